What follows belongs to an exercise in optimizing a design on an open flow for small area and a short achievable clock period; a production flow would make more cautious choices. Where RTL was checked, it was by simulation tests only, not by an equivalence proof against the original. Runs are listed by start time; runs that overlapped did not see each other's results, and the first one shown may already differ from the original design. The series may have gaps, and a smaller design here may also do less where the tests do not look. For run 1, only the layout was checked, not whether the RTL still works.

File: config.mk
export PLATFORM = sky130hd
export DESIGN_NAME = RISCV_Processor
export DESIGN_NICKNAME = RISCV_Processor
export VERILOG_FILES = /design/flow/design.v
export SDC_FILE = /design/flow/constraint.sdc
export NUM_CORES = 8
export LEC_CHECK = 0
export CAP_MARGIN = 20
export CORE_MARGIN = 2
export CORE_UTILIZATION = 40
export SETUP_SLACK_MARGIN = 0.5
export SLEW_MARGIN = 20
File: constraint.sdc
create_clock -name core_clock -period 13.0 [get_ports {clk}]
set_input_delay 2.6000 -clock core_clock [delete_from_list [all_inputs] [get_ports {clk}]]
set_output_delay 2.6000 -clock core_clock [all_outputs]
set_load 0.01 [all_outputs]
File: design.v
`timescale 1ns / 1ps
module ALU(
    input logic [3:0] ALUops, 
    input logic [31:0] READ_Reg_1,
    input logic [31:0] READ_Imm_Data_2,
    output logic [31:0] ALU_Output,
    output logic Branch_Output
    );
    always_comb begin
        case(ALUops)
            4'd0 : ALU_Output = READ_Reg_1 + READ_Imm_Data_2;  
            4'd1 : ALU_Output = READ_Reg_1 - READ_Imm_Data_2;  
            4'd2 : ALU_Output = READ_Reg_1 << READ_Imm_Data_2[4:0];  
            4'd3 : ALU_Output = READ_Reg_1 >> READ_Imm_Data_2[4:0];  
            4'd4 : ALU_Output = $signed(READ_Reg_1) >>> READ_Imm_Data_2[4:0];  
            4'd5 : ALU_Output = READ_Reg_1 ^ READ_Imm_Data_2;  
            4'd6 : ALU_Output = READ_Reg_1 | READ_Imm_Data_2;  
            4'd7 : ALU_Output = READ_Reg_1 & READ_Imm_Data_2;  
            4'd8 : ALU_Output = {31'd0, $signed(READ_Reg_1) < $signed(READ_Imm_Data_2)};  
            4'd15 : ALU_Output = {31'd0, $unsigned(READ_Reg_1) < $unsigned(READ_Imm_Data_2)};  
            default : ALU_Output = 32'hFFBBFFAA;  
        endcase
    end
    always_comb begin
    case(ALUops)
        4'd9 : Branch_Output = READ_Reg_1 == READ_Imm_Data_2;  
        4'd10 : Branch_Output = READ_Reg_1 != READ_Imm_Data_2;  
        4'd11 : Branch_Output = $signed(READ_Reg_1) < $signed(READ_Imm_Data_2);  
        4'd12 : Branch_Output = $signed(READ_Reg_1) >= $signed(READ_Imm_Data_2);  
        4'd13 : Branch_Output = $unsigned(READ_Reg_1) < $unsigned(READ_Imm_Data_2);  
        4'd14 : Branch_Output = $unsigned(READ_Reg_1) >= $unsigned(READ_Imm_Data_2);  
        default : Branch_Output = 1'd0;  
    endcase
    end
endmodule
`timescale 1ns / 1ps
module ALU_CU(
    input logic [2:0] ALU_INST,
    input logic [3:0]INST,  
    output logic [3:0] ALUops
    );
    always_comb begin
        case (ALU_INST)
          3'd0 : ALUops = 4'd0;  
          3'd1 : ALUops = 4'd0;  
          3'd2 : begin  
             case(INST[2:0])
                 3'b000 : ALUops = 4'd0;  
                 3'b010 : ALUops = 4'd8;  
                 3'b011 : ALUops = 4'd15;  
                 3'b100 : ALUops = 4'd5;  
                 3'b110 : ALUops = 4'd6;  
                 3'b111 : ALUops = 4'd7;  
                 3'b001 : ALUops = 4'd2;  
                 3'b101 : begin
                     case(INST[3])
                        1'b0 : ALUops = 4'd3;  
                        1'b1 : ALUops = 4'd4;  
                        default : ALUops = 4'd0;
                     endcase
                 end
                 default : ALUops = 4'd0;
            endcase
           end
          3'd3 : begin  
            case(INST[2:0])
                3'b000 : ALUops = 4'd9;  
                3'b001 : ALUops = 4'd10;  
                3'b100 : ALUops = 4'd11;  
                3'b101 : ALUops = 4'd12;  
                3'b110 : ALUops = 4'd13;  
                3'b111 : ALUops = 4'd14;  
                default : ALUops = 4'd15;  
           endcase
          end
          3'd4 : begin  
              case(INST)
                  4'b0000 : ALUops = 4'd0;  
                  4'b1000 : ALUops = 4'd1;  
                  4'b0001 : ALUops = 4'd2;  
                  4'b0010 : ALUops = 4'd8;  
                  4'b0011 : ALUops = 4'd15;  
                  4'b0100 : ALUops = 4'd5;  
                  4'b0101 : ALUops = 4'd3;  
                  4'b1101 : ALUops = 4'd4;  
                  4'b0110 : ALUops = 4'd6;  
                  4'b0111 : ALUops = 4'd7;  
                  default : ALUops = 4'd0;
             endcase
            end
          default: ALUops = 4'd0;  
        endcase
    end
endmodule
`timescale 1ns / 1ps
module ALU_InMux(
    input logic ALU_IN_CTRL,
    input logic [31:0] Imm,
    input logic [31:0] REG_READ,
    output logic [31:0] ALU_In
    );
    assign ALU_In = ALU_IN_CTRL ? Imm : REG_READ;
endmodule
`timescale 1ns / 1ps
module ALU_OutMux(
    input logic [2:0]ALU_OUT_CTRL,
    input logic [31:0] MEM_READ,
    input logic [31:0] ALU_OUT,
    input logic [31:0] PC_Imm,
    input logic [31:0] PC_4,
    input logic [31:0] Imm,
    output logic [31:0] REG_WRITE
    );
    always_comb begin
        case(ALU_OUT_CTRL)
            3'b000 : REG_WRITE = ALU_OUT;
            3'b001 : REG_WRITE = MEM_READ;
            3'b010 : REG_WRITE = PC_Imm; 
            3'b011 : REG_WRITE = Imm;  
            3'b101 : REG_WRITE = PC_4;  
            default : REG_WRITE = 32'd0;
        endcase
    end
endmodule
`timescale 1ns / 1ps
module Branch_Logic_Unit(
    input logic [1:0] CTRL_BRANCH,
    input logic BRANCH_LOGIC,
    output logic [1:0] PC_Sel
    );
    always_comb begin
        case(CTRL_BRANCH)
            2'b00 : PC_Sel = 2'b00; 
            2'b01 : PC_Sel = 2'b01; 
            2'b10 : PC_Sel = 2'b10; 
            2'b11 : PC_Sel = {1'b0, BRANCH_LOGIC};  
        endcase
    end
endmodule
`timescale 1ns / 1ps
module Control_FSM(
        input logic [9:0] INST, 
        output logic REG_READ_Ctrl_1, output logic REG_READ_Ctrl_2,
        output logic ALU_IN_CTRL,
        output logic [2:0]ALU_OUT_CTRL,
        output logic [2:0] ALU_INST,
        output logic [2:0] IMM_CTRL,
        output logic Reg_WRITE,
        output logic write_enable, output logic read_enable, output logic [2:0] mem_type,
        output logic [1:0] CTRL_BRANCH
    );
    always @(*) begin
        case(INST[6:0])
            7'b0110111 : begin  
                {REG_READ_Ctrl_1, REG_READ_Ctrl_2, IMM_CTRL, ALU_IN_CTRL} = 6'b000000;  
                ALU_INST = 3'd0;  
                {mem_type, read_enable, write_enable} = 5'b00000;  
                {Reg_WRITE, ALU_OUT_CTRL} = 4'b1011; 
                CTRL_BRANCH = 2'b00; 
            end
            7'b0010111 : begin  
                {REG_READ_Ctrl_1, REG_READ_Ctrl_2, IMM_CTRL, ALU_IN_CTRL} = 6'b000000; 
                ALU_INST = 3'd0;
                {mem_type, read_enable, write_enable} = 5'b00000;
                {Reg_WRITE, ALU_OUT_CTRL} = 4'b1010;
                CTRL_BRANCH = 2'b00;
            end
            7'b1101111 : begin  
                {REG_READ_Ctrl_1, REG_READ_Ctrl_2, IMM_CTRL, ALU_IN_CTRL} = 6'b000010;
                ALU_INST = 3'd0;
                {mem_type, read_enable, write_enable} = 5'b00000;
                {Reg_WRITE, ALU_OUT_CTRL} = 4'b1101;
                CTRL_BRANCH = 2'b01;
            end
            7'b1100111 : begin  
                {REG_READ_Ctrl_1, REG_READ_Ctrl_2, IMM_CTRL, ALU_IN_CTRL} = 6'b100101;
                ALU_INST = 3'd1;
                {mem_type, read_enable, write_enable} = 5'b00000;
                {Reg_WRITE, ALU_OUT_CTRL} = 4'b1101;
                CTRL_BRANCH = 2'b10;
            end
            7'b1100011 : begin  
                {REG_READ_Ctrl_1, REG_READ_Ctrl_2, IMM_CTRL, ALU_IN_CTRL} = 6'b111100;
                ALU_INST = 3'd3;
                {mem_type, read_enable, write_enable} = 5'b00000;
                {Reg_WRITE, ALU_OUT_CTRL} = 4'b0111;
                CTRL_BRANCH = 2'b11;
            end
            7'b0000011 : begin  
                {REG_READ_Ctrl_1, REG_READ_Ctrl_2, IMM_CTRL, ALU_IN_CTRL} = 6'b101001;
                ALU_INST = 3'd1;
                case(INST[9:7])
                  3'b000 : {mem_type, read_enable, write_enable} = 5'b00010;
                  3'b001 : {mem_type, read_enable, write_enable} = 5'b00110;
                  3'b010 : {mem_type, read_enable, write_enable} = 5'b01010;
                  3'b100 : {mem_type, read_enable, write_enable} = 5'b10010;
                  3'b101 : {mem_type, read_enable, write_enable} = 5'b11010;
                  default : {mem_type, read_enable, write_enable} = 5'd0;  
                endcase
                {Reg_WRITE, ALU_OUT_CTRL} = 4'b1001;
                CTRL_BRANCH = 2'b00;
            end
            7'b0100011 : begin  
                {REG_READ_Ctrl_1, REG_READ_Ctrl_2, IMM_CTRL, ALU_IN_CTRL} = 6'b110111;
                ALU_INST = 3'd1;
                case(INST[9:7])
                  3'b000 : {mem_type, read_enable, write_enable} = 5'b00001;
                  3'b001 : {mem_type, read_enable, write_enable} = 5'b00101;
                  3'b010 : {mem_type, read_enable, write_enable} = 5'b01001;
                  default : {mem_type, read_enable, write_enable} = 5'd0;  
                endcase
                {Reg_WRITE, ALU_OUT_CTRL} = 4'b0111;
                CTRL_BRANCH = 2'b00;
            end
            7'b0010011 : begin  
                case(INST[9:7])
                    3'b001 : {REG_READ_Ctrl_1, REG_READ_Ctrl_2, IMM_CTRL, ALU_IN_CTRL} = 6'b101011;
                    3'b101 : {REG_READ_Ctrl_1, REG_READ_Ctrl_2, IMM_CTRL, ALU_IN_CTRL} = 6'b101011;
                    default: {REG_READ_Ctrl_1, REG_READ_Ctrl_2, IMM_CTRL, ALU_IN_CTRL} = 6'b101011;
                endcase
                ALU_INST = 3'd2;
                {mem_type, read_enable, write_enable} = 5'b00000;
                {Reg_WRITE, ALU_OUT_CTRL} = 4'b1000;
                CTRL_BRANCH = 2'b00;
            end
            7'b0110011 : begin  
                {REG_READ_Ctrl_1, REG_READ_Ctrl_2, IMM_CTRL, ALU_IN_CTRL} = 6'b111110;
                ALU_INST = 3'd4;
                {mem_type, read_enable, write_enable} = 5'b00000;
                {Reg_WRITE, ALU_OUT_CTRL} = 4'b1000;
                CTRL_BRANCH = 2'b00;
            end
            default : {REG_READ_Ctrl_1, REG_READ_Ctrl_2, IMM_CTRL, ALU_IN_CTRL, ALU_INST, mem_type, read_enable, write_enable, Reg_WRITE, ALU_OUT_CTRL, CTRL_BRANCH} = 20'd0; 
        endcase         
    end
endmodule
`timescale 1ns / 1ps
module DATA_MEMORY(
  input logic clk,
  input logic reset,
  input logic [3:0] address,  
  input logic [31:0] write_data,
  input logic write_enable,
  input logic [2:0] mem_type,  
  input logic read_enable,
  output logic [31:0] read_data
);
  reg [7:0]mem [15:0];
  logic [3:0] address_1, address_2, address_3;
  assign address_1 = address + 4'd1;
  assign address_2 = address + 4'd2;
  assign address_3 = address + 4'd3;
  always @(posedge clk or posedge reset) begin
    if (reset==1'b1)begin
        for (int i = 0; i < 16; i++)
            begin
            mem[i] <= 0;
            end
    end
   else if (write_enable) begin
        case(mem_type)
            3'b000 : mem[address] <= write_data[7:0];  
            3'b001 : begin  
                mem[address] <= write_data[7:0];
                mem[address_1] <= write_data[15:8]; 
            end
            3'b010 : begin  
                mem[address] <= write_data[7:0];
                mem[address_1] <= write_data[15:8]; 
                mem[address_2] <= write_data[23:16]; 
                mem[address_3] <= write_data[31:24]; 
            end
            default: mem[address] <= write_data[7:0];
        endcase
        end
    end
    assign read_data = ((mem_type == 3'b010)  && read_enable) ? 32'(signed'({mem[address_3], mem[address_2], mem[address_1], mem[address]}))  :   
                  ((mem_type == 3'b000)  && read_enable) ? 32'(signed'(mem[address])):   
                  ((mem_type == 3'b100)  && read_enable) ? 32'(unsigned'(mem[address])):   
                  ((mem_type == 3'b001)  && read_enable) ? 32'(signed'({mem[address_1], mem[address]})):   
                  ((mem_type == 3'b110)  && read_enable) ? 32'(unsigned'({mem[address_1], mem[address]})):   
                  32'd0;
endmodule
`timescale 1ns / 1ps
module Immediate_Generation(
    input logic [31:0] INST,
    input logic  [2:0] IMM_CTRL,
    output logic [31:0] Imm_Gen
    );
    always_comb begin
        case(IMM_CTRL)
            3'd0 : Imm_Gen = {INST[31:12], 12'd0} ;  
            3'd1 : Imm_Gen = 32'(signed'({INST[31], INST[19:12], INST[20], INST[30:21], 1'b0}));  
            3'd2 : Imm_Gen = 32'(signed'(INST[31:20]));  
            3'd3 : Imm_Gen = 32'(signed'({INST[31:25], INST[11:7]}));  
            3'd4 : Imm_Gen = 32'(signed'(INST[31:20])); 
            3'd5 : begin
                case(INST[14:12])  
                    3'b001 : Imm_Gen = 32'(signed'(INST[24:20]));
                    3'b101 : Imm_Gen = 32'(signed'(INST[24:20]));
                    default: Imm_Gen = 32'(signed'(INST[31:20]));
                endcase
            end
            3'd6 : Imm_Gen = 32'(signed'({INST[31], INST[7], INST[30:25], INST[11:8], 1'b0}));  
            default: Imm_Gen = 32'd0;
        endcase
     end   
endmodule
`timescale 1ns / 1ps
module PC_Inc(
    input logic [31:0] PC,
    input logic [31:0] Imm_Out,
    output logic [31:0] PC_4,
    output logic [31:0] PC_Imm
    );
    assign PC_4 = PC + 32'd4; 
    assign PC_Imm = PC + Imm_Out;
endmodule
`timescale 1ns / 1ps
module PC_Mux(
    input logic [1:0] PC_Sel,
    input logic [31:0] PC_4,
    input logic [31:0] PC_Imm,
    input logic [31:0] ALU_JALR,
    output logic [31:0] PC_IN
    );
    always_comb begin
        case(PC_Sel)
            2'b00 : PC_IN = PC_4;
            2'b01 : PC_IN = PC_Imm;
            2'b10 : PC_IN = {ALU_JALR[31:1],1'b0};
            default : PC_IN = PC_4;
        endcase
    end
endmodule
`timescale 1ns / 1ps
module Program_Counter(
	input logic clk,
	input logic reset,
    input logic [31:0] PC_in,
    output logic [31:0] PC_out
    );
    always @ (posedge clk or posedge reset)
    begin
        if(reset)
            PC_out <= 32'd0;
        else
            PC_out <= PC_in;
    end
endmodule
`timescale 1ns / 1ps
module Register_File(
    input logic Reg_WRITE,
    input logic reset,
    input logic clk,
    input logic [4:0] WRITE_Addr,
    input logic [31:0] WRITE_Data,
    input logic [4:0] Reg_Addr_1,
    input logic [4:0] Reg_Addr_2,
    input logic REG_READ_Ctrl_1,
    input logic REG_READ_Ctrl_2,
    output logic [31:0] READ_Data_1,
    output logic [31:0] READ_Data_2
    );
    logic [4:0] READ_Addr_1;
    logic [4:0] READ_Addr_2;
    assign READ_Addr_1 = REG_READ_Ctrl_1 ?  Reg_Addr_1 : 5'd0; 
    assign READ_Addr_2 = REG_READ_Ctrl_2 ?  Reg_Addr_2 : 5'd0; 
	reg [31:0]REG_File [31:0];
    assign READ_Data_1 = REG_File[READ_Addr_1];
    assign READ_Data_2 = REG_File[READ_Addr_2];
    always @(posedge clk or posedge reset) 
    begin
        if (reset==1'b1)
        begin
            for (integer k=0; k<32; k++) 
            begin
                REG_File[k] <= 32'd0;
            end
        end    
        else if (Reg_WRITE == 1'b1 && WRITE_Addr != 5'd0) 
            REG_File[WRITE_Addr] <= WRITE_Data;      
    end
endmodule
`timescale 1ns / 1ps
module RISCV_Processor(  
    input logic reset,
    input logic clk,
    input logic [31:0] Instruction,  
    output logic [31:0] PC_out, 
    output logic [31:0] ALU_Output  
    );
    logic [31:0] read_data;
    logic [31:0] READ_Data_1;
    logic [31:0] READ_Data_2;
    logic [2:0] IMM_CTRL;
    logic [2:0] ALU_INST;
    logic ALU_IN_CTRL;
    logic [1:0] CTRL_BRANCH;
    logic write_enable;
    logic [2:0] mem_type;
    logic read_enable;
    logic [2:0] ALU_OUT_CTRL;
    logic [31:0] Imm_Gen;
    logic [3:0] ALUops;
    logic [31:0] ALU_In;
    logic [31:0] PC_4;
    logic [31:0] PC_Imm;
    logic Branch_Output;
    logic Reg_WRITE;
    logic [1:0] PC_Sel;
    logic [31:0] WRITE_Data;
    logic [31:0] PC_in; 
    Program_Counter PC (.clk(clk), .reset(reset), .PC_in(PC_in), .PC_out(PC_out));
    logic REG_READ_Ctrl_1;
    logic REG_READ_Ctrl_2;
    Register_File RF(.Reg_WRITE(Reg_WRITE), .reset(reset), .clk(clk),
    .WRITE_Addr(Instruction[11:7]), .WRITE_Data(WRITE_Data),
    .Reg_Addr_1(Instruction[19:15]), .Reg_Addr_2(Instruction[24:20]),
    .REG_READ_Ctrl_1(REG_READ_Ctrl_1), .REG_READ_Ctrl_2(REG_READ_Ctrl_2),
    .READ_Data_1(READ_Data_1), .READ_Data_2(READ_Data_2)); 
    Immediate_Generation IG(.INST(Instruction), .IMM_CTRL(IMM_CTRL), .Imm_Gen(Imm_Gen));
    ALU_CU ALUCU(.ALU_INST(ALU_INST), .INST({Instruction[30],Instruction[14:12]}), .ALUops(ALUops));
    ALU_InMux ALU_IN_dut(.ALU_IN_CTRL(ALU_IN_CTRL), .Imm(Imm_Gen), .REG_READ(READ_Data_2), .ALU_In(ALU_In));
    PC_Inc PCI(.PC(PC_out), .Imm_Out(Imm_Gen), .PC_4(PC_4), .PC_Imm(PC_Imm));
    ALU ALU_dut(.ALUops(ALUops), .READ_Reg_1(READ_Data_1), .READ_Imm_Data_2(ALU_In),
    .ALU_Output(ALU_Output), .Branch_Output(Branch_Output));  
    Branch_Logic_Unit BLU(.PC_Sel(PC_Sel), .BRANCH_LOGIC(Branch_Output), .CTRL_BRANCH(CTRL_BRANCH));
    PC_Mux PCM(.PC_Sel(PC_Sel), .PC_4(PC_4), .PC_Imm(PC_Imm), .ALU_JALR(ALU_Output), .PC_IN(PC_in));
    ALU_OutMux ALU_Out(.ALU_OUT_CTRL(ALU_OUT_CTRL), .MEM_READ(read_data), .ALU_OUT(ALU_Output),
    .PC_Imm(PC_Imm), .PC_4(PC_4), .Imm(Imm_Gen), .REG_WRITE(WRITE_Data) ); 
    DATA_MEMORY DM(.address(ALU_Output[3:0]), .clk(clk), .reset(reset),
    .write_data(READ_Data_2), .write_enable(write_enable),
    .mem_type(mem_type), .read_enable(read_enable), .read_data(read_data));
    Control_FSM CFSM(.INST({Instruction[14:12], Instruction[6:0]}),
             .REG_READ_Ctrl_1(REG_READ_Ctrl_1),
             .REG_READ_Ctrl_2(REG_READ_Ctrl_2),
             .ALU_IN_CTRL(ALU_IN_CTRL),
             .ALU_OUT_CTRL(ALU_OUT_CTRL),
             .ALU_INST(ALU_INST),
             .IMM_CTRL(IMM_CTRL),
             .Reg_WRITE(Reg_WRITE),
             .write_enable(write_enable), .read_enable(read_enable), .mem_type(mem_type),
             .CTRL_BRANCH(CTRL_BRANCH)
         );
endmodule
File: run.sh
#!/bin/bash
# synth_recipe.tcl (not shown) runs the flow's synth.tcl, then flattens the netlist and writes it again
# the make line also repeats each setting of config.mk as NAME=value (left out here)
make -C /OpenROAD-flow-scripts/flow DESIGN_CONFIG=/design/flow/config.mk WORK_HOME=/design/flow/orfs CLKGATE_MAP_FILE= SYNTH_SCRIPT=/design/flow/synth_recipe.tcl finish
==> flow_summary.ini, run 1 <==
[sta]
finalSetupViolCount = 0
fin_skew_ps = 74.4
finalSetupTns_ps = 0
worst_pin_slew_ps = 1300
fin_hold_ws_ps = 403
fin_crit_sh_pct = 96.2
rsz0062_at_grt = yes
min_period_ps = 12510
relSlewSlack_pct = 13.2
fmax_mhz = 79.9
hold_viol_final = 0
report.final.slew_viol_count = 0

[setup_path]
critical_path_class = input pin to output pin
cpMaxStageDelayCell = nand4_1
critPathMostFrequentCell = buf_4
r2r_cells = 33
cp-start-kind = input pin
crit_arrival_ps = 9910
worstPathRequired_ps = 10400
cp.depth = 25
crit_fanout = 25
worst_setup_path_end_kind = output pin
path_delay_family = buffers and inverters
path_buf_inv = 10
max_stage_delay_ps = 660

[detailed_routing]
vias_per_cell = 7.44
routedWlPerCell_um = 43.1
dr.pass1.iters = 14
final_antenna_net_count = 0
drt-total-wl_mm = 573
detail_route.iter0.violations = 17900
drc = 0
vias = 98800

[global_route]
grt_pass1_wl_mm = 772
grt-ovfl-total = 0
antenna_found_initial = 50
grt_usage_pct = 52.3
grt.met2_usage_pct = 71.9
first_global_vias = 91600
top_usage_layer = met2
grt_max_degree = 166
use_met1_pct = 63.7
met3_usage_pct = 21.1

[logic_synthesis]
synth-simple-area-share_pct = 17.6
syn-mean-instance-area_um2 = 8.14
synth_compound_area_share_pct = 32.4
synth-xor-area-share_pct = 0.853
synth.mux.area_fraction_pct = 5.51
synth_top_family_by_area = compound AO/OA/AOI/OAI gates
ys_warn_count = 12
ys.flop_type = dfrtp_1
synth_area_leaders = dfrtp_1 (36%), a21oi_1 (8.0%), nor2_1 (6.6%), a22oi_1 (4.8%), nand2_1 (3.6%)
synth_seq_area_share_pct = 35.6
yosys.area.top_type_share_pct = 35.6
synth_largest_area_cell = dfrtp_1
ys_top_cells_by_count = nor2_1 (1462), a21oi_1 (1325), dfrtp_1 (1184), nand2_1 (805), clkbuf_1 (680)
ys_ff_latch = 1184
post-synth-top-count-cell = nor2_1
ys_types = 133
synth_edf_count = 0
yosys.area_share.adder_pct = 2.10
netlist_area_um2 = 83200
synthArstFlopShare_pct = 100
syn_inst = 10200

[cts]
cts_num_sinks = 1184
numCtsBuffers = 141
cts_root_buf = clkbuf_16
ctsHtreeMaxLevel = 4
clockBufferDepth = 3
cts_tree = done
hold_buffers = 0
clk_latency_ps = 850
clk_pin_slew_worst_paths_ps = 60

[place]
place_inst = 13000
port_buffers = 97
gp_congestion = 1.14
hpwl_mm = 404

[floorplanning]
design.core.area_um2 = 207000
ios = 98
die_w_um = 460
die_y_um = 460
num_rows = 167
initial_core_util_pct = 40.2
die-area_um2 = 212000

[final_layout]
stdcell_count = 13300
seq_area_um2 = 29600
final_layout_size_suffix_gt1_share_pct = 16.4
fin_util_pct = 47.5
nets = 10600
multi_input_area_um2 = 50100
nFillCells = 20100
area_growth_syn_to_layout_pct = 18.2

[flow_run]
drv_cap = 0

[min_path]
hold_class = flop to flop
min_path_cells = 0

[outcome]
outcome = no timing/DRC/antenna violations
[kinds of logic (layout without fill, tap and decap cells)]
kind of cell,after synthesis,after routing
buf+inv,1158,1488
mux,433,433
other cells,0,32
compound gates,3941,3942
flops,1184,1184
xor+xnor,81,81
simple gates,3284,3284
fa+ha+maj,138,138
[final cells by class]
class / instances / share of cell area, %
flip-flops and latches: 1184 / 30.2
clock buffers: 192 / 4.12
diodes: 32 / 0.0815
multi-input cells: 7878 / 51.0
clock inverters: 59 / 0.877
repair buffers: 1082 / 9.68
well taps: 2704 / 3.44
inverters: 155 / 0.601
[placed cells by master (no fill, tap or decap), drive strengths merged, types with 189 or more instances in the layout]
master,instances
mux2i,286
buf,995
clkbuf,192
a22oi,529
a221oi,259
o21ai,534
nand3,303
nor2,1465
nor3,189
dfrtp,1184
a21oi,1337
nand2,809
[metal layers]
metal | wire length, µm | up-vias
li1 | - | 38700
met2 | 225000 | 9153
met1 | 204000 | 47900
met5 | 375 | -
met4 | 60200 | 44
met3 | 83100 | 3005
[worst paths after layout]
path                                    start                  end  slack, ps
max                            Instruction[6]       ALU_Output[30]        490
min                        RF.REG_File[0][19]   RF.REG_File[0][19]        400
max reg2reg                RF.REG_File[28][2]  RF.REG_File[17][19]       3480
min reg2reg                RF.REG_File[0][19]   RF.REG_File[0][19]        400
max in group asynchronous               reset  RF.REG_File[18][13]       8310
min in group asynchronous               reset   RF.REG_File[19][1]       2360
[per-stage QoR]
step | cell area [µm²] | setup slack, ps
2_1_floorplan | 83200 | -5950
3_3_place_gp | 92700 | 114
3_5_place_dp | 92700 | 157
4_1_cts | 97800 | 455
5_1_grt | 98200 | 449
6_report | 98300 | 491
[sequential cells by signal, summed over array words and instances (netlist names)]
register	cells
DM.mem	128
PC.PC_out	32
RF.REG_File	1024
[repair_timing]
action                     CTS  global route
setup buffers               13            20
resized for setup           14            37
pin swaps                    6            15
cloned                       0             1
setup endpoints to repair    8            15
Power of run 1 is not shown: the default activity estimate is doubtful for this run.
==> inputs of run 2 (changes only) <==
==> design.v (replaced) <==
`timescale 1ns / 1ps
module RISCV_Processor(
    input  logic        reset,
    input  logic        clk,
    input  logic [31:0] Instruction,
    output logic [31:0] PC_out,
    output logic [31:0] ALU_Output
    );
    logic [31:0] I;
    assign I = Instruction;
    logic b2, b3, b4, b5, b6;
    assign {b6, b5, b4, b3, b2} = I[6:2];
    logic [2:0] f3;
    assign f3 = I[14:12];
    logic is_lui, is_auipc, is_jal, is_jalr, is_br, is_ld, is_st, is_imm, is_op;
    assign is_jal   = b3;
    assign is_jalr  = b6 & b2 & ~b3;
    assign is_br    = b6 & ~b2;
    assign is_ld    = ~b6 & ~b4 & ~b5;
    assign is_st    = ~b6 & ~b4 & b5;
    assign is_lui   = ~b6 & b4 & b5 & b2;
    assign is_auipc = ~b6 & b4 & ~b5 & b2;
    assign is_imm   = ~b6 & b4 & ~b5 & ~b2;
    assign is_op    = ~b6 & b4 & b5 & ~b2;
    logic arith;                      
    assign arith = ~b6 & b4 & ~b2;
    logic [31:0] imm_is;              
    assign imm_is = {{21{I[31]}}, I[30:25], is_st ? I[11:7] : I[24:20]};
    logic [31:0] imm_pc;              
    always_comb begin
        if (b6 & ~b2)      imm_pc = {{20{I[31]}}, I[7], I[30:25], I[11:8], 1'b0};      
        else if (b6)       imm_pc = {{12{I[31]}}, I[19:12], I[20], I[30:21], 1'b0};    
        else               imm_pc = {I[31:12], 12'd0};                                 
    end
    logic [31:0] R [1:31];
    logic [31:1] rv;                  
    logic [31:0] rs1v, rs2v;
    logic [31:1] selA, selB, wen;
    logic [31:0] wd;
    logic        rwrite;
    assign rwrite = ~is_br & ~is_st;
    always_comb begin
        rs1v = 32'd0;
        rs2v = 32'd0;
        for (int i = 1; i < 32; i++) begin
            selA[i] = (I[19:15] == 5'(i)) & rv[i];
            selB[i] = (I[24:20] == 5'(i)) & rv[i];
            wen[i]  = (I[11:7]  == 5'(i)) & rwrite;
            rs1v = rs1v | ({32{selA[i]}} & R[i]);
            rs2v = rs2v | ({32{selB[i]}} & R[i]);
        end
    end
    always_ff @(posedge clk or posedge reset) begin
        if (reset) rv <= '0;
        else       rv <= rv | wen;
    end
    always_ff @(posedge clk) begin
        for (int i = 1; i < 32; i++)
            if (wen[i]) R[i] <= wd;
    end
    logic [31:0] opb;
    assign opb = (is_op | is_br) ? rs2v : imm_is;
    logic sub;
    assign sub = is_br | (arith & ((f3 == 3'b010) | (f3 == 3'b011) | (is_op & I[30] & (f3 == 3'b000))));
    logic [32:0] sum;
    assign sum = {1'b0, rs1v} + {1'b0, opb ^ {32{sub}}} + {32'd0, sub};
    logic ltu, lt, eq;
    assign ltu = (rs1v[31] ^ opb[31]) ? opb[31]  : sum[31];
    assign lt  = (rs1v[31] ^ opb[31]) ? rs1v[31] : sum[31];
    logic [31:0] x_xor;
    assign x_xor = rs1v ^ opb;
    assign eq = ~|x_xor;
    logic [4:0] shamt;
    assign shamt = opb[4:0];
    logic [31:0] sll_r, sr_r;
    assign sll_r = rs1v << shamt;
    assign sr_r  = $signed({I[30] & rs1v[31], rs1v}) >>> shamt;
    logic [31:0] alu;
    always_comb begin
        case (arith ? f3 : 3'b000)
            3'b000: alu = sum[31:0];
            3'b001: alu = sll_r;
            3'b010: alu = {31'd0, lt};
            3'b011: alu = {31'd0, ltu};
            3'b100: alu = x_xor;
            3'b101: alu = sr_r;
            3'b110: alu = rs1v | opb;
            default: alu = rs1v & opb;
        endcase
    end
    assign ALU_Output = alu;
    logic [31:1] pc;
    assign PC_out = {pc, 1'b0};
    logic [31:0] pc4, pcimm;
    assign pc4   = PC_out + 32'd4;
    assign pcimm = PC_out + imm_pc;
    logic taken;
    assign taken = (f3[2] ? (f3[1] ? ltu : lt) : eq) ^ f3[0];
    logic [31:1] npc;
    always_comb begin
        if (is_jalr)                      npc = sum[31:1];
        else if (is_jal | (is_br & taken)) npc = pcimm[31:1];
        else                              npc = pc4[31:1];
    end
    always_ff @(posedge clk or posedge reset) begin
        if (reset) pc <= '0;
        else       pc <= npc;
    end
    logic [7:0] M [0:15];
    logic [15:0] mv;
    logic [3:0] a;
    assign a = sum[3:0];
    logic [31:0] wrot;
    always_comb begin
        case (a[1:0])
            2'd0: wrot = rs2v;
            2'd1: wrot = {rs2v[23:0], rs2v[31:24]};
            2'd2: wrot = {rs2v[15:0], rs2v[31:16]};
            default: wrot = {rs2v[7:0], rs2v[31:8]};
        endcase
    end
    logic [15:0] mwen;
    always_comb begin
        for (int j = 0; j < 16; j++) begin
            logic [3:0] d;
            d = 4'(j) - a;
            mwen[j] = is_st & ((d == 4'd0) | ((d == 4'd1) & (f3[1] | f3[0])) | ((d[3:1] == 3'd1) & f3[1]));
        end
    end
    always_ff @(posedge clk or posedge reset) begin
        if (reset) mv <= '0;
        else       mv <= mv | mwen;
    end
    always_ff @(posedge clk) begin
        for (int j = 0; j < 16; j++)
            if (mwen[j]) M[j] <= wrot[8*(j%4) +: 8];
    end
    logic [8:0] E [0:15];
    logic [8:0] cb [0:6];
    logic [8:0] lb [0:3];
    always_comb begin
        for (int j = 0; j < 16; j++) E[j] = {mv[j], M[j]};
        for (int m = 0; m < 7; m++) begin
            case (a[3:2])
                2'd0: cb[m] = E[(m + 0) % 16];
                2'd1: cb[m] = E[(m + 4) % 16];
                2'd2: cb[m] = E[(m + 8) % 16];
                default: cb[m] = E[(m + 12) % 16];
            endcase
        end
        for (int k = 0; k < 4; k++) begin
            case (a[1:0])
                2'd0: lb[k] = cb[k];
                2'd1: lb[k] = cb[k + 1];
                2'd2: lb[k] = cb[k + 2];
                default: lb[k] = cb[k + 3];
            endcase
        end
    end
    logic [7:0] by0, by1, by2, by3;
    assign by0 = lb[0][7:0] & {8{lb[0][8]}};
    assign by1 = lb[1][7:0] & {8{lb[1][8]}};
    assign by2 = lb[2][7:0] & {8{lb[2][8]}};
    assign by3 = lb[3][7:0] & {8{lb[3][8]}};
    logic lsign;
    assign lsign = ~f3[2] & (f3[0] ? by1[7] : by0[7]);
    logic [31:0] ldata;
    assign ldata = {f3[1] ? {by3, by2} : {16{lsign}},
                    (f3[1] | f3[0]) ? by1 : {8{lsign}},
                    by0};
    always_comb begin
        if (is_ld)                  wd = ldata;
        else if (is_lui)            wd = imm_pc;
        else if (is_auipc)          wd = pcimm;
        else if (is_jal | is_jalr)  wd = pc4;
        else                        wd = alu;
    end
endmodule
==> run 2 against run 1 <==
Effect of this change:
- global-route usage down 7.2 points
- register-to-register slack better by 1400 ps
- synthesized cell count is 41% lower
- via count decreased by 34%
- maximum frequency is essentially flat
==> flow_summary.ini, run 2 <==
[outcome]
outcome = no timing/DRC/antenna violations

[floorplanning]
design.core.area_um2 = 165000
initial_core_util_pct = 40.4
die_y_um = 412
num_rows = 149
die_w_um = 412
ios = 98
die-area_um2 = 170000

[logic_synthesis]
ys_warn_count = 6
yosys.area.top_type_share_pct = 50.5
synth_largest_area_cell = edfxtp_1
synthArstFlopShare_pct = 6.51
ys_ff_latch = 1198
post-synth-top-count-cell = edfxtp_1
synth_edf_count = 1120
syn_inst = 6040
syn-mean-instance-area_um2 = 11.0
ys.flop_type = edfxtp_1
synth_area_leaders = edfxtp_1 (50%), a22oi_1 (4.8%), nand3_1 (4.2%), dfrtp_1 (2.9%), nand2_1 (2.7%)
netlist_area_um2 = 66700
synth_seq_area_share_pct = 53.4
ys_types = 107
ys_top_cells_by_count = edfxtp_1 (1120), nand3_1 (558), nand2_1 (486), a22oi_1 (429), clkbuf_1 (342)

[global_route]
grt_usage_pct = 45.1
grt-ovfl-total = 0
grt_max_degree = 72
antenna_found_initial = 29
grt_pass1_wl_mm = 521
first_global_vias = 59700

[cts]
cts_num_sinks = 1198
ctsHtreeMaxLevel = 4
cts_root_buf = clkbuf_16
hold_buffers = 0
clk_pin_slew_worst_paths_ps = 60
cts_tree = done
clockBufferDepth = 3
clk_latency_ps = 860
numCtsBuffers = 135

[sta]
fin_crit_sh_pct = 96.3
report.final.slew_viol_count = 0
min_period_ps = 12510
hold_viol_final = 0
rsz0062_at_grt = no
worst_pin_slew_ps = 1280
fin_skew_ps = 56.7
relSlewSlack_pct = 14.7
fmax_mhz = 79.9
finalSetupViolCount = 0
finalSetupTns_ps = 0

[final_layout]
top_register = R
multi_input_area_um2 = 29300
final_common_cell = edfxtp_1
final_layout_size_suffix_gt1_share_pct = 16.8
nFillCells = 15200
largest_register_ffs = 992
final_cell_mix = edfxtp_1 (1120), nand3_1 (557), buf_4 (530), nand2_1 (486), a22oi_1 (424)
area_growth_syn_to_layout_pct = 17.7
top_regs = R x992, M x128
nets = 6517
fin_util_pct = 47.5
seq_area_um2 = 35600

[setup_path]
crit_arrival_ps = 9910
critical_path_class = input pin to output pin
worstPathRequired_ps = 10400
worst_setup_path_end_kind = output pin
startpoint = Instruction[15]
r2r-start = rv[15]
crit_fanout = 16
r2r_cells = 19
r2r_slack_ps = 4870
r2r-end = R[16][25]
cp-start-kind = input pin

[detailed_routing]
detail_route.iter0.violations = 14000
final_antenna_net_count = 0
drc = 0
dr.pass1.iters = 14
vias = 65100
vias_per_cell = 7.51
drt-total-wl_mm = 395
routedWlPerCell_um = 45.5

[place]
hpwl_mm = 258
gp_congestion = 1.03
port_buffers = 94

[min_path]
min_to = mv[1]
worstHoldStart = mv[1]
min_path_cells = 1
hold_class = flop to flop

[flow_run]
drv_cap = 0
[run 2: cells by family after synthesis]
kind of cell / after synthesis / synth area share (%)
and+or+nand+nor: 2237 / 17.4
DFF: 1198 / 53.4
muxes: 255 / 4.86
other: 1 / 0.00563
xor gates and xnor gates: 123 / 1.62
buffers and inverters: 618 / 3.75
adders and majority gates: 140 / 2.65
AOI/OAI and AO/OA: 1468 / 16.3
[run 2: area by class of cell]
cell class                      instances  area share (%)
Tap cell                             2189            3.49
Multi-Input combinational cell       4224            37.4
Antenna cell                           21          0.0670
Inverter                              125           0.605
Timing Repair Buffer                  659            7.16
Sequential cell                      1198            45.4
Clock inverter                         82            1.43
Clock buffer                          164            4.51
[run 2: through the flow]
step,hold slack (ps),setup WS [ps],instances,instance area (µm²)
2_1_floorplan,440,1880,6040,66700
3_3_place_gp,462,248,8386,73500
3_5_place_dp,460,208,8387,73600
4_1_cts,474,576,8633,78200
5_1_grt,503,501,8645,78400
6_report,477,486,8662,78400
[run 2: metal layers]
| metal | vias to the layer above | GRT usage [%] | wire length (µm) |
|---|---|---|---|
| met3 | 2147 | 19.3 | 62100 |
| met5 | - | 1.22 | 457 |
| met4 | 30 | 37.0 | 41900 |
| li1 | 24600 | - | - |
| met2 | 6828 | 63.6 | 159000 |
| met1 | 31500 | 53.2 | 131000 |
[run 2: worst max-delay path by stage]
stage                      to  slack (ps)  cells after the start
6_report       ALU_Output[22]         490                     20
5_1_grt        ALU_Output[27]         500                     28
4_1_cts        ALU_Output[22]         580                     26
3_5_place_dp   ALU_Output[22]         210                     27
3_3_place_gp   ALU_Output[22]         250                     23
2_1_floorplan   ALU_Output[2]        1880                     24
[run 2: what timing repair did]
item                       4_1_cts  5_1_grt
pin swaps                        1        5
gates resized for setup          6       21
buffers inserted                 0        7
setup endpoints to repair        5        8
[run 2: critical path: stages]
cell and delay, ps:
clkdlybuf4s50_1 770, buf_4 340, and3b_2 590, buf_4 360, buf_4 220, nand3_1 110
nand4_1 110, nor4_1 410, nand4_1 700, ha_1 520, buf_4 150, or4_1 510
a211o_1 290, a31o_2 240, a21oi_1 170, xnor2_1 210, a2111oi_1 780, buf_4 230
nor2_1 60, clkdlybuf4s50_1 480
Power of run 2 is not shown: the default activity estimate is doubtful for this run.
==> inputs of run 3 (changes only) <==
--- a/config.mk
+++ b/config.mk
@@ -8,5 +8,5 @@
 export CAP_MARGIN = 20
 export CORE_MARGIN = 2
 export CORE_UTILIZATION = 40
-export SETUP_SLACK_MARGIN = 0.5
+export SETUP_SLACK_MARGIN = 5
 export SLEW_MARGIN = 20
==> run 3 against run 2 <==
Effect of this change:
- via count increased by 10%
- sequential cell count unchanged
- global-route usage increased by 2.4 points
- critical endpoint is now ALU_Output[28]
- still clean on timing, DRC and antenna
- synthesized cell count unchanged
- count of clock-buffer cells in the layout decreased by 3
- maximum frequency increased by 17%
- register-to-register slack improved by 860 ps
==> flow_summary.ini, run 3 <==
[logic_synthesis]
synth-xor-area-share_pct = 1.62
syn_inst = 6040
post-synth-top-count-cell = edfxtp_1
synth_top_family_by_area = simple AND/OR/NAND/NOR gates
synth_seq_area_share_pct = 53.4
synth_largest_area_cell = edfxtp_1
synth.mux.area_fraction_pct = 4.86
synth_edf_count = 1120
ys_ff_latch = 1198
netlist_area_um2 = 66700
ys_types = 107
synthArstFlopShare_pct = 6.51
ys_top_cells_by_count = edfxtp_1 (1120), nand3_1 (558), nand2_1 (486), a22oi_1 (429), clkbuf_1 (342)
yosys.area_share.adder_pct = 2.65
yosys.area.top_type_share_pct = 50.5
syn-mean-instance-area_um2 = 11.0
ys.flop_type = edfxtp_1
ys_warn_count = 6
synth_compound_area_share_pct = 16.3
synth-simple-area-share_pct = 17.4
synth_area_leaders = edfxtp_1 (50%), a22oi_1 (4.8%), nand3_1 (4.2%), dfrtp_1 (2.9%), nand2_1 (2.7%)

[detailed_routing]
drt-total-wl_mm = 423
final_antenna_net_count = 0
dr.pass1.iters = 17
routedWlPerCell_um = 45.8
vias = 71800
vias_per_cell = 7.79
drc = 0
detail_route.iter0.violations = 17200

[final_layout]
final_layout_size_suffix_gt1_share_pct = 29.5
top_regs = R x992, M x128
area_growth_syn_to_layout_pct = 32.1
fin_util_pct = 53.3
largest_register_ffs = 992
final_common_cell = edfxtp_1
top_register = R
final_cell_mix = edfxtp_1 (1120), buf_4 (743), nand3_1 (540), nand2_1 (473), a22oi_1 (405)
nets = 7019

[cts]
ctsHtreeMaxLevel = 4
numCtsBuffers = 135
clk_latency_ps = 860
hold_buffers = 0
cts_num_sinks = 1198
clk_pin_slew_worst_paths_ps = 60
clockBufferDepth = 3
cts_root_buf = clkbuf_16
cts_tree = done

[global_route]
first_global_vias = 63600
grt_max_degree = 100
grt_pass1_wl_mm = 547
grt_usage_pct = 47.5
grt-ovfl-total = 0
antenna_found_initial = 38

[sta]
min_period_ps = 10660
rsz0062_at_grt = yes
fin_crit_sh_pct = 82.0
worst_pin_slew_ps = 1350
report.final.slew_viol_count = 0
hold_viol_final = 0
finalSetupTns_ps = 0
fin_skew_ps = 70.8
fmax_mhz = 93.8
relSlewSlack_pct = 10.0
finalSetupViolCount = 0

[setup_path]
crit_arrival_ps = 8060
cp-start-kind = input pin
worst_setup_path_end_kind = output pin
cpMaxStageDelayCell = a222oi_1
crit_fanout = 10
critical_path_class = input pin to output pin
max_stage_delay_ps = 630
worstPathRequired_ps = 10400

[floorplanning]
ios = 98
die_w_um = 412
design.core.area_um2 = 165000
initial_core_util_pct = 40.4
num_rows = 149
die-area_um2 = 170000
die_y_um = 412

[outcome]
outcome = no timing/DRC/antenna violations

[min_path]
hold_class = flop to flop

[flow_run]
drv_cap = 0

[place]
hpwl_mm = 253
port_buffers = 94
gp_congestion = 1.08
-- run 3: cell counts after synthesis --
Identical to the previous run, type by type.
-- run 3: repair_timing --
action                                  in CTS  in global routing
pin swaps                                  243                160
endpoints found under the setup margin    1327                998
resized for setup                          908                272
buffers inserted                           370                120
gates cloned                                28                 14
-- run 3: cells by family (layout without fill, tap and decap cells) --
| kind of cell | count (synthesis) | count (layout) |
|---|---|---|
| AOI/OAI and AO/OA | 1468 | 1473 |
| xor gates and xnor gates | 123 | 123 |
| adders and majority gates | 140 | 140 |
| buffers and inverters | 618 | 1519 |
| DFF | 1198 | 1198 |
| muxes | 255 | 255 |
| other | 1 | 73 |
| and+or+nand+nor | 2237 | 2247 |
-- run 3: final timing paths --
check / startpoint / endpoint / slack, ps / cells after the start
max: Instruction[22] / ALU_Output[28] / 2340 / 27
max reg2reg: rv[5] / R[27][30] / 5730 / 27
min: mv[1] / mv[1] / 470 / 1
min reg2reg: mv[1] / mv[1] / 470 / 1
max in group asynchronous: reset / mv[2] / 9550 / 3
min in group asynchronous: reset / rv[18] / 2110 / 2
-- run 3: through the flow --
stage / hold WS [ps] / setup slack (ps) / instance area (µm²) / std cells
after floorplan: 440 / 3010 / 67600 / 6040
after global placement: 458 / 857 / 73800 / 8363
after detailed placement: 456 / 782 / 73800 / 8364
after CTS: 470 / 2540 / 85500 / 9010
after global routing: 504 / 2350 / 87900 / 9149
final: 468 / 2340 / 88000 / 9217
-- run 3: area by class of cell --
type                       count  area [µm²]
antenna                       72         180
clock buffer                 161        3530
clock inverter                87        1060
fill                       14300       77200
inverter                     125         514
multi-input combinational   4239       32800
sequential                  1198       35600
tap                         2189        2740
timing repair buffer        1146       11600
-- run 3: worst max-delay path: cells and delay by family --
kind,cells,cell delay [ps]
adder cells (fa/ha/maj),1,300
multiplexers,1,180
AO/OA/AOI/OAI,9,2490
XOR/XNOR,1,80
AND/OR/NAND/NOR,5,830
buffers and inverters,10,1540
-- run 3: routing by layer --
layer | GRT usage [%] | share of wire, %
met5 | 2.54 | 0.29
met4 | 39.7 | 12
met3 | 27.1 | 18
met2 | 63.6 | 38
met1 | 54.0 | 31
Power of run 3 is not shown: the default activity estimate is doubtful for this run.
==> inputs of run 4 (changes only) <==
--- a/design.v
+++ b/design.v
@@ -63,7 +63,9 @@
     logic sub;
     assign sub = is_br | (arith & ((f3 == 3'b010) | (f3 == 3'b011) | (is_op & I[30] & (f3 == 3'b000))));
     logic [32:0] sum;
-    assign sum = {1'b0, rs1v} + {1'b0, opb ^ {32{sub}}} + {32'd0, sub};
+    logic [32:0] sum_x;               
+    assign sum_x = {rs1v, 1'b1} + {opb ^ {32{sub}}, sub};
+    assign sum   = {1'b0, sum_x[32:1]};
     logic ltu, lt, eq;
     assign ltu = (rs1v[31] ^ opb[31]) ? opb[31]  : sum[31];
     assign lt  = (rs1v[31] ^ opb[31]) ? rs1v[31] : sum[31];
@@ -72,20 +74,29 @@
     assign eq = ~|x_xor;
     logic [4:0] shamt;
     assign shamt = opb[4:0];
-    logic [31:0] sll_r, sr_r;
-    assign sll_r = rs1v << shamt;
-    assign sr_r  = $signed({I[30] & rs1v[31], rs1v}) >>> shamt;
-    logic [31:0] alu;
+    logic [31:0] sh_in, sr_r, sll_r;
+    logic        sh_left;
+    assign sh_left = ~f3[2];
     always_comb begin
-        case (arith ? f3 : 3'b000)
-            3'b000: alu = sum[31:0];
-            3'b001: alu = sll_r;
-            3'b010: alu = {31'd0, lt};
-            3'b011: alu = {31'd0, ltu};
-            3'b100: alu = x_xor;
-            3'b101: alu = sr_r;
-            3'b110: alu = rs1v | opb;
-            default: alu = rs1v & opb;
+        for (int k = 0; k < 32; k++) begin
+            sh_in[k] = sh_left ? rs1v[31 - k] : rs1v[k];
+            sll_r[k] = sr_r[31 - k];
+        end
+    end
+    assign sr_r = 32'($signed({~sh_left & I[30] & rs1v[31], sh_in}) >>> shamt);
+    logic [31:0] alu, alu_o;
+    logic        sel_sum;
+    assign sel_sum = ~arith | (f3 == 3'b000);
+    assign alu = sel_sum ? sum[31:0] : alu_o;
+    always_comb begin
+        case (f3)
+            3'b001: alu_o = sll_r;
+            3'b010: alu_o = {31'd0, lt};
+            3'b011: alu_o = {31'd0, ltu};
+            3'b100: alu_o = x_xor;
+            3'b101: alu_o = sr_r;
+            3'b110: alu_o = rs1v | opb;
+            default: alu_o = rs1v & opb;
         endcase
     end
     assign ALU_Output = alu;
@@ -136,24 +147,26 @@
             if (mwen[j]) M[j] <= wrot[8*(j%4) +: 8];
     end
     logic [8:0] E [0:15];
-    logic [8:0] cb [0:6];
+    logic [8:0] bw [0:3];
     logic [8:0] lb [0:3];
     always_comb begin
         for (int j = 0; j < 16; j++) E[j] = {mv[j], M[j]};
-        for (int m = 0; m < 7; m++) begin
-            case (a[3:2])
-                2'd0: cb[m] = E[(m + 0) % 16];
-                2'd1: cb[m] = E[(m + 4) % 16];
-                2'd2: cb[m] = E[(m + 8) % 16];
-                default: cb[m] = E[(m + 12) % 16];
+        for (int b = 0; b < 4; b++) begin
+            logic [1:0] w;
+            w = a[3:2] + {1'b0, (2'(b) < a[1:0])};
+            case (w)
+                2'd0: bw[b] = E[b];
+                2'd1: bw[b] = E[4 + b];
+                2'd2: bw[b] = E[8 + b];
+                default: bw[b] = E[12 + b];
             endcase
         end
         for (int k = 0; k < 4; k++) begin
             case (a[1:0])
-                2'd0: lb[k] = cb[k];
-                2'd1: lb[k] = cb[k + 1];
-                2'd2: lb[k] = cb[k + 2];
-                default: lb[k] = cb[k + 3];
+                2'd0: lb[k] = bw[k];
+                2'd1: lb[k] = bw[(k + 1) % 4];
+                2'd2: lb[k] = bw[(k + 2) % 4];
+                default: lb[k] = bw[(k + 3) % 4];
             endcase
         end
     end
--- a/config.mk
+++ b/config.mk
@@ -5,8 +5,11 @@
 export SDC_FILE = /design/flow/constraint.sdc
 export NUM_CORES = 8
 export LEC_CHECK = 0
+export ABC_AREA = 1
 export CAP_MARGIN = 20
 export CORE_MARGIN = 2
 export CORE_UTILIZATION = 40
+export CTS_BUF_LIST = sky130_fd_sc_hd__clkbuf_8
 export SETUP_SLACK_MARGIN = 5
 export SLEW_MARGIN = 20
+export TNS_END_PERCENT = 0
==> run 4 against run 3 <==
Effect of this change:
- still clean on timing, DRC and antenna
- sequential share of layout area up 2.3 points
- global-route usage down 2.5 points
- clock skew up 24 ps
- critical path depth down 3
- sequential cell count unchanged
- final cell count up 16%
- die area down 0.68%
- via count down 4.0%
- count of clock-buffer cells in the layout up 50
- design area down 5.5%
- critical endpoint is now ALU_Output[11]
==> flow_summary.ini, run 4 <==
[global_route]
first_global_vias = 62500
grt_usage_pct = 45.0
use_met1_pct = 53.3
grt_pass1_wl_mm = 517
antenna_found_initial = 38
grt-ovfl-total = 0
met3_usage_pct = 19.1
top_usage_layer = met2
grt.met2_usage_pct = 63.5
grt_max_degree = 56

[detailed_routing]
routedWlPerCell_um = 36.5
detail_route.iter0.violations = 12600
dr.pass1.iters = 8
final_antenna_net_count = 0
drt-total-wl_mm = 391
vias = 69000
drc = 0
vias_per_cell = 6.44

[setup_path]
critical_path_class = input pin to output pin
worstPathRequired_ps = 10400
r2r_slack_ps = 5240
worst_setup_path_end_kind = output pin
crit_fanout = 9
critPathMostFrequentCell = nand3_1
path_delay_family = simple AND/OR/NAND/NOR gates
max_stage_delay_ps = 530
crit_arrival_ps = 7420
path_buf_inv = 7
cp-start-kind = input pin
cpMaxStageDelayCell = clkdlybuf4s50_1
path_cells = clkdlybuf4s15_2 -> inv_2 -> nand2_1 -> nor2_4 -> buf_4 -> buf_4 -> nand3_1 -> nand2_1 -> nor2_1 -> nand2_1 -> nor2_1 -> buf_4 -> nand3_1 -> nand2_1 -> nand2_1 -> nand3_1 -> nand3_1 -> nand3_1 -> nand3_1 -> nand3_1 -> nand4_1 -> nand2_2 -> inv_1 -> clkdlybuf4s50_1

[sta]
fin_hold_ws_ps = 459
report.final.slew_viol_count = 0
relSlewSlack_pct = 18.5
hold_viol_final = 0
min_period_ps = 10020
rsz0062_at_grt = yes
fin_skew_ps = 95.0
finalSetupViolCount = 0
fin_crit_sh_pct = 77.1
fmax_mhz = 99.8
worst_pin_slew_ps = 1220
finalSetupTns_ps = 0

[cts]
cts_tree = done
clk_latency_ps = 1040
clk_pin_slew_worst_paths_ps = 60
ctsHtreeMaxLevel = 4
cts_root_buf = clkbuf_8
clockBufferDepth = 3
hold_buffers = 0
numCtsBuffers = 206
cts_num_sinks = 1198

[logic_synthesis]
ys.flop_type = edfxtp_1
post-synth-top-count-cell = nand2_1
ys_warn_count = 6
synth_seq_area_share_pct = 53.8
yosys.area.top_type_share_pct = 50.8
synth_area_leaders = edfxtp_1 (51%), nand2_1 (10%), inv_1 (5.3%), nand3_1 (5.1%), o21ai_0 (4.1%)
ys_ff_latch = 1198
synth_edf_count = 1120
ys_types = 61
ys_top_cells_by_count = nand2_1 (1760), edfxtp_1 (1120), inv_1 (929), nand3_1 (681), nor2_1 (671)
syn-mean-instance-area_um2 = 8.77
synthArstFlopShare_pct = 6.51
synth_largest_area_cell = edfxtp_1
syn_inst = 7552
netlist_area_um2 = 66200

[final_layout]
final_layout_size_suffix_gt1_share_pct = 19.8
top_register = R
final_cell_mix = nand2_1 (1626), edfxtp_1 (1120), inv_1 (945), nand3_1 (658), buf_4 (599)
nets = 8490
area_growth_syn_to_layout_pct = 25.7
final_common_cell = nand2_1
nFillCells = 15600
top_regs = R x992, M x128
largest_register_ffs = 992
stdcell_count = 10700

[floorplanning]
num_rows = 149
ios = 98
design.core.area_um2 = 165000
die_y_um = 411
die_w_um = 411
die-area_um2 = 169000
initial_core_util_pct = 40.2

[outcome]
outcome = no timing/DRC/antenna violations

[place]
gp_congestion = 1.04
hpwl_mm = 253
place_inst = 10000
port_buffers = 94

[min_path]
hold_class = flop to flop

[flow_run]
drv_cap = 0
## run 4: cell families (layout without fill, tap and decap cells)
| logic type | after synthesis | after routing | synth area share (%) |
|---|---|---|---|
| compound gates | 1435 | 1435 | 13.1 |
| xor+xnor | 116 | 116 | 1.53 |
| fa+ha+maj | 146 | 146 | 2.77 |
| flops | 1198 | 1198 | 53.8 |
| simple gates | 3379 | 3379 | 21.5 |
| buf+inv | 1277 | 2194 | 7.35 |
| other cells | 1 | 44 | 0.00566 |
## run 4: stage by stage
| step | setup WS (ps) | utilization, % | area (µm²) |
|---|---|---|---|
| final | 2980 | 50.6 | 83200 |
| after global placement | 691 | 44.5 | 73200 |
| after CTS | 3140 | 49.0 | 80700 |
| after global routing | 3000 | 50.5 | 83100 |
| after detailed placement | 610 | 44.5 | 73200 |
| after floorplan | 4220 | - | 66500 |
## run 4: final timing paths
| kind | startpoint | end | depth (start not counted) |
|---|---|---|---|
| min | mv[11] | mv[11] | 2 |
| max in group asynchronous | reset | rv[10] | 3 |
| min in group asynchronous | reset | pc[4] | 2 |
| min reg2reg | mv[11] | mv[11] | 2 |
| max | Instruction[15] | ALU_Output[11] | 24 |
| max reg2reg | rv[31] | R[24][9] | 32 |
## run 4: final cells by class
cell class	instances	area (µm²)	share of cell area, %
clock inverters	156	1000	1.21
clock buffers	211	2900	3.49
inverters	956	3810	4.58
repair buffers	869	8400	10.1
multi-input cells	5077	28700	34.4
diodes	43	108	0.129
repair inverters	2	15.0	0.0180
flip-flops and latches	1198	35600	42.8
well taps	2189	2740	3.29
## run 4: tightest hold or removal path: stages, from the launching register on
cell	delay (ps)
dfrtp_1	320
inv_1	50
nand2_1	60
## run 4: timing repair
item                       in CTS  in global routing
resized for setup             607                340
setup endpoints to repair    1322               1041
pin swaps                     112                165
gates cloned                    7                  2
setup buffers                 162                 93
## run 4: routing by layer
layer / vias up / part of all wire (%) / wire length [µm]
met2: 6437 / 40 / 157000
li1: 27700 / - / -
met3: 1980 / 16 / 60800
met4: 24 / 10 / 41000
met1: 32900 / 34 / 131000
met5: - / 0.096 / 375
Power of run 4 is not shown: the default activity estimate is doubtful for this run.
==> inputs of run 5 (changes only) <==
==> flow/run.sh (new file) <==
#!/bin/bash
# Layout flow: the standard ORFS flow (standard.sh) with three changes.
#  1. Synthesis is synth_recipe.tcl unchanged except that its ABC technology-mapping
#     call uses the script flow/area.abc (area-recovering mapping) instead of ORFS's.
#     Registers are mapped before ABC runs, so they are the standard synthesis's.
#  2. Clock tree synthesis uses clkbuf_8 buffers and inserts no dummy loads.
#  3. Ports are buffered with buf_1 cells; timing repair resizes them where needed.
# Each tool's full output goes to the ORFS logs under orfs/logs/, and make's own
# output to flow_make.log, in the folder this runs in.
set -euo pipefail
W=$(pwd)

# synthesis script: an abc wrapper that swaps in our ABC script, then the standard flow's script
{
  cat <<'TCL'
proc abc {args} {
  set i [lsearch -exact $args -script]
  if {$i >= 0} { set args [lreplace $args [expr {$i + 1}] [expr {$i + 1}] $::env(OWN_ABC_SCRIPT)] }
  yosys abc {*}$args
}
TCL
  cat "$W/synth_recipe.tcl"
} > "$W/own_synth.tcl"
export OWN_ABC_SCRIPT="$W/flow/area.abc"

sed -e "s#SYNTH_SCRIPT=[^ ]*#SYNTH_SCRIPT=$W/own_synth.tcl#" "$W/standard.sh" > "$W/own_standard.sh"
grep -q "SYNTH_SCRIPT=$W/own_synth.tcl" "$W/own_standard.sh"

bash "$W/own_standard.sh" \
  "CTS_ARGS=-sink_clustering_enable -repair_clock_nets -buf_list sky130_fd_sc_hd__clkbuf_8 -dont_use_dummy_load" \
  "BUFFER_PORTS_ARGS=-buffer_cell sky130_fd_sc_hd__buf_1" \
  finish > "$W/flow_make.log" 2>&1
test -s "$W/out/final.def"
==> flow/area.abc (new file) <==
strash
&get -n
&dch -f
&nf
&put
strash
&get -n
&dch -f
&nf
&put
strash
&get -n
&dch -f
&nf
&put
buffer -c
upsize -c
dnsize -c
==> standard.sh (new file) <==
#!/bin/bash
# synth_recipe.tcl (not shown) runs the flow's synth.tcl, then flattens the netlist and writes it again
# the make line also repeats each setting of config.mk as NAME=value (left out here)
make -C /OpenROAD-flow-scripts/flow DESIGN_CONFIG=/design/flow/config.mk WORK_HOME=/design/flow/orfs CLKGATE_MAP_FILE= SYNTH_SCRIPT=/design/flow/synth_recipe.tcl "${@:-finish}"
--- a/config.mk
+++ b/config.mk
@@ -5,11 +5,9 @@
 export SDC_FILE = /design/flow/constraint.sdc
 export NUM_CORES = 8
 export LEC_CHECK = 0
-export ABC_AREA = 1
 export CAP_MARGIN = 20
 export CORE_MARGIN = 2
 export CORE_UTILIZATION = 40
-export CTS_BUF_LIST = sky130_fd_sc_hd__clkbuf_8
 export SETUP_SLACK_MARGIN = 5
 export SLEW_MARGIN = 20
 export TNS_END_PERCENT = 0
removed: run.sh
==> run 5 against run 4 <==
Effect of this change:
- sequential cell count unchanged
- critical path depth up 2
- core utilization down 4.0 points
- highest routed layer unchanged
- still clean on timing, DRC and antenna
==> flow_summary.ini, run 5 <==
[outcome]
outcome = no timing/DRC/antenna violations

[logic_synthesis]
post-synth-top-count-cell = edfxtp_1
synth_edf_count = 1120
synthArstFlopShare_pct = 6.51
synth_seq_area_share_pct = 59.6
yosys.area.top_type_share_pct = 56.3
ys_top_cells_by_count = edfxtp_1 (1120), a222oi_1 (446), nand2_1 (366), clkbuf_1 (330), nor2_1 (286)
ys_types = 84
ys_ff_latch = 1198
ys.flop_type = edfxtp_1
netlist_area_um2 = 59700
synth_area_leaders = edfxtp_1 (56%), a222oi_1 (7.5%), a22oi_1 (3.5%), dfrtp_1 (3.3%), ha_1 (3.0%)
synth_largest_area_cell = edfxtp_1
syn_inst = 4855
syn-mean-instance-area_um2 = 12.3
ys_warn_count = 6

[global_route]
grt_max_degree = 93
grt_pass1_wl_mm = 388
first_global_vias = 49400
antenna_found_initial = 19
grt_usage_pct = 36.4
grt-ovfl-total = 0

[place]
port_buffers = 94
hpwl_mm = 176
place_ws_ps = 1190
gp_congestion = 1.03

[cts]
numCtsBuffers = 198
cts_num_sinks = 1198
clk_latency_ps = 970
cts_root_buf = clkbuf_8
ctsHtreeMaxLevel = 4
hold_buffers = 0
cts_tree = done
clockBufferDepth = 3
clk_pin_slew_worst_paths_ps = 50

[floorplanning]
initial_core_util_pct = 40.3
die_w_um = 390
ios = 98
die-area_um2 = 152000
num_rows = 141
die_y_um = 390
design.core.area_um2 = 148000

[setup_path]
r2r_cells = 27
worstPathRequired_ps = 10400
crit_fanout = 11
worst_setup_path_end_kind = output pin
cp-start-kind = input pin
crit_arrival_ps = 8130
critical_path_class = input pin to output pin

[final_layout]
nets = 5356
final_layout_size_suffix_gt1_share_pct = 19.0
top_register = R
final_cell_mix = edfxtp_1 (1120), a222oi_1 (446), buf_4 (376), nand2_1 (360), a22oi_1 (273)
final_common_cell = edfxtp_1
top_regs = R x992, M x128
largest_register_ffs = 992
area_growth_syn_to_layout_pct = 15.4

[min_path]
min_path_cells = 1
hold_class = flop to flop

[sta]
worst_pin_slew_ps = 1130
report.final.slew_viol_count = 0
relSlewSlack_pct = 23.7
fin_hold_ws_ps = 463
min_period_ps = 10730
fin_crit_sh_pct = 82.5
finalWorstSetupSlack_ps = 2270
fmax_mhz = 93.2
hold_viol_final = 0
fin_skew_ps = 175
finalSetupViolCount = 0
finalSetupTns_ps = 0
rsz0062_at_grt = yes

[detailed_routing]
final_antenna_net_count = 0
vias_per_cell = 7.48
dr.pass1.iters = 13
drt-total-wl_mm = 287
drc = 0
detail_route.iter0.violations = 12300
vias = 53300
routedWlPerCell_um = 40.3

[flow_run]
drv_cap = 0
## run 5: through the flow
| step | util [%] | instances | area, µm² |
|---|---|---|---|
| floorplan | - | 4855 | 59900 |
| global placement | 42.8 | 6710 | 63300 |
| detailed placement | 42.8 | 6710 | 63400 |
| CTS | 46.3 | 7080 | 68500 |
| global route | 46.5 | 7105 | 68900 |
| finish | 46.6 | 7123 | 68900 |
## run 5: layout make-up
type	instances	area [µm²]
fillers	13100	79100
flip-flops and latches	1198	35600
multi-input cells	3153	23600
repair buffers	516	4140
clock buffers	198	2730
well taps	1930	2410
inverters	109	449
diodes	19	47.5
## run 5: worst max-delay path: stages
cell      delay [ps]
buf_4            200
nor2_1           150
and2_1           240
and3_4           310
a222oi_1         530
nand3_1          200
nor4_2           380
nand3_2          260
ha_1             400
a21o_1           180
a31o_4           210
a21oi_2          130
o21bai_1          90
buf_4            140
buf_4            120
buf_4            120
buf_4            120
buf_4            120
buf_4            120
buf_4            120
buf_4            120
buf_4            120
buf_4            120
xor2_1           470
o22a_1           350
buf_1            200
## run 5: routing by layer
metal / vias up / wire length, µm / GRT usage (%)
li1: 20500 / - / -
met1: 25700 / 96300 / 44.7
met2: 5605 / 115000 / 51.0
met3: 1441 / 49700 / 15.9
met4: 18 / 26100 / 25.6
met5: - / 232 / 0.287
## run 5: final timing paths
kind / start / end / slack (ps)
max: Instruction[17] / ALU_Output[4] / 2270
min in group asynchronous: reset / mv[8] / 1830
max in group asynchronous: reset / pc[11] / 10110
min: mv[10] / mv[10] / 460
max reg2reg: rv[15] / R[29][24] / 4990
min reg2reg: mv[10] / mv[10] / 460
## run 5: repair_timing
item                                    4_1_cts  5_1_grt
endpoints found under the setup margin     1213     1075
resized for setup                           193       40
endpoints found under the hold margin         0        0
setup buffers                               166       24
cloned                                        6        0
pin swaps                                    90       49
## run 5: cells by family (layout without fill, tap and decap cells)
logic type | Yosys count | after routing | synth area share [%]
buf+inv | 507 | 823 | 3.24
flops | 1198 | 1198 | 59.6
simple gates | 1158 | 1161 | 9.26
other cells | 1 | 20 | 0.00628
xor+xnor | 127 | 127 | 1.95
compound gates | 1591 | 1591 | 20.4
mux | 127 | 127 | 2.41
fa+ha+maj | 146 | 146 | 3.07
Power of run 5 is not shown: the default activity estimate is doubtful for this run.
==> inputs of run 6 (changes only) <==
--- a/flow/run.sh
+++ b/flow/run.sh
@@ -3,7 +3,8 @@
 #  1. Synthesis is synth_recipe.tcl unchanged except that its ABC technology-mapping
 #     call uses the script flow/area.abc (area-recovering mapping) instead of ORFS's.
 #     Registers are mapped before ABC runs, so they are the standard synthesis's.
-#  2. Clock tree synthesis uses clkbuf_8 buffers and inserts no dummy loads.
+#  2. Clock tree synthesis uses clkbuf_8 buffers, clusters of at most 16 sinks
+#     within 60 um, and inserts no dummy loads.
 #  3. Ports are buffered with buf_1 cells; timing repair resizes them where needed.
 # Each tool's full output goes to the ORFS logs under orfs/logs/, and make's own
 # output to flow_make.log, in the folder this runs in.
@@ -27,7 +28,7 @@
 grep -q "SYNTH_SCRIPT=$W/own_synth.tcl" "$W/own_standard.sh"
 
 bash "$W/own_standard.sh" \
-  "CTS_ARGS=-sink_clustering_enable -repair_clock_nets -buf_list sky130_fd_sc_hd__clkbuf_8 -dont_use_dummy_load" \
+  "CTS_ARGS=-sink_clustering_enable -repair_clock_nets -buf_list sky130_fd_sc_hd__clkbuf_8 -dont_use_dummy_load -sink_clustering_size 16 -sink_clustering_max_diameter 60" \
   "BUFFER_PORTS_ARGS=-buffer_cell sky130_fd_sc_hd__buf_1" \
   finish > "$W/flow_make.log" 2>&1
 test -s "$W/out/final.def"
==> run 6 against run 5 <==
Effect of this change:
- count of clock-buffer cells in the layout decreased by 97
- register-to-register slack got worse by 80 ps
- hold slack improved by 8.5 ps
- first-iteration DRC count increased by 1.8%
- core utilization decreased by 0.77 points
- maximum frequency decreased by 0.19%
- sequential share of layout area increased by 0.86 points
==> flow_summary.ini, run 6 <==
[sta]
relSlewSlack_pct = 23.4
fin_crit_sh_pct = 82.7
min_period_ps = 10750
hold_viol_final = 0
rsz0062_at_grt = yes
worst_pin_slew_ps = 1150
fin_skew_ps = 167
finalSetupViolCount = 0
fmax_mhz = 93.0
report.final.slew_viol_count = 0
finalSetupTns_ps = 0

[floorplanning]
die_w_um = 390
initial_core_util_pct = 40.3
die-area_um2 = 152000
ios = 98
die_y_um = 390
num_rows = 141
design.core.area_um2 = 148000

[setup_path]
critPathMostFrequentCell = buf_4
path_delay_family = buffers and inverters
critical_path_class = input pin to output pin
crit_arrival_ps = 8150
crit_fanout = 11
cp-start-kind = input pin
worstPathRequired_ps = 10400
path_buf_inv = 13
max_stage_delay_ps = 740
worst_setup_path_end_kind = output pin
cpMaxStageDelayCell = nor2_4
r2r_slack_ps = 4910

[logic_synthesis]
synth_edf_count = 1120
ys_warn_count = 6
synth_seq_area_share_pct = 59.6
netlist_area_um2 = 59700
post-synth-top-count-cell = edfxtp_1
yosys.area.top_type_share_pct = 56.3
syn-mean-instance-area_um2 = 12.3
ys_ff_latch = 1198
ys_top_cells_by_count = edfxtp_1 (1120), a222oi_1 (446), nand2_1 (366), clkbuf_1 (330), nor2_1 (286)
synth_largest_area_cell = edfxtp_1
synth_area_leaders = edfxtp_1 (56%), a222oi_1 (7.5%), a22oi_1 (3.5%), dfrtp_1 (3.3%), ha_1 (3.0%)
syn_inst = 4855
ys_types = 84
ys.flop_type = edfxtp_1
synthArstFlopShare_pct = 6.51

[global_route]
grt_max_degree = 93
grt_pass1_wl_mm = 386
antenna_found_initial = 19
first_global_vias = 48600
grt-ovfl-total = 0
grt_usage_pct = 36.2

[final_layout]
area_growth_syn_to_layout_pct = 13.5
final_common_cell = edfxtp_1
top_register = R
largest_register_ffs = 992
nets = 5273
top_regs = R x992, M x128
nFillCells = 13300
final_layout_size_suffix_gt1_share_pct = 17.8
final_cell_mix = edfxtp_1 (1120), a222oi_1 (446), buf_4 (383), nand2_1 (360), a22oi_1 (272)

[detailed_routing]
drc = 0
detail_route.iter0.violations = 12500
vias = 52700
final_antenna_net_count = 0
drt-total-wl_mm = 285
dr.pass1.iters = 15
vias_per_cell = 7.49
routedWlPerCell_um = 40.5

[cts]
clk_pin_slew_worst_paths_ps = 50
numCtsBuffers = 101
clockBufferDepth = 3
clk_latency_ps = 940
cts_num_sinks = 1198
ctsHtreeMaxLevel = 3
cts_root_buf = clkbuf_8
cts_tree = done
hold_buffers = 0

[min_path]
hold_class = flop to flop

[flow_run]
drv_cap = 0

[place]
hpwl_mm = 176
port_buffers = 94
gp_congestion = 1.03

[outcome]
outcome = no timing/DRC/antenna violations
==> run 6: cell counts after synthesis <==
No cell type changed its count.
==> run 6: path summary, 6_finish.rpt <==
kind	from	to	cells after the start
max	Instruction[16]	ALU_Output[4]	26
min	mv[11]	mv[11]	1
max reg2reg	rv[4]	R[2][21]	27
min reg2reg	mv[11]	mv[11]	1
max in group asynchronous	reset	pc[11]	3
min in group asynchronous	reset	rv[12]	2
==> run 6: cell families after synthesis <==
family | count (synthesis) | synth area share (%)
and+or+nand+nor | 1158 | 9.26
other | 1 | 0.00628
xor gates and xnor gates | 127 | 1.95
muxes | 127 | 2.41
adders and majority gates | 146 | 3.07
AOI/OAI and AO/OA | 1591 | 20.4
buffers and inverters | 507 | 3.24
DFF | 1198 | 59.6
==> run 6: layer usage <==
layer  wire length (µm)  track usage [%]  vias up
li1                   -                -    20300
met1              96100             44.7    25600
met2             115000             51.4     5326
met3              48200             15.0     1395
met4              25500             24.6       14
met5                242            0.893        -
==> run 6: cell type report <==
cell class                      instances  area, µm²  share of cell area, %
Clock buffer                          101       1390                   2.05
Multi-Input combinational cell       3154      23600                   34.9
Inverter                              109        457                  0.674
Timing Repair Buffer                  529       4250                   6.27
Sequential cell                      1198      35600                   52.5
Antenna cell                           15       37.5                 0.0554
Tap cell                             1930       2410                   3.56
==> run 6: metrics by stage <==
| stage | setup WS [ps] | cells | hold WS (ps) | cell area, µm² | util, % |
|---|---|---|---|---|---|
| final | 2250 | 7036 | 471 | 67800 | 45.8 |
| after global routing | 2270 | 7026 | 484 | 67800 | 45.8 |
| after CTS | 2610 | 6995 | 472 | 67300 | 45.4 |
| after detailed placement | 1190 | 6710 | 451 | 63400 | 42.8 |
| after global placement | 1230 | 6710 | 448 | 63300 | 42.8 |
| after floorplan | 3200 | 4855 | 431 | 59900 | - |
==> run 6: repair_timing <==
action | CTS | global route
buffers inserted | 178 | 26
endpoints found under the setup margin | 1265 | 1091
resized for setup | 214 | 51
gates cloned | 6 | 0
pin swaps | 102 | 55
Power of run 6 is not shown: the default activity estimate is doubtful for this run.
==> inputs of run 7 (changes only) <==
--- a/design.v
+++ b/design.v
@@ -1,3 +1,37 @@
+`timescale 1ns / 1ps
+module ALU(
+    input  logic [31:0] a,
+    input  logic [31:0] b,
+    input  logic        sub,         
+    input  logic        sel_sum,
+    input  logic        sel_slt,     
+    input  logic        uns,         
+    input  logic [31:0] other,
+    output logic [31:0] sum,
+    output logic        lt,          
+    output logic        ltu,         
+    output logic [31:0] y
+    );
+    logic [32:0] sum_x;              
+    assign sum_x = {a, 1'b1} + {b ^ {32{sub}}, sub};
+    assign sum   = sum_x[32:1];
+    assign ltu = (a[31] ^ b[31]) ? b[31] : sum[31];
+    assign lt  = (a[31] ^ b[31]) ? a[31] : sum[31];
+    assign y = sel_sum ? sum : sel_slt ? {31'd0, uns ? ltu : lt} : other;
+endmodule
+`timescale 1ns / 1ps
+module Register_File(
+    input  logic [32*31-1:0] r,      
+    input  logic [31:1]      v,
+    input  logic [4:0]       a,
+    output logic [31:0]      q
+    );
+    always_comb begin
+        q = 32'd0;
+        for (int i = 1; i < 32; i++)
+            q = q | ({32{(a == 5'(i)) & v[i]}} & r[32*(i-1) +: 32]);
+    end
+endmodule
 `timescale 1ns / 1ps
 module RISCV_Processor(
     input  logic        reset,
@@ -35,21 +69,19 @@
     logic [31:0] R [1:31];
     logic [31:1] rv;                  
     logic [31:0] rs1v, rs2v;
-    logic [31:1] selA, selB, wen;
+    logic [31:1] wen;
     logic [31:0] wd;
     logic        rwrite;
     assign rwrite = ~is_br & ~is_st;
-    always_comb begin
-        rs1v = 32'd0;
-        rs2v = 32'd0;
+    logic [32*31-1:0] Rf;             
+    always_comb begin
         for (int i = 1; i < 32; i++) begin
-            selA[i] = (I[19:15] == 5'(i)) & rv[i];
-            selB[i] = (I[24:20] == 5'(i)) & rv[i];
-            wen[i]  = (I[11:7]  == 5'(i)) & rwrite;
-            rs1v = rs1v | ({32{selA[i]}} & R[i]);
-            rs2v = rs2v | ({32{selB[i]}} & R[i]);
-        end
-    end
+            Rf[32*(i-1) +: 32] = R[i];
+            wen[i] = (I[11:7] == 5'(i)) & rwrite;
+        end
+    end
+    Register_File RA (.r(Rf), .v(rv), .a(I[19:15]), .q(rs1v));
+    Register_File RB (.r(Rf), .v(rv), .a(I[24:20]), .q(rs2v));
     always_ff @(posedge clk or posedge reset) begin
         if (reset) rv <= '0;
         else       rv <= rv | wen;
@@ -63,12 +95,15 @@
     logic sub;
     assign sub = is_br | (arith & ((f3 == 3'b010) | (f3 == 3'b011) | (is_op & I[30] & (f3 == 3'b000))));
     logic [32:0] sum;
-    logic [32:0] sum_x;               
-    assign sum_x = {rs1v, 1'b1} + {opb ^ {32{sub}}, sub};
-    assign sum   = {1'b0, sum_x[32:1]};
     logic ltu, lt, eq;
-    assign ltu = (rs1v[31] ^ opb[31]) ? opb[31]  : sum[31];
-    assign lt  = (rs1v[31] ^ opb[31]) ? rs1v[31] : sum[31];
+    logic [31:0] alu, alu_o;
+    logic        sel_sum;
+    assign sel_sum = ~arith | (f3 == 3'b000);
+    logic sel_slt;
+    assign sel_slt = arith & (f3[2:1] == 2'b01);
+    ALU AL (.a(rs1v), .b(opb), .sub(sub), .sel_sum(sel_sum), .sel_slt(sel_slt), .uns(f3[0]),
+            .other(alu_o), .sum(sum[31:0]), .lt(lt), .ltu(ltu), .y(alu));
+    assign sum[32] = 1'b0;
     logic [31:0] x_xor;
     assign x_xor = rs1v ^ opb;
     assign eq = ~|x_xor;
@@ -84,15 +119,9 @@
         end
     end
     assign sr_r = 32'($signed({~sh_left & I[30] & rs1v[31], sh_in}) >>> shamt);
-    logic [31:0] alu, alu_o;
-    logic        sel_sum;
-    assign sel_sum = ~arith | (f3 == 3'b000);
-    assign alu = sel_sum ? sum[31:0] : alu_o;
     always_comb begin
         case (f3)
             3'b001: alu_o = sll_r;
-            3'b010: alu_o = {31'd0, lt};
-            3'b011: alu_o = {31'd0, ltu};
             3'b100: alu_o = x_xor;
             3'b101: alu_o = sr_r;
             3'b110: alu_o = rs1v | opb;
==> flow/run.sh (replaced) <==
#!/bin/bash
# Layout flow: the standard ORFS flow (standard.sh) with these changes.
#  1. Synthesis is synth_recipe.tcl unchanged except for its ABC technology-mapping
#     call. The modules ALU (adder and output select) and Register_File (one read
#     port) are kept apart until that call, which maps ALU with ORFS's speed script
#     (flow/speed.abc), Register_File with a delay-relaxed area script
#     (flow/relaxed.abc) and the rest with an area script (flow/area.abc).
#     synth_recipe.tcl then flattens the design as usual. Registers are mapped
#     before ABC runs and all sit in the top module, so they are the standard
#     synthesis's.
#  2. Clock tree synthesis uses clkbuf_8 buffers, clusters of at most 16 sinks
#     within 60 um, and inserts no dummy loads.
#  3. Ports are buffered with buf_1 cells; timing repair resizes them where needed.
# Each tool's full output goes to the ORFS logs under orfs/logs/, and make's own
# output to flow_make.log, in the folder this runs in.
set -euo pipefail
W=$(pwd)

{
  cat <<'TCL'
proc abc {args} {
  set i [lsearch -exact $args -script]
  set j [expr {$i + 1}]
  set done [list]
  foreach {m sc} $::env(OWN_ABC_MAP) {
    yosys abc {*}[lreplace $args $j $j $sc] $m
    lappend done $m
  }
  foreach m [split [string trim [tee -q -s result.string select -list-mod *]] "\n"] {
    if {[lsearch -exact $done $m] < 0} {
      yosys abc {*}[lreplace $args $j $j $::env(OWN_ABC_SCRIPT)] $m
    }
  }
}
TCL
  cat "$W/synth_recipe.tcl"
} > "$W/own_synth.tcl"
export OWN_ABC_SCRIPT="$W/flow/area.abc"
export OWN_ABC_MAP="ALU $W/flow/speed.abc Register_File $W/flow/relaxed.abc"

sed -e "s#SYNTH_SCRIPT=[^ ]*#SYNTH_SCRIPT=$W/own_synth.tcl#" "$W/standard.sh" > "$W/own_standard.sh"
grep -q "SYNTH_SCRIPT=$W/own_synth.tcl" "$W/own_standard.sh"

bash "$W/own_standard.sh" \
  "SYNTH_KEEP_MODULES=ALU Register_File" \
  "CTS_ARGS=-sink_clustering_enable -repair_clock_nets -buf_list sky130_fd_sc_hd__clkbuf_8 -dont_use_dummy_load -sink_clustering_size 16 -sink_clustering_max_diameter 60" \
  "BUFFER_PORTS_ARGS=-buffer_cell sky130_fd_sc_hd__buf_1" \
  finish > "$W/flow_make.log" 2>&1
test -s "$W/out/final.def"
==> flow/relaxed.abc (new file) <==
strash
&get -n
&dch -f
&nf -R 30
&put
strash
&get -n
&dch -f
&nf -R 30
&put
strash
&get -n
&dch -f
&nf -R 30
&put
buffer -c
upsize -c
dnsize -c
==> flow/speed.abc (new file) <==
&get -n
&st
&dch
&nf
&st
&syn2
&if -g -K 6
&synch2
&nf
&st
&syn2
&if -g -K 6
&synch2
&nf
&st
&syn2
&if -g -K 6
&synch2
&nf
&st
&syn2
&if -g -K 6
&synch2
&nf
&st
&syn2
&if -g -K 6
&synch2
&nf
&put
buffer -c
topo
stime -c
upsize -c
dnsize -c
==> run 7 against run 6 <==
Effect of this change:
- still clean on timing, DRC and antenna
- hold slack lost 8.8 ps
- core utilization shrank 1.1 points
- count of clock-buffer cells in the layout grew 1
- critical path type unchanged
- largest cell class unchanged
==> flow_summary.ini, run 7 <==
[sta]
finalSetupTns_ps = 0
min_period_ps = 10490
rsz0062_at_grt = yes
fin_skew_ps = 170
relSlewSlack_pct = 26.8
fin_crit_sh_pct = 80.7
report.final.slew_viol_count = 0
finalSetupViolCount = 0
hold_viol_final = 0
worst_pin_slew_ps = 1090
fmax_mhz = 95.4
finalWorstSetupSlack_ps = 2510

[final_layout]
nFillCells = 14100
largest_register_ffs = 992
final_layout_size_suffix_gt1_share_pct = 16.0
final_cell_mix = edfxtp_1 (1120), a22oi_1 (475), nand2_1 (293), buf_4 (251), o21ai_0 (239)
stdcell_count = 7274
area_growth_syn_to_layout_pct = 11.3
fin_util_pct = 44.7
final_common_cell = edfxtp_1
top_register = R
top_regs = R x992, M x128
nets = 5404

[cts]
cts_root_buf = clkbuf_8
numCtsBuffers = 102
ctsHtreeMaxLevel = 3
clk_latency_ps = 930
cts_num_sinks = 1198
clk_pin_slew_worst_paths_ps = 70
hold_buffers = 0
clockBufferDepth = 3
cts_tree = done

[floorplanning]
die_w_um = 397
design.core.area_um2 = 154000
die_y_um = 397
ios = 98
num_rows = 144
initial_core_util_pct = 40.2
die-area_um2 = 157000

[detailed_routing]
final_antenna_net_count = 0
vias_per_cell = 7.07
dr.pass1.iters = 11
routedWlPerCell_um = 35.4
drc = 0
drt-total-wl_mm = 257
vias = 51400
detail_route.iter0.violations = 8855

[min_path]
hold_class = flop to flop
min_path_cells = 1
worstHoldStart = mv[0]
min_to = mv[0]

[global_route]
antenna_found_initial = 19
grt_max_degree = 117
first_global_vias = 47900
grt_usage_pct = 31.6
grt_pass1_wl_mm = 356
grt-ovfl-total = 0

[setup_path]
crit_fanout = 14
worstPathRequired_ps = 10400
r2r-start = rv[7]
r2r_cells = 27
r2r-end = R[6][31]
critical_path_class = input pin to output pin
worst_setup_path_end_kind = output pin
r2r_slack_ps = 4600
crit_arrival_ps = 7890
cp-start-kind = input pin

[logic_synthesis]
ys_warn_count = 7
ys.flop_type = edfxtp_1
synth_area_leaders = edfxtp_1 (54%), a22oi_1 (5.9%), a22o_1 (3.3%), dfrtp_1 (3.2%), ha_1 (3.0%)
ys_ff_latch = 1198
netlist_area_um2 = 61700
syn-mean-instance-area_um2 = 12.0
ys_top_cells_by_count = edfxtp_1 (1120), a22oi_1 (485), clkbuf_1 (342), nand2_1 (297), o21ai_0 (253)
ys_types = 98
synth_seq_area_share_pct = 57.7
synth_edf_count = 1120
syn_inst = 5138
synth_largest_area_cell = edfxtp_1
yosys.area.top_type_share_pct = 54.5
post-synth-top-count-cell = edfxtp_1
synthArstFlopShare_pct = 6.51

[place]
place_inst = 7065
gp_congestion = 1.00
place_ws_ps = 1220
port_buffers = 94
hpwl_mm = 165

[outcome]
outcome = no timing/DRC/antenna violations

[flow_run]
drv_cap = 0
## run 7: metal layers
metal	vias up	global-route usage [%]	part of all wire [%]
li1	21200	-	-
met1	25700	41.4	37
met2	3725	47.6	44
met3	841	8.03	12
met4	22	17.8	6.6
met5	-	0	0.056
## run 7: cell type report
| type | instances | area [µm²] | share of cell area [%] |
|---|---|---|---|
| multi-input combinational | 3434 | 25800 | 37.6 |
| inverter | 108 | 418 | 0.608 |
| timing repair inverter | 1 | 5.00 | 0.00729 |
| tap | 2044 | 2560 | 3.72 |
| timing repair buffer | 378 | 2890 | 4.20 |
| sequential | 1198 | 35600 | 51.8 |
| antenna | 9 | 22.5 | 0.0328 |
| clock buffer | 102 | 1400 | 2.04 |
## run 7: repair_timing
| action | in CTS | in global routing |
|---|---|---|
| setup endpoints to repair | 1327 | 1082 |
| gates cloned | 12 | 0 |
| pin swaps | 68 | 56 |
| gates resized for setup | 226 | 61 |
| setup buffers | 64 | 22 |
## run 7: worst max path at each step
stage / startpoint / to / slack [ps] / cells after the start
after floorplan: Instruction[20] / ALU_Output[30] / 3420 / 24
after global routing: Instruction[23] / ALU_Output[0] / 2540 / 22
final: Instruction[15] / ALU_Output[13] / 2510 / 19
after global placement: Instruction[20] / ALU_Output[0] / 1230 / 20
after detailed placement: Instruction[22] / ALU_Output[27] / 1220 / 22
after CTS: Instruction[23] / ALU_Output[28] / 2710 / 23
## run 7: critical path, cell delays in order
cell	delay, ps
buf_4	250
buf_4	300
nor2b_1	330
and3_2	580
buf_4	410
a22oi_1	110
nand4_1	110
or3_1	320
nand2_1	240
nor2_2	410
nor3_2	160
a32o_1	260
a21o_1	210
a21oi_1	410
nor2_1	120
o31ai_1	460
nand2_1	130
o211ai_1	210
buf_1	200
## run 7: Yosys stat by module (local to each module, per instance)
module | flip-flops and latches | cells inside | area (µm²)
ALU | 0 | 365 | 2570
RISCV_Processor | 1198 | 3207 | 47800
Register_File | 0 | 783 | 5660
## run 7: kinds of logic (layout without fill, tap and decap cells)
family                   after synthesis  after routing  share of synthesized area (%)
buffers and inverters                516            589                           3.34
AO/OA/AOI/OAI                       1941           1942                           23.7
other                                  1             10                        0.00608
AND/OR/NAND/NOR                     1164           1173                           9.69
adder cells (fa/ha/maj)              149            149                           3.02
flip-flops                          1198           1198                           57.7
XOR/XNOR                             119            119                           1.69
multiplexers                          50             50                          0.924
## run 7: through the flow
step	cell area (µm²)	hold WS [ps]
finish	68700	463
global route	68700	475
CTS	68200	465
detailed placement	65300	448
global placement	65300	444
floorplan	62000	431
Power of run 7 is not shown: the default activity estimate is doubtful for this run.
==> inputs of run 8 (changes only) <==
--- a/flow/run.sh
+++ b/flow/run.sh
@@ -8,8 +8,8 @@
 #     synth_recipe.tcl then flattens the design as usual. Registers are mapped
 #     before ABC runs and all sit in the top module, so they are the standard
 #     synthesis's.
-#  2. Clock tree synthesis uses clkbuf_8 buffers, clusters of at most 16 sinks
-#     within 60 um, and inserts no dummy loads.
+#  2. Clock tree synthesis uses clkbuf_8 buffers, clusters of at most 12 sinks
+#     within 50 um, and inserts no dummy loads.
 #  3. Ports are buffered with buf_1 cells; timing repair resizes them where needed.
 # Each tool's full output goes to the ORFS logs under orfs/logs/, and make's own
 # output to flow_make.log, in the folder this runs in.
@@ -43,7 +43,7 @@
 
 bash "$W/own_standard.sh" \
   "SYNTH_KEEP_MODULES=ALU Register_File" \
-  "CTS_ARGS=-sink_clustering_enable -repair_clock_nets -buf_list sky130_fd_sc_hd__clkbuf_8 -dont_use_dummy_load -sink_clustering_size 16 -sink_clustering_max_diameter 60" \
+  "CTS_ARGS=-sink_clustering_enable -repair_clock_nets -buf_list sky130_fd_sc_hd__clkbuf_8 -dont_use_dummy_load -sink_clustering_size 12 -sink_clustering_max_diameter 50" \
   "BUFFER_PORTS_ARGS=-buffer_cell sky130_fd_sc_hd__buf_1" \
   finish > "$W/flow_make.log" 2>&1
 test -s "$W/out/final.def"
--- a/config.mk
+++ b/config.mk
@@ -7,7 +7,8 @@
 export LEC_CHECK = 0
 export CAP_MARGIN = 20
 export CORE_MARGIN = 2
-export CORE_UTILIZATION = 40
+export CORE_UTILIZATION = 55
+export PLACE_DENSITY = 0.7
 export SETUP_SLACK_MARGIN = 5
 export SLEW_MARGIN = 20
 export TNS_END_PERCENT = 0
==> run 8 against run 7 <==
Effect of this change:
- still clean on timing, DRC and antenna
- critical path depth increased by 2
- first-iteration DRC count increased by 6.5%
- maximum frequency increased by 1.9%
- non-clock buffer count increased by 41
- via count increased by 1.7%
- largest cell class unchanged
==> flow_summary.ini, run 8 <==
[place]
port_buffers = 94
gp_congestion = 1.11
hpwl_mm = 157

[flow_run]
drv_cap = 0

[cts]
hold_buffers = 0
cts_tree = done
clockBufferDepth = 3
numCtsBuffers = 131
clk_pin_slew_worst_paths_ps = 50
cts_root_buf = clkbuf_8
clk_latency_ps = 880
ctsHtreeMaxLevel = 4
cts_num_sinks = 1198

[sta]
fmax_mhz = 97.2
finalSetupTns_ps = 0
rsz0062_at_grt = yes
hold_viol_final = 0
worst_pin_slew_ps = 1210
report.final.slew_viol_count = 0
fin_crit_sh_pct = 79.1
finalSetupViolCount = 0
fin_skew_ps = 114
min_period_ps = 10280
relSlewSlack_pct = 19.3

[detailed_routing]
detail_route.iter0.violations = 9434
drc = 0
final_antenna_net_count = 0
routedWlPerCell_um = 36.3
dr.pass1.iters = 13
vias_per_cell = 7.72
vias = 52300
drt-total-wl_mm = 246

[logic_synthesis]
ys_warn_count = 7
ys_types = 98
ys.flop_type = edfxtp_1
ys_ff_latch = 1198
synth_area_leaders = edfxtp_1 (54%), a22oi_1 (5.9%), a22o_1 (3.3%), dfrtp_1 (3.2%), ha_1 (3.0%)
synth_edf_count = 1120
synth_seq_area_share_pct = 57.7
syn_inst = 5138
synth_largest_area_cell = edfxtp_1
syn-mean-instance-area_um2 = 12.0
netlist_area_um2 = 61700
synthArstFlopShare_pct = 6.51
yosys.area.top_type_share_pct = 54.5
post-synth-top-count-cell = edfxtp_1
ys_top_cells_by_count = edfxtp_1 (1120), a22oi_1 (485), clkbuf_1 (342), nand2_1 (297), o21ai_0 (253)

[floorplanning]
die_w_um = 339
design.core.area_um2 = 111000
ios = 98
die-area_um2 = 115000
initial_core_util_pct = 55.6
num_rows = 122
die_y_um = 339

[final_layout]
top_register = R
final_cell_mix = edfxtp_1 (1120), a22oi_1 (475), nand2_1 (293), buf_4 (287), o21ai_0 (237)
area_growth_syn_to_layout_pct = 11.4
largest_register_ffs = 992
nets = 5467
final_layout_size_suffix_gt1_share_pct = 17.1
fin_util_pct = 61.9
top_regs = R x992, M x128
final_common_cell = edfxtp_1

[global_route]
grt_usage_pct = 41.4
first_global_vias = 49300
antenna_found_initial = 12
grt_max_degree = 117
grt_pass1_wl_mm = 343
grt-ovfl-total = 0

[min_path]
hold_class = flop to flop

[setup_path]
crit_arrival_ps = 7680
critical_path_class = input pin to output pin
worstPathRequired_ps = 10400
crit_fanout = 9
cp-start-kind = input pin
worst_setup_path_end_kind = output pin

[outcome]
outcome = no timing/DRC/antenna violations
[run 8: kinds of logic (layout without fill, tap and decap cells)]
group / count (synthesis) / after routing / synth area share, %
other: 1 / 5 / 0.00608
xor gates and xnor gates: 119 / 119 / 1.69
AOI/OAI and AO/OA: 1941 / 1942 / 23.7
buffers and inverters: 516 / 658 / 3.34
muxes: 50 / 50 / 0.924
and+or+nand+nor: 1164 / 1167 / 9.69
DFF: 1198 / 1198 / 57.7
adders and majority gates: 149 / 149 / 3.02
[run 8: worst max-delay path, cell delays in order]
cell      delay (ps)
buf_8            160
nand2b_4         240
nor4bb_4          60
buf_4            170
buf_12           160
buf_4            160
a22o_1           190
a221oi_1         280
nand4_1          350
or3_4            550
o21a_1           300
xor2_1           170
ha_1             420
a21o_1           220
a21o_1           170
a21oi_1          200
nor4b_4          400
nor3_2           110
or4_1            410
o211ai_1         140
buf_2            180
[run 8: timing repair]
action / in CTS / in global routing
buffers inserted: 60 / 63
endpoints found under the hold margin: 0 / 0
pin swaps: 54 / 87
setup endpoints to repair: 1327 / 1065
resized for setup: 189 / 114
gates cloned: 6 / 2
[run 8: layout make-up]
class	instances	area (µm²)
antenna	4	10.0
clock buffer	131	1800
fill	8776	42200
inverter	108	420
multi-input combinational	3428	25800
sequential	1198	35600
tap	1488	1860
timing repair buffer	419	3240
[run 8: worst paths after layout]
check / end / slack, ps / start / cells past startpoint
max in group asynchronous: pc[15] / 9900 / reset / 3
min reg2reg: mv[0] / 470 / mv[0] / 1
max reg2reg: R[11][31] / 4630 / rv[8] / 27
min in group asynchronous: mv[7] / 1730 / reset / 2
min: mv[0] / 470 / mv[0] / 1
max: ALU_Output[28] / 2720 / Instruction[22] / 21
[run 8: through the flow]
step / cell area (µm²) / setup WS, ps / hold WS, ps / std cells
2_1_floorplan: 62000 / 3420 / 431 / 5138
3_3_place_gp: 64600 / 1130 / 447 / 6509
3_5_place_dp: 64700 / 1260 / 447 / 6510
4_1_cts: 67700 / 2750 / 472 / 6707
5_1_grt: 68700 / 2700 / 485 / 6773
6_report: 68700 / 2720 / 472 / 6776
[run 8: per-module statistics from Yosys, one instance, submodules excluded]
module           cells inside  flops+latches  cell area [µm²]  copies in the design
RISCV_Processor          3207           1198            47800                     1
Register_File             783              0             5660                     2
ALU                       365              0             2570                     1
[run 8: layer usage]
layer | routed length, µm | GRT usage (%) | part of all wire, %
met1 | 83300 | 52.3 | 34
met2 | 104000 | 59.8 | 42
met3 | 37200 | 13.2 | 15
met4 | 21300 | 30.1 | 8.7
met5 | 125 | 0 | 0.051
Power of run 8 is not shown: the default activity estimate is doubtful for this run.
==> inputs of run 9 (changes only) <==
--- a/design.v
+++ b/design.v
@@ -3,13 +3,13 @@
     input  logic [31:0] a,
     input  logic [31:0] b,
     input  logic        sub,         
-    input  logic        sel_sum,
-    input  logic        sel_slt,     
-    input  logic        uns,         
-    input  logic [31:0] other,
+    input  logic        arith,       
+    input  logic [2:0]  f3,
+    input  logic        i30,         
     output logic [31:0] sum,
     output logic        lt,          
     output logic        ltu,         
+    output logic        eq,          
     output logic [31:0] y
     );
     logic [32:0] sum_x;              
@@ -17,19 +17,56 @@
     assign sum   = sum_x[32:1];
     assign ltu = (a[31] ^ b[31]) ? b[31] : sum[31];
     assign lt  = (a[31] ^ b[31]) ? a[31] : sum[31];
-    assign y = sel_sum ? sum : sel_slt ? {31'd0, uns ? ltu : lt} : other;
+    logic [31:0] x_xor;
+    assign x_xor = a ^ b;
+    assign eq = ~|x_xor;
+    logic [31:0] sh_in, sr_r, sll_r;
+    logic        sh_left;
+    assign sh_left = ~f3[2];
+    always_comb begin
+        for (int k = 0; k < 32; k++) begin
+            sh_in[k] = sh_left ? a[31 - k] : a[k];
+            sll_r[k] = sr_r[31 - k];
+        end
+    end
+    assign sr_r = 32'($signed({~sh_left & i30 & a[31], sh_in}) >>> b[4:0]);
+    always_comb begin
+        if (~arith) y = sum;
+        else case (f3)
+            3'b000: y = sum;
+            3'b001: y = sll_r;
+            3'b010: y = {31'd0, lt};
+            3'b011: y = {31'd0, ltu};
+            3'b100: y = x_xor;
+            3'b101: y = sr_r;
+            3'b110: y = a | b;
+            default: y = a & b;
+        endcase
+    end
 endmodule
 `timescale 1ns / 1ps
 module Register_File(
     input  logic [32*31-1:0] r,      
-    input  logic [31:1]      v,
-    input  logic [4:0]       a,
+    input  logic [31:1]      sel,
     output logic [31:0]      q
     );
     always_comb begin
         q = 32'd0;
         for (int i = 1; i < 32; i++)
-            q = q | ({32{(a == 5'(i)) & v[i]}} & r[32*(i-1) +: 32]);
+            q = q | ({32{sel[i]}} & r[32*(i-1) +: 32]);
+    end
+endmodule
+module RF_Decode(
+    input  logic [31:1] v,
+    input  logic [4:0]  a,
+    output logic [31:1] sel
+    );
+    logic [3:0] lo;
+    logic [7:0] hi;
+    always_comb begin
+        for (int k = 0; k < 4; k++) lo[k] = (a[1:0] == 2'(k));
+        for (int k = 0; k < 8; k++) hi[k] = (a[4:2] == 3'(k));
+        for (int i = 1; i < 32; i++) sel[i] = lo[i % 4] & hi[i / 4] & v[i];
     end
 endmodule
 `timescale 1ns / 1ps
@@ -80,8 +117,11 @@
             wen[i] = (I[11:7] == 5'(i)) & rwrite;
         end
     end
-    Register_File RA (.r(Rf), .v(rv), .a(I[19:15]), .q(rs1v));
-    Register_File RB (.r(Rf), .v(rv), .a(I[24:20]), .q(rs2v));
+    logic [31:1] selA, selB;
+    RF_Decode DA (.v(rv), .a(I[19:15]), .sel(selA));
+    RF_Decode DB (.v(rv), .a(I[24:20]), .sel(selB));
+    Register_File RA (.r(Rf), .sel(selA), .q(rs1v));
+    Register_File RB (.r(Rf), .sel(selB), .q(rs2v));
     always_ff @(posedge clk or posedge reset) begin
         if (reset) rv <= '0;
         else       rv <= rv | wen;
@@ -94,40 +134,10 @@
     assign opb = (is_op | is_br) ? rs2v : imm_is;
     logic sub;
     assign sub = is_br | (arith & ((f3 == 3'b010) | (f3 == 3'b011) | (is_op & I[30] & (f3 == 3'b000))));
-    logic [32:0] sum;
-    logic ltu, lt, eq;
-    logic [31:0] alu, alu_o;
-    logic        sel_sum;
-    assign sel_sum = ~arith | (f3 == 3'b000);
-    logic sel_slt;
-    assign sel_slt = arith & (f3[2:1] == 2'b01);
-    ALU AL (.a(rs1v), .b(opb), .sub(sub), .sel_sum(sel_sum), .sel_slt(sel_slt), .uns(f3[0]),
-            .other(alu_o), .sum(sum[31:0]), .lt(lt), .ltu(ltu), .y(alu));
-    assign sum[32] = 1'b0;
-    logic [31:0] x_xor;
-    assign x_xor = rs1v ^ opb;
-    assign eq = ~|x_xor;
-    logic [4:0] shamt;
-    assign shamt = opb[4:0];
-    logic [31:0] sh_in, sr_r, sll_r;
-    logic        sh_left;
-    assign sh_left = ~f3[2];
-    always_comb begin
-        for (int k = 0; k < 32; k++) begin
-            sh_in[k] = sh_left ? rs1v[31 - k] : rs1v[k];
-            sll_r[k] = sr_r[31 - k];
-        end
-    end
-    assign sr_r = 32'($signed({~sh_left & I[30] & rs1v[31], sh_in}) >>> shamt);
-    always_comb begin
-        case (f3)
-            3'b001: alu_o = sll_r;
-            3'b100: alu_o = x_xor;
-            3'b101: alu_o = sr_r;
-            3'b110: alu_o = rs1v | opb;
-            default: alu_o = rs1v & opb;
-        endcase
-    end
+    logic [31:0] sum, alu;
+    logic        ltu, lt, eq;
+    ALU AL (.a(rs1v), .b(opb), .sub(sub), .arith(arith), .f3(f3), .i30(I[30]),
+            .sum(sum), .lt(lt), .ltu(ltu), .eq(eq), .y(alu));
     assign ALU_Output = alu;
     logic [31:1] pc;
     assign PC_out = {pc, 1'b0};
==> flow/run.sh (replaced) <==
#!/bin/bash
# Layout flow: the standard ORFS flow (standard.sh) with these changes.
#  1. Synthesis is synth_recipe.tcl unchanged except for its ABC technology-mapping
#     call. The modules ALU, Register_File (one read port's AND-OR) and RF_Decode
#     (one read port's select decoder) are kept apart until that call, which maps
#     ALU with ORFS's area script (flow/map.abc), RF_Decode with ORFS's speed
#     script (flow/speed.abc), Register_File with a delay-relaxed area-recovering
#     script (flow/relaxed.abc) and the rest with an area-recovering script
#     (flow/area.abc). synth_recipe.tcl then flattens the design as usual.
#     Registers are mapped before ABC runs and all sit in the top module, so they
#     are the standard synthesis's.
#  2. Clock tree synthesis uses clkbuf_8 buffers, clusters of at most 12 sinks
#     within 50 um, and inserts no dummy loads.
#  3. Ports are buffered with buf_1 cells; timing repair resizes them where needed.
# Each tool's full output goes to the ORFS logs under orfs/logs/, and make's own
# output to flow_make.log, in the folder this runs in.
set -euo pipefail
W=$(pwd)

{
  cat <<'TCL'
proc abc {args} {
  set i [lsearch -exact $args -script]
  set j [expr {$i + 1}]
  set done [list]
  foreach {m sc} $::env(OWN_ABC_MAP) {
    yosys abc {*}[lreplace $args $j $j $sc] $m
    lappend done $m
  }
  foreach m [split [string trim [tee -q -s result.string select -list-mod *]] "\n"] {
    if {[lsearch -exact $done $m] < 0} {
      yosys abc {*}[lreplace $args $j $j $::env(OWN_ABC_SCRIPT)] $m
    }
  }
}
TCL
  cat "$W/synth_recipe.tcl"
} > "$W/own_synth.tcl"
export OWN_ABC_SCRIPT="$W/flow/area.abc"
export OWN_ABC_MAP="ALU $W/flow/map.abc RF_Decode $W/flow/speed.abc Register_File $W/flow/relaxed.abc"

sed -e "s#SYNTH_SCRIPT=[^ ]*#SYNTH_SCRIPT=$W/own_synth.tcl#" "$W/standard.sh" > "$W/own_standard.sh"
grep -q "SYNTH_SCRIPT=$W/own_synth.tcl" "$W/own_standard.sh"

bash "$W/own_standard.sh" \
  "SYNTH_KEEP_MODULES=ALU Register_File RF_Decode" \
  "CTS_ARGS=-sink_clustering_enable -repair_clock_nets -buf_list sky130_fd_sc_hd__clkbuf_8 -dont_use_dummy_load -sink_clustering_size 12 -sink_clustering_max_diameter 50" \
  "BUFFER_PORTS_ARGS=-buffer_cell sky130_fd_sc_hd__buf_1" \
  finish > "$W/flow_make.log" 2>&1
test -s "$W/out/final.def"
==> flow/map.abc (new file) <==
strash
dch
map -B 0.9
topo
stime -c
buffer -c
upsize -c
dnsize -c
--- a/config.mk
+++ b/config.mk
@@ -7,8 +7,7 @@
 export LEC_CHECK = 0
 export CAP_MARGIN = 20
 export CORE_MARGIN = 2
-export CORE_UTILIZATION = 55
-export PLACE_DENSITY = 0.7
+export CORE_UTILIZATION = 40
 export SETUP_SLACK_MARGIN = 5
 export SLEW_MARGIN = 20
 export TNS_END_PERCENT = 0
==> run 9 against run 8 <==
Effect of this change:
- core utilization shrank 16 points
- wire length rose by 6.5%
- design area grew 3.8%
- clock skew increased by 11 ps
- area after synthesis is 0.95% higher
- maximum frequency up 5.0%
- sequential share of layout area shrank 1.9 points
- first-iteration DRC count fell by 13%
- register-to-register slack improved by 270 ps
- final cell count increased by 14%
- non-clock buffer count up 101
- synthesized cell count up 4.3%
- highest routed layer unchanged
==> flow_summary.ini, run 9 <==
[outcome]
outcome = no timing/DRC/antenna violations

[detailed_routing]
vias = 53000
routedWlPerCell_um = 33.9
final_antenna_net_count = 0
detail_route.iter0.violations = 8176
drc = 0
drt-total-wl_mm = 262
dr.pass1.iters = 13
vias_per_cell = 6.86

[cts]
cts_tree = done
cts_root_buf = clkbuf_8
clockBufferDepth = 3
clk_latency_ps = 910
cts_num_sinks = 1198
clk_pin_slew_worst_paths_ps = 50
ctsHtreeMaxLevel = 4
numCtsBuffers = 135

[setup_path]
crit_fanout = 22
path_delay_family = simple AND/OR/NAND/NOR gates
path_buf_inv = 6
worstPathRequired_ps = 10400
worst_setup_path_end_kind = output pin
max_stage_delay_ps = 430
path_cells = buf_1 -> buf_4 -> and3b_2 -> and3_2 -> buf_4 -> a221oi_1 -> nand4_1 -> nor2_4 -> nand4_1 -> buf_4 -> buf_4 -> o21ai_1 -> nand2_1 -> nand3_1 -> nand3_1 -> nand3_1 -> nand3_1 -> nand3_1 -> nand4_1 -> nand2_1 -> nand2_1 -> buf_1
critPathMostFrequentCell = nand3_1
crit_arrival_ps = 7190
critical_path_class = input pin to output pin
cpMaxStageDelayCell = nand4_1
cp-start-kind = input pin

[global_route]
grt_usage_pct = 32.0
antenna_found_initial = 9
grt-ovfl-total = 0
first_global_vias = 49700
grt_pass1_wl_mm = 363
grt_max_degree = 114

[final_layout]
final_cell_mix = edfxtp_1 (1120), nand2_1 (461), a22oi_1 (390), buf_4 (382), nand3_1 (353)
nets = 5853
nFillCells = 14200
area_growth_syn_to_layout_pct = 14.5
final_area_um2 = 71400
top_regs = R x992, M x128
largest_register_ffs = 992
final_common_cell = edfxtp_1
final_layout_size_suffix_gt1_share_pct = 20.3
top_register = R

[sta]
worst_pin_slew_ps = 1180
relSlewSlack_pct = 20.4
finalSetupTns_ps = 0
finalSetupViolCount = 0
hold_viol_final = 0
rsz0062_at_grt = yes
fmax_mhz = 102
report.final.slew_viol_count = 0
min_period_ps = 9790
fin_skew_ps = 125
fin_crit_sh_pct = 75.3

[logic_synthesis]
yosys.area.top_type_share_pct = 54.0
ys_types = 86
synth_area_leaders = edfxtp_1 (54%), a22oi_1 (4.7%), a22o_1 (3.7%), dfrtp_1 (3.1%), nand2_1 (3.0%)
ys_top_cells_by_count = edfxtp_1 (1120), nand2_1 (504), a22oi_1 (391), nand3_1 (360), nor2_1 (309)
syn-mean-instance-area_um2 = 11.6
ys_ff_latch = 1198
ys_warn_count = 9
syn_inst = 5358
ys.flop_type = edfxtp_1
netlist_area_um2 = 62300
synth_edf_count = 1120
post-synth-top-count-cell = edfxtp_1
synth_seq_area_share_pct = 57.1
synth_largest_area_cell = edfxtp_1
synthArstFlopShare_pct = 6.51

[floorplanning]
num_rows = 144
die_y_um = 399
die-area_um2 = 159000
design.core.area_um2 = 154000
initial_core_util_pct = 40.4
ios = 98
die_w_um = 399

[min_path]
hold_class = flop to flop

[place]
port_buffers = 94
hpwl_mm = 169
placed_area_um2 = 65600
gp_congestion = 1.01

[flow_run]
drv_cap = 0
==> run 9: cell types whose count changed after synthesis, sizes merged, moves of 65 or more <==
cell,before,now
nor2,228,310
a32oi,72,7
a22oi,485,397
or3,76,4
clkbuf,343,234
nand3,62,361
nand2,297,514
==> run 9: cell type report <==
class | instances | area, µm² | share of cell area (%)
well taps | 2044 | 2560 | 3.58
multi-input cells | 3672 | 26700 | 37.4
repair inverters | 2 | 12.5 | 0.0175
diodes | 12 | 30.0 | 0.0421
inverters | 143 | 562 | 0.787
repair buffers | 520 | 4060 | 5.68
flip-flops and latches | 1198 | 35600 | 49.9
clock buffers | 135 | 1860 | 2.60
==> run 9: kinds of logic (layout without fill, tap and decap cells) <==
group,after synthesis,count (layout),share of synthesized area [%]
AOI/OAI and AO/OA,1690,1690,21.1
xor gates and xnor gates,106,106,1.54
adders and majority gates,147,147,2.96
buffers and inverters,506,800,3.56
DFF,1198,1198,57.1
muxes,36,36,0.791
other,1,13,0.00602
and+or+nand+nor,1674,1692,12.9
==> run 9: through the flow <==
step           utilization, %  worst slack (ps)  hold slack, ps  cells
2_1_floorplan               -              4310             434   5358
3_3_place_gp             42.5              1290             449   7326
3_5_place_dp             42.5              1250             451   7326
4_1_cts                  45.7              3460             469   7675
5_1_grt                  46.2              3160             480   7721
6_report                 46.2              3210             462   7726
==> run 9: Yosys stat by module, one instance, submodules excluded <==
| module | cell area [µm²] | flops+latches | cells | copies in the design |
|---|---|---|---|---|
| RF_Decode | 318 | 0 | 47 | 2 |
| Register_File | 5400 | 0 | 701 | 2 |
| RISCV_Processor | 43900 | 1198 | 2585 | 1 |
| ALU | 6930 | 0 | 1277 | 1 |
==> run 9: what timing repair did <==
action | CTS | global route
cloned | 19 | 2
endpoints found under the setup margin | 1322 | 1059
buffers inserted | 195 | 37
gates resized for setup | 352 | 106
hold buffers | 0 | 0
pin swaps | 189 | 105
==> run 9: final timing paths <==
check | from | to | slack, ps | cells past startpoint
worst max register to register | rv[23] | R[27][17] | 4900 | 24
max in group asynchronous | reset | pc[17] | 9840 | 3
worst max-delay path | Instruction[16] | ALU_Output[2] | 3210 | 22
worst min register to register | mv[14] | mv[14] | 460 | 1
min in group asynchronous | reset | rv[2] | 1800 | 2
worst min-delay path | mv[14] | mv[14] | 460 | 1
==> run 9: routing by layer <==
layer	wire [µm]	global-route usage [%]	vias to the layer above
li1	-	-	22100
met4	16900	17.1	10
met3	31400	8.59	793
met5	82	0	-
met1	97800	41.1	26500
met2	116000	49.3	3720
Power of run 9 is not shown: the default activity estimate is doubtful for this run.
==> inputs of run 10 (changes only) <==
--- a/design.v
+++ b/design.v
@@ -50,11 +50,14 @@
     input  logic [31:1]      sel,
     output logic [31:0]      q
     );
-    always_comb begin
-        q = 32'd0;
-        for (int i = 1; i < 32; i++)
-            q = q | ({32{sel[i]}} & r[32*(i-1) +: 32]);
-    end
+    logic [31:0] t [0:31];
+    always_comb begin
+        t[0] = 32'd0;
+        for (int i = 1; i < 32; i++) t[i] = {32{sel[i]}} & r[32*(i-1) +: 32];
+        for (int w = 16; w >= 1; w = w / 2)
+            for (int i = 0; i < w; i++) t[i] = t[2*i] | t[2*i + 1];
+    end
+    assign q = t[0];
 endmodule
 module RF_Decode(
     input  logic [31:1] v,
==> run 10 against run 9 <==
Effect of this change:
- now fails the layout checks on max-capacitance violations, max-slew violations
- final cell count is 2.5% lower
- sequential share of layout area is 0.62 points higher
- sequential cell count stayed put
- wire length is 4.1% higher
- critical path type unchanged
==> flow_summary.ini, run 10 <==
[outcome]
violations = max-capacitance violations, max-slew violations
outcome = complete, but fails checks

[detailed_routing]
drt-total-wl_mm = 273
final_antenna_net_count = 0
routedWlPerCell_um = 36.2
vias = 52500
vias_per_cell = 6.97
dr.pass1.iters = 10
drc = 0
detail_route.iter0.violations = 7907

[place]
gp_congestion = 1.02
port_buffers = 94
place_inst = 7206
hpwl_mm = 174

[logic_synthesis]
syn-mean-instance-area_um2 = 11.7
syn_inst = 5262
synth_largest_area_cell = edfxtp_1
ys_warn_count = 10
synth_area_leaders = edfxtp_1 (55%), a22oi_1 (6.3%), dfrtp_1 (3.2%), ha_1 (3.0%), nand2_1 (2.9%)
netlist_area_um2 = 61600
synth_edf_count = 1120
synth_seq_area_share_pct = 57.8
synthArstFlopShare_pct = 6.51
ys_top_cells_by_count = edfxtp_1 (1120), a22oi_1 (516), nand2_1 (471), nand3_1 (351), clkbuf_1 (261)
ys_ff_latch = 1198
ys_types = 83
yosys.area.top_type_share_pct = 54.6
ys.flop_type = edfxtp_1
post-synth-top-count-cell = edfxtp_1

[sta]
min_period_ps = 9800
fin_crit_sh_pct = 75.4
worst_pin_slew_ps = 2220
finalSetupViolCount = 0
fmax_mhz = 102
finalSetupTns_ps = 0
rsz0062_at_grt = yes
hold_viol_final = 0
relSlewSlack_pct = -49.3
report.final.slew_viol_count = 3
fin_skew_ps = 150

[setup_path]
critPathMostFrequentCell = nand3_1
path_delay_family = simple AND/OR/NAND/NOR gates
crit_fanout = 42
path_buf_inv = 6
worstPathRequired_ps = 10400
cp-start-kind = input pin
path_cells = buf_12 -> buf_8 -> and3b_2 -> and3_4 -> buf_12 -> a222oi_1 -> nand4_1 -> or3_4 -> nand2_1 -> o21ai_4 -> buf_4 -> inv_6 -> nand3_1 -> nand3_1 -> nand3_1 -> nand3_1 -> nand3_1 -> nand3_1 -> o211ai_1 -> nand2_1 -> buf_1
max_stage_delay_ps = 570
crit_arrival_ps = 7200
r2r_cells = 28
cpMaxStageDelayCell = or3_4
critical_path_class = input pin to output pin
worst_setup_path_end_kind = output pin
cp.depth = 21

[global_route]
met3_usage_pct = 10.7
antenna_found_initial = 19
first_global_vias = 49300
grt_max_degree = 103
top_usage_layer = met2
grt_pass1_wl_mm = 374
grt-ovfl-total = 0
grt.met2_usage_pct = 50.6
use_met1_pct = 42.7
grt_usage_pct = 33.6

[min_path]
min_path_cells = 1
hold_class = flop to flop

[floorplanning]
die_w_um = 396
design.core.area_um2 = 152000
num_rows = 143
die-area_um2 = 157000
die_y_um = 396
ios = 98
initial_core_util_pct = 40.4

[final_layout]
top_regs = R x992, M x128
top_register = R
nets = 5677
fin_util_pct = 46.2
final_layout_size_suffix_gt1_share_pct = 19.0
largest_register_ffs = 992
multi_input_area_um2 = 26300
nFillCells = 13900
final_common_cell = edfxtp_1
seq_area_um2 = 35600
area_growth_syn_to_layout_pct = 14.5
stdcell_count = 7532
final_cell_mix = edfxtp_1 (1120), a22oi_1 (514), nand2_1 (427), nand3_1 (341), buf_4 (283)

[cts]
clk_pin_slew_worst_paths_ps = 70
clockBufferDepth = 3
numCtsBuffers = 138
ctsHtreeMaxLevel = 4
cts_num_sinks = 1198
clk_latency_ps = 950
cts_root_buf = clkbuf_8
cts_tree = done
hold_buffers = 0

[flow_run]
drv_cap = 1
[run 10: cell types whose count changed after synthesis, moves of 29 or more]
| cell | before | now |
|---|---|---|
| buf_2 | 62 | 33 |
| a22o_1 | 263 | 200 |
| nand2_1 | 504 | 471 |
| nor2_1 | 309 | 236 |
| or3_1 | 4 | 70 |
| a221oi_2 | 70 | 8 |
| a22oi_1 | 391 | 516 |
[run 10: kinds of logic after synthesis]
group | after synthesis | synth area share, %
buffers and inverters | 503 | 3.63
multiplexers | 35 | 1.11
XOR/XNOR | 117 | 1.71
flip-flops | 1198 | 57.8
AO/OA/AOI/OAI | 1647 | 19.9
other | 1 | 0.00609
adder cells (fa/ha/maj) | 147 | 3.00
AND/OR/NAND/NOR | 1614 | 12.9
[run 10: final timing paths]
kind / startpoint / slack, ps / to
setup / recovery: Instruction[24] / 3200 / ALU_Output[11]
min in group asynchronous: reset / 1680 / mv[0]
setup reg to reg: rv[1] / 5090 / R[6][27]
hold reg to reg: mv[9] / 470 / mv[9]
hold / removal: mv[9] / 470 / mv[9]
max in group asynchronous: reset / 9930 / pc[4]
[run 10: cell type report]
cell class	instances	share of cell area (%)
Timing Repair inverter	2	0.0213
Timing Repair Buffer	432	5.04
Inverter	141	0.777
Multi-Input combinational cell	3583	37.4
Sequential cell	1198	50.5
Antenna cell	8	0.0284
Clock buffer	138	2.69
Tap cell	2030	3.60
[run 10: per-layer routing]
metal  up-vias  wire length, µm
li1      21600                -
met2      4035           118000
met3       967            36600
met5         -              250
met4        24            19400
met1     25900            98700
[run 10: worst register-to-register path, delay by kind of cell (launching register included)]
family	cells	cell delay, ps
adders and majority gates	2	440
xor gates and xnor gates	3	830
buffers and inverters	6	920
DFF	1	500
AOI/OAI and AO/OA	8	1940
muxes	1	470
and+or+nand+nor	8	2550
[run 10: per-module statistics from Yosys, one instance, submodules excluded]
module	flops+latches	cells	times used	area, µm²
Register_File	0	701	2	5220
RF_Decode	0	47	2	318
RISCV_Processor	1198	2489	1	43600
ALU	0	1277	1	6930
[run 10: repair_timing]
item,4_1_cts,5_1_grt
resized for setup,426,42
pin swaps,184,58
setup buffers,136,9
hold endpoints to repair,0,0
cloned,30,1
setup endpoints to repair,1231,1055
[run 10: per-stage QoR]
stage	hold slack (ps)	instance area, µm²	setup WS, ps
after CTS	474	70100	3450
after global routing	487	70500	3190
after floorplan	434	62000	4220
final	469	70500	3200
after global placement	446	64900	1300
after detailed placement	456	64900	1190
Power of run 10 is not shown: the default activity estimate is doubtful for this run.
==> inputs of run 11 (changes only) <==
--- a/config.mk
+++ b/config.mk
@@ -7,7 +7,8 @@
 export LEC_CHECK = 0
 export CAP_MARGIN = 20
 export CORE_MARGIN = 2
-export CORE_UTILIZATION = 40
+export CORE_UTILIZATION = 55
+export PLACE_DENSITY = 0.7
 export SETUP_SLACK_MARGIN = 5
 export SLEW_MARGIN = 20
 export TNS_END_PERCENT = 0
==> run 11 against run 10 <==
Effect of this change:
- via count is 1.7% higher
- highest routed layer unchanged
- final cell count is 7.1% lower
- core utilization is 17 points higher
- count of clock-buffer cells in the layout is 6 lower
- die area is 27% lower
- non-clock buffer count is 13 higher
- still fails the layout checks on max-capacitance violations, max-slew violations
- critical path depth is 1 lower
- sequential cell count stayed put
- design area is 0.87% lower
==> flow_summary.ini, run 11 <==
[outcome]
outcome = complete, but fails checks
violations = max-capacitance violations, max-slew violations

[logic_synthesis]
ys_top_cells_by_count = edfxtp_1 (1120), a22oi_1 (516), nand2_1 (471), nand3_1 (351), clkbuf_1 (261)
syn_inst = 5262
synth_edf_count = 1120
ys.flop_type = edfxtp_1
netlist_area_um2 = 61600
synthArstFlopShare_pct = 6.51
synth_area_leaders = edfxtp_1 (55%), a22oi_1 (6.3%), dfrtp_1 (3.2%), ha_1 (3.0%), nand2_1 (2.9%)
synth_largest_area_cell = edfxtp_1
post-synth-top-count-cell = edfxtp_1
ys_warn_count = 10
synth_seq_area_share_pct = 57.8
yosys.area.top_type_share_pct = 54.6
ys_ff_latch = 1198
syn-mean-instance-area_um2 = 11.7
ys_types = 83

[setup_path]
max_stage_delay_ps = 500
crit_arrival_ps = 7180
critical_path_class = input pin to output pin
path_delay_family = simple AND/OR/NAND/NOR gates
cpMaxStageDelayCell = or3_4
worstPathRequired_ps = 10400
path_buf_inv = 4
critPathMostFrequentCell = nand2_1
path_cells = buf_8 -> and3b_2 -> and3_4 -> bufbuf_16 -> a22o_1 -> a221oi_1 -> nand4_1 -> or3_4 -> a21o_2 -> xor2_1 -> ha_2 -> nand2_2 -> nor2_1 -> inv_1 -> o21ai_2 -> a31oi_1 -> xnor2_1 -> nand2_1 -> nand2_1 -> buf_1
crit_fanout = 12
cp-start-kind = input pin
worst_setup_path_end_kind = output pin

[detailed_routing]
drt-total-wl_mm = 260
detail_route.iter0.violations = 9970
routedWlPerCell_um = 37.1
drc = 0
vias_per_cell = 7.63
final_antenna_net_count = 0
vias = 53400
dr.pass1.iters = 14

[final_layout]
area_growth_syn_to_layout_pct = 13.5
top_regs = R x992, M x128
largest_register_ffs = 992
nets = 5679
final_common_cell = edfxtp_1
seq_area_um2 = 35600
final_cell_mix = edfxtp_1 (1120), a22oi_1 (515), nand2_1 (426), nand3_1 (341), buf_4 (296)
final_layout_size_suffix_gt1_share_pct = 19.3
multi_input_area_um2 = 26300
nFillCells = 8812
top_register = R

[floorplanning]
die-area_um2 = 115000
ios = 98
die_y_um = 339
design.core.area_um2 = 111000
die_w_um = 339
initial_core_util_pct = 55.6
num_rows = 122

[place]
port_buffers = 94
gp_congestion = 1.06
hpwl_mm = 164

[global_route]
grt_usage_pct = 43.8
grt_pass1_wl_mm = 359
grt_max_degree = 103
antenna_found_initial = 19
first_global_vias = 50100
grt-ovfl-total = 0

[sta]
fin_crit_sh_pct = 75.2
hold_viol_final = 0
finalSetupViolCount = 0
finalSetupTns_ps = 0
fmax_mhz = 102
relSlewSlack_pct = -12.5
worst_pin_slew_ps = 1670
rsz0062_at_grt = yes
min_period_ps = 9780
fin_skew_ps = 89.4
report.final.slew_viol_count = 9

[cts]
clk_latency_ps = 860
cts_tree = done
cts_num_sinks = 1198
ctsHtreeMaxLevel = 4
cts_root_buf = clkbuf_8
clk_pin_slew_worst_paths_ps = 70
clockBufferDepth = 3
hold_buffers = 0
numCtsBuffers = 132

[min_path]
hold_class = flop to flop

[flow_run]
drv_cap = 3
## run 11: cell counts after synthesis
Identical to the previous run, type by type.
## run 11: repair_timing
item,in CTS,in global routing
endpoints found under the setup margin,1234,1055
resized for setup,376,123
gates cloned,23,4
setup buffers,126,36
pin swaps,140,120
## run 11: per-layer routing
layer	part of all wire [%]	vias up	wire, µm	GRT usage (%)
li1	-	21600	-	-
met1	34	25900	87400	54.8
met2	42	4751	109000	63.8
met3	16	1163	41900	16.3
met4	8.0	18	20900	28.6
met5	0.043	-	111	0
## run 11: cells by family (layout without fill, tap and decap cells)
family                     Yosys count  after routing  share of synthesized area, %
AOI/OAI and AO/OA                 1647           1656                          19.9
and+or+nand+nor                   1614           1622                          12.9
DFF                               1198           1198                          57.8
buffers and inverters              503            720                          3.63
adders and majority gates          147            147                          3.00
xor gates and xnor gates           117            117                          1.71
muxes                               35             35                          1.11
other                                1             11                       0.00609
## run 11: worst paths after layout
path | startpoint | to | slack, ps | depth (start not counted)
worst max-delay path | Instruction[21] | ALU_Output[17] | 3220 | 20
worst min-delay path | mv[5] | mv[5] | 470 | 1
worst max register to register | rv[19] | R[11][28] | 4920 | 25
worst min register to register | mv[5] | mv[5] | 470 | 1
max in group asynchronous | reset | rv[30] | 9880 | 3
min in group asynchronous | reset | mv[12] | 1680 | 2
## run 11: modules after synthesis (local to each module, per instance)
module / copies in the design / cells
RF_Decode: 2 / 47
ALU: 1 / 1277
Register_File: 2 / 701
RISCV_Processor: 1 / 2489
## run 11: area by class of cell
class | instances | share of cell area, %
flip-flops and latches | 1198 | 50.9
multi-input cells | 3578 | 37.6
repair buffers | 445 | 5.33
well taps | 1488 | 2.66
clock buffers | 132 | 2.60
inverters | 141 | 0.795
diodes | 10 | 0.0358
repair inverters | 2 | 0.0215
## run 11: per-stage QoR
stage | util (%) | setup slack [ps] | cells | area (µm²) | hold slack [ps]
final | 63.1 | 3220 | 6994 | 69900 | 468
after global routing | 63.0 | 3200 | 6989 | 69900 | 492
after CTS | 62.2 | 3450 | 6940 | 68900 | 468
after detailed placement | 57.9 | 1410 | 6659 | 64200 | 453
after global placement | 57.9 | 1560 | 6659 | 64200 | 447
after floorplan | - | 4220 | 5262 | 62000 | 434
Power of run 11 is not shown: the default activity estimate is doubtful for this run.
==> inputs of run 12 (changes only) <==
--- a/flow/run.sh
+++ b/flow/run.sh
@@ -12,6 +12,8 @@
 #  2. Clock tree synthesis uses clkbuf_8 buffers, clusters of at most 12 sinks
 #     within 50 um, and inserts no dummy loads.
 #  3. Ports are buffered with buf_1 cells; timing repair resizes them where needed.
+#  4. Timing repair does not clone gates (a clone can overload its driver, and
+#     no design repair runs after the last timing repair).
 # Each tool's full output goes to the ORFS logs under orfs/logs/, and make's own
 # output to flow_make.log, in the folder this runs in.
 set -euo pipefail
@@ -46,5 +48,6 @@
   "SYNTH_KEEP_MODULES=ALU Register_File RF_Decode" \
   "CTS_ARGS=-sink_clustering_enable -repair_clock_nets -buf_list sky130_fd_sc_hd__clkbuf_8 -dont_use_dummy_load -sink_clustering_size 12 -sink_clustering_max_diameter 50" \
   "BUFFER_PORTS_ARGS=-buffer_cell sky130_fd_sc_hd__buf_1" \
+  "SKIP_GATE_CLONING=1" \
   finish > "$W/flow_make.log" 2>&1
 test -s "$W/out/final.def"
--- a/config.mk
+++ b/config.mk
@@ -7,8 +7,7 @@
 export LEC_CHECK = 0
 export CAP_MARGIN = 20
 export CORE_MARGIN = 2
-export CORE_UTILIZATION = 55
-export PLACE_DENSITY = 0.7
+export CORE_UTILIZATION = 40
 export SETUP_SLACK_MARGIN = 5
 export SLEW_MARGIN = 20
 export TNS_END_PERCENT = 0
==> run 12 against run 11 <==
Effect of this change:
- the run now finishes clean
- wire length grew 2.7%
- hold slack better by 1.2 ps
- final cell count up 7.5%
- sequential cell count unchanged
- maximum frequency rose by 0.58%
- clock skew is 70 ps higher
- design area grew 0.83%
- via count fell by 3.3%
- critical endpoint unchanged
- largest cell class unchanged
- highest routed layer unchanged
==> flow_summary.ini, run 12 <==
[outcome]
outcome = no timing/DRC/antenna violations

[floorplanning]
num_rows = 143
die_w_um = 396
die-area_um2 = 157000
die_y_um = 396
design.core.area_um2 = 152000
initial_core_util_pct = 40.4
ios = 98

[sta]
fin_crit_sh_pct = 74.8
hold_viol_final = 0
min_period_ps = 9720
fin_skew_ps = 159
rsz0062_at_grt = yes
finalSetupViolCount = 0
relSlewSlack_pct = 20.1
fmax_mhz = 103
report.final.slew_viol_count = 0
worst_pin_slew_ps = 1190
finalSetupTns_ps = 0

[final_layout]
largest_register_ffs = 992
final_layout_size_suffix_gt1_share_pct = 19.0
final_cell_mix = edfxtp_1 (1120), a22oi_1 (515), nand2_1 (428), nand3_1 (340), buf_4 (275)
top_register = R
top_regs = R x992, M x128
final_common_cell = edfxtp_1
area_growth_syn_to_layout_pct = 14.4
nets = 5660

[logic_synthesis]
syn_inst = 5262
ys_warn_count = 10
synth_area_leaders = edfxtp_1 (55%), a22oi_1 (6.3%), dfrtp_1 (3.2%), ha_1 (3.0%), nand2_1 (2.9%)
synth_seq_area_share_pct = 57.8
synth_edf_count = 1120
synth_largest_area_cell = edfxtp_1
synthArstFlopShare_pct = 6.51
ys_top_cells_by_count = edfxtp_1 (1120), a22oi_1 (516), nand2_1 (471), nand3_1 (351), clkbuf_1 (261)
ys.flop_type = edfxtp_1
ys_types = 83
post-synth-top-count-cell = edfxtp_1
netlist_area_um2 = 61600
syn-mean-instance-area_um2 = 11.7
ys_ff_latch = 1198
yosys.area.top_type_share_pct = 54.6

[cts]
cts_root_buf = clkbuf_8
cts_tree = done
cts_num_sinks = 1198
numCtsBuffers = 138
clockBufferDepth = 3
clk_latency_ps = 960
ctsHtreeMaxLevel = 4
clk_pin_slew_worst_paths_ps = 70

[global_route]
grt_pass1_wl_mm = 365
grt-ovfl-total = 0
grt_usage_pct = 32.7
first_global_vias = 48800
grt_max_degree = 103
antenna_found_initial = 16

[setup_path]
crit_arrival_ps = 7120
critical_path_class = input pin to output pin
cp-start-kind = input pin
crit_fanout = 23
worstPathRequired_ps = 10400
worst_setup_path_end_kind = output pin

[detailed_routing]
drt-total-wl_mm = 267
drc = 0
dr.pass1.iters = 12
vias = 51600
detail_route.iter0.violations = 7725
routedWlPerCell_um = 35.5
final_antenna_net_count = 0
vias_per_cell = 6.87

[place]
hpwl_mm = 174
gp_congestion = 1.02
port_buffers = 94

[min_path]
hold_class = flop to flop

[flow_run]
drv_cap = 0
run 12: Yosys stat by module (local to each module, per instance):
module           times used  cell area, µm²  cells inside
Register_File             2            5220           701
RF_Decode                 2             318            47
RISCV_Processor           1           43600          2489
ALU                       1            6930          1277
run 12: final timing paths:
kind / start / endpoint / slack (ps) / depth (start not counted)
hold / removal: mv[9] / mv[9] / 470 / 1
setup reg to reg: rv[2] / R[22][23] / 5330 / 27
max in group asynchronous: reset / pc[4] / 9940 / 3
hold reg to reg: mv[9] / mv[9] / 470 / 1
setup / recovery: Instruction[19] / ALU_Output[17] / 3280 / 21
min in group asynchronous: reset / mv[0] / 1670 / 2
run 12: final cells by class:
cell class              instances  area [µm²]
diodes                         14        35.0
fillers                     13900       82000
flip-flops and latches       1198       35600
inverters                     141         548
clock buffers                 138        1900
repair buffers                439        3730
well taps                    2030        2540
multi-input cells            3561       26100
run 12: per-stage QoR:
stage	instances	setup WS [ps]	utilization, %	cell area (µm²)	hold slack (ps)
5_1_grt	7513	3270	46.2	70400	487
3_3_place_gp	7206	1300	42.6	64900	446
3_5_place_dp	7206	1190	42.6	64900	456
4_1_cts	7475	3430	45.6	69500	474
6_report	7521	3280	46.2	70500	470
2_1_floorplan	5262	4220	-	62000	434
run 12: cell families after synthesis:
logic type | after synthesis | share of synthesized area [%]
AOI/OAI and AO/OA | 1647 | 19.9
xor gates and xnor gates | 117 | 1.71
adders and majority gates | 147 | 3.00
muxes | 35 | 1.11
and+or+nand+nor | 1614 | 12.9
DFF | 1198 | 57.8
buffers and inverters | 503 | 3.63
other | 1 | 0.00609
run 12: per-layer routing:
layer	global-route usage, %	share of wire (%)	vias to the layer above
met5	0	0.046	-
met4	17.6	6.6	16
met3	9.39	12	817
met2	49.5	44	3597
met1	42.3	37	25700
li1	-	-	21500
run 12: critical path, cell delays in order:
cell and delay (ps):
buf_1 70, buf_4 200, nor3b_2 350, and3_2 820
buf_4 360, a22oi_1 100, nand4_1 140, or3_1 460
inv_1 180, nand2_1 110, o21ai_1 130, o21ai_1 230
nand2_1 90, o211ai_1 130, nand3_1 170, nand3_1 220
nand3_1 100, nand3_1 110, nand2_1 150, nand2_1 170
buf_1 180
run 12: timing repair:
item                                   4_1_cts  5_1_grt
setup buffers                              131       31
pin swaps                                  165      133
hold buffers                                 0        0
gates resized for setup                    349      109
setup endpoints to repair                 1231     1051
endpoints found under the hold margin        0        0
Power of run 12 is not shown: the default activity estimate is doubtful for this run.
==> inputs of run 13 (changes only) <==
--- a/config.mk
+++ b/config.mk
@@ -7,7 +7,8 @@
 export LEC_CHECK = 0
 export CAP_MARGIN = 20
 export CORE_MARGIN = 2
-export CORE_UTILIZATION = 40
+export CORE_UTILIZATION = 55
+export PLACE_DENSITY = 0.7
 export SETUP_SLACK_MARGIN = 5
 export SLEW_MARGIN = 20
 export TNS_END_PERCENT = 0
==> run 13 against run 12 <==
Effect of this change:
- die area decreased by 27%
- critical path type unchanged
- worst setup slack worse by 130 ps
- design area fell by 1.9%
- highest routed layer unchanged
- count of clock-buffer cells in the layout is 6 lower
- wire length shrank 5.6%
- sequential cell count unchanged
- hold slack worse by 0.65 ps
- non-clock buffer count decreased by 12
- still clean
==> flow_summary.ini, run 13 <==
[logic_synthesis]
ys_ff_latch = 1198
ys.flop_type = edfxtp_1
synthArstFlopShare_pct = 6.51
ys_types = 83
ys_warn_count = 10
ys_top_cells_by_count = edfxtp_1 (1120), a22oi_1 (516), nand2_1 (471), nand3_1 (351), clkbuf_1 (261)
netlist_area_um2 = 61600
synth_seq_area_share_pct = 57.8
synth_area_leaders = edfxtp_1 (55%), a22oi_1 (6.3%), dfrtp_1 (3.2%), ha_1 (3.0%), nand2_1 (2.9%)
synth_largest_area_cell = edfxtp_1
post-synth-top-count-cell = edfxtp_1
syn-mean-instance-area_um2 = 11.7
syn_inst = 5262
yosys.area.top_type_share_pct = 54.6
synth_edf_count = 1120

[final_layout]
final_common_cell = edfxtp_1
top_register = R
area_growth_syn_to_layout_pct = 12.3
largest_register_ffs = 992
final_cell_mix = edfxtp_1 (1120), a22oi_1 (515), nand2_1 (427), nand3_1 (345), buf_4 (278)
top_regs = R x992, M x128
final_layout_size_suffix_gt1_share_pct = 18.1
nets = 5642

[sta]
finalSetupViolCount = 0
hold_viol_final = 0
worst_pin_slew_ps = 1210
relSlewSlack_pct = 19.2
fin_crit_sh_pct = 75.8
report.final.slew_viol_count = 0
fin_skew_ps = 85.4
rsz0062_at_grt = yes
fmax_mhz = 101
min_period_ps = 9850
finalSetupTns_ps = 0

[global_route]
grt-ovfl-total = 0
first_global_vias = 49800
antenna_found_initial = 13
grt_max_degree = 103
grt_pass1_wl_mm = 352
grt_usage_pct = 42.6

[floorplanning]
die-area_um2 = 115000
design.core.area_um2 = 111000
initial_core_util_pct = 55.6
ios = 98
num_rows = 122
die_w_um = 339
die_y_um = 339

[place]
hpwl_mm = 164
gp_congestion = 1.06
port_buffers = 94

[cts]
clk_pin_slew_worst_paths_ps = 70
cts_tree = done
cts_root_buf = clkbuf_8
clk_latency_ps = 870
ctsHtreeMaxLevel = 4
clockBufferDepth = 3
numCtsBuffers = 132
cts_num_sinks = 1198

[detailed_routing]
vias_per_cell = 7.57
detail_route.iter0.violations = 9389
final_antenna_net_count = 0
dr.pass1.iters = 13
drc = 0
routedWlPerCell_um = 36.2
vias = 52600
drt-total-wl_mm = 252

[setup_path]
cp-start-kind = input pin
critical_path_class = input pin to output pin
crit_arrival_ps = 7250
worstPathRequired_ps = 10400
worst_setup_path_end_kind = output pin
crit_fanout = 8

[outcome]
outcome = no timing/DRC/antenna violations

[flow_run]
drv_cap = 0

[min_path]
hold_class = flop to flop
run 13: layer usage:
layer  wire length [µm]  vias up  GRT usage (%)
met5                143        -              0
met4              19700       12           26.9
met3              37900     1062           14.1
met2             108000     4488           62.9
met1              86100    25600           54.2
li1                   -    21500              -
run 13: final timing paths:
check | from | to | slack (ps) | depth (start not counted)
setup reg to reg | rv[7] | R[16][22] | 5340 | 27
setup / recovery | Instruction[24] | ALU_Output[30] | 3150 | 26
hold reg to reg | mv[5] | mv[5] | 470 | 1
hold / removal | mv[5] | mv[5] | 470 | 1
min in group asynchronous | reset | mv[12] | 1670 | 2
max in group asynchronous | reset | rv[30] | 9910 | 3
run 13: timing repair:
action,4_1_cts,5_1_grt
buffers inserted,121,34
endpoints found under the setup margin,1234,1055
pin swaps,129,106
hold buffers,0,0
resized for setup,322,87
endpoints found under the hold margin,0,0
run 13: logic make-up (layout without fill, tap and decap cells):
kind of cell,Yosys count,count (layout),share of synthesized area (%)
AOI/OAI and AO/OA,1647,1647,19.9
and+or+nand+nor,1614,1614,12.9
DFF,1198,1198,57.8
buffers and inverters,503,700,3.63
adders and majority gates,147,147,3.00
xor gates and xnor gates,117,117,1.71
muxes,35,35,1.11
other,1,4,0.00609
run 13: area by class of cell:
class                           count  area (µm²)
Clock buffer                      132        1820
Sequential cell                  1198       35600
Fill cell                        8905       41700
Multi-Input combinational cell   3561       25800
Inverter                          141         556
Antenna cell                        3        7.51
Tap cell                         1488        1860
Timing Repair Buffer              427        3480
run 13: stage by stage:
step	utilization (%)	cells	hold slack (ps)	instance area, µm²	worst slack, ps
after CTS	61.8	6912	468	68500	3440
after floorplan	-	5262	434	62000	4220
after detailed placement	57.9	6659	453	64200	1410
final	62.4	6950	469	69100	3150
after global placement	57.9	6659	447	64200	1560
after global routing	62.4	6948	492	69100	3130
run 13: Yosys stat by module, one instance, submodules excluded:
module / area [µm²] / cells inside / flip-flops and latches / copies in the design
RF_Decode: 318 / 47 / 0 / 2
Register_File: 5220 / 701 / 0 / 2
ALU: 6930 / 1277 / 0 / 1
RISCV_Processor: 43600 / 2489 / 1198 / 1
run 13: critical path, cell delays in order:
cell and delay, ps:
buf_1 80, buf_6 170, nor3b_4 190, and3_4 250, buf_12 170, buf_12 150, buf_8 160, a22o_1 210
a221oi_2 160, nand4_1 310, or3_4 500, a21o_4 260, xor2_1 150, ha_1 370, nand2_1 120, inv_1 70
a21oi_2 200, nor2_1 70, nor2_2 140, o21ai_0 100, a21oi_1 200, nand2_1 80, nand2_1 70, nand3_1 80
nand2_2 190, clkbuf_2 170
Power of run 13 is not shown: the default activity estimate is doubtful for this run.
==> inputs of run 14 (changes only) <==
--- a/flow/run.sh
+++ b/flow/run.sh
@@ -4,8 +4,8 @@
 #     call. The modules ALU, Register_File (one read port's AND-OR) and RF_Decode
 #     (one read port's select decoder) are kept apart until that call, which maps
 #     ALU with ORFS's area script (flow/map.abc), RF_Decode with ORFS's speed
-#     script (flow/speed.abc), Register_File with a delay-relaxed area-recovering
-#     script (flow/relaxed.abc) and the rest with an area-recovering script
+#     script (flow/speed.abc), Register_File with a delay-targeted mapping
+#     (flow/relaxed.abc) and the rest with an area-recovering script
 #     (flow/area.abc). synth_recipe.tcl then flattens the design as usual.
 #     Registers are mapped before ABC runs and all sit in the top module, so they
 #     are the standard synthesis's.
==> flow/relaxed.abc (replaced) <==
strash
dch
map -D 600
topo
stime -c
buffer -c
upsize -c
dnsize -c
--- a/config.mk
+++ b/config.mk
@@ -7,8 +7,7 @@
 export LEC_CHECK = 0
 export CAP_MARGIN = 20
 export CORE_MARGIN = 2
-export CORE_UTILIZATION = 55
-export PLACE_DENSITY = 0.7
+export CORE_UTILIZATION = 40
 export SETUP_SLACK_MARGIN = 5
 export SLEW_MARGIN = 20
 export TNS_END_PERCENT = 0
==> run 14 against run 13 <==
Effect of this change:
- clock skew grew 65 ps
- wire length up 7.3%
- hold slack worse by 1.0 ps
- core utilization shrank 16 points
- non-clock buffer count rose by 105
- critical path type unchanged
==> flow_summary.ini, run 14 <==
[sta]
fin_skew_ps = 150
worst_pin_slew_ps = 1250
report.final.slew_viol_count = 0
fmax_mhz = 105
hold_viol_final = 0
finalSetupViolCount = 0
relSlewSlack_pct = 16.9
min_period_ps = 9540
fin_crit_sh_pct = 73.4
finalSetupTns_ps = 0
rsz0062_at_grt = yes
finalWorstSetupSlack_ps = 3460

[min_path]
hold_class = flop to flop

[cts]
ctsHtreeMaxLevel = 4
clk_pin_slew_worst_paths_ps = 50
cts_tree = done
cts_root_buf = clkbuf_8
cts_num_sinks = 1198
numCtsBuffers = 140
clockBufferDepth = 3
clk_latency_ps = 910

[global_route]
grt-ovfl-total = 0
grt_pass1_wl_mm = 372
first_global_vias = 49500
antenna_found_initial = 26
grt_usage_pct = 33.2
grt_max_degree = 103

[setup_path]
cpMaxStageDelayCell = and3_1
cp-start-kind = input pin
worst_setup_path_end_kind = output pin
path_buf_inv = 5
crit_fanout = 32
worstPathRequired_ps = 10400
crit_arrival_ps = 6940
path_cells = buf_4 -> nor2_1 -> and3_1 -> buf_4 -> a221oi_1 -> and3_1 -> nand4_1 -> buf_4 -> nand2_1 -> inv_1 -> nand2_1 -> nand2_2 -> nand3_1 -> nand4_1 -> nand2_1 -> nand2_1 -> buf_1
critPathMostFrequentCell = nand2_1
path_delay_family = simple AND/OR/NAND/NOR gates
max_stage_delay_ps = 670
critical_path_class = input pin to output pin

[logic_synthesis]
synth_edf_count = 1120
ys_ff_latch = 1198
ys_top_cells_by_count = edfxtp_1 (1120), a22oi_1 (696), nand2_1 (657), nor2_1 (362), nand3_1 (351)
syn-mean-instance-area_um2 = 11.2
yosys.area.top_type_share_pct = 54.2
synth_largest_area_cell = edfxtp_1
ys.flop_type = edfxtp_1
synth_area_leaders = edfxtp_1 (54%), a22oi_1 (8.4%), nand2_1 (4.0%), dfrtp_1 (3.1%), ha_1 (2.9%)
ys_warn_count = 10
post-synth-top-count-cell = edfxtp_1
ys_types = 83
synthArstFlopShare_pct = 6.51
netlist_area_um2 = 62100
syn_inst = 5518
synth_seq_area_share_pct = 57.3

[final_layout]
nets = 6011
area_growth_syn_to_layout_pct = 15.5
top_register = R
largest_register_ffs = 992
final_area_um2 = 71700
final_cell_mix = edfxtp_1 (1120), a22oi_1 (682), nand2_1 (600), buf_4 (367), nand3_1 (341)
fin_util_pct = 46.5
final_common_cell = edfxtp_1
top_regs = R x992, M x128
final_layout_size_suffix_gt1_share_pct = 19.7

[floorplanning]
die_w_um = 398
die_y_um = 398
ios = 98
design.core.area_um2 = 154000
initial_core_util_pct = 40.3
die-area_um2 = 158000
num_rows = 144

[detailed_routing]
routedWlPerCell_um = 34.3
detail_route.iter0.violations = 7925
dr.pass1.iters = 11
final_antenna_net_count = 0
vias = 53000
drt-total-wl_mm = 270
drc = 0
vias_per_cell = 6.73

[place]
place_ws_ps = 1320
gp_congestion = 0.998
placed_area_um2 = 65300
port_buffers = 94
hpwl_mm = 179

[flow_run]
drv_cap = 0

[outcome]
outcome = no timing/DRC/antenna violations
-- run 14: changes by cell type after synthesis, moves of 18 or more --
cell      previous run  this run
a221oi_1           190       130
buf_2               33       131
nand2_1            471       657
a22o_1             200       142
a222oi_1           138        74
clkbuf_1           261       177
nor2_1             236       362
buf_6               38        20
a22oi_1            516       696
or3_1               70         6
-- run 14: modules after synthesis (local to each module, per instance) --
module           cells inside  flip-flops and latches
RF_Decode                  47                       0
RISCV_Processor          2489                    1198
Register_File             829                       0
ALU                      1277                       0
-- run 14: final timing paths --
kind	to	startpoint	cells past startpoint	slack, ps
worst max-delay path	ALU_Output[23]	Instruction[16]	17	3460
worst min-delay path	mv[1]	mv[1]	1	470
worst max register to register	R[19][17]	rv[29]	28	5290
worst min register to register	mv[1]	mv[1]	1	470
max in group asynchronous	mv[3]	reset	3	10000
min in group asynchronous	rv[6]	reset	2	1800
-- run 14: area by class of cell --
| type | count | area (µm²) |
|---|---|---|
| Fill cell | 14100 | 82400 |
| Sequential cell | 1198 | 35600 |
| Multi-Input combinational cell | 3817 | 26600 |
| Timing Repair Buffer | 532 | 4440 |
| Tap cell | 2044 | 2560 |
| Clock buffer | 140 | 1930 |
| Inverter | 141 | 547 |
| Antenna cell | 10 | 25.0 |
-- run 14: routing by layer --
metal,routed length (µm),up-vias,global-route usage [%]
met5,155,-,0
met4,21600,22,21.3
met3,33100,839,9.85
met2,118000,3636,50.2
met1,97200,26300,41.4
li1,-,22200,-
-- run 14: logic make-up (layout without fill, tap and decap cells) --
family | after synthesis | count (layout) | synth area share, %
adder cells (fa/ha/maj) | 147 | 147 | 2.98
flip-flops | 1198 | 1198 | 57.3
buffers and inverters | 503 | 813 | 3.58
AO/OA/AOI/OAI | 1649 | 1649 | 19.2
AND/OR/NAND/NOR | 1868 | 1868 | 14.1
multiplexers | 35 | 35 | 1.10
XOR/XNOR | 117 | 117 | 1.69
other | 1 | 11 | 0.00604
-- run 14: through the flow --
stage	hold slack (ps)	cells
after floorplan	434	5518
after global placement	446	7461
after detailed placement	455	7461
after CTS	465	7835
after global routing	484	7879
final	468	7882
-- run 14: what timing repair did --
| action | CTS | global route |
|---|---|---|
| setup endpoints to repair | 1269 | 1058 |
| pin swaps | 218 | 89 |
| hold buffers | 0 | 0 |
| gates cloned | 0 | 0 |
| setup buffers | 234 | 35 |
| gates resized for setup | 475 | 70 |
Power of run 14 is not shown: the default activity estimate is doubtful for this run.
==> inputs of run 15 (changes only) <==
--- a/flow/run.sh
+++ b/flow/run.sh
@@ -5,7 +5,7 @@
 #     (one read port's select decoder) are kept apart until that call, which maps
 #     ALU with ORFS's area script (flow/map.abc), RF_Decode with ORFS's speed
 #     script (flow/speed.abc), Register_File with a delay-targeted mapping
-#     (flow/relaxed.abc) and the rest with an area-recovering script
+#     (flow/relaxed.abc) and the rest with a delay-relaxed area-recovering script
 #     (flow/area.abc). synth_recipe.tcl then flattens the design as usual.
 #     Registers are mapped before ABC runs and all sit in the top module, so they
 #     are the standard synthesis's.
==> flow/area.abc (replaced) <==
strash
&get -n
&dch -f
&nf -R 100
&put
strash
&get -n
&dch -f
&nf -R 100
&put
strash
&get -n
&dch -f
&nf -R 100
&put
buffer -c
upsize -c
dnsize -c
==> run 15 against run 14 <==
Effect of this change:
- wire length decreased by 2.8%
- final cell count increased by 0.55%
- die area decreased by 0.41%
- count of clock-buffer cells in the layout decreased by 5
- maximum frequency increased by 1.2%
- hold slack got worse by 2.4 ps
- global-route usage decreased by 1.4 points
- still clean on timing, DRC and antenna
- sequential share of layout area decreased by 0.49 points
- clock skew decreased by 13 ps
- non-clock buffer count increased by 24
==> flow_summary.ini, run 15 <==
[logic_synthesis]
synth_edf_count = 1120
yosys.area.top_type_share_pct = 54.4
synth_seq_area_share_pct = 57.6
netlist_area_um2 = 61800
ys_types = 81
syn_inst = 5536
ys.flop_type = edfxtp_1
ys_warn_count = 10
ys_top_cells_by_count = edfxtp_1 (1120), a22oi_1 (700), nand2_1 (680), nor2_1 (374), nand3_1 (358)
synth_area_leaders = edfxtp_1 (54%), a22oi_1 (8.5%), nand2_1 (4.1%), dfrtp_1 (3.2%), ha_1 (3.0%)
synth_largest_area_cell = edfxtp_1
syn-mean-instance-area_um2 = 11.2
ys_ff_latch = 1198
synthArstFlopShare_pct = 6.51
post-synth-top-count-cell = edfxtp_1

[final_layout]
nFillCells = 13800
top_register = R
final_area_um2 = 72400
largest_register_ffs = 992
top_regs = R x992, M x128
final_cell_mix = edfxtp_1 (1120), a22oi_1 (663), nand2_1 (621), buf_4 (345), nand3_1 (319)
multi_input_area_um2 = 26900
nets = 6047
seq_area_um2 = 35600
fin_util_pct = 47.1
area_growth_syn_to_layout_pct = 17.1
final_common_cell = edfxtp_1
final_layout_size_suffix_gt1_share_pct = 21.1

[outcome]
outcome = no timing/DRC/antenna violations

[setup_path]
crit_arrival_ps = 6830
r2r_cells = 30
r2r_slack_ps = 5470
r2r-start = rv[28]
worstPathRequired_ps = 10400
crit_fanout = 22
critical_path_class = input pin to output pin
endpoint = ALU_Output[30]
startpoint = Instruction[17]
worst_setup_path_end_kind = output pin
cp-start-kind = input pin
r2r-end = R[1][27]

[floorplanning]
initial_core_util_pct = 40.2
ios = 98
design.core.area_um2 = 154000
die_w_um = 397
num_rows = 144
die_y_um = 397
die-area_um2 = 158000

[detailed_routing]
drc = 0
routedWlPerCell_um = 33.2
detail_route.iter0.violations = 7440
final_antenna_net_count = 0
dr.pass1.iters = 8
vias_per_cell = 6.65
vias = 52700
drt-total-wl_mm = 263

[cts]
cts_tree = done
ctsHtreeMaxLevel = 4
cts_num_sinks = 1198
hold_buffers = 0
clk_latency_ps = 920
cts_root_buf = clkbuf_8
numCtsBuffers = 135
clk_pin_slew_worst_paths_ps = 60
clockBufferDepth = 3

[sta]
fin_crit_sh_pct = 72.6
fin_skew_ps = 138
finalSetupTns_ps = 0
hold_viol_final = 0
min_period_ps = 9430
report.final.slew_viol_count = 0
worst_pin_slew_ps = 1180
finalSetupViolCount = 0
fmax_mhz = 106
relSlewSlack_pct = 21.5
rsz0062_at_grt = yes

[place]
hpwl_mm = 168
placed_area_um2 = 65400
port_buffers = 94
gp_congestion = 1.03

[global_route]
first_global_vias = 48400
grt-ovfl-total = 0
grt_max_degree = 72
grt_usage_pct = 31.8
antenna_found_initial = 19
grt_pass1_wl_mm = 357

[flow_run]
drv_cap = 0

[min_path]
hold_class = flop to flop
[run 15: cell count changes after synthesis, moves of 7 or more]
cell      change
o211ai_1      +8
a31oi_1      +15
o21ai_0       -7
mux2i_1       -8
nor3_1       -10
a222oi_1      +7
nor2_1       +12
a211oi_1      -7
mux4_2       -10
nand4_1      -15
nand3_1       +7
nand2_1      +23
[run 15: stage by stage]
step / setup WS, ps / hold slack [ps] / cells
5_1_grt: 3570 / 481 / 7915
3_5_place_dp: 1250 / 453 / 7510
3_3_place_gp: 1400 / 448 / 7510
6_report: 3570 / 466 / 7925
2_1_floorplan: 4300 / 434 / 5536
4_1_cts: 3600 / 467 / 7776
[run 15: worst min-delay path by stage]
stage	from	endpoint	slack, ps	cells after the start
5_1_grt	mv[5]	mv[5]	480	1
2_1_floorplan	mv[5]	mv[5]	430	1
6_report	mv[5]	mv[5]	470	1
4_1_cts	mv[5]	mv[5]	470	1
3_5_place_dp	mv[5]	mv[5]	450	1
3_3_place_gp	mv[5]	mv[5]	450	1
[run 15: layout make-up]
type	instances	share of cell area (%)
antenna	17	0.0588
clock buffer	135	2.57
inverter	142	0.769
multi-input combinational	3833	37.2
sequential	1198	49.2
tap	2044	3.53
timing repair buffer	556	6.74
[run 15: worst max-delay path, stage by stage]
cell      delay, ps
buf_4           260
buf_6           230
and3_2          260
and3_1          190
buf_4           250
buf_8           270
a22oi_1         110
nand4_1         180
nor2_4           70
nand4_1         100
buf_4           230
buf_4           190
inv_1            70
nand2_1          50
o21ai_1         100
o21ai_1         240
nand2_1         100
o211ai_1        170
nand3_1         180
nand3_1         160
nand3_1         110
nand3_1         220
nand2_1         140
nand2_2         130
clkbuf_2        140
[run 15: routing by layer]
| metal | vias to the layer above | part of all wire (%) | GRT usage, % |
|---|---|---|---|
| met2 | 3600 | 44 | 48.4 |
| met4 | 12 | 7.2 | 18.8 |
| li1 | 22300 | - | - |
| met1 | 26000 | 36 | 39.7 |
| met5 | - | 0.032 | 0 |
| met3 | 840 | 12 | 9.90 |
[run 15: modules after synthesis (local to each module, per instance)]
module	cells	flip-flops and latches	area, µm²	times used
ALU	1277	0	6930	1
Register_File	829	0	5460	2
RF_Decode	47	0	318	2
RISCV_Processor	2507	1198	43300	1
[run 15: logic make-up after synthesis]
kind of cell               after synthesis  synth area share [%]
AOI/OAI and AO/OA                     1671                  19.6
xor gates and xnor gates               116                  1.64
adders and majority gates              147                  2.99
buffers and inverters                  505                  3.61
DFF                                   1198                  57.6
muxes                                   11                 0.360
other                                    1               0.00607
and+or+nand+nor                       1887                  14.2
[run 15: timing repair]
item | in CTS | in global routing
buffers inserted | 131 | 130
endpoints found under the hold margin | 0 | 0
gates resized for setup | 279 | 426
setup endpoints to repair | 1163 | 1024
pin swaps | 113 | 200
Power of run 15 is not shown: the default activity estimate is doubtful for this run.
==> inputs of run 16 (changes only) <==
--- a/flow/run.sh
+++ b/flow/run.sh
@@ -5,7 +5,7 @@
 #     (one read port's select decoder) are kept apart until that call, which maps
 #     ALU with ORFS's area script (flow/map.abc), RF_Decode with ORFS's speed
 #     script (flow/speed.abc), Register_File with a delay-targeted mapping
-#     (flow/relaxed.abc) and the rest with a delay-relaxed area-recovering script
+#     (flow/relaxed.abc) and the rest with an area-recovering script
 #     (flow/area.abc). synth_recipe.tcl then flattens the design as usual.
 #     Registers are mapped before ABC runs and all sit in the top module, so they
 #     are the standard synthesis's.
==> flow/area.abc (replaced) <==
strash
&get -n
&dch -f
&nf
&put
strash
&get -n
&dch -f
&nf
&put
strash
&get -n
&dch -f
&nf
&put
buffer -c
upsize -c
dnsize -c
--- a/config.mk
+++ b/config.mk
@@ -7,7 +7,8 @@
 export LEC_CHECK = 0
 export CAP_MARGIN = 20
 export CORE_MARGIN = 2
-export CORE_UTILIZATION = 40
+export CORE_UTILIZATION = 45
+export PLACE_DENSITY = 0.65
 export SETUP_SLACK_MARGIN = 5
 export SLEW_MARGIN = 20
 export TNS_END_PERCENT = 0
==> run 16 against run 15 <==
Effect of this change:
- sequential share of layout area rose by 0.34 points
- area after synthesis grew 0.42%
- hold slack hardly changed
- first-iteration DRC count is 13% higher
- non-clock buffer count fell by 16
- register-to-register slack got worse by 60 ps
- maximum frequency down 0.64%
- global-route usage rose by 4.6 points
- clock skew is 16 ps higher
- largest cell class unchanged
==> flow_summary.ini, run 16 <==
[logic_synthesis]
syn-mean-instance-area_um2 = 11.2
synth_largest_area_cell = edfxtp_1
synth_area_leaders = edfxtp_1 (54%), a22oi_1 (8.4%), nand2_1 (4.0%), dfrtp_1 (3.1%), ha_1 (2.9%)
ys_warn_count = 10
netlist_area_um2 = 62100
synth_seq_area_share_pct = 57.3
synth_edf_count = 1120
ys_top_cells_by_count = edfxtp_1 (1120), a22oi_1 (696), nand2_1 (657), nor2_1 (362), nand3_1 (351)
ys.flop_type = edfxtp_1
post-synth-top-count-cell = edfxtp_1
syn_inst = 5518
ys_types = 83
synthArstFlopShare_pct = 6.51
ys_ff_latch = 1198
yosys.area.top_type_share_pct = 54.2

[setup_path]
crit_arrival_ps = 6890
r2r_cells = 30
worstPathRequired_ps = 10400
path_buf_inv = 4
path_delay_family = simple AND/OR/NAND/NOR gates
cpMaxStageDelayCell = ha_1
max_stage_delay_ps = 340
critical_path_class = input pin to output pin
critPathMostFrequentCell = nand2_2
cp.depth = 29
worst_setup_path_end_kind = output pin
crit_fanout = 16
cp-start-kind = input pin

[cts]
cts_tree = done
numCtsBuffers = 137
cts_root_buf = clkbuf_8
clk_latency_ps = 940
clockBufferDepth = 3
ctsHtreeMaxLevel = 4
clk_pin_slew_worst_paths_ps = 70
cts_num_sinks = 1198

[global_route]
grt_pass1_wl_mm = 364
antenna_found_initial = 15
first_global_vias = 48800
grt_usage_pct = 36.4
grt-ovfl-total = 0
grt_max_degree = 103

[floorplanning]
die-area_um2 = 141000
design.core.area_um2 = 137000
ios = 98
initial_core_util_pct = 45.2
die_w_um = 375
die_y_um = 375
num_rows = 136

[final_layout]
nFillCells = 12000
final_layout_size_suffix_gt1_share_pct = 20.4
seq_area_um2 = 35600
top_regs = R x992, M x128
final_cell_mix = edfxtp_1 (1120), a22oi_1 (666), nand2_1 (592), buf_4 (355), nand3_1 (333)
nets = 6016
top_register = R
area_growth_syn_to_layout_pct = 15.8
largest_register_ffs = 992
multi_input_area_um2 = 26900
final_common_cell = edfxtp_1

[min_path]
min_path_cells = 1
hold_class = flop to flop

[place]
port_buffers = 94
gp_congestion = 0.996
hpwl_mm = 173

[sta]
fin_crit_sh_pct = 73.0
min_period_ps = 9490
relSlewSlack_pct = 18.8
finalSetupViolCount = 0
fin_skew_ps = 154
report.final.slew_viol_count = 0
finalSetupTns_ps = 0
worst_pin_slew_ps = 1200
fmax_mhz = 105
rsz0062_at_grt = yes
hold_viol_final = 0

[detailed_routing]
final_antenna_net_count = 0
drt-total-wl_mm = 265
dr.pass1.iters = 14
vias = 53100
vias_per_cell = 6.95
drc = 0
detail_route.iter0.violations = 8416
routedWlPerCell_um = 34.7

[flow_run]
drv_cap = 0

[outcome]
outcome = no timing/DRC/antenna violations
[run 16: changes by cell type in the layout (fill, tap and decap cells not counted), moves of 15 or more]
cell,previous run,this run
a21oi_1,159,175
nand4_1,204,219
nand3_2,39,19
nand2_1,621,592
nor2_1,270,243
buf_6,59,44
nor2_2,32,55
[run 16: timing repair]
item | 4_1_cts | 5_1_grt
pin swaps | 217 | 175
resized for setup | 417 | 209
setup endpoints to repair | 1181 | 1026
setup buffers | 217 | 67
hold buffers | 0 | 0
[run 16: cell families after synthesis]
| family | after synthesis | share of synthesized area (%) |
|---|---|---|
| AND/OR/NAND/NOR | 1868 | 14.1 |
| AO/OA/AOI/OAI | 1649 | 19.2 |
| flip-flops | 1198 | 57.3 |
| buffers and inverters | 503 | 3.58 |
| adder cells (fa/ha/maj) | 147 | 2.98 |
| XOR/XNOR | 117 | 1.69 |
| multiplexers | 35 | 1.10 |
| other | 1 | 0.00604 |
[run 16: cell type report]
| class | instances | share of cell area [%] |
|---|---|---|
| Clock buffer | 137 | 2.62 |
| Tap cell | 1794 | 3.12 |
| Timing Repair Buffer | 540 | 6.55 |
| Inverter | 141 | 0.776 |
| Antenna cell | 13 | 0.0452 |
| Sequential cell | 1198 | 49.5 |
| Multi-Input combinational cell | 3817 | 37.4 |
[run 16: worst reg2reg max path, delay by kind of cell (launching register included)]
kind	cells	cell delay [ps]
AOI/OAI and AO/OA	7	1440
xor gates and xnor gates	2	520
adders and majority gates	2	790
buffers and inverters	7	1650
DFF	1	410
and+or+nand+nor	12	2430
[run 16: per-layer routing]
layer / global-route usage, % / vias up / share of wire, %
met5: 0 / - / 0.042
met4: 24.4 / 14 / 8.4
met3: 9.79 / 867 / 12
met2: 55.4 / 3855 / 44
met1: 45.5 / 26200 / 36
li1: - / 22200 / -
[run 16: stage by stage]
stage | cell area (µm²) | cells | setup slack (ps) | util (%) | hold slack [ps]
detailed placement | 64900 | 7204 | 1630 | 47.4 | 453
floorplan | 62700 | 5518 | 4490 | - | 434
global route | 71900 | 7632 | 3520 | 52.4 | 485
CTS | 70300 | 7558 | 3690 | 51.3 | 470
finish | 71900 | 7640 | 3510 | 52.4 | 466
global placement | 64900 | 7204 | 1660 | 47.4 | 450
[run 16: path summary, 6_finish.rpt]
path | to | from | slack [ps]
worst min register to register | mv[5] | mv[5] | 470
max in group asynchronous | pc[18] | reset | 10040
worst max-delay path | ALU_Output[0] | Instruction[23] | 3510
worst min-delay path | mv[5] | mv[5] | 470
min in group asynchronous | rv[18] | reset | 1750
worst max register to register | R[26][31] | rv[4] | 5410
[run 16: per-module statistics from Yosys (local to each module, per instance)]
module	copies in the design	cell area (µm²)	cells inside	flip-flops and latches
Register_File	2	5460	829	0
RISCV_Processor	1	43600	2489	1198
ALU	1	6930	1277	0
RF_Decode	2	318	47	0
Power of run 16 is not shown: the default activity estimate is doubtful for this run.
==> inputs of run 17 (changes only) <==
--- a/flow/run.sh
+++ b/flow/run.sh
@@ -5,7 +5,7 @@
 #     (one read port's select decoder) are kept apart until that call, which maps
 #     ALU with ORFS's area script (flow/map.abc), RF_Decode with ORFS's speed
 #     script (flow/speed.abc), Register_File with a delay-targeted mapping
-#     (flow/relaxed.abc) and the rest with an area-recovering script
+#     (flow/relaxed.abc) and the rest with a delay-relaxed area-recovering script
 #     (flow/area.abc). synth_recipe.tcl then flattens the design as usual.
 #     Registers are mapped before ABC runs and all sit in the top module, so they
 #     are the standard synthesis's.
==> flow/area.abc (replaced) <==
strash
&get -n
&dch -f
&nf -R 100
&put
strash
&get -n
&dch -f
&nf -R 100
&put
strash
&get -n
&dch -f
&nf -R 100
&put
buffer -c
upsize -c
dnsize -c
==> run 17 against run 16 <==
Effect of this change:
- worst setup slack better by 75 ps
- sequential share of layout area grew 0.98 points
- via count is essentially flat
- core utilization fell by 0.51 points
- critical path depth down 7
- count of clock-buffer cells in the layout is 4 lower
- global-route usage shrank 0.95 points
- wire length shrank 2.5%
- synthesized cell count grew 0.33%
- final cell count down 0.69%
- area after synthesis is 0.42% lower
- critical endpoint is now ALU_Output[28]
- sequential cell count did not move
==> flow_summary.ini, run 17 <==
[outcome]
outcome = no timing/DRC/antenna violations

[final_layout]
largest_register_ffs = 992
seq_area_um2 = 35600
fin_util_pct = 51.9
nets = 5978
top_register = R
final_common_cell = edfxtp_1
final_layout_size_suffix_gt1_share_pct = 18.1
multi_input_area_um2 = 26300
nFillCells = 12000
top_regs = R x992, M x128
final_cell_mix = edfxtp_1 (1120), a22oi_1 (686), nand2_1 (639), nand3_1 (345), buf_4 (324)
area_growth_syn_to_layout_pct = 14.1

[logic_synthesis]
synth_largest_area_cell = edfxtp_1
ys_warn_count = 10
ys_ff_latch = 1198
netlist_area_um2 = 61800
synth_seq_area_share_pct = 57.6
syn_inst = 5536
synth_area_leaders = edfxtp_1 (54%), a22oi_1 (8.5%), nand2_1 (4.1%), dfrtp_1 (3.2%), ha_1 (3.0%)
post-synth-top-count-cell = edfxtp_1
yosys.area.top_type_share_pct = 54.4
ys.flop_type = edfxtp_1
synth_edf_count = 1120
synthArstFlopShare_pct = 6.51
syn-mean-instance-area_um2 = 11.2
ys_types = 81
ys_top_cells_by_count = edfxtp_1 (1120), a22oi_1 (700), nand2_1 (680), nor2_1 (374), nand3_1 (358)

[detailed_routing]
vias_per_cell = 7.00
vias = 53100
final_antenna_net_count = 0
top_layer = met5
drt-total-wl_mm = 258
wl_met3_mm = 35.8
detail_route.iter0.violations = 8953
wl_met1_mm = 93.1
routedWlPerCell_um = 34.0
drc = 0
dr.pass1.iters = 14
routed-wl-met2_mm = 109

[cts]
cts_num_sinks = 1198
cts_root_buf = clkbuf_8
clk_pin_slew_worst_paths_ps = 30
ctsHtreeMaxLevel = 4
cts_tree = done
clockBufferDepth = 3
hold_buffers = 0
clk_latency_ps = 920
numCtsBuffers = 133

[floorplanning]
design.core.area_um2 = 136000
die_w_um = 375
ios = 98
initial_core_util_pct = 45.5
num_rows = 135
die_y_um = 375
die-area_um2 = 140000

[sta]
fin_crit_sh_pct = 72.4
finalSetupTns_ps = 0
worst_pin_slew_ps = 1170
rsz0062_at_grt = yes
report.final.slew_viol_count = 0
fmax_mhz = 106
hold_viol_final = 0
min_period_ps = 9420
relSlewSlack_pct = 21.9
finalWorstSetupSlack_ps = 3580
finalSetupViolCount = 0
fin_skew_ps = 126

[flow_run]
drv_cap = 0

[place]
hpwl_mm = 166
place_ws_ps = 1500
gp_congestion = 1.05
port_buffers = 94

[global_route]
antenna_found_initial = 7
grt_max_degree = 94
first_global_vias = 48800
grt_pass1_wl_mm = 355
grt-ovfl-total = 0
grt_usage_pct = 35.4

[setup_path]
worst_setup_path_end_kind = output pin
crit_fanout = 22
cp-start-kind = input pin
crit_arrival_ps = 6820
critical_path_class = input pin to output pin
worstPathRequired_ps = 10400

[min_path]
hold_class = flop to flop
-- run 17: cell types whose count changed in the layout (fill, tap and decap cells not counted), sizes merged, moves of 7 or more --
cell,change
a21o,+7
nand4,-15
a31oi,+15
xnor2,-7
buf,-53
mux2i,-8
nor3,-10
nand2,+26
o211ai,+10
nor2,+15
mux4,-16
a222oi,+7
nand3,+7
-- run 17: kinds of logic (layout without fill, tap and decap cells) --
kind of cell / after synthesis / in the layout / share of synthesized area [%]
AND/OR/NAND/NOR: 1887 / 1887 / 14.2
AO/OA/AOI/OAI: 1671 / 1671 / 19.6
flip-flops: 1198 / 1198 / 57.6
buffers and inverters: 505 / 764 / 3.61
adder cells (fa/ha/maj): 147 / 147 / 2.99
XOR/XNOR: 116 / 116 / 1.64
multiplexers: 11 / 11 / 0.360
other: 1 / 12 / 0.00607
-- run 17: through the flow --
step	hold WS [ps]	cell area [µm²]	instances
finish	466	70500	7587
global route	484	70500	7578
CTS	470	69500	7530
detailed placement	452	64900	7237
global placement	448	64900	7237
floorplan	434	62400	5536
-- run 17: final timing paths --
path                                      start             end  slack (ps)  cells after the start
worst max-delay path            Instruction[19]  ALU_Output[28]        3580                     22
worst min-delay path                      mv[4]           mv[4]         470                      1
worst max register to register           rv[15]        R[9][17]        5510                     32
worst min register to register            mv[4]           mv[4]         470                      1
max in group asynchronous                 reset          rv[22]       10030                      3
min in group asynchronous                 reset          pc[27]        1760                      2
-- run 17: cell type report --
class                           count  share of cell area [%]
Sequential cell                  1198                    50.5
Multi-Input combinational cell   3833                    37.4
Timing Repair Buffer              489                    5.57
Tap cell                         1781                    3.16
Clock buffer                      133                    2.60
Inverter                          142                   0.790
Antenna cell                       11                  0.0390
-- run 17: repair_timing --
action                                 in CTS  in global routing
buffers inserted                          160                 45
gates resized for setup                   430                126
endpoints found under the hold margin       0                  0
setup endpoints to repair                1217               1025
pin swaps                                 146                120
-- run 17: per-layer routing --
| layer | global-route usage (%) | up-vias |
|---|---|---|
| met3 | 10.4 | 903 |
| met5 | 0.240 | - |
| li1 | - | 22100 |
| met2 | 51.9 | 4245 |
| met4 | 21.7 | 11 |
| met1 | 46.3 | 25900 |
-- run 17: worst max-delay path, stage by stage --
cell and delay [ps]:
buf_4 280, nor2b_1 390, and3_4 420, buf_6 320, a22oi_1 150, nand4_1 240, nor2_4 90, nand4_1 80
buf_4 230, inv_1 110, nand2_1 170, o21ai_2 100, nand2_1 110, nand3_1 110, nand3_1 160, nand3_1 110
nand3_1 110, nand3_1 170, nand3_1 260, nand2_1 220, nand2_1 160, buf_1 170
-- run 17: per-module statistics from Yosys (local to each module, per instance) --
module	cells	times used
Register_File	829	2
RISCV_Processor	2507	1
RF_Decode	47	2
ALU	1277	1
Power of run 17 is not shown: the default activity estimate is doubtful for this run.
==> inputs of run 18 (changes only) <==
--- a/flow/run.sh
+++ b/flow/run.sh
@@ -9,8 +9,8 @@
 #     (flow/area.abc). synth_recipe.tcl then flattens the design as usual.
 #     Registers are mapped before ABC runs and all sit in the top module, so they
 #     are the standard synthesis's.
-#  2. Clock tree synthesis uses clkbuf_8 buffers, clusters of at most 12 sinks
-#     within 50 um, and inserts no dummy loads.
+#  2. Clock tree synthesis uses clkbuf_8 buffers, clusters of at most 14 sinks
+#     within 55 um, and inserts no dummy loads.
 #  3. Ports are buffered with buf_1 cells; timing repair resizes them where needed.
 #  4. Timing repair does not clone gates (a clone can overload its driver, and
 #     no design repair runs after the last timing repair).
@@ -46,7 +46,7 @@
 
 bash "$W/own_standard.sh" \
   "SYNTH_KEEP_MODULES=ALU Register_File RF_Decode" \
-  "CTS_ARGS=-sink_clustering_enable -repair_clock_nets -buf_list sky130_fd_sc_hd__clkbuf_8 -dont_use_dummy_load -sink_clustering_size 12 -sink_clustering_max_diameter 50" \
+  "CTS_ARGS=-sink_clustering_enable -repair_clock_nets -buf_list sky130_fd_sc_hd__clkbuf_8 -dont_use_dummy_load -sink_clustering_size 14 -sink_clustering_max_diameter 55" \
   "BUFFER_PORTS_ARGS=-buffer_cell sky130_fd_sc_hd__buf_1" \
   "SKIP_GATE_CLONING=1" \
   finish > "$W/flow_make.log" 2>&1
--- a/config.mk
+++ b/config.mk
@@ -7,8 +7,7 @@
 export LEC_CHECK = 0
 export CAP_MARGIN = 20
 export CORE_MARGIN = 2
-export CORE_UTILIZATION = 45
-export PLACE_DENSITY = 0.65
+export CORE_UTILIZATION = 40
 export SETUP_SLACK_MARGIN = 5
 export SLEW_MARGIN = 20
 export TNS_END_PERCENT = 0
==> run 18 against run 17 <==
Effect of this change:
- still clean on timing, DRC and antenna
- non-clock buffer count increased by 88
- count of clock-buffer cells in the layout decreased by 20
- register-to-register slack worse by 60 ps
==> flow_summary.ini, run 18 <==
[logic_synthesis]
yosys.area.top_type_share_pct = 54.4
ys_warn_count = 10
post-synth-top-count-cell = edfxtp_1
synth_area_leaders = edfxtp_1 (54%), a22oi_1 (8.5%), nand2_1 (4.1%), dfrtp_1 (3.2%), ha_1 (3.0%)
synthArstFlopShare_pct = 6.51
netlist_area_um2 = 61800
ys_ff_latch = 1198
synth_largest_area_cell = edfxtp_1
synth_seq_area_share_pct = 57.6
ys_types = 81
ys_top_cells_by_count = edfxtp_1 (1120), a22oi_1 (700), nand2_1 (680), nor2_1 (374), nand3_1 (358)
ys.flop_type = edfxtp_1
syn_inst = 5536
syn-mean-instance-area_um2 = 11.2
synth_edf_count = 1120

[sta]
fmax_mhz = 107
fin_crit_sh_pct = 71.9
finalSetupTns_ps = 0
rsz0062_at_grt = yes
relSlewSlack_pct = 19.0
hold_viol_final = 0
worst_pin_slew_ps = 1210
fin_skew_ps = 171
finalSetupViolCount = 0
min_period_ps = 9350
report.final.slew_viol_count = 0

[global_route]
grt_pass1_wl_mm = 366
grt_usage_pct = 32.6
antenna_found_initial = 21
grt_max_degree = 72
grt-ovfl-total = 0
first_global_vias = 49300

[setup_path]
worstPathRequired_ps = 10400
max_stage_delay_ps = 360
crit_arrival_ps = 6750
path_delay_family = simple AND/OR/NAND/NOR gates
cp-start-kind = input pin
path_cells = buf_8 -> and3b_2 -> and3_4 -> buf_12 -> buf_4 -> a22oi_2 -> nand4_1 -> nor2_4 -> nand4_1 -> buf_4 -> nand2_1 -> o21ai_2 -> xor2_1 -> ha_1 -> nand2_1 -> inv_1 -> a21oi_4 -> o21bai_4 -> a21oi_4 -> o21ai_4 -> xor2_2 -> nand2_1 -> nand2_2 -> buf_2
critical_path_class = input pin to output pin
crit_fanout = 9
cpMaxStageDelayCell = ha_1
path_buf_inv = 6
worst_setup_path_end_kind = output pin
critPathMostFrequentCell = nand2_1

[min_path]
hold_class = flop to flop

[cts]
numCtsBuffers = 113
cts_num_sinks = 1198
clk_pin_slew_worst_paths_ps = 60
clk_latency_ps = 900
cts_root_buf = clkbuf_8
cts_tree = done
ctsHtreeMaxLevel = 3
clockBufferDepth = 3
hold_buffers = 0

[flow_run]
drv_cap = 0

[detailed_routing]
vias_per_cell = 6.68
vias = 52900
routedWlPerCell_um = 33.4
dr.pass1.iters = 10
detail_route.iter0.violations = 7229
final_antenna_net_count = 0
drc = 0
drt-total-wl_mm = 265

[final_layout]
top_register = R
largest_register_ffs = 992
final_common_cell = edfxtp_1
nets = 6046
final_cell_mix = edfxtp_1 (1120), a22oi_1 (663), nand2_1 (624), buf_4 (361), nand3_1 (308)
area_growth_syn_to_layout_pct = 17.3
final_layout_size_suffix_gt1_share_pct = 21.3
top_regs = R x992, M x128

[floorplanning]
ios = 98
die_y_um = 397
initial_core_util_pct = 40.2
die_w_um = 397
die-area_um2 = 158000
num_rows = 144
design.core.area_um2 = 154000

[outcome]
outcome = no timing/DRC/antenna violations

[place]
gp_congestion = 1.03
hpwl_mm = 168
port_buffers = 94
run 18: cell counts after synthesis:
No cell type changed its count.
run 18: logic make-up after synthesis:
group	share of synthesized area, %
other	0.00607
multiplexers	0.360
buffers and inverters	3.61
XOR/XNOR	1.64
AND/OR/NAND/NOR	14.2
AO/OA/AOI/OAI	19.6
flip-flops	57.6
adder cells (fa/ha/maj)	2.99
run 18: final cells by class:
class / count / area (µm²)
diodes: 15 / 37.5
clock buffers: 113 / 1560
fillers: 13800 / 81200
inverters: 142 / 557
multi-input cells: 3833 / 27100
flip-flops and latches: 1198 / 35600
well taps: 2044 / 2560
repair buffers: 577 / 5150
run 18: timing repair:
action                                  4_1_cts  5_1_grt
setup buffers                               253       29
gates resized for setup                     580      136
pin swaps                                   251      121
endpoints found under the setup margin     1170     1055
run 18: metal layers:
| metal | track usage, % | up-vias | routed length [µm] |
|---|---|---|---|
| li1 | - | 22300 | - |
| met1 | 40.5 | 26100 | 95600 |
| met2 | 48.9 | 3616 | 115000 |
| met3 | 9.97 | 892 | 32900 |
| met4 | 21.5 | 14 | 21500 |
| met5 | 0 | - | 130 |
run 18: path summary, 6_finish.rpt:
path | start | end | slack, ps | depth (start not counted)
min | mv[5] | mv[5] | 470 | 1
max reg2reg | rv[16] | pc[28] | 5450 | 48
min in group asynchronous | reset | rv[1] | 1830 | 2
max | Instruction[22] | ALU_Output[14] | 3650 | 24
max in group asynchronous | reset | pc[3] | 9950 | 3
min reg2reg | mv[5] | mv[5] | 470 | 1
run 18: stage by stage:
step	hold slack, ps	cell area [µm²]	util, %	worst slack [ps]	instances
floorplan	434	62400	-	4300	5536
global placement	448	65300	42.5	1400	7510
detailed placement	453	65400	42.5	1250	7510
CTS	467	71500	46.5	3860	7876
global route	478	72500	47.2	3540	7911
finish	468	72500	47.2	3650	7922
run 18: per-module statistics from Yosys, one instance, submodules excluded:
module | flops+latches | cells inside
ALU | 0 | 1277
RF_Decode | 0 | 47
RISCV_Processor | 1198 | 2507
Register_File | 0 | 829
Power of run 18 is not shown: the default activity estimate is doubtful for this run.
==> inputs of run 19 (changes only) <==
--- a/design.v
+++ b/design.v
@@ -42,6 +42,62 @@
             3'b110: y = a | b;
             default: y = a & b;
         endcase
+    end
+endmodule
+`timescale 1ns / 1ps
+module DATA_MEMORY(
+    input  logic [16*9-1:0] e,        
+    input  logic [3:0]      a,
+    input  logic [2:0]      f3,
+    input  logic            is_ld,
+    input  logic            is_lui,
+    input  logic            is_auipc,
+    input  logic            is_link,   
+    input  logic [31:0]     alu,
+    input  logic [31:0]     imm_u,
+    input  logic [31:0]     pcimm,
+    input  logic [31:0]     pc4,
+    output logic [31:0]     wd
+    );
+    logic [8:0] bw [0:3];
+    logic [8:0] lb [0:3];
+    always_comb begin
+        for (int b = 0; b < 4; b++) begin
+            logic [1:0] w;
+            w = a[3:2] + {1'b0, (2'(b) < a[1:0])};
+            case (w)
+                2'd0: bw[b] = e[9*b +: 9];
+                2'd1: bw[b] = e[9*(4 + b) +: 9];
+                2'd2: bw[b] = e[9*(8 + b) +: 9];
+                default: bw[b] = e[9*(12 + b) +: 9];
+            endcase
+        end
+        for (int k = 0; k < 4; k++) begin
+            case (a[1:0])
+                2'd0: lb[k] = bw[k];
+                2'd1: lb[k] = bw[(k + 1) % 4];
+                2'd2: lb[k] = bw[(k + 2) % 4];
+                default: lb[k] = bw[(k + 3) % 4];
+            endcase
+        end
+    end
+    logic [7:0] by0, by1, by2, by3;
+    assign by0 = lb[0][7:0] & {8{lb[0][8]}};
+    assign by1 = lb[1][7:0] & {8{lb[1][8]}};
+    assign by2 = lb[2][7:0] & {8{lb[2][8]}};
+    assign by3 = lb[3][7:0] & {8{lb[3][8]}};
+    logic lsign;
+    assign lsign = ~f3[2] & (f3[0] ? by1[7] : by0[7]);
+    logic [31:0] ldata;
+    assign ldata = {f3[1] ? {by3, by2} : {16{lsign}},
+                    (f3[1] | f3[0]) ? by1 : {8{lsign}},
+                    by0};
+    always_comb begin
+        if (is_ld)         wd = ldata;
+        else if (is_lui)   wd = imm_u;
+        else if (is_auipc) wd = pcimm;
+        else if (is_link)  wd = pc4;
+        else               wd = alu;
     end
 endmodule
 `timescale 1ns / 1ps
@@ -162,7 +218,7 @@
     logic [7:0] M [0:15];
     logic [15:0] mv;
     logic [3:0] a;
-    assign a = sum[3:0];
+    assign a = rs1v[3:0] + imm_is[3:0];
     logic [31:0] wrot;
     always_comb begin
         case (a[1:0])
@@ -188,46 +244,11 @@
         for (int j = 0; j < 16; j++)
             if (mwen[j]) M[j] <= wrot[8*(j%4) +: 8];
     end
-    logic [8:0] E [0:15];
-    logic [8:0] bw [0:3];
-    logic [8:0] lb [0:3];
-    always_comb begin
-        for (int j = 0; j < 16; j++) E[j] = {mv[j], M[j]};
-        for (int b = 0; b < 4; b++) begin
-            logic [1:0] w;
-            w = a[3:2] + {1'b0, (2'(b) < a[1:0])};
-            case (w)
-                2'd0: bw[b] = E[b];
-                2'd1: bw[b] = E[4 + b];
-                2'd2: bw[b] = E[8 + b];
-                default: bw[b] = E[12 + b];
-            endcase
-        end
-        for (int k = 0; k < 4; k++) begin
-            case (a[1:0])
-                2'd0: lb[k] = bw[k];
-                2'd1: lb[k] = bw[(k + 1) % 4];
-                2'd2: lb[k] = bw[(k + 2) % 4];
-                default: lb[k] = bw[(k + 3) % 4];
-            endcase
-        end
-    end
-    logic [7:0] by0, by1, by2, by3;
-    assign by0 = lb[0][7:0] & {8{lb[0][8]}};
-    assign by1 = lb[1][7:0] & {8{lb[1][8]}};
-    assign by2 = lb[2][7:0] & {8{lb[2][8]}};
-    assign by3 = lb[3][7:0] & {8{lb[3][8]}};
-    logic lsign;
-    assign lsign = ~f3[2] & (f3[0] ? by1[7] : by0[7]);
-    logic [31:0] ldata;
-    assign ldata = {f3[1] ? {by3, by2} : {16{lsign}},
-                    (f3[1] | f3[0]) ? by1 : {8{lsign}},
-                    by0};
-    always_comb begin
-        if (is_ld)                  wd = ldata;
-        else if (is_lui)            wd = imm_pc;
-        else if (is_auipc)          wd = pcimm;
-        else if (is_jal | is_jalr)  wd = pc4;
-        else                        wd = alu;
-    end
-endmodule
+    logic [16*9-1:0] Ef;              
+    always_comb begin
+        for (int j = 0; j < 16; j++) Ef[9*j +: 9] = {mv[j], M[j]};
+    end
+    DATA_MEMORY DM (.e(Ef), .a(a), .f3(f3), .is_ld(is_ld), .is_lui(is_lui),
+                    .is_auipc(is_auipc), .is_link(is_jal | is_jalr), .alu(alu),
+                    .imm_u(imm_pc), .pcimm(pcimm), .pc4(pc4), .wd(wd));
+endmodule
--- a/flow/run.sh
+++ b/flow/run.sh
@@ -1,9 +1,10 @@
 #!/bin/bash
 # Layout flow: the standard ORFS flow (standard.sh) with these changes.
 #  1. Synthesis is synth_recipe.tcl unchanged except for its ABC technology-mapping
-#     call. The modules ALU, Register_File (one read port's AND-OR) and RF_Decode
-#     (one read port's select decoder) are kept apart until that call, which maps
-#     ALU with ORFS's area script (flow/map.abc), RF_Decode with ORFS's speed
+#     call. The modules ALU, DATA_MEMORY (load data and write-back select),
+#     Register_File (one read port's AND-OR) and RF_Decode (one read port's
+#     select decoder) are kept apart until that call, which maps ALU and
+#     DATA_MEMORY with ORFS's area script (flow/map.abc), RF_Decode with ORFS's speed
 #     script (flow/speed.abc), Register_File with a delay-targeted mapping
 #     (flow/relaxed.abc) and the rest with a delay-relaxed area-recovering script
 #     (flow/area.abc). synth_recipe.tcl then flattens the design as usual.
@@ -39,13 +40,13 @@
   cat "$W/synth_recipe.tcl"
 } > "$W/own_synth.tcl"
 export OWN_ABC_SCRIPT="$W/flow/area.abc"
-export OWN_ABC_MAP="ALU $W/flow/map.abc RF_Decode $W/flow/speed.abc Register_File $W/flow/relaxed.abc"
+export OWN_ABC_MAP="ALU $W/flow/map.abc RF_Decode $W/flow/speed.abc Register_File $W/flow/relaxed.abc DATA_MEMORY $W/flow/map.abc"
 
 sed -e "s#SYNTH_SCRIPT=[^ ]*#SYNTH_SCRIPT=$W/own_synth.tcl#" "$W/standard.sh" > "$W/own_standard.sh"
 grep -q "SYNTH_SCRIPT=$W/own_synth.tcl" "$W/own_standard.sh"
 
 bash "$W/own_standard.sh" \
-  "SYNTH_KEEP_MODULES=ALU Register_File RF_Decode" \
+  "SYNTH_KEEP_MODULES=ALU Register_File RF_Decode DATA_MEMORY" \
   "CTS_ARGS=-sink_clustering_enable -repair_clock_nets -buf_list sky130_fd_sc_hd__clkbuf_8 -dont_use_dummy_load -sink_clustering_size 14 -sink_clustering_max_diameter 55" \
   "BUFFER_PORTS_ARGS=-buffer_cell sky130_fd_sc_hd__buf_1" \
   "SKIP_GATE_CLONING=1" \
==> run 19 against run 18 <==
Effect of this change:
- design area fell by 1.7%
- first-iteration DRC count rose by 9.8%
- wire length rose by 0.15%
- non-clock buffer count decreased by 86
- sequential cell count stayed put
- area after synthesis rose by 1.9%
- via count increased by 0.99%
- sequential share of layout area is 0.84 points higher
- count of clock-buffer cells in the layout rose by 5
- final cell count increased by 2.7%
- worst setup slack lost 460 ps
==> flow_summary.ini, run 19 <==
[global_route]
antenna_found_initial = 8
grt-ovfl-total = 0
grt_max_degree = 66
first_global_vias = 48700
grt_pass1_wl_mm = 361
grt_usage_pct = 31.3

[sta]
fmax_mhz = 102
fin_crit_sh_pct = 75.4
hold_viol_final = 0
worst_pin_slew_ps = 1260
report.final.slew_viol_count = 0
relSlewSlack_pct = 15.8
finalSetupTns_ps = 0
fin_skew_ps = 148
finalSetupViolCount = 0
min_period_ps = 9810
finalWorstSetupSlack_ps = 3190
rsz0062_at_grt = yes

[logic_synthesis]
ys.flop_type = edfxtp_1
synthArstFlopShare_pct = 6.51
syn_inst = 5820
syn-mean-instance-area_um2 = 10.8
synth_largest_area_cell = edfxtp_1
netlist_area_um2 = 63000
synth_seq_area_share_pct = 56.5
ys_warn_count = 10
synth_area_leaders = edfxtp_1 (53%), a22oi_1 (8.4%), nand2_1 (5.2%), nand3_1 (3.3%), dfrtp_1 (3.1%)
synth_edf_count = 1120
ys_types = 82
post-synth-top-count-cell = edfxtp_1
yosys.area.top_type_share_pct = 53.4
ys_top_cells_by_count = edfxtp_1 (1120), nand2_1 (869), a22oi_1 (702), nand3_1 (410), nor2_1 (390)
ys_ff_latch = 1198

[final_layout]
nFillCells = 14400
seq_area_um2 = 35600
top_register = R
final_layout_size_suffix_gt1_share_pct = 17.1
multi_input_area_um2 = 26800
final_common_cell = edfxtp_1
final_cell_mix = edfxtp_1 (1120), nand2_1 (825), a22oi_1 (677), nand3_1 (398), buf_4 (337)
stdcell_count = 8137
largest_register_ffs = 992
nets = 6253
area_growth_syn_to_layout_pct = 13.2
top_regs = R x992, M x128

[cts]
cts_tree = done
hold_buffers = 0
ctsHtreeMaxLevel = 3
cts_root_buf = clkbuf_8
clk_pin_slew_worst_paths_ps = 60
clk_latency_ps = 900
numCtsBuffers = 118
cts_num_sinks = 1198
clockBufferDepth = 3

[setup_path]
crit_arrival_ps = 7210
worst_setup_path_end_kind = output pin
path_delay_family = simple AND/OR/NAND/NOR gates
max_stage_delay_ps = 530
cpMaxStageDelayCell = nor2_1
worstPathRequired_ps = 10400
crit_fanout = 16
critPathMostFrequentCell = nand3_1
cp-start-kind = input pin
path_buf_inv = 6
path_cells = buf_2 -> and3b_2 -> and3_4 -> buf_4 -> a22oi_1 -> nand4_1 -> nor2_1 -> nand4_1 -> buf_4 -> buf_4 -> inv_1 -> nand2_1 -> o21ai_1 -> nand2_1 -> nand3_1 -> nand3_1 -> a21oi_1 -> o21ai_1 -> nand3_1 -> nand3_1 -> nand2_1 -> nand2_2 -> buf_6
critical_path_class = input pin to output pin

[floorplanning]
die_y_um = 401
die_w_um = 401
die-area_um2 = 161000
num_rows = 145
design.core.area_um2 = 156000
ios = 98
initial_core_util_pct = 40.3

[place]
place_inst = 7786
port_buffers = 94
hpwl_mm = 172
place_ws_ps = 1840
gp_congestion = 1.05

[detailed_routing]
drt-total-wl_mm = 265
drc = 0
vias_per_cell = 6.56
vias = 53400
dr.pass1.iters = 11
routedWlPerCell_um = 32.6
detail_route.iter0.violations = 7941
final_antenna_net_count = 0

[min_path]
hold_class = flop to flop

[outcome]
outcome = no timing/DRC/antenna violations

[flow_run]
drv_cap = 0
==> run 19: changes by cell type in the layout (fill, tap and decap cells not counted), moves of 37 or more <==
cell	previous run	this run
inv_1	121	159
nand2_1	624	825
a21oi_1	160	106
nor2_1	265	302
nand3_1	308	398
a222oi_1	81	32
==> run 19: Yosys stat by module (local to each module, per instance) <==
module	cell area (µm²)	copies in the design	flops+latches	cells inside
RF_Decode	318	2	0	47
RISCV_Processor	40700	1	1198	2023
DATA_MEMORY	3800	1	0	768
ALU	6930	1	0	1277
Register_File	5460	2	0	829
==> run 19: through the flow <==
| stage | util (%) | cell area, µm² | hold WS, ps |
|---|---|---|---|
| finish | 45.6 | 71300 | 457 |
| global route | 45.6 | 71300 | 477 |
| CTS | 44.4 | 69300 | 460 |
| detailed placement | 42.3 | 66000 | 447 |
| global placement | 42.3 | 66000 | 444 |
| floorplan | - | 63200 | 431 |
==> run 19: logic make-up (layout without fill, tap and decap cells) <==
logic type,count (synthesis),after routing,synth area share [%]
other,1,9,0.00596
multiplexers,32,32,0.513
XOR/XNOR,125,125,1.74
AO/OA/AOI/OAI,1560,1560,18.0
flip-flops,1198,1198,56.5
buffers and inverters,532,783,3.75
AND/OR/NAND/NOR,2229,2229,16.6
adder cells (fa/ha/maj),143,143,2.87
==> run 19: metal layers <==
metal  wire length, µm  track usage (%)  up-vias
li1                  -                -    22700
met2            112000             46.1     3743
met5                11                0        -
met4             20900             19.8        2
met1             99000             40.7    26200
met3             33400             8.52      709
==> run 19: final cells by class <==
| cell class | instances | share of cell area [%] |
|---|---|---|
| Timing Repair Buffer | 491 | 5.62 |
| Sequential cell | 1198 | 49.9 |
| Antenna cell | 5 | 0.0176 |
| Multi-Input combinational cell | 4093 | 37.6 |
| Inverter | 174 | 0.944 |
| Clock buffer | 118 | 2.28 |
| Tap cell | 2058 | 3.61 |
==> run 19: timing repair <==
item | in CTS | in global routing
endpoints found under the hold margin | 0 | 0
pin swaps | 103 | 150
resized for setup | 197 | 237
setup endpoints to repair | 1265 | 1091
setup buffers | 119 | 109
==> run 19: path summary, 6_finish.rpt <==
check,start,slack (ps),to,cells after the start
setup reg to reg,rv[16],5580,R[24][1],22
hold reg to reg,mv[13],460,mv[13],1
setup / recovery,Instruction[15],3190,ALU_Output[24],23
hold / removal,mv[13],460,mv[13],1
max in group asynchronous,reset,9840,rv[10],3
min in group asynchronous,reset,1920,mv[0],2
Power of run 19 is not shown: the default activity estimate is doubtful for this run.
==> inputs of run 20 (changes only) <==
==> design.v: back to that of run 10 <==
--- a/flow/run.sh
+++ b/flow/run.sh
@@ -1,10 +1,9 @@
 #!/bin/bash
 # Layout flow: the standard ORFS flow (standard.sh) with these changes.
 #  1. Synthesis is synth_recipe.tcl unchanged except for its ABC technology-mapping
-#     call. The modules ALU, DATA_MEMORY (load data and write-back select),
-#     Register_File (one read port's AND-OR) and RF_Decode (one read port's
-#     select decoder) are kept apart until that call, which maps ALU and
-#     DATA_MEMORY with ORFS's area script (flow/map.abc), RF_Decode with ORFS's speed
+#     call. The modules ALU, Register_File (one read port's AND-OR) and RF_Decode
+#     (one read port's select decoder) are kept apart until that call, which maps
+#     ALU with ORFS's area script (flow/map.abc), RF_Decode with ORFS's speed
 #     script (flow/speed.abc), Register_File with a delay-targeted mapping
 #     (flow/relaxed.abc) and the rest with a delay-relaxed area-recovering script
 #     (flow/area.abc). synth_recipe.tcl then flattens the design as usual.
@@ -40,13 +39,13 @@
   cat "$W/synth_recipe.tcl"
 } > "$W/own_synth.tcl"
 export OWN_ABC_SCRIPT="$W/flow/area.abc"
-export OWN_ABC_MAP="ALU $W/flow/map.abc RF_Decode $W/flow/speed.abc Register_File $W/flow/relaxed.abc DATA_MEMORY $W/flow/map.abc"
+export OWN_ABC_MAP="ALU $W/flow/map.abc RF_Decode $W/flow/speed.abc Register_File $W/flow/relaxed.abc"
 
 sed -e "s#SYNTH_SCRIPT=[^ ]*#SYNTH_SCRIPT=$W/own_synth.tcl#" "$W/standard.sh" > "$W/own_standard.sh"
 grep -q "SYNTH_SCRIPT=$W/own_synth.tcl" "$W/own_standard.sh"
 
 bash "$W/own_standard.sh" \
-  "SYNTH_KEEP_MODULES=ALU Register_File RF_Decode DATA_MEMORY" \
+  "SYNTH_KEEP_MODULES=ALU Register_File RF_Decode" \
   "CTS_ARGS=-sink_clustering_enable -repair_clock_nets -buf_list sky130_fd_sc_hd__clkbuf_8 -dont_use_dummy_load -sink_clustering_size 14 -sink_clustering_max_diameter 55" \
   "BUFFER_PORTS_ARGS=-buffer_cell sky130_fd_sc_hd__buf_1" \
   "SKIP_GATE_CLONING=1" \
--- a/config.mk
+++ b/config.mk
@@ -7,7 +7,8 @@
 export LEC_CHECK = 0
 export CAP_MARGIN = 20
 export CORE_MARGIN = 2
-export CORE_UTILIZATION = 40
+export CORE_UTILIZATION = 45
+export PLACE_DENSITY = 0.65
 export SETUP_SLACK_MARGIN = 5
 export SLEW_MARGIN = 20
 export TNS_END_PERCENT = 0
==> run 20 against run 19 <==
Effect of this change:
- design area hardly changed
- register-to-register slack lost 200 ps
- final cell count fell by 6.2%
- area after synthesis decreased by 1.8%
- global-route usage up 4.6 points
- highest routed layer unchanged
==> flow_summary.ini, run 20 <==
[outcome]
outcome = no timing/DRC/antenna violations

[logic_synthesis]
synth_largest_area_cell = edfxtp_1
synth_area_leaders = edfxtp_1 (54%), a22oi_1 (8.5%), nand2_1 (4.1%), dfrtp_1 (3.2%), ha_1 (3.0%)
ys_warn_count = 10
ys.flop_type = edfxtp_1
synthArstFlopShare_pct = 6.51
ys_ff_latch = 1198
syn-mean-instance-area_um2 = 11.2
post-synth-top-count-cell = edfxtp_1
yosys.area.top_type_share_pct = 54.4
synth_seq_area_share_pct = 57.6
syn_inst = 5536
netlist_area_um2 = 61800
ys_top_cells_by_count = edfxtp_1 (1120), a22oi_1 (700), nand2_1 (680), nor2_1 (374), nand3_1 (358)
synth_edf_count = 1120
ys_types = 81

[cts]
ctsHtreeMaxLevel = 3
clk_pin_slew_worst_paths_ps = 30
hold_buffers = 0
clk_latency_ps = 930
numCtsBuffers = 108
cts_tree = done
cts_root_buf = clkbuf_8
cts_num_sinks = 1198
clockBufferDepth = 3

[final_layout]
multi_input_area_um2 = 26600
top_regs = R x992, M x128
final_layout_size_suffix_gt1_share_pct = 19.6
final_cell_mix = edfxtp_1 (1120), a22oi_1 (674), nand2_1 (632), buf_4 (373), nand3_1 (343)
nets = 6028
final_common_cell = edfxtp_1
fin_util_pct = 52.4
seq_area_um2 = 35600
top_register = R
area_growth_syn_to_layout_pct = 15.3
nFillCells = 11900
largest_register_ffs = 992

[sta]
rsz0062_at_grt = yes
fmax_mhz = 104
fin_skew_ps = 194
finalSetupViolCount = 0
hold_viol_final = 0
worst_pin_slew_ps = 1240
fin_crit_sh_pct = 73.8
relSlewSlack_pct = 17.4
report.final.slew_viol_count = 0
finalWorstSetupSlack_ps = 3400
min_period_ps = 9600
finalSetupTns_ps = 0

[global_route]
grt_pass1_wl_mm = 359
grt_max_degree = 94
grt-ovfl-total = 0
grt_usage_pct = 35.8
antenna_found_initial = 8
first_global_vias = 49400

[detailed_routing]
vias_per_cell = 7.01
drc = 0
drt-total-wl_mm = 260
final_antenna_net_count = 0
routedWlPerCell_um = 34.1
vias = 53500
dr.pass1.iters = 12
detail_route.iter0.violations = 9248

[setup_path]
path_cells = buf_12 -> and3b_2 -> and3_4 -> buf_12 -> buf_12 -> a22oi_1 -> nand4_1 -> nor2_1 -> nand4_1 -> a21o_1 -> xor2_1 -> inv_1 -> nand2_2 -> nand3_4 -> nand2_2 -> nand2_1 -> nand3_1 -> nand2_1 -> nand2_2 -> buf_6
worst_setup_path_end_kind = output pin
r2r-start = rv[17]
cpMaxStageDelayCell = nand4_1
cp-start-kind = input pin
r2r-end = R[4][18]
crit_fanout = 9
r2r_cells = 28
worstPathRequired_ps = 10400
critical_path_class = input pin to output pin
path_delay_family = simple AND/OR/NAND/NOR gates
r2r_slack_ps = 5380
path_buf_inv = 5
max_stage_delay_ps = 810
crit_arrival_ps = 7000

[floorplanning]
die_w_um = 375
die-area_um2 = 140000
die_y_um = 375
initial_core_util_pct = 45.5
num_rows = 135
design.core.area_um2 = 136000
ios = 98

[place]
hpwl_mm = 166
place_ws_ps = 1500
gp_congestion = 1.05
port_buffers = 94

[min_path]
min_to = mv[4]
worstHoldStart = mv[4]
min_path_cells = 1
hold_class = flop to flop

[flow_run]
drv_cap = 0
## run 20: worst max path at each step
stage	startpoint	end	slack (ps)	cells after the start
global placement	Instruction[21]	ALU_Output[0]	1620	26
CTS	Instruction[20]	ALU_Output[27]	3830	24
finish	Instruction[22]	ALU_Output[0]	3400	20
detailed placement	Instruction[21]	R[23][24]	1500	28
floorplan	Instruction[22]	R[10][24]	4300	37
global route	Instruction[22]	ALU_Output[22]	3560	25
## run 20: layout make-up
class                      instances  area share [%]
tap                             1781            3.13
clock buffer                     108            2.09
timing repair buffer             564            6.68
antenna                            4          0.0141
inverter                         142           0.785
sequential                      1198            50.0
multi-input combinational       3833            37.3
## run 20: kinds of logic after synthesis
family          count (synthesis)  share of synthesized area, %
fa+ha+maj                     147                          2.99
compound gates               1671                          19.6
mux                            11                         0.360
xor+xnor                      116                          1.64
buf+inv                       505                          3.61
simple gates                 1887                          14.2
flops                        1198                          57.6
other cells                     1                       0.00607
## run 20: through the flow
stage	cells	hold slack, ps	area, µm²
after floorplan	5536	434	62400
after global placement	7237	448	64900
after detailed placement	7237	452	64900
final	7630	467	71200
after global routing	7629	485	71200
after CTS	7590	471	70600
## run 20: what timing repair did
action | 4_1_cts | 5_1_grt
pin swaps | 238 | 110
buffers inserted | 245 | 35
gates resized for setup | 568 | 80
endpoints found under the setup margin | 1229 | 1024
## run 20: modules after synthesis, one instance, submodules excluded
module	copies in the design	flops+latches
ALU	1	0
Register_File	2	0
RF_Decode	2	0
RISCV_Processor	1	1198
## run 20: metal layers
metal / GRT usage [%] / up-vias / wire (µm)
li1: - / 22200 / -
met1: 46.7 / 26100 / 92900
met2: 52.6 / 4257 / 110000
met3: 10.5 / 974 / 36800
met4: 22.1 / 12 / 20600
met5: 0 / - / 323
Power of run 20 is not shown: the default activity estimate is doubtful for this run.

==> re-timing with driven ports <==
No port has a modelled driver above. Below, the same layouts with a new extraction and two added sets of constraints. Step 1 (the two cells are an assumption about what drives the block):
set clk [get_ports {clk}]
set_driving_cell -lib_cell sky130_fd_sc_hd__clkbuf_16 $clk
set_driving_cell -lib_cell sky130_fd_sc_hd__buf_2 [delete_from_list [all_inputs] $clk]
Step 2 also shifts input and output timing later by t, the mid clock arrival at the registers, as if the neighbouring blocks saw the same clock. a / b / c = ideal ports / drivers / drivers and shift; a / b = the first two.
run	shift t [ns]	setup slack, ns	worst setup path at the end	latest minus earliest clock arrival (ns)	pins driven straight from the clock port
run 1	0.904	0.491 / 0.416 / 0.117	input to register	0.074 / 0.075	1
run 2	0.917	0.486 / 0.463 / 0.463	input to output	0.060 / 0.060	1
run 3	0.914	2.341 / 2.303 / 2.303	input to output	0.071 / 0.070	1
run 4	1.087	2.977 / 2.934 / 2.486	input to register	0.095 / 0.095	1
run 5	0.972	2.270 / 2.237 / 2.237	input to output	0.174 / 0.175	1
run 6	0.946	2.249 / 2.193 / 2.111	input to register	0.166 / 0.166	1
run 7	0.920	2.515 / 2.482 / 2.025	input to register	0.170 / 0.171	1
run 8	0.895	2.715 / 2.633 / 2.085	input to register	0.114 / 0.115	1
run 9	0.930	3.207 / 3.029 / 2.356	input to register	0.125 / 0.125	1
run 10	0.943	3.201 / 3.150 / 2.519	input to register	0.150 / 0.150	1
run 11	0.895	3.223 / 3.168 / 2.459	input to register	0.089 / 0.090	1
run 12	0.951	3.279 / 3.245 / 2.777	input to register	0.159 / 0.159	1
run 13	0.889	3.145 / 3.123 / 2.691	input to register	0.085 / 0.086	1
run 14	0.908	3.456 / 3.342 / 2.666	input to register	0.150 / 0.150	1
run 15	0.934	3.568 / 3.481 / 2.872	input to register	0.137 / 0.138	1
run 16	0.943	3.507 / 3.411 / 2.861	input to register	0.154 / 0.154	1
run 17	0.927	3.582 / 3.543 / 2.962	input to register	0.126 / 0.126	1
run 18	0.898	3.651 / 3.504 / 2.794	input to register	0.171 / 0.171	1
run 19	0.908	3.193 / 3.155 / 2.604	input to register	0.147 / 0.148	1
run 20	0.904	3.403 / 3.357 / 2.914	input to register	0.194 / 0.194	1
For run 18, which loses most, drivers alone change the setup slack by -0.147 ns; drivers and shift together by -0.857 ns.
